What follows belongs to an exercise in optimizing a design on an open flow for small area; a production flow would make more cautious choices.
Where RTL was checked, it was by simulation tests only, not by an equivalence proof against the original.
Runs are listed by start time; runs that overlapped did not see each other's results, and the first one shown may already differ from the original design.
Not every run is shown, and edits may drop behaviour that the tests do not exercise.
For runs 2 and 8, only the layout was checked, not whether the RTL still works.
The clock cells of runs 5 to 10 and 12 to 15 come from the design's own scripts or RTL, not from TritonCTS.
The clock input has no modelled driver; a real chip could not lean on it and would need a root buffer or a full tree.
No activity file was given, so power comes from the tool's default toggle rates.

## design.v

```verilog
`timescale 1ns / 1ps
module sel_adj(
    input adj,
    input clk_1hz,
    input clk_2hz,
    output which_clk
);
    reg which_clk_temp;
    always @(*) begin
        if (adj) begin
            which_clk_temp = clk_2hz;
        end
        else begin
            which_clk_temp = clk_1hz;
        end
    end
    assign which_clk = which_clk_temp;
endmodule
`timescale 1ns / 1ps
module clock_divider(
    input clk,
    input por,
    input rst,
    output reg clk_2hz,
    output reg clk_1hz,
    output reg clk_fast,
    output reg clk_blink
);
    localparam TWO_HZ_COUNT = 250;
    localparam ONE_HZ_COUNT = 500;
    localparam FAST_COUNT = 2;
    localparam BLINK_COUNT = 375;
    reg [15:0] counter_2hz;
    reg [15:0] counter_1hz;
    reg [15:0] counter_fast;
    reg [15:0] counter_blink;
    always @(posedge clk) begin
        if (por || rst) begin
            counter_2hz <= 0;
            counter_1hz <= 0;
            counter_fast <= 0;
            counter_blink <= 0;
            clk_2hz <= 0;
            clk_1hz <= 0;
            clk_fast <= 0;
            clk_blink <= 0;
        end
        else begin
            counter_2hz <= counter_2hz + 1;
            counter_1hz  <= counter_1hz + 1;
            counter_fast <= counter_fast + 1;
            counter_blink <= counter_blink + 1;
            if (counter_2hz >= TWO_HZ_COUNT) begin
                counter_2hz <= 0;
                clk_2hz <= ~clk_2hz;
            end
            if (counter_1hz >= ONE_HZ_COUNT) begin
                counter_1hz <= 0;
                clk_1hz <= ~clk_1hz;
            end
            if (counter_fast >= FAST_COUNT) begin
                counter_fast <= 0;
                clk_fast <= ~clk_fast;
            end
            if (counter_blink >= BLINK_COUNT) begin
                counter_blink <= 0;
                clk_blink <= ~clk_blink;
            end
        end
    end
endmodule
`timescale 1ns / 1ps
module debouncer(
   input clk,
   input por,
   input signal_i,
   output signal_f
);
   localparam DB_COUNT = 15;
   reg [15:0] counter;
   wire store;
   reg temp_signal;
   reg cur_signal;
   assign store = signal_i;
   always @(posedge clk) begin
       if (por)
           temp_signal <= 1'b0;
       else
           temp_signal <= store;
   end
   always @(posedge clk) begin
       if (por) begin
           counter <= 0;
           cur_signal <= 1'b0;
       end else if (cur_signal == temp_signal) begin
           counter <= 0;
       end else begin
           counter <= counter + 1'b1;
           if (counter == DB_COUNT) begin
               cur_signal <= temp_signal;
               counter <= 0;
           end
       end
   end
   assign signal_f = cur_signal;
endmodule
`timescale 1ns / 1ps
module counter(
	input clk,
	input por,
	input clk_1hz,
	input clk_2hz,
	input sel,
	input adj,
	input rst,
	input pause,
	output reg [3:0] minutes_tens,
	output reg [3:0] minutes_ones,
	output reg [3:0] seconds_tens,
	output reg [3:0] seconds_ones
);
	localparam MAX_ONES = 9;
	localparam MAX_TENS = 5;
	reg is_paused;
	reg pause_q;
	wire which_clk;
	reg which_clk_q;
	wire tick;
	sel_adj adjust(.adj(adj), .clk_1hz(clk_1hz), .clk_2hz(clk_2hz), .which_clk(which_clk));
	assign tick = which_clk & ~which_clk_q;
	always @(posedge clk) begin
		if (por) begin
			which_clk_q <= 1'b0;
			pause_q <= 1'b0;
			is_paused <= 1'b0;
		end else begin
			which_clk_q <= which_clk;
			pause_q <= pause;
			if (pause & ~pause_q)
				is_paused <= ~is_paused;
		end
	end
	always @(posedge clk) begin
		if (por || rst) begin
			minutes_tens <= 0;
			minutes_ones <= 0;
			seconds_tens <= 0;
			seconds_ones <= 0;
		end else if (tick) begin
		if (adj && ~is_paused) begin
			if (~sel) begin
				if (minutes_ones == MAX_ONES) begin
					minutes_ones <= 0;
					if (minutes_tens == MAX_TENS) begin
						minutes_tens <= 0;
					end else begin
						minutes_tens <= minutes_tens + 1'b1;
					end
				end else begin
					minutes_ones <= minutes_ones + 1'b1;
				end
			end else begin
				if (seconds_ones == MAX_ONES) begin
					seconds_ones <= 0;
					if (seconds_tens == MAX_TENS) begin
						seconds_tens <= 0;
					end else begin
						seconds_tens <= seconds_tens + 1'b1;
					end
				end else begin
					seconds_ones <= seconds_ones + 1'b1;
				end
			end
		end else if (~adj && ~is_paused) begin
			if (seconds_ones == MAX_ONES) begin
				seconds_ones <= 0;
				if (seconds_tens == MAX_TENS) begin
					seconds_tens <= 0;
					if (minutes_ones == MAX_ONES) begin
						minutes_ones <= 0;
						if (minutes_tens == MAX_TENS) begin
							minutes_tens <= 0;
						end else begin
							minutes_tens <= minutes_tens + 1'b1;
						end
					end else begin
						minutes_ones <= minutes_ones + 1'b1;
					end
				end else begin
					seconds_tens <= seconds_tens + 1'b1;
				end
			end else begin
				seconds_ones <= seconds_ones + 1'b1;
			end
		end
		end
	end
endmodule
`timescale 1ns / 1ps
module get_cathode(
   input [3:0] display_state,
   output reg [6:0] cathode
);
   localparam ZERO = 7'b1000000;
   localparam ONE = 7'b1111001;
   localparam TWO = 7'b0100100;
   localparam THREE = 7'b0110000;
   localparam FOUR = 7'b0011001;
   localparam FIVE = 7'b0010010;
   localparam SIX = 7'b0000010;
   localparam SEVEN = 7'b1111000;
   localparam EIGHT = 7'b0000000;
   localparam NINE = 7'b0010000;
   localparam OFF = 7'b1111111;
   always @* begin
       case(display_state)
           0: cathode = ZERO;
           1: cathode = ONE;
           2: cathode = TWO;
           3: cathode = THREE;
           4: cathode = FOUR;
           5: cathode = FIVE;
           6: cathode = SIX;
           7: cathode = SEVEN;
           8: cathode = EIGHT;
           9: cathode = NINE;
           default: cathode = OFF;
       endcase
   end
endmodule
`timescale 1ns / 1ps
module create_display(
    input clk,
    input por,
    input clk_fast,
    input clk_blink,
    input sel, input adj,
    input [6:0] minutes_tens_cathode,
	input [6:0] minutes_ones_cathode,
	input [6:0] seconds_tens_cathode,
	input [6:0] seconds_ones_cathode,
	output  [6:0] cathode,
	output  [3:0] anode
);
	localparam OFF = 7'b1111111;
	reg [1:0] switch;
	reg [6:0] cathode_temp;
	reg [3:0] anode_temp;
	reg clk_fast_q;
	always @(posedge clk) begin
		if (por) begin
			clk_fast_q <= 1'b0;
			switch <= 2'b00;
			anode_temp <= 4'b1111;
			cathode_temp <= OFF;
		end else begin
		clk_fast_q <= clk_fast;
		if (clk_fast & ~clk_fast_q) begin
		if (switch == 0) begin
			switch <= switch + 2'b1;
			anode_temp <= 4'b0111;
			if (adj && !sel) begin
				if (clk_blink) begin
					cathode_temp <= minutes_tens_cathode;
				end
				else begin
					cathode_temp <= OFF;
				end
			end
			else begin
				cathode_temp <= minutes_tens_cathode;
			end
		end
		else if (switch == 1) begin
			switch <= switch + 2'b1;
			anode_temp <= 4'b1011;
			if (adj && !sel) begin
				if (clk_blink) begin
					cathode_temp <= minutes_ones_cathode;
				end
				else begin
					cathode_temp <= OFF;
				end
			end
			else begin
				cathode_temp <= minutes_ones_cathode;
			end
		end
		else if (switch == 2) begin
			switch <= switch + 2'b1;
			anode_temp <= 4'b1101;
			if (adj && sel) begin
				if (clk_blink) begin
					cathode_temp <= seconds_tens_cathode;
				end
				else begin
					cathode_temp <= OFF;
				end
			end
			else begin
				cathode_temp <= seconds_tens_cathode;
			end
		end
		else if (switch == 3) begin
			switch <= 2'b0;
			anode_temp <= 4'b1110;
			if (adj && sel) begin
				if (clk_blink) begin
					cathode_temp <= seconds_ones_cathode;
				end
				else begin
					cathode_temp <= OFF;
				end
			end
			else begin
				cathode_temp <= seconds_ones_cathode;
			end
		end
		end
		end
	end
    assign cathode = cathode_temp;
	assign anode = anode_temp;
endmodule
`timescale 1ns / 1ps
module stopwatch(
	input clk,
	input rst,
	input SEL,
	input ADJ,
	input RESET,
	input PAUSE,
	output [6:0] cathode,
	output [3:0] anode
);
	wire clk_2hz;
	wire clk_1hz;
	wire clk_fast;
	wire clk_blink;
	wire sel;
	wire adj;
	wire rst_db;
	wire pause;
	wire [3:0] minutes_tens;
	wire [3:0] minutes_ones;
	wire [3:0] seconds_tens;
	wire [3:0] seconds_ones;
	wire [6:0] minutes_tens_cathode;
	wire [6:0] minutes_ones_cathode;
	wire [6:0] seconds_tens_cathode;
	wire [6:0] seconds_ones_cathode;
	clock_divider clk_div (
		.clk(clk),
		.por(rst),
		.rst(RESET),
		.clk_2hz(clk_2hz),
		.clk_1hz(clk_1hz),
		.clk_fast(clk_fast),
		.clk_blink(clk_blink)
	);
	debouncer sel_debouncer (
		.clk(clk),
		.por(rst),
		.signal_i(SEL),
		.signal_f(sel)
	);
	debouncer adj_debouncer (
		.clk(clk),
		.por(rst),
		.signal_i(ADJ),
		.signal_f(adj)
	);
	debouncer rst_debouncer (
		.clk(clk),
		.por(rst),
		.signal_i(RESET),
		.signal_f(rst_db)
	);
	debouncer pause_debouncer (
		.clk(clk),
		.por(rst),
		.signal_i(PAUSE),
		.signal_f(pause)
	);
	counter decade_counter (
		.clk(clk),
		.por(rst),
		.clk_1hz(clk_1hz),
		.clk_2hz(clk_2hz),
		.sel(sel),
		.adj(adj),
		.rst(rst_db),
		.pause(pause),
		.minutes_tens(minutes_tens),
		.minutes_ones(minutes_ones),
		.seconds_tens(seconds_tens),
		.seconds_ones(seconds_ones)
	);
	get_cathode translate_minutes_tens (
		.display_state(minutes_tens),
		.cathode(minutes_tens_cathode)
	);
	get_cathode translate_minutes_ones (
		.display_state(minutes_ones),
		.cathode(minutes_ones_cathode)
	);
	get_cathode translate_seconds_tens (
		.display_state(seconds_tens),
		.cathode(seconds_tens_cathode)
	);
	get_cathode translate_seconds_ones (
		.display_state(seconds_ones),
		.cathode(seconds_ones_cathode)
	);
	create_display display (
		.clk(clk),
		.por(rst),
		.clk_fast(clk_fast),
		.clk_blink(clk_blink),
		.sel(sel),
		.adj(adj),
		.minutes_tens_cathode(minutes_tens_cathode),
		.minutes_ones_cathode(minutes_ones_cathode),
		.seconds_tens_cathode(seconds_tens_cathode),
		.seconds_ones_cathode(seconds_ones_cathode),
		.cathode(cathode),
		.anode(anode)
	);
endmodule
```

## run.sh

```bash
#!/bin/bash
# synth_recipe.tcl (not shown) runs the flow's synth.tcl, then flattens the netlist and writes it again
# the make line also repeats each setting of config.mk as NAME=value (left out here)
make -C /OpenROAD-flow-scripts/flow DESIGN_CONFIG=/design/flow/config.mk WORK_HOME=/design/flow/orfs CLKGATE_MAP_FILE= SYNTH_SCRIPT=/design/flow/synth_recipe.tcl finish
```

## config.mk

```make
export PLATFORM = sky130hd
export DESIGN_NAME = stopwatch
export DESIGN_NICKNAME = stopwatch
export VERILOG_FILES = /design/flow/design.v
export SDC_FILE = /design/flow/constraint.sdc
export NUM_CORES = 4
export LEC_CHECK = 0
export CAP_MARGIN = 20
export CORE_MARGIN = 2
export CORE_UTILIZATION = 40
export SLEW_MARGIN = 20
```

## constraint.sdc

```tcl
create_clock -name core_clock -period 10.0 [get_ports {clk}]
set_input_delay 2.0000 -clock core_clock [delete_from_list [all_inputs] [get_ports {clk}]]
set_output_delay 2.0000 -clock core_clock [all_outputs]
set_load 0.01 [all_outputs]
```

==> results of run 1 <==
cell families after synthesis:
family | Yosys count | share of synthesized area (%)
flip-flops | 201 | 46.8
buffers and inverters | 58 | 2.97
other | 1 | 0.0437
AO/OA/AOI/OAI | 137 | 11.7
AND/OR/NAND/NOR | 354 | 20.5
multiplexers | 26 | 3.09
adder cells (fa/ha/maj) | 46 | 6.70
XOR/XNOR | 80 | 8.16
layout make-up:
type	count	area share (%)
clock buffers	29	6.47
flip-flops and latches	201	40.8
repair buffers	20	1.97
multi-input cells	678	45.2
inverters	37	1.42
clock inverters	7	0.660
well taps	275	3.49
power by group through the flow:
stage / logic [uW] / registers [uW] / clock network [uW]
3_3_place_gp: 54.7 / 843 / 0
4_1_cts: 55.3 / 825 / 805
5_1_grt: 62.6 / 827 / 837
3_5_place_dp: 55.0 / 843 / 0
2_1_floorplan: 35.0 / 843 / 0
6_report: 55.4 / 825 / 780
worst reg2reg max path, stage by stage (launching register included):
cell and delay (ns):
dfxtp_1 0.42, inv_1 0.07, ha_1 0.23, and3b_1 0.25, or2_2 0.31, o21ai_0 0.46
and2_1 0.26, inv_1 0.09, ha_1 0.22, o22ai_1 0.18, a211oi_1 0.09, nor3_1 0.24
a21oi_1 0.07
cell usage after synthesis (17+ instances only):
library cell / n
nand4_1: 17
ha_1: 46
dfxtp_1: 201
nand3_1: 39
mux2i_1: 24
a21oi_1: 32
nor4_1: 22
nand2_1: 44
o21ai_0: 31
xnor2_1: 42
inv_1: 35
xor2_1: 38
and3_1: 25
nor2_1: 133
state kept, by name (all words and copies together), names as in the netlist, 2 cells and up:
register                      cells
decade_counter.seconds_tens       4
display.switch                    2
clk_div.counter_1hz              16
display.anode_temp                4
display.minutes_tens_cathode      7
sel_debouncer.counter            16
adj_debouncer.counter            16
clk_div.counter_2hz              16
decade_counter.minutes_ones       4
decade_counter.minutes_tens       4
clk_div.counter_fast             16
decade_counter.seconds_ones       4
display.cathode_temp              7
clk_div.counter_blink            16
display.minutes_ones_cathode      7
pause_debouncer.counter          16
display.seconds_ones_cathode      7
display.seconds_tens_cathode      7
rst_debouncer.counter            16
worst paths after layout:
| path | cells after the start | to |
|---|---|---|
| setup reg to reg | 12 | display.seconds_tens_cathode[0]$_DFF_P_ |
| hold reg to reg | 1 | sel_debouncer.counter[0]$_SDFF_PP0_ |
| setup / recovery | 10 | display.minutes_ones_cathode[3]$_DFF_P_ |
| hold / removal | 1 | sel_debouncer.counter[0]$_SDFF_PP0_ |
layer usage:
layer  routed length, um  GRT usage (%)  up-vias
met2                6970           23.5       57
met5                  13              0        -
met3                 565           2.97       28
met1                7680           19.1     2846
met4                 306           4.53        2
li1                    -              -     3230
metrics by stage:
step           hold slack [ns]  std cells
3_5_place_dp             0.436       1210
2_1_floorplan            0.413        937
3_3_place_gp             0.427       1210
6_report                 0.443       1247
5_1_grt                  0.462       1247
4_1_cts                  0.446       1246
==> metrics.md, run 1 <==
| Metric | Value |
|---|---|
| Outcome | no timing/DRC/antenna violations |
| Most frequent cells in the layout | dfxtp_1 (201), nor2_1 (133), ha_1 (46) |
| Max-Cap Viols | 0 |
| Area growth, synth to finish | 14.7% |
| Routability-driven placement congestion ratio | just under 0.8 |
| Part of the power in registers | between 40% and 50% |
| Area contributors post-synth | dfxtp_1 (47%), ha_1 (6.7%), nor2_1 (5.8%), xnor2_1 (4.3%), xor2_1 (3.9%) |
| Post-Synthesis Cells | around 900 |
| Max IR drop VDD | slightly below 0.09 mV |
| Crit path cell chain | clkdlybuf4s50_1 -> buf_4 -> or2_1 -> buf_4 -> or3_1 -> mux2i_1 -> inv_1 -> ha_1 -> mux2i_1 -> a21oi_1 |
| CP Launch Type | input pin |
| Worst path required time | 10.37 ns |
| Sw Share | 21.0% |
| Antenna violations before repair | 1 |
| Worst slew margin | between 40 and 50% |
| Final Max Slew Viols | 0 |
| Initial Utilization | 40.9% |
| First-pass GRT wire length | between 20 and 30 mm |
| Final Power | 1660 uW |
| Psw | between 300 and 400 uW |
| CP top delay family | buffers and inverters |
| ANT nets after route | 0 |
| Register bit total from synthesis | 201 |
| Ys flop type | dfxtp_1 |
| Crit-path max cell delay | 0.39 ns |
| Total core area | 21000 sq um |
| Internal Power | between 1000 and 1500 uW |
| Setup Fix Bufs, Post-CTS | 0 |
| Combinational Power Share | under 10% |
| GRT Overall Usage | between 10 and 15% |
| Slowest cell on crit path | clkdlybuf4s50_1 |
| CTS tree | yes |
| Root buf cell | clkbuf_16 |
| Rows | 53 |
| Fin worst setup slack | 5.83 ns |
| Clock Power Share | 47.0% |
| DP Area | 9140 sq um |
| Fmax | 240 MHz |
| HP Class | flip-flop to flip-flop |
| PD cells | 168 nW/um^2 |
| DR vias | 6163 |
| Synth unique cells | 73 |
| Synth Cell Area | about 8600 sq um |
| Skew-Pair Late Insertion Delay | 0.51 ns |
| Number of port buffers | 16 |
| Share of cells above drive strength 1 | 6.89% |
| WL/cell | between 10 and 15 um |
| Final HPWL from detailed placement | 10.8 mm |
| Minimum clock period | 4.17 ns |
| Num CTS Buffers | 22 |
| Fillers | 2011 |
| Seq/Total Area, Yosys | a little under half |
| Reg clk slew, reported paths | 0.06 ns |
| Buf/Inv on CP | 4 |
| Layout Skew | 0.0167 ns |
| Sink Count | 201 |
| Commonest non-fill, non-tap cell in the layout | dfxtp_1 |
| Final Instance Area | 9860 sq um |
| Via-per-instance ratio | 4.94 |
| Endpoint class of the critical path | flip-flop |
| DRC viols | 0 |
| Synth top area share | 46.8% |
| Syn avg cell area | 9.51 sq um |
| Unrepaired setup endpoints after global routing | false |
| Final core occ | 46.9% |
| CP Class | input pin to flip-flop |
| Longest Clk Path Bufs | 3 |
| Pre-antenna DRT Iters | 4 |
| Largest area contributor in the netlist | dfxtp_1 |
| H-tree levels | 1 |
| Leak | 0.00376 uW |
| Hold Violations, Final | 0 |
| Final #Nets | 1012 |
| Arr. time, crit path | 4.54 ns |
| Final period utilization | between 40% and 50% |
| R2r startpoint | decade_counter.seconds_tens[1]$_SDFFE_PP0N_ |
| DRT iter0 DRCs | 202 |
| FF-to-FF setup slack | 6.99 ns |
| Worst Tran Pin Value | a little over 0.8 ns |
| Synth warn | 6 |
| Crit path max fanout | 38 |
| FFs w/ async S/R, synth | 0% |
| Worst Min Path Start | sel_debouncer.counter[0]$_SDFF_PP0_ |
| Post-synth EDFFs | 0 |
| Die W | 151 um |
| Worst setup startpoint | rst |
| Largest net degree at the start of global routing | 39 |
| Total grt overflow | 0 |
| Register Area | slightly above 4000 sq um |
| Multi-input logic area | 4450 sq um |
| Die height | 151 um |
| PostCTS Resize Cnt | 0 |
| WL final | 15.5 mm |
| N_diodes | 0 |
| Setup Viol. Count Final | 0 |
| Vias in the first global route | 5843 |
| Die area | 22700 sq um |
| Setup TNS | 0 ns |
| I/O pins | 17 |
| CTS Hold Bufs | 0 |
| Post-place setup slack | 5.34 ns |
==> run 2: changes to the inputs <==
==> design.v (replaced) <==
`timescale 1ns / 1ps
module sel_adj(
    input adj,
    input clk_1hz,
    input clk_2hz,
    output which_clk
);
    assign which_clk = adj ? clk_2hz : clk_1hz;
endmodule
`timescale 1ns / 1ps
module clock_divider(
    input clk,
    input por,
    input rst,
    output reg clk_2hz,
    output reg clk_1hz,
    output fast_step,
    output reg clk_blink
);
    wire clr = por | rst;
    reg [2:0] fast;
    assign fast_step = fast[2] & fast[0];
    reg [7:0] counter_2hz;
    reg [8:0] counter_1hz;
    reg [8:0] counter_blink;
    wire end_2hz = counter_2hz == 8'd250;
    wire end_1hz = counter_1hz == 9'd500;
    wire end_blink = counter_blink == 9'd375;
    always @(posedge clk) begin
        if (clr) begin
            fast <= 3'b000;
            counter_2hz <= 0;
            counter_1hz <= 0;
            counter_blink <= 0;
            clk_2hz <= 0;
            clk_1hz <= 0;
            clk_blink <= 0;
        end else begin
            fast <= {fast[1:0], ~fast[2]};
            counter_2hz <= end_2hz ? 8'd0 : counter_2hz + 1'b1;
            counter_1hz <= end_1hz ? 9'd0 : counter_1hz + 1'b1;
            counter_blink <= end_blink ? 9'd0 : counter_blink + 1'b1;
            clk_2hz <= clk_2hz ^ end_2hz;
            clk_1hz <= clk_1hz ^ end_1hz;
            clk_blink <= clk_blink ^ end_blink;
        end
    end
endmodule
`timescale 1ns / 1ps
module debouncer(
   input clk,
   input por,
   input signal_i,
   output signal_f
);
   reg [3:0] counter;
   reg temp_signal;
   reg cur_signal;
   wire diff = (cur_signal ^ temp_signal) & ~por;
   always @(posedge clk) begin
       temp_signal <= signal_i & ~por;
       counter <= diff ? counter + 1'b1 : 4'd0;
       if (por)
           cur_signal <= 1'b0;
       else if (diff && counter == 4'd15)
           cur_signal <= temp_signal;
   end
   assign signal_f = cur_signal;
endmodule
`timescale 1ns / 1ps
module counter(
	input clk,
	input por,
	input clk_1hz,
	input clk_2hz,
	input sel,
	input adj,
	input rst,
	input pause,
	output reg [2:0] minutes_tens,
	output reg [3:0] minutes_ones,
	output reg [2:0] seconds_tens,
	output reg [3:0] seconds_ones
);
	reg is_paused;
	reg pause_q;
	reg which_clk_q;
	wire which_clk;
	sel_adj adjust(.adj(adj), .clk_1hz(clk_1hz), .clk_2hz(clk_2hz), .which_clk(which_clk));
	wire step = which_clk & ~which_clk_q & ~is_paused;
	always @(posedge clk) begin
		if (por) begin
			which_clk_q <= 1'b0;
			pause_q <= 1'b0;
			is_paused <= 1'b0;
		end else begin
			which_clk_q <= which_clk;
			pause_q <= pause;
			is_paused <= is_paused ^ (pause & ~pause_q);
		end
	end
	wire so_end = seconds_ones == 4'd9;
	wire st_end = seconds_tens == 3'd5;
	wire mo_end = minutes_ones == 4'd9;
	wire mt_end = minutes_tens == 3'd5;
	wire sec_en = step & (~adj | sel);
	wire min_en = step & (adj ? ~sel : (so_end & st_end));
	wire clr = por | rst;
	always @(posedge clk) begin
		if (clr) begin
			minutes_tens <= 0;
			minutes_ones <= 0;
			seconds_tens <= 0;
			seconds_ones <= 0;
		end else begin
			if (sec_en) begin
				seconds_ones <= so_end ? 4'd0 : seconds_ones + 1'b1;
				if (so_end)
					seconds_tens <= st_end ? 3'd0 : seconds_tens + 1'b1;
			end
			if (min_en) begin
				minutes_ones <= mo_end ? 4'd0 : minutes_ones + 1'b1;
				if (mo_end)
					minutes_tens <= mt_end ? 3'd0 : minutes_tens + 1'b1;
			end
		end
	end
endmodule
`timescale 1ns / 1ps
module get_cathode(
   input [3:0] display_state,
   output reg [6:0] cathode
);
   always @* begin
       case(display_state)
           4'd0: cathode = 7'b1000000;
           4'd1: cathode = 7'b1111001;
           4'd2: cathode = 7'b0100100;
           4'd3: cathode = 7'b0110000;
           4'd4: cathode = 7'b0011001;
           4'd5: cathode = 7'b0010010;
           4'd6: cathode = 7'b0000010;
           4'd7: cathode = 7'b1111000;
           4'd8: cathode = 7'b0000000;
           4'd9: cathode = 7'b0010000;
           default: cathode = 7'b1111111;
       endcase
   end
endmodule
`timescale 1ns / 1ps
module create_display(
    input clk,
    input por,
    input fast_step,
    input clk_blink,
    input sel,
    input adj,
    input [2:0] minutes_tens,
    input [3:0] minutes_ones,
    input [2:0] seconds_tens,
    input [3:0] seconds_ones,
    output [6:0] cathode,
    output [3:0] anode
);
	reg [1:0] switch;
	reg started;
	reg [3:0] digit;
	reg [3:0] cur;
	always @* begin
		case (switch)
			2'd0: cur = {1'b0, minutes_tens};
			2'd1: cur = minutes_ones;
			2'd2: cur = {1'b0, seconds_tens};
			default: cur = seconds_ones;
		endcase
	end
	wire blank = adj & ~clk_blink & (switch[1] ~^ sel);
	always @(posedge clk) begin
		if (por) begin
			switch <= 2'd0;
			started <= 1'b0;
			digit <= 4'hf;
		end else if (fast_step) begin
			switch <= switch + 1'b1;
			started <= 1'b1;
			digit <= blank ? 4'hf : cur;
		end
	end
	get_cathode decode(.display_state(digit), .cathode(cathode));
	assign anode = ~started ? 4'b1111 :
	               switch == 2'd1 ? 4'b0111 :
	               switch == 2'd2 ? 4'b1011 :
	               switch == 2'd3 ? 4'b1101 : 4'b1110;
endmodule
`timescale 1ns / 1ps
module stopwatch(
	input clk,
	input rst,
	input SEL,
	input ADJ,
	input RESET,
	input PAUSE,
	output [6:0] cathode,
	output [3:0] anode
);
	wire clk_2hz, clk_1hz, fast_step, clk_blink;
	wire sel, adj, rst_db, pause;
	wire [2:0] minutes_tens, seconds_tens;
	wire [3:0] minutes_ones, seconds_ones;
	clock_divider clk_div (
		.clk(clk), .por(rst), .rst(RESET),
		.clk_2hz(clk_2hz), .clk_1hz(clk_1hz), .fast_step(fast_step), .clk_blink(clk_blink)
	);
	debouncer sel_debouncer (.clk(clk), .por(rst), .signal_i(SEL), .signal_f(sel));
	debouncer adj_debouncer (.clk(clk), .por(rst), .signal_i(ADJ), .signal_f(adj));
	debouncer rst_debouncer (.clk(clk), .por(rst), .signal_i(RESET), .signal_f(rst_db));
	debouncer pause_debouncer (.clk(clk), .por(rst), .signal_i(PAUSE), .signal_f(pause));
	counter decade_counter (
		.clk(clk), .por(rst), .clk_1hz(clk_1hz), .clk_2hz(clk_2hz),
		.sel(sel), .adj(adj), .rst(rst_db), .pause(pause),
		.minutes_tens(minutes_tens), .minutes_ones(minutes_ones),
		.seconds_tens(seconds_tens), .seconds_ones(seconds_ones)
	);
	create_display display (
		.clk(clk), .por(rst), .fast_step(fast_step), .clk_blink(clk_blink),
		.sel(sel), .adj(adj),
		.minutes_tens(minutes_tens), .minutes_ones(minutes_ones),
		.seconds_tens(seconds_tens), .seconds_ones(seconds_ones),
		.cathode(cathode), .anode(anode)
	);
endmodule
==> run 2 against run 1 <==
Net effect:
- still clean on timing, DRC and antenna
- fmax increased by 10%
- critical path depth down 6
- total power decreased by 62%
- sequential power decreased by 57%
- synthesized area fell by 57%
- sequential share of layout area rose by 0.90 points
- utilization rose by 0.52 points
- synthesized cell count decreased by 56%
- largest power group unchanged
==> metrics.md, run 2 <==
| Metric | Value |
|---|---|
| Outcome | no timing/DRC/antenna violations |
| Final #Nets | 442 |
| GRT Overall Usage | 14.0% |
| Rows | 34 |
| HP Class | flip-flop to flip-flop |
| Worst Tran Pin Value | 0.612 ns |
| Skew-Pair Late Insertion Delay | 0.35 ns |
| Die area | 9980 sq um |
| Sink Count | 87 |
| Largest area contributor in the netlist | dfxtp_1 |
| Longest Clk Path Bufs | 2 |
| Psw | 135 uW |
| Post-Synthesis Cells | around 400 |
| WL final | 6.28 mm |
| Via-per-instance ratio | between 5 and 6 |
| Syn avg cell area | 9.22 sq um |
| Largest net degree at the start of global routing | 31 |
| Ys flop type | dfxtp_1 |
| Setup Viol. Count Final | 0 |
| R2r endpoint | cathode[0]$_DFF_P_ |
| Num CTS Buffers | 9 |
| Worst hold slack | 0.439 ns |
| Post-synth EDFFs | 0 |
| CTS Hold Bufs | 0 |
| PD cells | 153 nW/um^2 |
| Most frequent cell after synthesis | dfxtp_1 |
| Root buf cell | clkbuf_8 |
| I/O pins | 17 |
| DR vias | 2682 |
| Final Max Slew Viols | 0 |
| First-pass GRT wire length | 11.4 mm |
| Setup Fix Bufs, Post-CTS | 0 |
| PostCTS Resize Cnt | 0 |
| Antenna violations before repair | 0 |
| Reg clk slew, reported paths | approximately 0.090 ns |
| Synth Cell Area | 3680 sq um |
| Combinational Power Share | about 2.2% |
| FFs w/ async S/R, synth | 0% |
| Worst slew margin | 58.9% |
| Synth warn | 5 |
| Share of cells above drive strength 1 | approximately 7% |
| Min-Delay Path Depth | 1 |
| Seq/Total Area, Yosys | 47.3% |
| H-tree levels | 3 |
| R2r startpoint | display.switch[1]$_SDFFE_PP0P_ |
| Most frequent cells after synthesis | dfxtp_1 (87), nor2_1 (68), nand2_1 (27), xnor2_1 (20), xor2_1 (19) |
| Part of the power in registers | 55.1% |
| Max IR drop VDD | 0.0901 mV |
| Die W | 99.9 um |
| Hold Violations, Final | 0 |
| Final HPWL from detailed placement | 4.60 mm |
| Max-Cap Viols | 0 |
| Hold Path End | clk_div.fast[2]$_SDFF_PP0_ |
| Worst Min Path Start | clk_div.fast[1]$_SDFF_PP0_ |
| ANT nets after route | 0 |
| Total core area | 8810 sq um |
| Total grt overflow | 0 |
| Synth top area share | a little under half |
| Arr. time, crit path | 1.79 ns |
| Endpoint class of the critical path | primary output |
| Most frequent cells in the layout | dfxtp_1 (87), nor2_1 (68), nand2_1 (27) |
| DRT iter0 DRCs | 80 |
| Clock Power Share | 42.7% |
| CTS tree | yes |
| Vias in the first global route | about 2600 |
| Met1 wire length | 3.00 mm |
| CP Launch Type | flip-flop |
| Placed cells | 516 |
| Number of port buffers | 16 |
| Max layer used | met4 |
| Met2 WL | 2.95 mm |
| Final Power | 639 uW |
| Fin cells | ~530 |
| WL/cell | 11.8 um |
| Initial Utilization | 41.8% |
| Pre-antenna DRT Iters | 4 |
| DRC viols | 0 |
| Top flop regs | clk_div.counter_1hz x9, clk_div.counter_blink x9, clk_div.counter_2hz x8 |
| Die height | 99.9 um |
| N_diodes | 0 |
| Area growth, synth to finish | 13.4% |
| Area contributors post-synth | dfxtp_1 (47%), nor2_1 (6.9%), ha_1 (5.8%), xnor2_1 (4.8%), xor2_1 (4.5%) |
| Leak | 0.00152 uW |
| Commonest non-fill, non-tap cell in the layout | dfxtp_1 |
| FF-to-FF setup slack | 7.70 ns |
| Routability-driven placement congestion ratio | 0.790 |
| Crit path max fanout | 6 |
| Unrepaired setup endpoints after global routing | false |
| Met3 wire length | between 200 and 250 um |
| Fillers | ~860 |
| R2r worst-path depth | 8 |
| Register bit total from synthesis | between 80 and 90 |
| Worst path required time | 8.00 ns |
| Synth unique cells | 48 |
| Setup TNS | 0 ns |
| Layout Skew | about 0.009 ns |
| Fmax | 264 MHz |
| Minimum clock period | ~3.8 ns |
| Internal Power | roughly 500 uW |
| Sw Share | 21.2% |
| Final period utilization | 37.9% |
| CP Class | flip-flop to primary output |
## run 2: changes by cell type in the layout (fill, tap and decap cells not counted), moves of 23 or more
cell       change
ha_1          -29
conb_1        -35
clkbuf_16     -23
nor2_1        -65
dfxtp_1      -114
## run 2: cell families (layout without fill, tap and decap cells)
logic type      Yosys count  after routing  synth area share (%)
simple gates            172            172                  22.7
flops                    87             87                  47.3
compound gates           52             52                  9.83
xor+xnor                 39             39                  9.28
buf+inv                  23             48                  2.58
fa+ha+maj                17             17                  5.78
mux                       9              9                  2.45
## run 2: how the worst max path moves through the flow
stage                                         startpoint            endpoint  slack (ns)  cells after the start
after floorplan                                      rst  cathode[5]$_DFF_P_        6.90                      5
after global placement                               rst  cathode[5]$_DFF_P_        6.28                      6
after detailed placement                             rst  cathode[5]$_DFF_P_        6.28                      6
after CTS                 display.switch[1]$_SDFFE_PP0P_            anode[3]        6.17                      4
after global routing      display.switch[1]$_SDFFE_PP0P_            anode[3]        6.09                      4
final                     display.switch[1]$_SDFFE_PP0P_            anode[3]        6.21                      4
## run 2: per-layer routing
layer	vias to the layer above	GRT usage, %
li1	1390	-
met1	1247	17.6
met2	36	22.8
met3	9	4.04
met4	0	5.37
met5	-	0
## run 2: power by group through the flow
stage	combinational, uW	clock [uW]	sequential [uW]
floorplan	9.52	0	360
finish	13.8	273	352
global placement	14.0	0	360
global route	16.1	298	353
detailed placement	14.2	0	360
CTS	14.4	284	352
## run 2: critical path, cell delays in order, from the launching register on
cell and delay (ns):
dfxtp_1 0.46, inv_1 0.10, ha_1 0.26, nand2_1 0.09, clkdlybuf4s50_1 0.53
## run 2: cell type report
class / instances / area (sq um) / share of cell area (%)
Clock buffer: 10 / 138 / 3.30
Sequential cell: 87 / 1740 / 41.7
Tap cell: 108 / 135 / 3.24
Inverter: 15 / 56.3 / 1.35
Timing Repair Buffer: 17 / 168 / 4.02
Multi-Input combinational cell: 289 / 1840 / 44.2
Clock inverter: 6 / 92.6 / 2.22
## run 2: stage by stage
stage / setup WS [ns] / utilization, % / instance area (sq um)
after floorplan: 6.90 / - / 3680
after global placement: 6.28 / 44.8 / 3940
after detailed placement: 6.28 / 44.8 / 3940
after CTS: 6.17 / 47.4 / 4170
after global routing: 6.09 / 47.4 / 4170
final: 6.21 / 47.4 / 4170
==> run 3: changes to the inputs <==
--- a/design.v
+++ b/design.v
@@ -19,17 +19,28 @@
 );
+    localparam [8:0] MASK = 9'b010101010;
     wire clr = por | rst;
-    reg [2:0] fast;
+    reg [2:0] fast_x;
+    wire [2:0] fast = fast_x ^ 3'b010;
     assign fast_step = fast[2] & fast[0];
-    reg [7:0] counter_2hz;
-    reg [8:0] counter_1hz;
-    reg [8:0] counter_blink;
-    wire end_2hz = counter_2hz == 8'd250;
-    wire end_1hz = counter_1hz == 9'd500;
-    wire end_blink = counter_blink == 9'd375;
+    reg [8:0] x_2hz, x_1hz, x_blink;
+    wire [8:0] s_2hz = x_2hz ^ MASK;
+    wire [8:0] s_1hz = x_1hz ^ MASK;
+    wire [8:0] s_blink = x_blink ^ MASK;
+    wire end_2hz = {s_2hz[8], s_2hz[5:3], s_2hz[1:0]} == 6'b111111;
+    wire end_1hz = s_1hz == 9'b010000111;
+    wire end_blink = {s_blink[8], s_blink[6:3], s_blink[1:0]} == 7'b1111111;
+    function [8:0] step;
+        input [8:0] s;
+        step = {s[7:0], s[8] ~^ s[3]};
+    endfunction
+    wire [8:0] n_2hz = (clr | end_2hz) ? 9'd0 : step(s_2hz);
+    wire [8:0] n_1hz = (clr | end_1hz) ? 9'd0 : step(s_1hz);
+    wire [8:0] n_blink = (clr | end_blink) ? 9'd0 : step(s_blink);
+    wire [2:0] n_fast = clr ? 3'b000 : {fast[1:0], ~fast[2]};
     always @(posedge clk) begin
+        x_2hz <= n_2hz ^ MASK;
+        x_1hz <= n_1hz ^ MASK;
+        x_blink <= n_blink ^ MASK;
+        fast_x <= n_fast ^ 3'b010;
         if (clr) begin
-            fast <= 3'b000;
-            counter_2hz <= 0;
-            counter_1hz <= 0;
-            counter_blink <= 0;
             clk_2hz <= 0;
@@ -38,6 +49,2 @@
         end else begin
-            fast <= {fast[1:0], ~fast[2]};
-            counter_2hz <= end_2hz ? 8'd0 : counter_2hz + 1'b1;
-            counter_1hz <= end_1hz ? 9'd0 : counter_1hz + 1'b1;
-            counter_blink <= end_blink ? 9'd0 : counter_blink + 1'b1;
             clk_2hz <= clk_2hz ^ end_2hz;
@@ -55,12 +62,18 @@
 );
-   reg [3:0] counter;
-   reg temp_signal;
+   localparam [3:0] MASK = 4'b0101;
+   reg [3:0] counter_x;
+   reg temp_n;
    reg cur_signal;
+   wire [3:0] counter = counter_x ^ MASK;
+   wire temp_signal = ~temp_n;
    wire diff = (cur_signal ^ temp_signal) & ~por;
+   wire last = counter == 4'b1000;
+   wire feedback = counter[3] ~^ (counter[2] & counter[1] & ~counter[0]);
+   wire [3:0] counter_n = diff ? {counter[2:0], feedback} : 4'd0;
    always @(posedge clk) begin
-       temp_signal <= signal_i & ~por;
-       counter <= diff ? counter + 1'b1 : 4'd0;
+       temp_n <= ~(signal_i & ~por);
+       counter_x <= counter_n ^ MASK;
        if (por)
            cur_signal <= 1'b0;
-       else if (diff && counter == 4'd15)
+       else if (diff && last)
            cur_signal <= temp_signal;
@@ -101,27 +114,23 @@
 	end
-	wire so_end = seconds_ones == 4'd9;
-	wire st_end = seconds_tens == 3'd5;
-	wire mo_end = minutes_ones == 4'd9;
-	wire mt_end = minutes_tens == 3'd5;
-	wire sec_en = step & (~adj | sel);
-	wire min_en = step & (adj ? ~sel : (so_end & st_end));
+	wire so_end = seconds_ones[3] & seconds_ones[0];
+	wire st_end = seconds_tens[2] & seconds_tens[0];
+	wire mo_end = minutes_ones[3] & minutes_ones[0];
+	wire e_so = step & (~adj | sel);
+	wire e_st = e_so & so_end;
+	wire e_mo = step & (adj ? ~sel : (so_end & st_end));
+	wire e_mt = e_mo & mo_end;
+	function [3:0] ones_flip;
+		input [3:0] q;
+		ones_flip = {q[0] & (q[3] | (q[2] & q[1])), q[0] & q[1], q[0] & ~q[3], 1'b1};
+	endfunction
+	function [2:0] tens_flip;
+		input [2:0] q;
+		tens_flip = {q[0] & (q[2] | q[1]), q[0] & ~q[2], 1'b1};
+	endfunction
 	wire clr = por | rst;
 	always @(posedge clk) begin
-		if (clr) begin
-			minutes_tens <= 0;
-			minutes_ones <= 0;
-			seconds_tens <= 0;
-			seconds_ones <= 0;
-		end else begin
-			if (sec_en) begin
-				seconds_ones <= so_end ? 4'd0 : seconds_ones + 1'b1;
-				if (so_end)
-					seconds_tens <= st_end ? 3'd0 : seconds_tens + 1'b1;
-			end
-			if (min_en) begin
-				minutes_ones <= mo_end ? 4'd0 : minutes_ones + 1'b1;
-				if (mo_end)
-					minutes_tens <= mt_end ? 3'd0 : minutes_tens + 1'b1;
-			end
-		end
+		seconds_ones <= {4{~clr}} & (seconds_ones ^ ({4{e_so}} & ones_flip(seconds_ones)));
+		seconds_tens <= {3{~clr}} & (seconds_tens ^ ({3{e_st}} & tens_flip(seconds_tens)));
+		minutes_ones <= {4{~clr}} & (minutes_ones ^ ({4{e_mo}} & ones_flip(minutes_ones)));
+		minutes_tens <= {3{~clr}} & (minutes_tens ^ ({3{e_mt}} & tens_flip(minutes_tens)));
 	end
@@ -131,19 +140,18 @@
    input [3:0] display_state,
-   output reg [6:0] cathode
-);
-   always @* begin
-       case(display_state)
-           4'd0: cathode = 7'b1000000;
-           4'd1: cathode = 7'b1111001;
-           4'd2: cathode = 7'b0100100;
-           4'd3: cathode = 7'b0110000;
-           4'd4: cathode = 7'b0011001;
-           4'd5: cathode = 7'b0010010;
-           4'd6: cathode = 7'b0000010;
-           4'd7: cathode = 7'b1111000;
-           4'd8: cathode = 7'b0000000;
-           4'd9: cathode = 7'b0010000;
-           default: cathode = 7'b1111111;
-       endcase
-   end
+   output [6:0] cathode
+);
+   wire [3:0] d = display_state;
+   wire off = d[3] & (d[2] | d[1]);
+   wire [9:0] is;
+   genvar i;
+   generate for (i = 0; i < 10; i = i + 1) begin : dec
+       assign is[i] = d == i;
+   end endgenerate
+   assign cathode[0] = off | is[1] | is[4];
+   assign cathode[1] = off | is[5] | is[6];
+   assign cathode[2] = off | is[2];
+   assign cathode[3] = off | is[1] | is[4] | is[7];
+   assign cathode[4] = off | is[1] | is[3] | is[4] | is[5] | is[7] | is[9];
+   assign cathode[5] = off | is[1] | is[2] | is[3] | is[7];
+   assign cathode[6] = off | is[0] | is[1] | is[7];
 endmodule
==> run 3 against run 2 <==
Net effect:
- still clean
- total power shrank 2.1%
- synthesized area shrank 17%
- register-to-register slack gained 0.56 ns
- clock power grew 4%
- die area shrank 16%
- synthesized cell count shrank 19%
- wire length shrank 16%
- clock skew is essentially flat
- non-clock buffer count shrank 1
- critical path type unchanged
- critical endpoint is now cathode[6]
==> metrics.md, run 3 <==
| Metric | Value |
|---|---|
| Share of cells above drive strength 1 | 6.07% |
| N_diodes | 0 |
| FFs w/ async S/R, synth | 0% |
| CTS Hold Bufs | 0 |
| Fillers | 695 |
| WL final | 5.27 mm |
| Initial Utilization | 41.7% |
| Total grt overflow | 0 |
| Worst Min Path Start | clk_div.x_2hz[2]$_SDFF_PP0_ |
| Synth top area share | ~53% |
| I/O pins | 17 |
| Minimum clock period | 3.87 ns |
| Final period utilization | 38.7% |
| Setup Viol. Count Final | 0 |
| First-pass GRT wire length | just over 9 mm |
| Max-Cap Viols | 0 |
| Top flop regs | clk_div.x_1hz x9, clk_div.x_2hz x9, clk_div.x_blink x9 |
| Worst slew margin | 52.6% |
| Hold Violations, Final | 0 |
| Final HPWL from detailed placement | 3.72 mm |
| Internal Power | 503 uW |
| PD cells | 177 nW/um^2 |
| Ys flop type | dfxtp_1 |
| Die W | 91.4 um |
| Endpoint class of the critical path | primary output |
| DR vias | 2212 |
| Syn avg cell area | 9.40 sq um |
| Num CTS Buffers | 9 |
| Setup Fix Bufs, Post-CTS | 0 |
| Most frequent cells in the layout | dfxtp_1 (81), nor2_1 (50), nand2_1 (50) |
| Combinational Power Share | ~2% |
| CP Launch Type | flip-flop |
| Final #Nets | 352 |
| Routability-driven placement congestion ratio | 0.761 |
| Largest net degree at the start of global routing | 22 |
| ANT nets after route | 0 |
| Final Max Slew Viols | 0 |
| FF-to-FF setup slack | 8.26 ns |
| Longest Clk Path Bufs | 2 |
| Most frequent cells after synthesis | dfxtp_1 (81), nand2_1 (50), nor2_1 (50), xnor2_1 (13) |
| Pre-antenna DRT Iters | 4 |
| Area growth, synth to finish | 15.7% |
| Hold Path End | clk_div.x_2hz[3]$_DFF_P_ |
| R2r endpoint | decade_counter.minutes_tens[2]$_DFF_P_ |
| Placed cells | 429 |
| Post-Synthesis Cells | 325 |
| Worst Tran Pin Value | roughly 0.7 ns |
| CTS tree | yes |
| Worst hold slack | 0.362 ns |
| Largest area contributor in the netlist | dfxtp_1 |
| Total core area | between 7000 and 8000 sq um |
| Fin cells | 445 |
| Sw Share | between 10% and 20% |
| Clock Power Share | between 40% and 50% |
| Arr. time, crit path | between 1.5 and 2 ns |
| R2r worst-path depth | 4 |
| Layout Skew | 0.00916 ns |
| Unrepaired setup endpoints after global routing | false |
| Psw | approximately 120 uW |
| GRT Overall Usage | roughly 14% |
| Sink Count | 81 |
| Seq/Total Area, Yosys | between 50% and 60% |
| Vias in the first global route | 2126 |
| CP Class | flip-flop to primary output |
| Rows | 31 |
| Synth Cell Area | 3060 sq um |
| Synth warn | 4 |
| Number of port buffers | 16 |
| Leak | 0.00125 uW |
| Setup TNS | 0 ns |
| Area contributors post-synth | dfxtp_1 (53%), nand2_1 (6.1%), nor2_1 (6.1%), xnor2_1 (3.7%), xor2_1 (2.3%) |
| Worst path required time | about 8 ns |
| Outcome | no timing/DRC/antenna violations |
| H-tree levels | 3 |
| Min-Delay Path Depth | 1 |
| DRC viols | 0 |
| Root buf cell | clkbuf_8 |
| Max IR drop VDD | 0.0809 mV |
| Antenna violations before repair | 0 |
| PostCTS Resize Cnt | 0 |
| Skew-Pair Late Insertion Delay | ~0.34 ns |
| HP Class | flip-flop to flip-flop |
| Part of the power in registers | 52.4% |
| WL/cell | 11.8 um |
| Register bit total from synthesis | 81 |
| Commonest non-fill, non-tap cell in the layout | dfxtp_1 |
| Crit path max fanout | 11 |
| Synth unique cells | 45 |
| Via-per-instance ratio | around 5 |
| Most frequent cell after synthesis | dfxtp_1 |
| Fmax | roughly 260 MHz |
| Reg clk slew, reported paths | ~0.08 ns |
| DRT iter0 DRCs | 66 |
| R2r startpoint | decade_counter.is_paused$_SDFF_PP0_ |
| Die height | 91.4 um |
| Die area | 8350 sq um |
| Post-synth EDFFs | 0 |
run 3: cell count changes after synthesis, moves of 5 or more:
cell | before | now
xnor2_1 | 20 | 13
o21ai_0 | 14 | 7
nor2_1 | 68 | 50
nor3_1 | 7 | 0
mux2i_1 | 9 | 3
and3_1 | 5 | 0
a211oi_1 | 0 | 5
ha_1 | 17 | 5
a21oi_1 | 16 | 11
dfxtp_1 | 87 | 81
nand2_1 | 27 | 50
nand3_1 | 17 | 4
xor2_1 | 19 | 8
nor2b_1 | 11 | 3
run 3: power by group through the flow:
stage                     registers [uW]  clock network (uW)  logic (uW)
after global placement               335                   0        12.7
final                                328                 285        12.6
after CTS                            328                 291        12.8
after floorplan                      335                   0        8.56
after detailed placement             335                   0        12.7
after global routing                 328                 306        14.2
run 3: how the worst max path moves through the flow:
stage	from	to	slack (ns)	cells past startpoint
after floorplan	display.digit[0]$_SDFFE_PP1P_	cathode[5]	6.99	4
final	display.digit[2]$_SDFFE_PP1P_	cathode[6]	6.13	3
after CTS	display.digit[2]$_SDFFE_PP1P_	cathode[6]	6.09	3
after global placement	rst	decade_counter.minutes_tens[0]$_DFF_P_	6.01	4
after detailed placement	rst	decade_counter.minutes_tens[0]$_DFF_P_	5.98	4
after global routing	display.digit[0]$_SDFFE_PP1P_	cathode[5]	5.99	4
run 3: final cells by class:
type                       count  area, sq um  share of cell area [%]
clock buffer                  11          141                    4.00
clock inverter                 5          103                    2.90
inverter                      11         41.3                    1.17
multi-input combinational    222         1340                    38.0
sequential                    81         1620                    45.9
tap                           99          124                    3.50
timing repair buffer          16          160                    4.53
run 3: critical path: stages (launching register included):
cell,delay (ns)
dfxtp_1,0.53
nor2_1,0.16
a221o_1,0.37
clkdlybuf4s50_1,0.47
run 3: cell families (layout without fill, tap and decap cells):
kind of cell / Yosys count / count (layout) / synth area share [%]
AND/OR/NAND/NOR: 147 / 147 / 23.5
flip-flops: 81 / 81 / 53.1
AO/OA/AOI/OAI: 46 / 46 / 11.5
buffers and inverters: 22 / 43 / 2.95
XOR/XNOR: 21 / 21 / 6.02
adder cells (fa/ha/maj): 5 / 5 / 2.05
multiplexers: 3 / 3 / 0.983
run 3: per-layer routing:
layer  routed length [um]  GRT usage, %  part of all wire, %  vias up
met2                 2280          21.6                   43       21
met4                   97          6.31                  1.8        0
met1                 2740          17.5                   52     1037
li1                     -             -                    -     1145
met3                  154          4.32                  2.9        9
met5                    0             0                    0        -
run 3: per-stage QoR:
stage          setup slack (ns)  total power [uW]  cell area (sq um)  util (%)
4_1_cts                    6.09               631               3530      48.2
6_report                   6.13               625               3530      48.2
5_1_grt                    5.99               648               3530      48.2
2_1_floorplan              6.99               343               3060         -
3_3_place_gp               6.01               348               3290      44.9
3_5_place_dp               5.98               348               3290      44.9
==> run 4: changes to the inputs <==
--- a/design.v
+++ b/design.v
@@ -143,15 +143,9 @@
    wire [3:0] d = display_state;
-   wire off = d[3] & (d[2] | d[1]);
-   wire [9:0] is;
-   genvar i;
-   generate for (i = 0; i < 10; i = i + 1) begin : dec
-       assign is[i] = d == i;
-   end endgenerate
-   assign cathode[0] = off | is[1] | is[4];
-   assign cathode[1] = off | is[5] | is[6];
-   assign cathode[2] = off | is[2];
-   assign cathode[3] = off | is[1] | is[4] | is[7];
-   assign cathode[4] = off | is[1] | is[3] | is[4] | is[5] | is[7] | is[9];
-   assign cathode[5] = off | is[1] | is[2] | is[3] | is[7];
-   assign cathode[6] = off | is[0] | is[1] | is[7];
+   assign cathode[0] = (d == 4'd1) | (d == 4'd4) | (d == 4'd11) | (d == 4'd14) | (d == 4'd15);
+   assign cathode[1] = (d == 4'd5) | (d == 4'd6) | (d == 4'd13) | (d == 4'd14) | (d == 4'd15);
+   assign cathode[2] = (d == 4'd2) | (d == 4'd10) | (d == 4'd11) | (d == 4'd14) | (d == 4'd15);
+   assign cathode[3] = (d == 4'd1) | (d == 4'd4) | (d == 4'd7) | (d == 4'd10) | (d == 4'd11) | (d == 4'd14) | (d == 4'd15);
+   assign cathode[4] = (d == 4'd1) | (d == 4'd3) | (d == 4'd4) | (d == 4'd5) | (d == 4'd7) | (d == 4'd9) | (d == 4'd11) | (d == 4'd13) | (d == 4'd15);
+   assign cathode[5] = (d == 4'd1) | (d == 4'd2) | (d == 4'd3) | (d == 4'd7) | (d == 4'd11) | (d == 4'd15);
+   assign cathode[6] = (d == 4'd0) | (d == 4'd1) | (d == 4'd7) | (d == 4'd15);
 endmodule
==> flow/run.sh (new file) <==
#!/bin/bash
# Own layout flow: the standard ORFS flow with three changes.
#  1. Synthesis is the standard flow's script (synth_recipe.tcl) with ABC's mapping script
#     replaced by flow/abc_area.script (no buffering or upsizing for speed).
#  2. Ports are buffered with sky130_fd_sc_hd__buf_1.
#  3. Clock tree synthesis uses small buffers and no dummy loads.
# Each tool's output goes to a log file in the work folder.
set -euo pipefail
W=$(pwd)
F=$W/flow

{
  head -n 1 synth_recipe.tcl
  echo "proc abc {args} { set i [lsearch \$args -script]; lset args [expr {\$i + 1}] $F/abc_area.script; yosys abc {*}\$args }"
  tail -n +2 synth_recipe.tcl
} > "$W/own_synth.tcl"

ARGS=(
  "SYNTH_SCRIPT=$W/own_synth.tcl"
  "BUFFER_PORTS_ARGS=-buffer_cell sky130_fd_sc_hd__buf_1"
  "CTS_ARGS=-sink_clustering_enable -repair_clock_nets -dont_use_dummy_load -buf_list {${CTS_BUFS:-sky130_fd_sc_hd__clkbuf_4 sky130_fd_sc_hd__clkbuf_8}} -sink_clustering_size ${CTS_SIZE:-40} -sink_clustering_max_diameter ${CTS_DIAM:-100}"
)

bash "$W/standard.sh" "${ARGS[@]}" synth > "$W/log_synth.txt" 2>&1
bash "$W/standard.sh" "${ARGS[@]}" finish > "$W/log_layout.txt" 2>&1
==> flow/abc_area.script (new file) <==
&get -n
&st
&dch
&nf -R 1000
&st
&syn2
&if -g -K 6
&synch2
&nf -R 1000
&st
&syn2
&if -g -K 6
&synch2
&nf -R 1000
&st
&syn2
&dch
&nf -R 1000 -p
&put
==> standard.sh (new file) <==
#!/bin/bash
# synth_recipe.tcl (not shown) runs the flow's synth.tcl, then flattens the netlist and writes it again
# the make line also repeats each setting of config.mk as NAME=value (left out here)
make -C /OpenROAD-flow-scripts/flow DESIGN_CONFIG=/design/flow/config.mk WORK_HOME=/design/flow/orfs CLKGATE_MAP_FILE= SYNTH_SCRIPT=/design/flow/synth_recipe.tcl "${@:-finish}"
removed: run.sh
==> run 4 against run 3 <==
Net effect:
- synthesized area decreased by 7.3%
- register-to-register slack got worse by 0.09 ns
- clock power shrank 38%
- utilization is 2.3 points lower
- design area decreased by 11%
- sequential power hardly changed
- critical path depth is 2 higher
- first-iteration DRC count rose by 26%
- global-route usage fell by 0.13 points
- total power shrank 17%
- largest power group unchanged
==> metrics.md, run 4 <==
| Metric | Value |
|---|---|
| Seq/Total Area, Yosys | 57.2% |
| ANT nets after route | 0 |
| Multi-input logic area | 1200 sq um |
| Fmax | 291 MHz |
| Die area | 7770 sq um |
| Fin cells | 421 |
| DP Area | 3010 sq um |
| Top flop regs | clk_div.x_1hz x9, clk_div.x_2hz x9, clk_div.x_blink x9 |
| Final Instance Area | between 3000 and 4000 sq um |
| Area growth, synth to finish | 10.7% |
| Die height | about 88 um |
| Num CTS Buffers | 9 |
| Area contributors post-synth | dfxtp_1 (57%), nor2_1 (6.6%), nand2_1 (5.4%), nor2b_1 (2.7%), a21oi_1 (2.5%) |
| Pre-antenna DRT Iters | 4 |
| Max IR drop VDD | 0.0680 mV |
| Most frequent cell after synthesis | dfxtp_1 |
| Skew-Pair Late Insertion Delay | around 0.34 ns |
| Worst slew margin | 41.9% |
| CP Launch Type | flip-flop |
| Reg clk slew, reported paths | ~0.07 ns |
| Synth top area share | 57.2% |
| Most frequent cells in the layout | dfxtp_1 (81), nor2_1 (50), nand2_1 (41) |
| CTS Hold Bufs | 0 |
| CP Class | flip-flop to primary output |
| Post-Synthesis Cells | 300 |
| Setup TNS | 0 ns |
| Fillers | 673 |
| Die W | 88.2 um |
| Ys flop type | dfxtp_1 |
| GRT Overall Usage | 13.7% |
| Final period utilization | 34.4% |
| Total core area | 6830 sq um |
| PD cells | between 150 and 200 nW/um^2 |
| Final Max Slew Viols | 0 |
| DRC viols | 0 |
| WL/cell | ~11 um |
| PostCTS Resize Cnt | 0 |
| Vias in the first global route | 1831 |
| Crit path max fanout | 7 |
| Leak | 0.00108 uW |
| Largest net degree at the start of global routing | 26 |
| Placed cells | 412 |
| N_diodes | 0 |
| Final HPWL from detailed placement | between 3 and 4 mm |
| Worst Tran Pin Value | 0.871 ns |
| Commonest non-fill, non-tap cell in the layout | dfxtp_1 |
| Hold Violations, Final | 0 |
| Final #Nets | 338 |
| Longest Clk Path Bufs | 2 |
| Share of cells above drive strength 1 | 2.77% |
| Outcome | no timing/DRC/antenna violations |
| First-pass GRT wire length | 8.13 mm |
| Antenna violations before repair | 0 |
| DRT iter0 DRCs | between 80 and 90 |
| Endpoint class of the critical path | primary output |
| Sink Count | 81 |
| FFs w/ async S/R, synth | 0% |
| DR vias | 2028 |
| H-tree levels | 3 |
| Register Area | 1620 sq um |
| Most frequent cells after synthesis | dfxtp_1 (81), nor2_1 (50), nand2_1 (41), a21oi_1 (14), nor2b_1 (12) |
| Post-synth EDFFs | 0 |
| I/O pins | 17 |
| Worst hold slack | 0.366 ns |
| Syn avg cell area | ~9.4 sq um |
| Setup Viol. Count Final | 0 |
| CTS tree | yes |
| Via-per-instance ratio | around 4.8 |
| Arr. time, crit path | 1.44 ns |
| Max-Cap Viols | 0 |
| Synth unique cells | 32 |
| Routability-driven placement congestion ratio | around 0.76 |
| Number of port buffers | 16 |
| Worst path required time | 8.00 ns |
| Register bit total from synthesis | 81 |
| Rows | 30 |
| HP Class | flip-flop to flip-flop |
| Unrepaired setup endpoints after global routing | false |
| Layout Skew | 0.0130 ns |
| Synth Cell Area | 2830 sq um |
| Final core occ | between 40 and 50% |
| Setup Fix Bufs, Post-CTS | 0 |
| Total grt overflow | 0 |
| Synth warn | 4 |
| Root buf cell | clkbuf_8 |
| Initial Utilization | 41.5% |
| Largest area contributor in the netlist | dfxtp_1 |
| WL final | roughly 4.7 mm |
| Minimum clock period | approximately 3.4 ns |
-- run 4: worst paths after layout --
kind	start	to	slack, ns	cells past startpoint
max	display.digit[0]$_SDFFE_PP1P_	cathode[0]	6.56	5
min	clk_div.x_2hz[6]$_SDFF_PP0_	clk_div.x_2hz[7]$_DFF_P_	0.37	1
max reg2reg	decade_counter.seconds_ones[3]$_DFF_P_	decade_counter.minutes_tens[1]$_DFF_P_	8.17	7
min reg2reg	clk_div.x_2hz[6]$_SDFF_PP0_	clk_div.x_2hz[7]$_DFF_P_	0.37	1
-- run 4: worst max-delay path: stages, from the launching register on --
cell and delay [ns]:
dfxtp_1 0.43, nor2_1 0.11, nor3_1 0.19, a22oi_1 0.12, nor2_1 0.10, buf_1 0.15
-- run 4: final cells by class --
class	instances	area share [%]
Inverter	2	0.239
Clock buffer	9	3.95
Sequential cell	81	51.7
Multi-Input combinational cell	217	38.4
Tap cell	96	3.83
Timing Repair Buffer	16	1.91
-- run 4: metrics by stage --
step / worst slack [ns] / power [uW]
6_report: 6.56 / 522
5_1_grt: 6.41 / 548
4_1_cts: 6.54 / 531
3_5_place_dp: 6.29 / 352
3_3_place_gp: 6.30 / 352
2_1_floorplan: 7.10 / 347
-- run 4: per-layer routing --
metal	track usage, %	share of wire [%]
met1	18.3	52
met2	20.0	42
met3	3.96	3.6
met4	7.44	2.1
met5	0	0
-- run 4: where the power goes --
group / total [uW] / switching [uW] / internal (uW)
clock: 177 / 96.8 / 80.4
sequential: 330 / 3.27 / 327
combinational: 15.0 / 9.87 / 5.14
-- run 4: logic make-up (layout without fill, tap and decap cells) --
| logic type | Yosys count | in the layout | share of synthesized area [%] |
|---|---|---|---|
| adder cells (fa/ha/maj) | 5 | 5 | 2.21 |
| AO/OA/AOI/OAI | 43 | 43 | 9.85 |
| flip-flops | 81 | 81 | 57.2 |
| AND/OR/NAND/NOR | 161 | 161 | 28.0 |
| buffers and inverters | 2 | 27 | 0.265 |
| XOR/XNOR | 8 | 8 | 2.47 |
==> run 5: changes to the inputs <==
--- a/flow/run.sh
+++ b/flow/run.sh
@@ -3,5 +3,7 @@
 #  1. Synthesis is the standard flow's script (synth_recipe.tcl) with ABC's mapping script
-#     replaced by flow/abc_area.script (no buffering or upsizing for speed).
+#     replaced by flow/abc_area.script (area-oriented mapping, no buffering
+#     or upsizing for speed), and without mapping adders to half/full adder
+#     cells ahead of ABC (ADDER_MAP_FILE empty).
 #  2. Ports are buffered with sky130_fd_sc_hd__buf_1.
-#  3. Clock tree synthesis uses small buffers and no dummy loads.
+#  3. The clock tree is one level of buffers, made by flow/cts_own.tcl.
 # Each tool's output goes to a log file in the work folder.
@@ -19,4 +21,5 @@
   "SYNTH_SCRIPT=$W/own_synth.tcl"
+  "ADDER_MAP_FILE="
   "BUFFER_PORTS_ARGS=-buffer_cell sky130_fd_sc_hd__buf_1"
-  "CTS_ARGS=-sink_clustering_enable -repair_clock_nets -dont_use_dummy_load -buf_list {${CTS_BUFS:-sky130_fd_sc_hd__clkbuf_4 sky130_fd_sc_hd__clkbuf_8}} -sink_clustering_size ${CTS_SIZE:-40} -sink_clustering_max_diameter ${CTS_DIAM:-100}"
+  "PRE_CTS_TCL=$F/cts_own.tcl"
 )
==> flow/abc_area.script (replaced) <==
strash
dch -f
amap
mfs2
strash
dch -f
amap
==> flow/cts_own.tcl (new file) <==
# Sourced before clock tree synthesis (PRE_CTS_TCL). Replaces ORFS's clock
# tree with one level of clock buffers: the flip-flops are split into K
# groups by position (k-means), and each group gets one buffer of type BUF at
# its centre, driven straight from the clock port. Every register sees the
# same single buffer stage.
proc clock_tree_synthesis { args } {
  set k [expr {[info exists ::env(OWN_CTS_K)] ? $::env(OWN_CTS_K) : 3}]
  set bufname [expr {[info exists ::env(OWN_CTS_BUF)] ? $::env(OWN_CTS_BUF) : "sky130_fd_sc_hd__clkbuf_16"}]
  set block [ord::get_db_block]
  set master [[ord::get_db] findMaster $bufname]
  set clk [$block findNet clk]
  set sinks {}
  foreach it [$clk getITerms] {
    set bb [[$it getInst] getBBox]
    lappend sinks [list $it [expr {([$bb xMin] + [$bb xMax]) / 2}] [expr {([$bb yMin] + [$bb yMax]) / 2}]]
  }
  set n [llength $sinks]
  set sorted [lsort -real -index 1 $sinks]
  set centers {}
  for {set c 0} {$c < $k} {incr c} {
    set s [lindex $sorted [expr {int(($c + 0.5) * $n / $k)}]]
    lappend centers [list [lindex $s 1] [lindex $s 2]]
  }
  for {set iter 0} {$iter < 30} {incr iter} {
    set assign {}
    foreach s $sinks {
      set best 0
      set bd 1e18
      for {set c 0} {$c < $k} {incr c} {
        set d [expr {abs([lindex $s 1] - [lindex $centers $c 0]) + abs([lindex $s 2] - [lindex $centers $c 1])}]
        if {$d < $bd} {
          set bd $d
          set best $c
        }
      }
      lappend assign $best
    }
    set new {}
    for {set c 0} {$c < $k} {incr c} {
      set sx 0
      set sy 0
      set m 0
      foreach s $sinks a $assign {
        if {$a == $c} {
          set sx [expr {$sx + [lindex $s 1]}]
          set sy [expr {$sy + [lindex $s 2]}]
          incr m
        }
      }
      if {$m == 0} {
        lappend new [lindex $centers $c]
      } else {
        lappend new [list [expr {$sx / $m}] [expr {$sy / $m}]]
      }
    }
    set centers $new
  }
  for {set c 0} {$c < $k} {incr c} {
    set net [odb::dbNet_create $block clknet_own_$c]
    $net setSigType CLOCK
    set inst [odb::dbInst_create $block $master clkbuf_own_$c]
    [$inst findITerm A] connect $clk
    [$inst findITerm X] connect $net
    set m 0
    foreach s $sinks a $assign {
      if {$a == $c} {
        set it [lindex $s 0]
        $it disconnect
        $it connect $net
        incr m
      }
    }
    $inst setLocation [expr {int([lindex $centers $c 0])}] [expr {int([lindex $centers $c 1])}]
    $inst setPlacementStatus PLACED
    puts "own clock buffer $c ($bufname): $m sinks"
  }
  set_propagated_clock [all_clocks]
}
==> run 5 against run 4 <==
Net effect:
- hold slack better by 0.022 ns
- wire length fell by 1.5%
- register-to-register slack got worse by 0.36 ns
- design area is 4.2% lower
- critical endpoint is now clk_div.x_1hz[0]$_SDFF_PP0_
- largest cell class unchanged
- still clean on timing, DRC and antenna
==> metrics.md, run 5 <==
| Metric | Value |
|---|---|
| WL/cell | 11.0 um |
| Final HPWL from detailed placement | 3.52 mm |
| Most frequent cells after synthesis | dfxtp_1 (81), nor2_1 (74), clkinv_1 (37), nand2_1 (24), a211oi_1 (16) |
| Routability-driven placement congestion ratio | 0.788 |
| Hold Path End | clk_div.fast_x[2]$_SDFF_PP0_ |
| Syn avg cell area | 8.71 sq um |
| PostCTS Resize Cnt | 0 |
| Setup Fix Bufs, Post-CTS | 0 |
| Vias in the first global route | 1873 |
| R2r endpoint | decade_counter.minutes_tens[2]$_DFF_P_ |
| Post-Synthesis Cells | 318 |
| Area growth, synth to finish | 8.50% |
| HP Class | flip-flop to flip-flop |
| Die height | slightly below 90 um |
| Max-Cap Viols | 0 |
| Total core area | 6760 sq um |
| N_diodes | 0 |
| Max IR drop VDD | 0.135 mV |
| Register bit total from synthesis | 81 |
| Buf/Inv on CP | 3 |
| GRT Overall Usage | 12.4% |
| Min-Delay Path Depth | 1 |
| Crit path max fanout | 14 |
| Setup Viol. Count Final | 0 |
| Unrepaired setup endpoints after global routing | false |
| Arr. time, crit path | 3.98 ns |
| Commonest non-fill, non-tap cell in the layout | dfxtp_1 |
| Pre-antenna DRT Iters | 6 |
| Leak | around 0.00095 uW |
| Crit path cell chain | buf_1 -> nor2_1 -> clkinv_1 -> nor2_1 -> clkinv_1 -> a211oi_1 |
| Area contributors post-synth | dfxtp_1 (59%), nor2_1 (10%), clkinv_1 (5.0%), a211oi_1 (4.3%), nand2_1 (3.3%) |
| Synth top area share | 58.6% |
| Most frequent cell after synthesis | dfxtp_1 |
| Final period utilization | 39.0% |
| Crit-path max cell delay | 0.68 ns |
| Share of cells above drive strength 1 | 0.890% |
| Number of port buffers | 16 |
| Fillers | around 690 |
| CTS Hold Bufs | 0 |
| Synth Cell Area | 2770 sq um |
| Multi-input logic area | 1010 sq um |
| Rows | 30 |
| Slowest cell on crit path | nor2_1 |
| R2r worst-path depth | 12 |
| Worst Tran Pin Value | 0.770 ns |
| Total grt overflow | 0 |
| DR vias | 2076 |
| Most frequent cells in the layout | dfxtp_1 (81), nor2_1 (74), clkinv_1 (37) |
| Worst path required time | 10.07 ns |
| Largest net degree at the start of global routing | 31 |
| Register Area | 1620 sq um |
| R2r startpoint | adj_debouncer.cur_signal$_SDFFE_PP0P_ |
| Fin cells | 417 |
| Largest area contributor in the netlist | dfxtp_1 |
| DRT iter0 DRCs | between 50 and 60 |
| Fmax | around 260 MHz |
| Setup TNS | 0 ns |
| ANT nets after route | 0 |
| FF-to-FF setup slack | slightly below 8 ns |
| Antenna violations before repair | 0 |
| CP Class | input pin to flip-flop |
| Die area | 7600 sq um |
| DRC viols | 0 |
| Skew-Pair Late Insertion Delay | 0.16 ns |
| Final #Nets | 345 |
| CP Launch Type | input pin |
| Placed cells | just over 400 |
| Minimum clock period | 3.90 ns |
| Initial Utilization | 41.0% |
| Reg clk slew, reported paths | 0.10 ns |
| Die W | roughly 87 um |
| Endpoint class of the critical path | flip-flop |
| Worst slew margin | 48.7% |
| First-pass GRT wire length | 8.03 mm |
| Synth warn | 4 |
| CP top delay family | simple AND/OR/NAND/NOR gates |
| I/O pins | 17 |
| Final Max Slew Viols | 0 |
| Worst Min Path Start | clk_div.fast_x[1]$_DFF_P_ |
| Layout Skew | roughly 0.015 ns |
| Via-per-instance ratio | 4.98 |
| WL final | roughly 4.6 mm |
| PD cells | ~160 nW/um^2 |
| Hold Violations, Final | 0 |
| Seq/Total Area, Yosys | 58.6% |
| Post-synth EDFFs | 0 |
| Worst hold slack | 0.387 ns |
| Top flop regs | clk_div.x_1hz x9, clk_div.x_2hz x9, clk_div.x_blink x9 |
| Ys flop type | dfxtp_1 |
| FFs w/ async S/R, synth | 0% |
| Synth unique cells | 28 |
| Outcome | no timing/DRC/antenna violations |
==> run 5: worst reg2reg max path, stage by stage (launching register included) <==
cell and delay (ns):
dfxtp_1 0.37, clkinv_1 0.13, o22ai_1 0.12, nor3_1 0.22
o21ai_0 0.19, nor2_1 0.22, clkinv_1 0.11, nor2_1 0.15
clkinv_1 0.12, nor3_1 0.19, and2_0 0.19, a21oi_1 0.05
nor2_1 0.09
==> run 5: cell families after synthesis <==
group                  count (synthesis)  share of synthesized area, %
AO/OA/AOI/OAI                         60                          14.4
buffers and inverters                 37                          5.02
flip-flops                            81                          58.6
AND/OR/NAND/NOR                      140                          22.0
==> run 5: cell type report <==
cell class              count  area share [%]
plain buffers               3            2.50
inverters                  37            4.62
repair buffers             16            2.00
multi-input cells         200            33.6
flip-flops and latches     81            54.0
well taps                  80            3.33
==> run 5: layer usage <==
metal  global-route usage, %  vias to the layer above  routed length [um]
met4                   0.839                        0                  19
met3                   0.853                        2                 126
met2                    22.5                       27                2090
met5                       0                        -                   0
li1                        -                     1133                   -
met1                    16.9                      914                2360
==> run 5: how the worst max path moves through the flow <==
stage	start	to	slack, ns	cells past startpoint
floorplan	rst	clk_div.x_1hz[0]$_SDFF_PP0_	6.63	5
global placement	rst	clk_div.x_1hz[0]$_SDFF_PP0_	5.99	6
detailed placement	rst	clk_div.x_1hz[0]$_SDFF_PP0_	5.82	6
CTS	rst	clk_div.x_1hz[0]$_SDFF_PP0_	6.03	6
global route	rst	clk_div.x_1hz[0]$_SDFF_PP0_	5.77	6
finish	rst	clk_div.x_1hz[0]$_SDFF_PP0_	6.10	6
==> run 5: stage by stage <==
| step | worst slack, ns | utilization (%) | total power (uW) | instance area [sq um] |
|---|---|---|---|---|
| 6_report | 6.10 | 44.5 | 469 | 3000 |
| 2_1_floorplan | 6.63 | - | 341 | 2770 |
| 4_1_cts | 6.03 | 44.5 | 475 | 3000 |
| 3_5_place_dp | 5.82 | 43.4 | 345 | 2930 |
| 3_3_place_gp | 5.99 | 43.4 | 345 | 2930 |
| 5_1_grt | 5.77 | 44.5 | 489 | 3000 |
==> run 5: report_power, final <==
part / internal [uW] / switching, uW
Clock: 55.3 / 76.4
Combinational: 2.69 / 7.23
Sequential: 326 / 1.92
Total: 384 / 85.6
==> run 6: changes to the inputs <==
--- a/flow/cts_own.tcl
+++ b/flow/cts_own.tcl
@@ -7,3 +7,3 @@
   set k [expr {[info exists ::env(OWN_CTS_K)] ? $::env(OWN_CTS_K) : 3}]
-  set bufname [expr {[info exists ::env(OWN_CTS_BUF)] ? $::env(OWN_CTS_BUF) : "sky130_fd_sc_hd__clkbuf_16"}]
+  set bufname [expr {[info exists ::env(OWN_CTS_BUF)] ? $::env(OWN_CTS_BUF) : "sky130_fd_sc_hd__buf_12"}]
   set block [ord::get_db_block]
==> run 6 against run 5 <==
Net effect:
- synthesized area is the same
- combinational power about the same
- total power decreased by 2.0%
- worst setup slack worse by 0.029 ns
- final cell count unchanged
- sequential cell count unchanged
- critical path type unchanged
- design area is 0.50% lower
==> metrics.md, run 6 <==
| Metric | Value |
|---|---|
| Final Max Slew Viols | 0 |
| Vias in the first global route | 1880 |
| Antenna violations before repair | 0 |
| Max-Cap Viols | 0 |
| First-pass GRT wire length | about 8.0 mm |
| Area growth, synth to finish | 7.95% |
| Largest area contributor in the netlist | dfxtp_1 |
| DRC viols | 0 |
| Slowest cell on crit path | nor2_1 |
| Fmax | 254 MHz |
| Outcome | no timing/DRC/antenna violations |
| Max IR drop VDD | 0.140 mV |
| Area contributors post-synth | dfxtp_1 (59%), nor2_1 (10%), clkinv_1 (5.0%), a211oi_1 (4.3%), nand2_1 (3.3%) |
| DRT iter0 DRCs | 80 |
| WL/cell | about 11 um |
| Fin worst setup slack | between 6 and 7 ns |
| Setup TNS | 0 ns |
| HP Class | flip-flop to flip-flop |
| Final HPWL from detailed placement | 3.52 mm |
| Largest family of logic cells by synthesized area | simple AND/OR/NAND/NOR gates |
| Die W | 87.2 um |
| Worst path required time | 10.04 ns |
| Die area | 7600 sq um |
| DR vias | 2083 |
| Skew-Pair Late Insertion Delay | 0.13 ns |
| Minimum clock period | between 3 and 4 ns |
| Post-synthesis mux area share | 0% |
| Share of cells above drive strength 1 | less than 1% |
| Synth warn | 4 |
| Final period utilization | 39.3% |
| Synth Area in Compound Gates | about 14% |
| Largest net degree at the start of global routing | 31 |
| Endpoint class of the critical path | flip-flop |
| Seq/Total Area, Yosys | 58.6% |
| Via-per-instance ratio | 5.00 |
| CP Launch Type | input pin |
| CTS Hold Bufs | 0 |
| Post-Synth XOR/XNOR Area | 0% |
| PD cells | 154 nW/um^2 |
| Post-synth EDFFs | 0 |
| Unrepaired setup endpoints after global routing | false |
| Worst hold slack | about 0.39 ns |
| Initial Utilization | 41.0% |
| Final Instance Area | about 3000 sq um |
| Most frequent cell after synthesis | dfxtp_1 |
| Setup Viol. Count Final | 0 |
| Pre-antenna DRT Iters | 6 |
| Worst slew margin | 48.7% |
| Register bit total from synthesis | 81 |
| Most frequent cells in the layout | dfxtp_1 (81), nor2_1 (74), clkinv_1 (37) |
| Reg clk slew, reported paths | 0.10 ns |
| Final core occ | 44.2% |
| Worst Tran Pin Value | 0.770 ns |
| Top flop regs | clk_div.x_1hz x9, clk_div.x_2hz x9, clk_div.x_blink x9 |
| I/O pins | 17 |
| Routability-driven placement congestion ratio | 0.788 |
| Final #Nets | 345 |
| CP top delay family | simple AND/OR/NAND/NOR gates |
| DP Area | 2930 sq um |
| Rows | 30 |
| Synth Area in Adders | 0% |
| Total core area | 6760 sq um |
| Most frequent cells after synthesis | dfxtp_1 (81), nor2_1 (74), clkinv_1 (37), nand2_1 (24), a211oi_1 (16) |
| Syn avg cell area | just under 9 sq um |
| Synth Area in Simple Gates | 22.0% |
| N_diodes | 0 |
| Buf/Inv on CP | 3 |
| Number of port buffers | 16 |
| Commonest non-fill, non-tap cell in the layout | dfxtp_1 |
| Synth unique cells | 28 |
| Leak | 0.000945 uW |
| Layout Skew | 0.0167 ns |
| Synth Cell Area | ~2800 sq um |
| GRT Overall Usage | 12.3% |
| Post-place setup slack | 5.82 ns |
| FFs w/ async S/R, synth | 0% |
| PostCTS Resize Cnt | 0 |
| Register Area | 1620 sq um |
| Hold Violations, Final | 0 |
| Fillers | slightly below 700 |
| Die height | 87.2 um |
| Crit path cell chain | buf_1 -> nor2_1 -> clkinv_1 -> nor2_1 -> clkinv_1 -> a211oi_1 |
| Crit path max fanout | 14 |
| ANT nets after route | 0 |
| Setup Fix Bufs, Post-CTS | 0 |
| Synth top area share | between 50% and 60% |
| Crit-path max cell delay | 0.68 ns |
| Multi-input logic area | 1010 sq um |
| CP Class | input pin to flip-flop |
| Arr. time, crit path | approximately 4.0 ns |
| Post-Synthesis Cells | around 320 |
| WL final | about 4.6 mm |
| Total grt overflow | 0 |
| Ys flop type | dfxtp_1 |
| FF-to-FF setup slack | 7.80 ns |
-- run 6: final timing paths --
| kind | endpoint | startpoint | cells after the start |
|---|---|---|---|
| max reg2reg | decade_counter.minutes_tens[2]$_DFF_P_ | adj_debouncer.cur_signal$_SDFFE_PP0P_ | 12 |
| min | clk_div.fast_x[2]$_SDFF_PP0_ | clk_div.fast_x[1]$_DFF_P_ | 1 |
| min reg2reg | clk_div.fast_x[2]$_SDFF_PP0_ | clk_div.fast_x[1]$_DFF_P_ | 1 |
| max | clk_div.x_1hz[0]$_SDFF_PP0_ | rst | 6 |
-- run 6: cells by family (layout without fill, tap and decap cells) --
group / count (synthesis) / count (layout)
AOI/OAI and AO/OA: 60 / 60
buffers and inverters: 37 / 56
and+or+nand+nor: 140 / 140
DFF: 81 / 81
-- run 6: power by group --
part	internal (uW)	switching (uW)
sequential	326	1.90
clock	48.9	73.2
combinational	2.69	7.21
total	377	82.3
-- run 6: through the flow --
| step | std cells | total power (uW) |
|---|---|---|
| 2_1_floorplan | 318 | 341 |
| 3_5_place_dp | 414 | 345 |
| 4_1_cts | 417 | 468 |
| 5_1_grt | 417 | 480 |
| 6_report | 417 | 460 |
| 3_3_place_gp | 414 | 345 |
-- run 6: worst register-to-register path, cell delays in order (launching register included) --
cell	delay (ns)
dfxtp_1	0.37
clkinv_1	0.13
o22ai_1	0.12
nor3_1	0.22
o21ai_0	0.19
nor2_1	0.22
clkinv_1	0.11
nor2_1	0.15
clkinv_1	0.12
nor3_1	0.19
and2_0	0.19
a21oi_1	0.05
nor2_1	0.09
-- run 6: routing by layer --
metal / global-route usage, % / wire length [um] / vias to the layer above
met4: 1.12 / 34 / 0
met5: 0 / 0 / -
met2: 22.6 / 2080 / 30
li1: - / - / 1134
met3: 0.853 / 143 / 4
met1: 16.6 / 2320 / 915
-- run 6: cell type report --
cell class	count	share of cell area, %
plain buffers	3	2.01
inverters	37	4.65
multi-input cells	200	33.7
flip-flops and latches	81	54.2
well taps	80	3.35
repair buffers	16	2.01
==> run 7: changes to the inputs <==
--- a/config.mk
+++ b/config.mk
@@ -9,3 +9,3 @@
 export CORE_MARGIN = 2
-export CORE_UTILIZATION = 40
+export CORE_UTILIZATION = 70
 export SLEW_MARGIN = 20
==> run 7 against run 6 <==
Net effect:
- critical endpoint unchanged
- critical path type unchanged
- combinational power increased by 0.4%
- register-to-register slack got worse by 0.06 ns
- worst setup slack got worse by 0.019 ns
- die area fell by 41%
==> metrics.md, run 7 <==
| Metric | Value |
|---|---|
| Crit path cell chain | buf_1 -> nor2_1 -> clkinv_1 -> nor2_1 -> clkinv_1 -> a211oi_1 |
| Area contributors post-synth | dfxtp_1 (59%), nor2_1 (10%), clkinv_1 (5.0%), a211oi_1 (4.3%), nand2_1 (3.3%) |
| Buf/Inv on CP | 3 |
| Unrepaired setup endpoints after global routing | false |
| R2r startpoint | adj_debouncer.cur_signal$_SDFFE_PP0P_ |
| Rows | 22 |
| Final HPWL from detailed placement | 3.49 mm |
| Synth warn | 4 |
| Top flop regs | clk_div.x_1hz x9, clk_div.x_2hz x9, clk_div.x_blink x9 |
| Routability-driven placement congestion ratio | 0.814 |
| Endpoint class of the critical path | flip-flop |
| Pre-antenna DRT Iters | 4 |
| DRT iter0 DRCs | 154 |
| N_diodes | 0 |
| Layout Skew | 0.0195 ns |
| Synth Cell Area | ~2800 sq um |
| Share of cells above drive strength 1 | 0.890% |
| Final #Nets | 345 |
| DRC viols | 0 |
| Register bit total from synthesis | 81 |
| Psw | ~82 uW |
| CP top delay family | simple AND/OR/NAND/NOR gates |
| Worst slew margin | around 46% |
| Final core occ | 78.8% |
| Post-synth EDFFs | 0 |
| Slowest cell on crit path | nor2_1 |
| FFs w/ async S/R, synth | 0% |
| Synth unique cells | 28 |
| Combinational Power Share | 2.2% |
| Die W | roughly 67 um |
| Ys flop type | dfxtp_1 |
| Outcome | no timing/DRC/antenna violations |
| Worst setup startpoint | rst |
| Hold Path End | clk_div.fast_x[1]$_DFF_P_ |
| First-pass GRT wire length | 7.75 mm |
| Most frequent cells after synthesis | dfxtp_1 (81), nor2_1 (74), clkinv_1 (37), nand2_1 (24), a211oi_1 (16) |
| Minimum clock period | slightly below 4 ns |
| FF-to-FF setup slack | 7.74 ns |
| Worst path required time | 10.07 ns |
| Via-per-instance ratio | 5.52 |
| Total grt overflow | 0 |
| Total core area | 3740 sq um |
| Part of the power in registers | between 70% and 80% |
| Setup Fix Bufs, Post-CTS | 0 |
| GRT Overall Usage | a little over a fifth |
| Max-Cap Viols | 0 |
| Initial Utilization | 74.0% |
| PostCTS Resize Cnt | 0 |
| Commonest non-fill, non-tap cell in the layout | dfxtp_1 |
| Seq/Total Area, Yosys | 58.6% |
| Setup Viol. Count Final | 0 |
| WL/cell | ~12 um |
| Final period utilization | between 30 and 40% |
| R2r endpoint | decade_counter.minutes_tens[2]$_DFF_P_ |
| Max IR drop VDD | 0.171 mV |
| Die area | 4470 sq um |
| Largest area contributor in the netlist | dfxtp_1 |
| ANT nets after route | 0 |
| Arr. time, crit path | 4.02 ns |
| Sw Share | 17.9% |
| Worst Min Path Start | clk_div.fast_x[0]$_SDFF_PP0_ |
| CTS Hold Bufs | 0 |
| Number of port buffers | 16 |
| Setup TNS | 0 ns |
| Area growth, synth to finish | 6.51% |
| Skew-Pair Late Insertion Delay | between 0.1 and 0.15 ns |
| Min-Delay Path Depth | 1 |
| CP Class | input pin to flip-flop |
| Most frequent cell after synthesis | dfxtp_1 |
| Fmax | ~250 MHz |
| Die height | 66.9 um |
| Worst Tran Pin Value | 0.807 ns |
| Final Max Slew Viols | 0 |
| Most frequent cells in the layout | dfxtp_1 (81), nor2_1 (74), clkinv_1 (37) |
| Clock Power Share | 26.5% |
| Antenna violations before repair | 0 |
| HP Class | flip-flop to flip-flop |
| Synth top area share | about three fifths |
| Fin cells | 385 |
| Leak | 0.000945 uW |
| DR vias | around 2100 |
| Worst path depth | 6 |
| Internal Power | ~380 uW |
| Crit path max fanout | 14 |
| Crit-path max cell delay | 0.71 ns |
| I/O pins | 17 |
| Hold Violations, Final | 0 |
| PD cells | 156 nW/um^2 |
| Post-Synthesis Cells | 318 |
| R2r worst-path depth | 12 |
| Vias in the first global route | 1959 |
| WL final | 4.58 mm |
| Syn avg cell area | between 8 and 9 sq um |
| Largest net degree at the start of global routing | 33 |
| Reg clk slew, reported paths | 0.11 ns |
| Placed cells | about 380 |
| CP Launch Type | input pin |
==> run 7: cells by family after synthesis <==
logic type	count (synthesis)	share of synthesized area, %
AOI/OAI and AO/OA	60	14.4
DFF	81	58.6
buffers and inverters	37	5.02
and+or+nand+nor	140	22.0
==> run 7: layout make-up <==
cell class | instances | area (sq um)
flip-flops and latches | 81 | 1620
multi-input cells | 200 | 1010
fillers | 254 | 795
inverters | 37 | 139
repair buffers | 16 | 60.1
plain buffers | 3 | 60.1
well taps | 48 | 60.1
==> run 7: worst register-to-register path, delay by kind of cell (launching register included) <==
| kind | cells | cell delay, ns |
|---|---|---|
| buffers and inverters | 3 | 0.36 |
| and+or+nand+nor | 6 | 1.13 |
| DFF | 1 | 0.35 |
| AOI/OAI and AO/OA | 3 | 0.36 |
==> run 7: routing by layer <==
| layer | wire (um) | vias up | track usage, % |
|---|---|---|---|
| met5 | 0 | - | 0 |
| li1 | - | 1129 | - |
| met2 | 2190 | 36 | 40.8 |
| met3 | 167 | 6 | 1.52 |
| met4 | 42 | 0 | 3.32 |
| met1 | 2190 | 953 | 27.0 |
==> run 7: per-stage QoR <==
| stage | hold slack, ns | total power, uW | cell area, sq um | worst slack [ns] |
|---|---|---|---|---|
| 5_1_grt | 0.392 | 475 | 2950 | 5.76 |
| 6_report | 0.382 | 460 | 2950 | 6.05 |
| 3_5_place_dp | 0.368 | 345 | 2890 | 5.92 |
| 2_1_floorplan | 0.353 | 341 | 2770 | 6.63 |
| 4_1_cts | 0.384 | 463 | 2950 | 6.06 |
| 3_3_place_gp | 0.359 | 345 | 2890 | 6.04 |
==> run 7: worst max-delay path by stage <==
stage,end,slack [ns]
2_1_floorplan,clk_div.x_1hz[0]$_SDFF_PP0_,6.63
3_3_place_gp,clk_div.x_1hz[0]$_SDFF_PP0_,6.04
3_5_place_dp,clk_div.x_1hz[0]$_SDFF_PP0_,5.92
4_1_cts,clk_div.x_1hz[0]$_SDFF_PP0_,6.06
5_1_grt,clk_div.x_1hz[0]$_SDFF_PP0_,5.76
6_report,clk_div.x_1hz[0]$_SDFF_PP0_,6.05
==> run 7: power groups by stage <==
| stage | clock, uW | sequential (uW) | combinational (uW) |
|---|---|---|---|
| after global routing | 136 | 328 | 11.4 |
| after detailed placement | 0 | 335 | 10.1 |
| final | 122 | 328 | 9.93 |
| after global placement | 0 | 335 | 9.57 |
| after floorplan | 0 | 335 | 6.55 |
| after CTS | 125 | 328 | 10.1 |
==> run 8: changes to the inputs <==
--- a/design.v
+++ b/design.v
@@ -24,7 +24,8 @@
     assign fast_step = fast[2] & fast[0];
-    reg [8:0] x_2hz, x_1hz, x_blink;
-    wire [8:0] s_2hz = x_2hz ^ MASK;
+    reg [7:0] x_2hz;
+    reg [8:0] x_1hz, x_blink;
+    wire [7:0] s_2hz = x_2hz ^ MASK[7:0];
     wire [8:0] s_1hz = x_1hz ^ MASK;
     wire [8:0] s_blink = x_blink ^ MASK;
-    wire end_2hz = {s_2hz[8], s_2hz[5:3], s_2hz[1:0]} == 6'b111111;
+    wire end_2hz = {s_2hz[7:4], s_2hz[2:0]} == 7'b1111000;
     wire end_1hz = s_1hz == 9'b010000111;
@@ -35,3 +36,3 @@
     endfunction
-    wire [8:0] n_2hz = (clr | end_2hz) ? 9'd0 : step(s_2hz);
+    wire [7:0] n_2hz = (clr | end_2hz) ? 8'd0 : {s_2hz[6:0], s_2hz[7] ^ ~(s_2hz[0] & s_2hz[4])};
     wire [8:0] n_1hz = (clr | end_1hz) ? 9'd0 : step(s_1hz);
@@ -40,3 +41,3 @@
     always @(posedge clk) begin
-        x_2hz <= n_2hz ^ MASK;
+        x_2hz <= n_2hz ^ MASK[7:0];
         x_1hz <= n_1hz ^ MASK;
==> flow/run.sh (replaced) <==
#!/bin/bash
set -euo pipefail
W=$(pwd)
F=$W/flow

{
  head -n 1 synth_recipe.tcl
  cat "$F/multi_abc.tcl"
  tail -n +2 synth_recipe.tcl
} > "$W/own_synth.tcl"
export OWN_ABC_DIR="$F/abc"

ARGS=(
  "SYNTH_SCRIPT=$W/own_synth.tcl"
  "ADDER_MAP_FILE="
  "BUFFER_PORTS_ARGS=-buffer_cell sky130_fd_sc_hd__buf_1"
  "PRE_CTS_TCL=$F/cts_own.tcl"
)

bash "$W/standard.sh" "${ARGS[@]}" synth > "$W/log_synth.txt" 2>&1
bash "$W/standard.sh" "${ARGS[@]}" finish > "$W/log_layout.txt" 2>&1
==> flow/abc/a.script (new file) <==
strash
dch -f
amap
mfs2
strash
dch -f
amap
==> flow/abc/b.script (new file) <==
strash
balance
rewrite
refactor
balance
rewrite
rewrite -z
balance
refactor -z
rewrite -z
balance
dch -f
amap
==> flow/abc/c.script (new file) <==
strash
dch -f
map -a
strash
dch -f
amap
==> flow/abc/d.script (new file) <==
&get -n
&st
&dch
&nf -R 1000
&st
&syn2
&if -g -K 6
&synch2
&nf -R 1000
&st
&syn2
&if -g -K 6
&synch2
&nf -R 1000
&st
&syn2
&dch
&put
amap
==> flow/abc/e.script (new file) <==
&get -n
&st
&syn2
&dch -f
&put
dch -f
amap
==> flow/abc/f.script (new file) <==
&get -n
&st
&dch
&nf -R 1000
&st
&syn2
&if -g -K 6
&synch2
&nf -R 1000
&st
&syn2
&if -g -K 6
&synch2
&nf -R 1000
&st
&syn2
&dch
&nf -R 1000 -p
&put
==> flow/multi_abc.tcl (new file) <==
# ABC with several mapping scripts; keeps the smallest result.
proc abc {args} {
  set i [lsearch $args -script]
  set libs {}
  foreach {k v} $args { if {$k eq "-liberty"} { lappend libs -liberty $v } }
  yosys design -save own_pre_abc
  set best ""
  set best_area 1e18
  foreach s [lsort [glob $::env(OWN_ABC_DIR)/*.script]] {
    yosys design -load own_pre_abc
    lset args [expr {$i + 1}] $s
    yosys abc {*}$args
    set st [yosys tee -q -s result.string stat {*}$libs]
    regexp {Chip area for module[^:]*:\s*([0-9.]+)} $st -> area
    puts "OWN_ABC $s area $area"
    if {$area < $best_area} {
      set best_area $area
      set best $s
      yosys design -save own_best_abc
    }
  }
  puts "OWN_ABC best $best area $best_area"
  yosys design -load own_best_abc
}
removed: flow/abc_area.script
==> run 8 against run 7 <==
Net effect:
- clock power barely moved
- worst setup slack improved by 0.31 ns
- synthesized cell count is 0.63% lower
- critical path type unchanged
- combinational power increased by 0.6%
- still clean on timing, DRC and antenna
==> metrics.md, run 8 <==
| Metric | Value |
|---|---|
| Unrepaired setup endpoints after global routing | false |
| Vias in the first global route | 1827 |
| PD cells | 156 nW/um^2 |
| Post-synth EDFFs | 0 |
| Minimum clock period | between 3 and 4 ns |
| CP Launch Type | input pin |
| Final period utilization | 36.4% |
| Area contributors post-synth | dfxtp_1 (58%), nor2_1 (9.6%), clkinv_1 (4.9%), a211oi_1 (4.6%), nand2_1 (4.2%) |
| Worst Tran Pin Value | 0.567 ns |
| Largest area contributor in the netlist | dfxtp_1 |
| Arr. time, crit path | between 3 and 4 ns |
| Most frequent cells after synthesis | dfxtp_1 (80), nor2_1 (70), clkinv_1 (36), nand2_1 (31), a211oi_1 (17) |
| Share of cells above drive strength 1 | 0.896% |
| Antenna violations before repair | 0 |
| Register bit total from synthesis | 80 |
| Die W | 66.6 um |
| Largest net degree at the start of global routing | 30 |
| CTS Hold Bufs | 0 |
| ANT nets after route | 0 |
| DRT iter0 DRCs | 138 |
| Reg clk slew, reported paths | 0.10 ns |
| Final Power | 456 uW |
| HP Class | flip-flop to flip-flop |
| Die area | approximately 4400 sq um |
| Ys flop type | dfxtp_1 |
| Seq/Total Area, Yosys | 58.3% |
| Outcome | no timing/DRC/antenna violations |
| Die height | 66.6 um |
| Commonest non-fill, non-tap cell in the layout | dfxtp_1 |
| Syn avg cell area | a little under 9 sq um |
| Most frequent cells in the layout | dfxtp_1 (80), nor2_1 (70), clkinv_1 (36) |
| PostCTS Resize Cnt | 0 |
| Fmax | roughly 270 MHz |
| FFs w/ async S/R, synth | 0% |
| First-pass GRT wire length | between 7 and 8 mm |
| Rows | 22 |
| Endpoint class of the critical path | flip-flop |
| Met2 Use GR | between 40% and 50% |
| Number of port buffers | 16 |
| Max IR drop VDD | 0.150 mV |
| Layer with the highest usage | met2 |
| Area growth, synth to finish | 6.56% |
| Total core area | 3720 sq um |
| GR Util met3 | 1.35% |
| DRC viols | 0 |
| Total grt overflow | 0 |
| Final core occ | 78.7% |
| Pre-antenna DRT Iters | 4 |
| Leak | 0.000960 uW |
| Max-Cap Viols | 0 |
| I/O pins | 17 |
| DR vias | 2144 |
| Most frequent cell after synthesis | dfxtp_1 |
| N_diodes | 0 |
| GRT Overall Usage | 21.7% |
| Top flop regs | clk_div.x_1hz x9, clk_div.x_blink x9, clk_div.x_2hz x8 |
| Synth Cell Area | 2750 sq um |
| Via-per-instance ratio | roughly 5.6 |
| WL/cell | 12.4 um |
| WL final | around 4.8 mm |
| Crit path max fanout | 13 |
| Final HPWL from detailed placement | 3.53 mm |
| CP Class | input pin to flip-flop |
| Initial Utilization | 73.9% |
| Skew-Pair Late Insertion Delay | around 0.13 ns |
| Layout Skew | 0.0113 ns |
| Synth warn | 4 |
| Final #Nets | 343 |
| Synth unique cells | 27 |
| FF-to-FF setup slack | 8.00 ns |
| Fillers | between 200 and 300 |
| Setup Viol. Count Final | 0 |
| Setup TNS | 0 ns |
| Setup Fix Bufs, Post-CTS | 0 |
| Worst path required time | 10.06 ns |
| Worst slew margin | 62.2% |
| Routability-driven placement congestion ratio | approximately 0.74 |
| Met1 Use GR | 29.2% |
| Final Max Slew Viols | 0 |
| Post-Synthesis Cells | ~320 |
| Hold Violations, Final | 0 |
| Synth top area share | 58.3% |
run 8: cell types whose count changed after synthesis, moves of 2 or more:
cell,change
a21oi_1,-4
nand3_1,-5
nand2_1,+7
nor3_1,+3
nor2_1,-4
o221ai_1,+2
run 8: through the flow:
step / cells / setup WS, ns / instance area [sq um] / hold slack (ns)
6_report: 383 / 6.36 / 2930 / 0.394
5_1_grt: 383 / 6.19 / 2930 / 0.397
4_1_cts: 383 / 6.36 / 2930 / 0.391
3_5_place_dp: 380 / 6.22 / 2870 / 0.375
3_3_place_gp: 380 / 6.31 / 2870 / 0.368
2_1_floorplan: 316 / 6.82 / 2750 / 0.353
run 8: critical path, cell delays in order:
cell and delay (ns):
buf_1 0.25, nor2_1 0.43, clkinv_1 0.27, nor2_1 0.34, clkinv_1 0.22, a211oi_1 0.19
run 8: cell type report:
class | instances | area, sq um | area share, %
inverters | 36 | 135 | 4.62
multi-input cells | 200 | 1010 | 34.5
repair buffers | 16 | 60.1 | 2.05
flip-flops and latches | 80 | 1600 | 54.7
plain buffers | 3 | 60.1 | 2.05
well taps | 48 | 60.1 | 2.05
run 8: per-layer routing:
| metal | wire, um | part of all wire, % |
|---|---|---|
| met1 | 2270 | 48 |
| met2 | 2310 | 49 |
| met3 | 142 | 3.0 |
| met4 | 38 | 0.80 |
| met5 | 0 | 0 |
run 8: power breakdown:
group          switching [uW]  internal (uW)
Sequential               2.10            322
Clock                    73.2           48.9
Combinational            7.33           2.66
run 8: cells by family (layout without fill, tap and decap cells):
group,Yosys count,count (layout),share of synthesized area [%]
AND/OR/NAND/NOR,142,142,22.5
flip-flops,80,80,58.3
AO/OA/AOI/OAI,58,58,14.3
buffers and inverters,36,55,4.92
run 8: final timing paths:
path,start,endpoint,depth (start not counted)
worst max-delay path,rst,clk_div.x_1hz[0]$_SDFF_PP0_,6
worst min-delay path,clk_div.x_blink[7]$_DFF_P_,clk_div.x_blink[8]$_SDFF_PP0_,1
worst max register to register,adj_debouncer.cur_signal$_SDFFE_PP0P_,decade_counter.minutes_tens[2]$_DFF_P_,9
worst min register to register,clk_div.x_blink[7]$_DFF_P_,clk_div.x_blink[8]$_SDFF_PP0_,1
==> run 9: changes to the inputs <==
--- a/design.v
+++ b/design.v
@@ -173,5 +173,5 @@
 		case (switch)
-			2'd0: cur = {1'b0, minutes_tens};
-			2'd1: cur = minutes_ones;
-			2'd2: cur = {1'b0, seconds_tens};
+			2'b00: cur = {1'b0, minutes_tens};
+			2'b01: cur = minutes_ones;
+			2'b11: cur = {1'b0, seconds_tens};
 			default: cur = seconds_ones;
@@ -186,3 +186,3 @@
 		end else if (fast_step) begin
-			switch <= switch + 1'b1;
+			switch <= {switch[0], ~switch[1]};
 			started <= 1'b1;
@@ -193,5 +193,5 @@
 	assign anode = ~started ? 4'b1111 :
-	               switch == 2'd1 ? 4'b0111 :
-	               switch == 2'd2 ? 4'b1011 :
-	               switch == 2'd3 ? 4'b1101 : 4'b1110;
+	               switch == 2'b01 ? 4'b0111 :
+	               switch == 2'b11 ? 4'b1011 :
+	               switch == 2'b10 ? 4'b1101 : 4'b1110;
 endmodule
==> run 9 against run 8 <==
Net effect:
- still clean on timing, DRC and antenna
- clock power is essentially flat
- worst setup slack lost 0.053 ns
- sequential share of layout area grew 0.24 points
- sequential power is essentially flat
- die area shrank 0.42%
==> metrics.md, run 9 <==
| Metric | Value |
|---|---|
| Synth warn | 4 |
| WL/cell | 13.3 um |
| Register Area | 1600 sq um |
| Fillers | 251 |
| Synth unique cells | 28 |
| Crit path cell chain | buf_1 -> nor2_1 -> clkinv_1 -> nor2_1 -> clkinv_1 -> a211oi_1 |
| Fmax | 271 MHz |
| Most frequent cells in the layout | dfxtp_1 (80), nor2_1 (70), clkinv_1 (32) |
| Slowest cell on crit path | nor2_1 |
| Pre-antenna DRT Iters | 4 |
| R2r worst-path depth | 8 |
| Synth Cell Area | ~2700 sq um |
| Endpoint class of the critical path | flip-flop |
| Top flop regs | clk_div.x_1hz x9, clk_div.x_blink x9, clk_div.x_2hz x8 |
| Die height | 66.5 um |
| Setup Fix Bufs, Post-CTS | 0 |
| Unrepaired setup endpoints after global routing | false |
| Routability-driven placement congestion ratio | 0.739 |
| Die area | 4420 sq um |
| Seq/Total Area, Yosys | 58.6% |
| Syn avg cell area | a little under 9 sq um |
| Layout Skew | 0.00966 ns |
| Via-per-instance ratio | between 5 and 6 |
| Minimum clock period | 3.69 ns |
| Most frequent cells after synthesis | dfxtp_1 (80), nor2_1 (70), clkinv_1 (32), nand2_1 (29), a211oi_1 (18) |
| Largest net degree at the start of global routing | 30 |
| Total core area | 3720 sq um |
| Die W | 66.5 um |
| Commonest non-fill, non-tap cell in the layout | dfxtp_1 |
| CP Launch Type | input pin |
| Register bit total from synthesis | 80 |
| Most frequent cell after synthesis | dfxtp_1 |
| Worst slew margin | 47.2% |
| Hold Path End | clk_div.x_1hz[7]$_DFF_P_ |
| Ys flop type | dfxtp_1 |
| Rows | 22 |
| Skew-Pair Late Insertion Delay | 0.14 ns |
| Outcome | no timing/DRC/antenna violations |
| Crit-path max cell delay | 0.45 ns |
| PD cells | 157 nW/um^2 |
| Antenna violations before repair | 0 |
| ANT nets after route | 0 |
| CTS Hold Bufs | 0 |
| First-pass GRT wire length | approximately 8.4 mm |
| Initial Utilization | between 70% and 80% |
| Final #Nets | 336 |
| Area growth, synth to finish | 6.59% |
| Worst Min Path Start | clk_div.x_1hz[6]$_SDFF_PP0_ |
| DR vias | 2112 |
| Final period utilization | 36.9% |
| Final HPWL from detailed placement | between 3 and 4 mm |
| Reg clk slew, reported paths | approximately 0.1 ns |
| PostCTS Resize Cnt | 0 |
| CP Class | input pin to flip-flop |
| Min-Delay Path Depth | 1 |
| Synth top area share | 58.6% |
| Crit path max fanout | 13 |
| Hold Violations, Final | 0 |
| Fin worst setup slack | 6.31 ns |
| Largest area contributor in the netlist | dfxtp_1 |
| Leak | 0.000970 uW |
| Post-synth EDFFs | 0 |
| R2r endpoint | decade_counter.minutes_tens[1]$_DFF_P_ |
| Vias in the first global route | 1948 |
| Total grt overflow | 0 |
| DRC viols | 0 |
| Max IR drop VDD | 0.115 mV |
| Number of port buffers | 16 |
| Worst path required time | around 10 ns |
| Setup Viol. Count Final | 0 |
| Setup TNS | 0 ns |
| I/O pins | 17 |
| N_diodes | 0 |
| Max-Cap Viols | 0 |
| Worst Tran Pin Value | 0.792 ns |
| DRT iter0 DRCs | 111 |
| Share of cells above drive strength 1 | 0.915% |
| Area contributors post-synth | dfxtp_1 (59%), nor2_1 (9.6%), a211oi_1 (4.9%), clkinv_1 (4.4%), nand2_1 (4.0%) |
| Post-Synthesis Cells | roughly 310 |
| Final Max Slew Viols | 0 |
| HP Class | flip-flop to flip-flop |
| Arr. time, crit path | 3.76 ns |
| FF-to-FF setup slack | 7.97 ns |
| GRT Overall Usage | approximately a quarter |
| FFs w/ async S/R, synth | 0% |
| R2r startpoint | adj_debouncer.cur_signal$_SDFFE_PP0P_ |
| Worst hold slack | 0.383 ns |
| Multi-input logic area | 1010 sq um |
| WL final | 4.99 mm |
| Post-place setup slack | slightly above 6 ns |
[run 9: final cells by class]
type                            instances  share of cell area, %
Sequential cell                        80                   55.0
Multi-Input combinational cell        197                   34.7
Inverter                               32                   4.12
Timing Repair Buffer                   16                   2.06
Buffer                                  3                   2.06
Tap cell                               48                   2.06
[run 9: how the worst max path moves through the flow]
| stage | to | slack [ns] | startpoint |
|---|---|---|---|
| 5_1_grt | clk_div.x_2hz[0]$_SDFF_PP0_ | 5.94 | rst |
| 3_5_place_dp | clk_div.x_2hz[0]$_SDFF_PP0_ | 6.17 | rst |
| 6_report | clk_div.x_2hz[0]$_SDFF_PP0_ | 6.31 | rst |
| 4_1_cts | clk_div.x_2hz[0]$_SDFF_PP0_ | 6.30 | rst |
| 2_1_floorplan | clk_div.x_1hz[0]$_SDFF_PP0_ | 6.82 | rst |
| 3_3_place_gp | clk_div.x_1hz[0]$_SDFF_PP0_ | 6.31 | rst |
[run 9: cells by family after synthesis]
kind of cell,share of synthesized area (%)
flip-flops,58.6
AND/OR/NAND/NOR,21.5
AO/OA/AOI/OAI,15.5
buffers and inverters,4.40
[run 9: power breakdown]
part           internal (uW)  switching, uW
registers                322           2.19
clock network           48.9           74.5
logic                   2.70           7.31
[run 9: layer usage]
metal	global-route usage [%]	up-vias	share of wire [%]
met5	0	-	0
met4	3.83	0	1.5
met3	1.52	8	2.7
li1	-	1098	-
met2	43.9	36	50
met1	30.8	970	46
[run 9: critical path, delay by kind of cell]
kind	cells	cell delay, ns
buf+inv	3	0.74
simple gates	2	0.83
compound gates	1	0.18
[run 9: metrics by stage]
stage | power, uW | instances | instance area [sq um] | util [%]
after global placement | 341 | 373 | 2850 | 76.8
after detailed placement | 341 | 373 | 2850 | 76.8
after floorplan | 337 | 309 | 2730 | -
final | 457 | 376 | 2910 | 78.4
after global routing | 473 | 376 | 2910 | 78.4
after CTS | 458 | 376 | 2910 | 78.4
==> run 10: changes to the inputs <==
--- a/design.v
+++ b/design.v
@@ -63,9 +63,12 @@
 );
-   localparam [3:0] MASK = 4'b0101;
+   localparam [3:0] MASK = 4'b1101;
+   localparam TP = 1'b0;
+   localparam CP = 1'b1;
    reg [3:0] counter_x;
-   reg temp_n;
-   reg cur_signal;
+   reg temp_x;
+   reg cur_x;
    wire [3:0] counter = counter_x ^ MASK;
-   wire temp_signal = ~temp_n;
-   wire diff = (cur_signal ^ temp_signal) & ~por;
+   wire temp_signal = temp_x ^ TP;
+   wire cur_signal = cur_x ^ CP;
+   wire diff = cur_signal ^ temp_signal;
    wire last = counter == 4'b1000;
@@ -73,9 +76,7 @@
    wire [3:0] counter_n = diff ? {counter[2:0], feedback} : 4'd0;
+   wire cur_n = por ? 1'b0 : (diff & last) ? temp_signal : cur_signal;
    always @(posedge clk) begin
-       temp_n <= ~(signal_i & ~por);
+       temp_x <= (signal_i & ~por) ^ TP;
        counter_x <= counter_n ^ MASK;
-       if (por)
-           cur_signal <= 1'b0;
-       else if (diff && last)
-           cur_signal <= temp_signal;
+       cur_x <= cur_n ^ CP;
    end
@@ -105,11 +106,8 @@
 	always @(posedge clk) begin
-		if (por) begin
-			which_clk_q <= 1'b0;
-			pause_q <= 1'b0;
+		which_clk_q <= which_clk;
+		pause_q <= pause;
+		if (por)
 			is_paused <= 1'b0;
-		end else begin
-			which_clk_q <= which_clk;
-			pause_q <= pause;
+		else
 			is_paused <= is_paused ^ (pause & ~pause_q);
-		end
 	end
==> flow/abc/j.script (new file) <==
strash
dch -f
amap -m -F 3 -A 8
mfs2
strash
dc2
dch -f
amap -m -F 3 -A 8
mfs2
strash
dch -f
amap -m -F 3 -A 8
==> flow/abc/x1.script (new file) <==
strash
dch -f
amap
mfs2
strash
dch -f
amap
==> flow/abc/x10.script (new file) <==
strash
balance
rewrite
refactor
balance
rewrite
rewrite -z
balance
refactor -z
rewrite -z
balance
dch -f
amap -m
mfs2
strash
dch -f
amap
==> flow/abc/x11.script (new file) <==
strash
balance
rewrite
refactor
balance
rewrite
rewrite -z
balance
refactor -z
rewrite -z
balance
dch
amap -F 2 -A 6
mfs2
strash
dch
amap
==> flow/abc/x12.script (new file) <==
strash
balance
rewrite
refactor
balance
rewrite
rewrite -z
balance
refactor -z
rewrite -z
balance
dch -f
amap
mfs2
strash
dc2
dch -f
amap
mfs2
strash
dch -f
amap
==> flow/abc/x13.script (new file) <==
strash
ifraig
dc2
dch -f
amap
mfs2
strash
dch -f
amap
==> flow/abc/x14.script (new file) <==
strash
ifraig
dc2
dch -f
amap -m
mfs2
strash
dch -f
amap
==> flow/abc/x15.script (new file) <==
strash
ifraig
dc2
dch
amap -F 2 -A 6
mfs2
strash
dch
amap
==> flow/abc/x16.script (new file) <==
strash
ifraig
dc2
dch -f
amap
mfs2
strash
dc2
dch -f
amap
mfs2
strash
dch -f
amap
==> flow/abc/x17.script (new file) <==
&get -n
&st
&syn2
&put
dch -f
amap
mfs2
strash
dch -f
amap
==> flow/abc/x18.script (new file) <==
&get -n
&st
&syn2
&put
dch -f
amap -m
mfs2
strash
dch -f
amap
==> flow/abc/x19.script (new file) <==
&get -n
&st
&syn2
&put
dch
amap -F 2 -A 6
mfs2
strash
dch
amap
==> flow/abc/x2.script (new file) <==
strash
dch -f
amap -m
mfs2
strash
dch -f
amap
==> flow/abc/x20.script (new file) <==
&get -n
&st
&syn2
&put
dch -f
amap
mfs2
strash
dc2
dch -f
amap
mfs2
strash
dch -f
amap
==> flow/abc/x3.script (new file) <==
strash
dch
amap -F 2 -A 6
mfs2
strash
dch
amap
==> flow/abc/x4.script (new file) <==
strash
dch -f
amap
mfs2
strash
dc2
dch -f
amap
mfs2
strash
dch -f
amap
==> flow/abc/x5.script (new file) <==
strash
dc2
dch -f
amap
mfs2
strash
dch -f
amap
==> flow/abc/x6.script (new file) <==
strash
dc2
dch -f
amap -m
mfs2
strash
dch -f
amap
==> flow/abc/x7.script (new file) <==
strash
dc2
dch
amap -F 2 -A 6
mfs2
strash
dch
amap
==> flow/abc/x8.script (new file) <==
strash
dc2
dch -f
amap
mfs2
strash
dc2
dch -f
amap
mfs2
strash
dch -f
amap
==> flow/abc/x9.script (new file) <==
strash
balance
rewrite
refactor
balance
rewrite
rewrite -z
balance
refactor -z
rewrite -z
balance
dch -f
amap
mfs2
strash
dch -f
amap
==> run 10 against run 9 <==
Net effect:
- still clean
- register-to-register slack worse by 0.30 ns
- sequential share of layout area is 0.60 points higher
- synthesized cell count is 0.32% lower
- hold slack worse by 0.0026 ns
- critical endpoint is now clk_div.x_1hz[0]$_SDFF_PP0_
- largest power group unchanged
==> metrics.md, run 10 <==
| Metric | Value |
|---|---|
| Outcome | no timing/DRC/antenna violations |
| WL final | 4.84 mm |
| Skew-Pair Late Insertion Delay | 0.14 ns |
| PD cells | 159 nW/um^2 |
| Reg clk slew, reported paths | 0.10 ns |
| Top flop regs | clk_div.x_1hz x9, clk_div.x_blink x9, clk_div.x_2hz x8 |
| Seq/Total Area, Yosys | between 50 and 60% |
| Setup Fix Bufs, Post-CTS | 0 |
| Endpoint class of the critical path | flip-flop |
| Area contributors post-synth | dfxtp_1 (59%), nor2_1 (8.5%), nand2_1 (4.6%), a21oi_1 (3.7%), clkinv_1 (3.6%) |
| Most frequent cell after synthesis | dfxtp_1 |
| First-pass GRT wire length | 8.25 mm |
| Total grt overflow | 0 |
| Die height | 66.1 um |
| Worst path required time | 10.05 ns |
| Crit path cell chain | buf_1 -> nor2_1 -> clkinv_1 -> nor2_1 -> clkinv_1 -> a211oi_1 |
| Share of cells above drive strength 1 | 0.917% |
| FFs w/ async S/R, synth | 0% |
| Final HPWL from detailed placement | 3.59 mm |
| I/O pins | 17 |
| CP top delay family | buffers and inverters |
| Final Power | 459 uW |
| Synth top area share | approximately three fifths |
| Worst path depth | 6 |
| Die area | 4370 sq um |
| Min-Delay Path Depth | 1 |
| Final period utilization | 34.6% |
| Synth unique cells | 27 |
| Slowest cell on crit path | nor2_1 |
| Vias in the first global route | 1989 |
| GRT Overall Usage | a little under a quarter |
| Crit-path max cell delay | 0.34 ns |
| Commonest non-fill, non-tap cell in the layout | dfxtp_1 |
| N_diodes | 0 |
| Minimum clock period | 3.46 ns |
| Fmax | 289 MHz |
| Arr. time, crit path | 3.50 ns |
| Area growth, synth to finish | 6.67% |
| Number of port buffers | 16 |
| Setup Viol. Count Final | 0 |
| Post-Synthesis Cells | 308 |
| WL/cell | around 13 um |
| CP Launch Type | input pin |
| Largest area contributor in the netlist | dfxtp_1 |
| Rows | 22 |
| Crit path max fanout | 14 |
| Register bit total from synthesis | 80 |
| Most frequent cells after synthesis | dfxtp_1 (80), nor2_1 (61), nand2_1 (33), clkinv_1 (26), a21oi_1 (20) |
| Worst Tran Pin Value | 0.628 ns |
| CP Class | input pin to flip-flop |
| Total core area | about 3700 sq um |
| PostCTS Resize Cnt | 0 |
| Max IR drop VDD | 0.159 mV |
| Buf/Inv on CP | 3 |
| Syn avg cell area | 8.77 sq um |
| Synth warn | 4 |
| Fillers | 274 |
| ANT nets after route | 0 |
| CTS Hold Bufs | 0 |
| HP Class | flip-flop to flip-flop |
| Hold Violations, Final | 0 |
| Unrepaired setup endpoints after global routing | false |
| Layout Skew | between 0.015 and 0.02 ns |
| Max-Cap Viols | 0 |
| DR vias | roughly 2200 |
| DRT iter0 DRCs | 140 |
| Final #Nets | between 300 and 400 |
| Antenna violations before repair | 0 |
| Largest net degree at the start of global routing | 29 |
| Die W | 66.1 um |
| Initial Utilization | approximately 73% |
| Post-synth EDFFs | 0 |
| Leak | between 0.001 and 0.0015 uW |
| Final Max Slew Viols | 0 |
| Pre-antenna DRT Iters | 4 |
| Setup TNS | 0 ns |
| DRC viols | 0 |
| Ys flop type | dfxtp_1 |
| Via-per-instance ratio | 5.74 |
| R2r worst-path depth | 10 |
| Synth Cell Area | 2700 sq um |
| Most frequent cells in the layout | dfxtp_1 (80), nor2_1 (61), nand2_1 (33) |
| Routability-driven placement congestion ratio | 0.742 |
| Worst slew margin | between 50% and 60% |
[run 10: cell count changes in the layout (fill, tap and decap cells not counted), moves of 3 or more]
cell      delta
nor3_1       -4
or2_0        -4
o21ai_0      +9
o221ai_1     -6
a21oi_1      +9
nand3b_1     -4
nor2_1       -9
nand2_1      +4
a211oi_1    -10
nand4_1      -3
and3_1       +6
o22ai_1      +4
nor2b_1      +5
clkinv_1     -6
[run 10: power by group]
group	internal [uW]	switching [uW]
clock	48.9	73.9
sequential	323	2.97
combinational	3.29	7.22
[run 10: per-stage QoR]
step	utilization, %	hold slack (ns)	setup WS, ns	cell area, sq um	std cells
floorplan	-	0.343	7.03	2700	308
CTS	78.1	0.379	6.51	2880	375
global placement	76.5	0.350	6.45	2820	372
finish	78.1	0.381	6.54	2880	375
detailed placement	76.5	0.362	6.39	2820	372
global route	78.1	0.389	6.35	2880	375
[run 10: cell families after synthesis]
group	synth area share [%]
buffers and inverters	3.61
AND/OR/NAND/NOR	21.2
flip-flops	59.3
AO/OA/AOI/OAI	15.9
[run 10: worst register-to-register path: stages, from the launching register on]
cell	delay, ns
dfxtp_1	0.42
clkinv_1	0.16
nor2b_1	0.21
a21oi_1	0.10
nor4_1	0.49
nand2_1	0.17
nor2_1	0.23
nand2_1	0.11
nor2_1	0.17
o21ai_0	0.10
a21oi_1	0.13
[run 10: layer usage]
layer	share of wire, %	global-route usage [%]	up-vias	routed length (um)
li1	-	-	1101	-
met1	44	29.5	981	2110
met2	50	44.0	57	2430
met3	3.8	1.19	14	185
met4	2.5	5.10	0	122
met5	0	0	-	0
[run 10: final cells by class]
cell class / count / area (sq um) / area share (%)
Buffer: 3 / 60.1 / 2.08
Tap cell: 48 / 60.1 / 2.08
Inverter: 26 / 97.6 / 3.39
Multi-Input combinational cell: 202 / 1000 / 34.8
Timing Repair Buffer: 16 / 60.1 / 2.08
Sequential cell: 80 / 1600 / 55.6
[run 10: worst paths after layout]
check             slack (ns)                          start                                     end
hold / removal          0.38  clk_div.x_blink[2]$_SDFF_PP0_              clk_div.x_blink[3]$_DFF_P_
hold reg to reg         0.38  clk_div.x_blink[2]$_SDFF_PP0_              clk_div.x_blink[3]$_DFF_P_
setup / recovery        6.54                            rst             clk_div.x_1hz[0]$_SDFF_PP0_
setup reg to reg        7.67    adj_debouncer.cur_x$_DFF_P_  decade_counter.minutes_tens[1]$_DFF_P_
==> run 11: changes to the inputs <==
--- a/flow/cts_own.tcl
+++ b/flow/cts_own.tcl
@@ -6,4 +6,4 @@
 proc clock_tree_synthesis { args } {
-  set k [expr {[info exists ::env(OWN_CTS_K)] ? $::env(OWN_CTS_K) : 3}]
-  set bufname [expr {[info exists ::env(OWN_CTS_BUF)] ? $::env(OWN_CTS_BUF) : "sky130_fd_sc_hd__buf_12"}]
+  set k [expr {[info exists ::env(OWN_CTS_K)] ? $::env(OWN_CTS_K) : 2}]
+  set bufname [expr {[info exists ::env(OWN_CTS_BUF)] ? $::env(OWN_CTS_BUF) : "sky130_fd_sc_hd__buf_16"}]
   set block [ord::get_db_block]
--- a/config.mk
+++ b/config.mk
@@ -9,3 +9,3 @@
 export CORE_MARGIN = 2
-export CORE_UTILIZATION = 70
+export CORE_UTILIZATION = 85
 export SLEW_MARGIN = 20
==> run 11 against run 10 <==
Net effect:
- the flow now stops in global placement (3_3_place_gp)
- synthesized area did not move
- synthesized cell count unchanged
==> metrics.md, run 11 <==
| Metric | Value |
|---|---|
| Post-synth EDFFs | 0 |
| Register bit total from synthesis | 80 |
| Ys flop type | dfxtp_1 |
| Area contributors post-synth | dfxtp_1 (59%), nor2_1 (8.5%), nand2_1 (4.6%), a21oi_1 (3.7%), clkinv_1 (3.6%) |
| FFs w/ async S/R, synth | 0% |
| Seq/Total Area, Yosys | 59.3% |
| Halt Stage | global placement (3_3_place_gp) |
| Most frequent cells after synthesis | dfxtp_1 (80), nor2_1 (61), nand2_1 (33), clkinv_1 (26), a21oi_1 (20) |
| Outcome | aborted with a tool error |
| Most frequent cell after synthesis | dfxtp_1 |
| I/O pins | 17 |
| Synth Cell Area | 2700 sq um |
| Number of port buffers | 16 |
| Post-Synthesis Cells | 308 |
| Syn avg cell area | between 8 and 9 sq um |
| Rows | 20 |
| Die height | 60.4 um |
| Synth unique cells | 27 |
| Die W | a little over 60 um |
| Largest area contributor in the netlist | dfxtp_1 |
| Synth top area share | between 50% and 60% |
| Stop err | [ERROR GPL-0301] Utilization 102.019 % exceeds 100%. |
| Initial Utilization | 89.2% |
| Synth warn | 4 |
-- run 11: kinds of logic after synthesis --
| family | count (synthesis) | synth area share (%) |
|---|---|---|
| buf+inv | 26 | 3.61 |
| simple gates | 132 | 21.2 |
| compound gates | 70 | 15.9 |
| flops | 80 | 59.3 |
==> run 12: changes to the inputs <==
--- a/design.v
+++ b/design.v
@@ -190,6 +190,6 @@
 	get_cathode decode(.display_state(digit), .cathode(cathode));
-	assign anode = ~started ? 4'b1111 :
-	               switch == 2'b01 ? 4'b0111 :
-	               switch == 2'b11 ? 4'b1011 :
-	               switch == 2'b10 ? 4'b1101 : 4'b1110;
+	assign anode[3] = switch != 2'b01;
+	assign anode[2] = switch != 2'b11;
+	assign anode[1] = switch != 2'b10;
+	assign anode[0] = ~(started & (switch == 2'b00));
 endmodule
==> flow/abc/ds10_0.script (new file) <==
&get -n
&deepsyn -T 10 -S 0
&put
dch -f
amap
mfs2
strash
dch -f
amap
==> flow/abc/ds10_1.script (new file) <==
&get -n
&deepsyn -T 10 -S 1
&put
dch -f
amap
mfs2
strash
dch -f
amap
--- a/flow/cts_own.tcl
+++ b/flow/cts_own.tcl
@@ -6,4 +6,4 @@
 proc clock_tree_synthesis { args } {
-  set k [expr {[info exists ::env(OWN_CTS_K)] ? $::env(OWN_CTS_K) : 2}]
-  set bufname [expr {[info exists ::env(OWN_CTS_BUF)] ? $::env(OWN_CTS_BUF) : "sky130_fd_sc_hd__buf_16"}]
+  set k [expr {[info exists ::env(OWN_CTS_K)] ? $::env(OWN_CTS_K) : 3}]
+  set bufname [expr {[info exists ::env(OWN_CTS_BUF)] ? $::env(OWN_CTS_BUF) : "sky130_fd_sc_hd__buf_12"}]
   set block [ord::get_db_block]
--- a/config.mk
+++ b/config.mk
@@ -9,3 +9,3 @@
 export CORE_MARGIN = 2
-export CORE_UTILIZATION = 85
+export CORE_UTILIZATION = 70
 export SLEW_MARGIN = 20
removed: flow/abc/c.script
removed: flow/abc/f.script
removed: flow/abc/j.script
removed: flow/abc/x1.script
removed: flow/abc/x11.script
removed: flow/abc/x12.script
removed: flow/abc/x15.script
removed: flow/abc/x16.script
removed: flow/abc/x18.script
removed: flow/abc/x2.script
removed: flow/abc/x20.script
removed: flow/abc/x3.script
removed: flow/abc/x4.script
removed: flow/abc/x5.script
removed: flow/abc/x6.script
removed: flow/abc/x7.script
removed: flow/abc/x9.script
==> run 12 against run 11 <==
Net effect:
- now clean on timing, DRC and antenna
- synthesized area barely moved
- synthesized cell count fell by 0.65%
==> metrics.md, run 12 <==
| Metric | Value |
|---|---|
| Skew-Pair Late Insertion Delay | 0.14 ns |
| Setup TNS | 0 ns |
| R2r startpoint | adj_debouncer.cur_x$_DFF_P_ |
| Leak | a little over 0.001 uW |
| Largest net degree at the start of global routing | 33 |
| Ys flop type | dfxtp_1 |
| Endpoint class of the critical path | flip-flop |
| Antenna violations before repair | 0 |
| Max IR drop VDD | 0.145 mV |
| N_diodes | 0 |
| Largest area contributor in the netlist | dfxtp_1 |
| Reg clk slew, reported paths | 0.09 ns |
| Slowest cell on crit path | nor2_1 |
| Vias in the first global route | approximately 1800 |
| CP top delay family | simple AND/OR/NAND/NOR gates |
| Post-Synthesis Cells | 306 |
| Buf/Inv on CP | 3 |
| Worst path depth | 6 |
| Fin worst setup slack | 6.25 ns |
| Synth unique cells | 26 |
| CP Class | input pin to flip-flop |
| Syn avg cell area | 8.82 sq um |
| CTS Hold Bufs | 0 |
| Die area | 4370 sq um |
| R2r endpoint | decade_counter.minutes_tens[2]$_DFF_P_ |
| Total grt overflow | 0 |
| Pre-antenna DRT Iters | 6 |
| Worst hold slack | 0.382 ns |
| Outcome | no timing/DRC/antenna violations |
| Worst slew margin | about 65% |
| Routability-driven placement congestion ratio | ~0.84 |
| Final Max Slew Viols | 0 |
| DP Area | 2820 sq um |
| Hold Path End | clk_div.x_blink[3]$_DFF_P_ |
| I/O pins | 17 |
| WL/cell | 11.7 um |
| WL final | 4.36 mm |
| PostCTS Resize Cnt | 0 |
| Final HPWL from detailed placement | 3.21 mm |
| Number of port buffers | 16 |
| Most frequent cells after synthesis | dfxtp_1 (80), nor2_1 (56), nand2_1 (35), clkinv_1 (32) |
| DRC viols | 0 |
| Fmax | 267 MHz |
| Area growth, synth to finish | 6.68% |
| First-pass GRT wire length | 7.62 mm |
| Total core area | between 3000 and 4000 sq um |
| Hold Violations, Final | 0 |
| Area contributors post-synth | dfxtp_1 (59%), nor2_1 (7.8%), nand2_1 (4.9%), clkinv_1 (4.5%), o22ai_1 (2.5%) |
| Final Instance Area | 2880 sq um |
| Crit path cell chain | buf_1 -> nor2_1 -> clkinv_1 -> nor2_1 -> clkinv_1 -> a211oi_1 |
| FFs w/ async S/R, synth | 0% |
| Seq/Total Area, Yosys | between 50% and 60% |
| Die height | 66.1 um |
| Die W | 66.1 um |
| Register bit total from synthesis | 80 |
| ANT nets after route | 0 |
| Post-place setup slack | 6.09 ns |
| FF-to-FF setup slack | about 7.7 ns |
| Synth top area share | 59.3% |
| Crit-path max cell delay | 0.49 ns |
| Synth warn | 4 |
| Max-Cap Viols | 0 |
| PD cells | between 150 and 200 nW/um^2 |
| Commonest non-fill, non-tap cell in the layout | dfxtp_1 |
| Worst Min Path Start | clk_div.x_blink[2]$_SDFF_PP0_ |
| Via-per-instance ratio | 5.38 |
| Setup Fix Bufs, Post-CTS | 0 |
| Unrepaired setup endpoints after global routing | false |
| Worst Tran Pin Value | 0.520 ns |
| Setup Viol. Count Final | 0 |
| Share of cells above drive strength 1 | 0.923% |
| HP Class | flip-flop to flip-flop |
| Most frequent cell after synthesis | dfxtp_1 |
| Initial Utilization | ~73% |
| Worst path required time | approximately 10 ns |
| Arr. time, crit path | ~3.8 ns |
| GRT Overall Usage | 21.2% |
| R2r worst-path depth | 12 |
| Min-Delay Path Depth | 1 |
| Post-synth EDFFs | 0 |
| Most frequent cells in the layout | dfxtp_1 (80), nor2_1 (56), nand2_1 (35) |
| Synth Cell Area | 2700 sq um |
| Final #Nets | around 330 |
| DR vias | between 2000 and 2500 |
| Crit path max fanout | 12 |
| Top flop regs | clk_div.x_1hz x9, clk_div.x_blink x9, clk_div.x_2hz x8 |
| DRT iter0 DRCs | 109 |
| CP Launch Type | input pin |
| Final period utilization | a little under two fifths |
| Layout Skew | 0.0151 ns |
| Rows | 22 |
| Minimum clock period | 3.75 ns |
[run 12: changes by cell type after synthesis, sizes merged, moves of 4 or more]
cell	previous run	this run
a21oi	20	13
clkinv	26	32
nor2	61	56
nor3	6	13
nor4	4	0
o21ai	19	9
o22a	0	4
o22ai	6	11
or2	1	5
[run 12: routing by layer]
metal	vias to the layer above	share of wire (%)	GRT usage, %
li1	1078	-	-
met1	892	51	29.9
met2	31	45	37.0
met3	4	3.0	1.19
met4	0	0.96	3.06
met5	-	0	0
[run 12: cells by family (layout without fill, tap and decap cells)]
group,Yosys count,in the layout,share of synthesized area [%]
AOI/OAI and AO/OA,55,55,13.0
and+or+nand+nor,139,139,23.2
DFF,80,80,59.3
buffers and inverters,32,51,4.45
[run 12: how the worst max path moves through the flow]
stage / endpoint / slack, ns / startpoint
finish: clk_div.x_blink[0]$_SDFF_PP0_ / 6.25 / rst
global placement: clk_div.x_blink[0]$_SDFF_PP0_ / 6.22 / rst
global route: clk_div.x_blink[0]$_SDFF_PP0_ / 5.90 / rst
CTS: clk_div.x_blink[0]$_SDFF_PP0_ / 6.24 / rst
floorplan: clk_div.x_blink[0]$_SDFF_PP0_ / 6.75 / rst
detailed placement: clk_div.x_blink[0]$_SDFF_PP0_ / 6.09 / rst
[run 12: per-stage QoR]
stage | total power [uW] | utilization (%) | instances
after floorplan | 339 | - | 306
after detailed placement | 343 | 76.4 | 370
after CTS | 462 | 78.1 | 373
after global placement | 343 | 76.4 | 370
after global routing | 475 | 78.1 | 373
final | 459 | 78.1 | 373
[run 12: report_power, final]
part | switching, uW | internal [uW] | leakage, uW
sequential | 2.80 | 323 | 0.000650
clock | 74.1 | 48.9 | 0.0000282
combinational | 7.11 | 3.31 | 0.000327
total | 84.0 | 375 | 0.00101
[run 12: worst register-to-register path, cell delays in order, from the launching register on]
cell and delay [ns]:
dfxtp_1 0.47, clkinv_1 0.13, o22ai_1 0.23, nor3_1 0.11
o21ai_0 0.20, o21a_1 0.23, nand2_1 0.08, nor2_1 0.16
nand2_1 0.11, or2_0 0.24, nor2_1 0.16, a21oi_1 0.06
nor2_1 0.08
[run 12: layout make-up]
cell class              instances  area, sq um
plain buffers                   3         60.1
inverters                      32          120
fillers                       270          810
multi-input cells             194          977
flip-flops and latches         80         1600
well taps                      48         60.1
repair buffers                 16         60.1
==> run 13: changes to the inputs <==
==> flow/abc/ds10_2.script (new file) <==
&get -n
&deepsyn -T 10 -S 2
&put
dch -f
amap
mfs2
strash
dch -f
amap
==> flow/abc/ds10_3.script (new file) <==
&get -n
&deepsyn -T 10 -S 3
&put
dch -f
amap
mfs2
strash
dch -f
amap
==> flow/abc/ds10_4.script (new file) <==
&get -n
&deepsyn -T 10 -S 4
&put
dch -f
amap
mfs2
strash
dch -f
amap
==> flow/abc/ds10_5.script (new file) <==
&get -n
&deepsyn -T 10 -S 5
&put
dch -f
amap
mfs2
strash
dch -f
amap
==> flow/abc/ds10_6.script (new file) <==
&get -n
&deepsyn -T 10 -S 6
&put
dch -f
amap
mfs2
strash
dch -f
amap
==> flow/abc/ds10_7.script (new file) <==
&get -n
&deepsyn -T 10 -S 7
&put
dch -f
amap
mfs2
strash
dch -f
amap
==> run 13 against run 12 <==
Net effect:
- sequential share of layout area grew 0.22 points
- final cell count shrank 1.1%
- clock skew shrank 0.0033 ns
- synthesized area shrank 0.42%
- total power grew 0.18%
- sequential cell count is the same
- sequential power is essentially flat
- global-route usage grew 1.4 points
- critical endpoint unchanged
- wire length grew 7.2%
- via count grew 1.8%
- hold slack lost 0.0067 ns
==> metrics.md, run 13 <==
| Metric | Value |
|---|---|
| Outcome | no timing/DRC/antenna violations |
| HP Class | flip-flop to flip-flop |
| Via-per-instance ratio | 5.53 |
| Crit-path max cell delay | 0.47 ns |
| Hold Violations, Final | 0 |
| Die height | 66.0 um |
| Fin cells | 369 |
| Min-Delay Path Depth | 1 |
| Setup Viol. Count Final | 0 |
| PD cells | roughly 160 nW/um^2 |
| Total core area | 3690 sq um |
| WL/cell | 12.7 um |
| Final Max Slew Viols | 0 |
| Die area | approximately 4400 sq um |
| R2r endpoint | decade_counter.minutes_tens[1]$_DFF_P_ |
| Internal Power | 375 uW |
| CP Class | input pin to flip-flop |
| Crit path max fanout | 12 |
| Fillers | approximately 270 |
| Pre-antenna DRT Iters | 4 |
| Synth unique cells | 26 |
| Fin worst setup slack | 6.27 ns |
| Multi-input logic area | between 900 and 1000 sq um |
| CP Capture Point | clk_div.x_blink[0]$_SDFF_PP0_ |
| Skew-Pair Late Insertion Delay | 0.13 ns |
| Max IR drop VDD | 0.168 mV |
| Met1 Use GR | 29.8% |
| CP Launch Type | input pin |
| Largest net degree at the start of global routing | 29 |
| Final HPWL from detailed placement | 3.45 mm |
| Setup Fix Bufs, Post-CTS | 0 |
| Layout Skew | 0.0118 ns |
| Final #Nets | 329 |
| Register Area | 1600 sq um |
| Slowest cell on crit path | nor2_1 |
| Worst path required time | 10.06 ns |
| Minimum clock period | approximately 3.7 ns |
| Final period utilization | 37.3% |
| Top flop regs | clk_div.x_1hz x9, clk_div.x_blink x9, clk_div.x_2hz x8 |
| Seq/Total Area, Yosys | between 50% and 60% |
| Placed cells | 366 |
| Post-synth EDFFs | 0 |
| Max-Cap Viols | 0 |
| Post-Synthesis Cells | around 300 |
| Largest area contributor in the netlist | dfxtp_1 |
| FF-to-FF setup slack | between 7 and 8 ns |
| Synth warn | 4 |
| Area contributors post-synth | dfxtp_1 (60%), nor2_1 (7.4%), nand2_1 (4.9%), clkinv_1 (4.3%), a21oi_1 (3.0%) |
| Synth Cell Area | 2690 sq um |
| FFs w/ async S/R, synth | 0% |
| Most frequent cell after synthesis | dfxtp_1 |
| Worst slew margin | 64.7% |
| Worst setup startpoint | rst |
| Setup TNS | 0 ns |
| Syn avg cell area | around 8.9 sq um |
| PostCTS Resize Cnt | 0 |
| Part of the power in registers | between 70% and 80% |
| Post-place setup slack | 6.09 ns |
| R2r worst-path depth | 10 |
| N_diodes | 0 |
| Endpoint class of the critical path | flip-flop |
| Sw Share | 18.5% |
| Most frequent cells after synthesis | dfxtp_1 (80), nor2_1 (53), nand2_1 (35), clkinv_1 (31), a21oi_1 (16) |
| First-pass GRT wire length | 8.01 mm |
| Most frequent cells in the layout | dfxtp_1 (80), nor2_1 (53), nand2_1 (35) |
| ANT nets after route | 0 |
| Clock Power Share | 26.9% |
| Unrepaired setup endpoints after global routing | false |
| Number of port buffers | 16 |
| Worst Tran Pin Value | about 0.52 ns |
| Worst hold slack | 0.376 ns |
| Crit path cell chain | buf_1 -> nor2_1 -> clkinv_1 -> nor2_1 -> clkinv_1 -> a211oi_1 |
| Routability-driven placement congestion ratio | 0.762 |
| Vias in the first global route | 1889 |
| Met2 Use GR | 41.5% |
| Commonest non-fill, non-tap cell in the layout | dfxtp_1 |
| Total grt overflow | 0 |
| DRT iter0 DRCs | 106 |
| Share of cells above drive strength 1 | less than 1% |
| Leak | 0.00101 uW |
| Layer with the highest usage | met2 |
| Reg clk slew, reported paths | about 0.10 ns |
| Synth top area share | approximately three fifths |
| I/O pins | 17 |
| Ys flop type | dfxtp_1 |
| Initial Utilization | 72.9% |
| Combinational Power Share | 2.3% |
| Area growth, synth to finish | 6.70% |
| CTS Hold Bufs | 0 |
| Psw | 84.8 uW |
| DR vias | 2041 |
| Rows | 22 |
| DRC viols | 0 |
| Die W | approximately 66 um |
| GR Util met3 | 1.70% |
| Antenna violations before repair | 0 |
| WL final | 4.67 mm |
| Fmax | 268 MHz |
| GRT Overall Usage | 22.6% |
| Register bit total from synthesis | 80 |
| R2r startpoint | adj_debouncer.cur_x$_DFF_P_ |
| Arr. time, crit path | 3.79 ns |
## run 13: cell types whose count changed after synthesis, sizes merged
cell,before,now
a21oi,13,16
nor2,56,53
nor3,13,10
o21a,1,4
nor2b,7,5
clkinv,32,31
o21bai,0,1
o31ai,1,0
or2,5,4
## run 13: per-layer routing
metal | up-vias | share of wire, %
met5 | - | 0
met2 | 30 | 48
met1 | 937 | 48
li1 | 1069 | -
met4 | 0 | 0.86
met3 | 5 | 2.5
## run 13: layout make-up
type	count	area share (%)
flip-flops and latches	80	55.8
multi-input cells	191	33.8
inverters	31	4.06
repair buffers	16	2.09
plain buffers	3	2.09
well taps	48	2.09
## run 13: cells by family (layout without fill, tap and decap cells)
| group | after synthesis | count (layout) | synth area share [%] |
|---|---|---|---|
| compound gates | 61 | 61 | 14.5 |
| buf+inv | 31 | 50 | 4.33 |
| flops | 80 | 80 | 59.6 |
| simple gates | 130 | 130 | 21.6 |
## run 13: stage by stage
step                      area [sq um]  total power, uW  utilization (%)
after floorplan                   2690              339                -
after global placement            2810              343             76.1
after detailed placement          2810              343             76.1
after CTS                         2870              461             77.7
after global routing              2870              475             77.7
final                             2870              460             77.7
## run 13: worst max-delay path: cells and delay by family
kind	cells	cell delay (ns)
simple gates	2	0.81
buf+inv	3	0.79
compound gates	1	0.19
## run 13: how the worst min path moves through the flow
stage	startpoint	end	slack (ns)
detailed placement	clk_div.x_2hz[0]$_SDFF_PP0_	clk_div.x_2hz[1]$_DFF_P_	0.36
floorplan	clk_div.x_blink[2]$_SDFF_PP0_	clk_div.x_blink[3]$_DFF_P_	0.34
global route	clk_div.fast_x[1]$_DFF_P_	clk_div.fast_x[2]$_SDFF_PP0_	0.38
finish	clk_div.fast_x[1]$_DFF_P_	clk_div.fast_x[2]$_SDFF_PP0_	0.38
global placement	clk_div.x_blink[2]$_SDFF_PP0_	clk_div.x_blink[3]$_DFF_P_	0.36
CTS	clk_div.fast_x[1]$_DFF_P_	clk_div.fast_x[2]$_SDFF_PP0_	0.38
## run 13: power by group through the flow
stage | logic, uW | registers (uW) | clock network [uW]
after global routing | 12.3 | 326 | 136
after detailed placement | 10.7 | 333 | 0
after global placement | 10.1 | 333 | 0
after CTS | 10.8 | 325 | 125
after floorplan | 7.30 | 332 | 0
final | 10.6 | 325 | 124
==> run 14: changes to the inputs <==
--- a/design.v
+++ b/design.v
@@ -72,3 +72,3 @@
    wire cur_signal = cur_x ^ CP;
-   wire diff = cur_signal ^ temp_signal;
+   wire diff = (cur_signal ^ temp_signal) & ~por;
    wire last = counter == 4'b1000;
@@ -106,8 +106,11 @@
 	always @(posedge clk) begin
-		which_clk_q <= which_clk;
-		pause_q <= pause;
-		if (por)
+		if (por) begin
+			which_clk_q <= 1'b0;
+			pause_q <= 1'b0;
 			is_paused <= 1'b0;
-		else
+		end else begin
+			which_clk_q <= which_clk;
+			pause_q <= pause;
 			is_paused <= is_paused ^ (pause & ~pause_q);
+		end
 	end
==> run 14 against run 13 <==
Net effect:
- critical endpoint unchanged
- die area is 0.36% higher
- still clean on timing, DRC and antenna
- clock power about the same
- final cell count down 0.81%
- fmax decreased by 4.3%
- synthesized area rose by 0.37%
- critical path type unchanged
- combinational power shrank 6%
- sequential power hardly changed
- largest power group unchanged
- total power fell by 0.73%
- hold slack better by 0.0052 ns
- via count is 1.7% lower
- register-to-register slack got worse by 0.12 ns
==> metrics.md, run 14 <==
| Metric | Value |
|---|---|
| Outcome | no timing/DRC/antenna violations |
| Initial Utilization | 73.1% |
| Hold Violations, Final | 0 |
| Layout Skew | 0.0302 ns |
| DRT iter0 DRCs | about 120 |
| Final period utilization | 39.0% |
| Arr. time, crit path | 3.94 ns |
| Area contributors post-synth | dfxtp_1 (59%), nor2_1 (7.8%), nand2_1 (4.5%), a211oi_1 (3.3%), clkinv_1 (3.3%) |
| Fmax | 257 MHz |
| CTS Hold Bufs | 0 |
| Total core area | 3690 sq um |
| Die area | around 4400 sq um |
| Number of port buffers | 16 |
| Post-synth EDFFs | 0 |
| Syn avg cell area | ~9.0 sq um |
| Seq/Total Area, Yosys | 59.4% |
| Worst setup startpoint | rst |
| Most frequent cell after synthesis | dfxtp_1 |
| Area growth, synth to finish | 6.68% |
| Commonest non-fill, non-tap cell in the layout | dfxtp_1 |
| Endpoint class of the critical path | flip-flop |
| CP Launch Type | input pin |
| Skew-Pair Late Insertion Delay | roughly 0.15 ns |
| Synth warn | 4 |
| Placed cells | roughly 360 |
| R2r worst-path depth | 11 |
| CP Class | input pin to flip-flop |
| Total grt overflow | 0 |
| GRT Overall Usage | 22.4% |
| Die W | 66.1 um |
| N_diodes | 0 |
| I/O pins | 17 |
| Max IR drop VDD | 0.147 mV |
| R2r startpoint | adj_debouncer.cur_x$_DFF_P_ |
| Setup Fix Bufs, Post-CTS | 0 |
| PostCTS Resize Cnt | 0 |
| Min-Delay Path Depth | 1 |
| Setup TNS | 0 ns |
| Final #Nets | 326 |
| WL/cell | 12.5 um |
| Max-Cap Viols | 0 |
| First-pass GRT wire length | ~8 mm |
| Worst path required time | 10.04 ns |
| Synth Cell Area | 2700 sq um |
| Top flop regs | clk_div.x_1hz x9, clk_div.x_blink x9, clk_div.x_2hz x8 |
| Final Max Slew Viols | 0 |
| Register bit total from synthesis | 80 |
| DR vias | 2007 |
| Most frequent cells after synthesis | dfxtp_1 (80), nor2_1 (56), nand2_1 (32), clkinv_1 (24), a21oi_1 (15) |
| Setup Viol. Count Final | 0 |
| Rows | 22 |
| Routability-driven placement congestion ratio | 0.772 |
| R2r endpoint | decade_counter.seconds_tens[2]$_DFF_P_ |
| FFs w/ async S/R, synth | 0% |
| Minimum clock period | 3.90 ns |
| Pre-antenna DRT Iters | 4 |
| Reg clk slew, reported paths | 0.09 ns |
| Leak | between 0.0009 and 0.001 uW |
| Synth top area share | between 50% and 60% |
| Ys flop type | dfxtp_1 |
| Fin cells | 366 |
| Worst Tran Pin Value | 0.608 ns |
| PD cells | 159 nW/um^2 |
| ANT nets after route | 0 |
| Fillers | 258 |
| DP Area | 2820 sq um |
| WL final | around 4.6 mm |
| Worst hold slack | 0.381 ns |
| Largest area contributor in the netlist | dfxtp_1 |
| Largest net degree at the start of global routing | 34 |
| Antenna violations before repair | 0 |
| Vias in the first global route | 1926 |
| Most frequent cells in the layout | dfxtp_1 (80), nor2_1 (56), nand2_1 (32) |
| Via-per-instance ratio | 5.48 |
| Final Instance Area | 2880 sq um |
| Crit path max fanout | 15 |
| HP Class | flip-flop to flip-flop |
| CP Capture Point | clk_div.x_blink[0]$_SDFF_PP0_ |
| Final HPWL from detailed placement | 3.48 mm |
| DRC viols | 0 |
| FF-to-FF setup slack | ~7.7 ns |
| Unrepaired setup endpoints after global routing | false |
| Worst slew margin | 59.5% |
| Die height | 66.1 um |
| Synth unique cells | 28 |
| Share of cells above drive strength 1 | 0.943% |
| Post-Synthesis Cells | between 200 and 300 |
-- run 14: cell type report --
cell class / instances / area, sq um / share of cell area (%)
repair buffers: 16 / 60.1 / 2.09
plain buffers: 3 / 60.1 / 2.09
multi-input cells: 195 / 1010 / 35.0
flip-flops and latches: 80 / 1600 / 55.7
well taps: 48 / 60.1 / 2.09
inverters: 24 / 90.1 / 3.13
-- run 14: worst max-delay path, cell delays in order --
cell and delay (ns):
buf_1 0.26, nor2_1 0.51, clkinv_1 0.36, nor2_1 0.37, clkinv_1 0.21, a211oi_1 0.22
-- run 14: per-layer routing --
layer / GRT usage [%] / routed length [um] / vias up
li1: - / - / 1066
met4: 3.06 / 56 / 0
met5: 0 / 0 / -
met3: 1.87 / 131 / 6
met2: 40.4 / 2220 / 29
met1: 30.0 / 2150 / 906
-- run 14: logic make-up (layout without fill, tap and decap cells) --
family,Yosys count,in the layout,synth area share [%]
flip-flops,80,80,59.4
buffers and inverters,24,43,3.34
AO/OA/AOI/OAI,67,67,16.2
AND/OR/NAND/NOR,128,128,21.1
-- run 14: power by group --
| group | internal (uW) | switching (uW) | total [uW] |
|---|---|---|---|
| sequential | 322 | 2.06 | 324 |
| combinational | 3.04 | 6.94 | 9.98 |
| clock | 48.9 | 73.5 | 122 |
| total | 374 | 82.5 | 456 |
-- run 14: how the worst min path moves through the flow --
| stage | slack, ns | endpoint | start |
|---|---|---|---|
| global placement | 0.36 | clk_div.x_blink[3]$_DFF_P_ | clk_div.x_blink[2]$_SDFF_PP0_ |
| global route | 0.40 | clk_div.x_blink[3]$_DFF_P_ | clk_div.x_blink[2]$_SDFF_PP0_ |
| detailed placement | 0.36 | clk_div.x_blink[3]$_DFF_P_ | clk_div.x_blink[2]$_SDFF_PP0_ |
| finish | 0.38 | clk_div.x_blink[3]$_DFF_P_ | clk_div.x_blink[2]$_SDFF_PP0_ |
| CTS | 0.39 | clk_div.x_blink[3]$_DFF_P_ | clk_div.x_blink[2]$_SDFF_PP0_ |
| floorplan | 0.34 | clk_div.x_blink[3]$_DFF_P_ | clk_div.x_blink[2]$_SDFF_PP0_ |
-- run 14: metrics by stage --
step / worst slack (ns) / util (%) / total power, uW
floorplan: 6.73 / - / 337
global placement: 6.15 / 76.4 / 341
detailed placement: 5.99 / 76.4 / 341
CTS: 6.12 / 78.0 / 458
global route: 5.86 / 78.0 / 470
finish: 6.10 / 78.0 / 456
==> run 15: changes to the inputs <==
--- a/design.v
+++ b/design.v
@@ -29,4 +29,5 @@
     wire [8:0] s_blink = x_blink ^ MASK;
+    localparam [8:0] ONE_HZ_START = 9'b011101110;
     wire end_2hz = {s_2hz[7:4], s_2hz[2:0]} == 7'b1111000;
-    wire end_1hz = s_1hz == 9'b010000111;
+    wire end_1hz = {s_1hz[8:7], s_1hz[5:3], s_1hz[1:0]} == 7'b1111111;
     wire end_blink = {s_blink[8], s_blink[6:3], s_blink[1:0]} == 7'b1111111;
@@ -37,3 +38,3 @@
     wire [7:0] n_2hz = (clr | end_2hz) ? 8'd0 : {s_2hz[6:0], s_2hz[7] ^ ~(s_2hz[0] & s_2hz[4])};
-    wire [8:0] n_1hz = (clr | end_1hz) ? 9'd0 : step(s_1hz);
+    wire [8:0] n_1hz = (clr | end_1hz) ? ONE_HZ_START : step(s_1hz);
     wire [8:0] n_blink = (clr | end_blink) ? 9'd0 : step(s_blink);
@@ -72,3 +73,3 @@
    wire cur_signal = cur_x ^ CP;
-   wire diff = (cur_signal ^ temp_signal) & ~por;
+   wire diff = cur_signal ^ temp_signal;
    wire last = counter == 4'b1000;
@@ -106,11 +107,8 @@
 	always @(posedge clk) begin
-		if (por) begin
-			which_clk_q <= 1'b0;
-			pause_q <= 1'b0;
+		which_clk_q <= which_clk;
+		pause_q <= pause;
+		if (por)
 			is_paused <= 1'b0;
-		end else begin
-			which_clk_q <= which_clk;
-			pause_q <= pause;
+		else
 			is_paused <= is_paused ^ (pause & ~pause_q);
-		end
 	end
==> run 15 against run 14 <==
Net effect:
- clock power hardly changed
- final cell count is 0.55% higher
- sequential cell count stayed put
- synthesized area is 0.56% lower
- combinational power is 9% higher
- die area is 0.53% lower
- design area is 0.52% lower
- global-route usage is 1.0 points lower
- critical path type unchanged
- critical endpoint is now clk_div.x_1hz[0]$_SDFF_PP0_
- largest cell class unchanged
==> metrics.md, run 15 <==
| Metric | Value |
|---|---|
| Min-Delay Path Depth | 1 |
| Via-per-instance ratio | 5.55 |
| Met1 wire length | 2.02 mm |
| FFs w/ async S/R, synth | 0% |
| Synth Area in Compound Gates | between 10% and 20% |
| Setup Viol. Count Final | 0 |
| Synth Area in Simple Gates | 20.6% |
| Layout Skew | between 0.02 and 0.03 ns |
| Fmax | 275 MHz |
| Post-place setup slack | 6.24 ns |
| Final Max Slew Viols | 0 |
| Psw | 83.8 uW |
| Clock Power Share | a little over a quarter |
| Sw Share | a little under a fifth |
| Synth Area in Adders | 0% |
| I/O pins | 17 |
| Setup Fix Bufs, Post-CTS | 0 |
| Synth Cell Area | 2680 sq um |
| Total grt overflow | 0 |
| Post-synthesis mux area share | 0% |
| Unrepaired setup endpoints after global routing | false |
| Arr. time, crit path | 3.71 ns |
| CP Class | input pin to flip-flop |
| Setup TNS | 0 ns |
| Ys flop type | dfxtp_1 |
| Area growth, synth to finish | 6.72% |
| Die W | 65.9 um |
| Synth unique cells | 27 |
| Initial Utilization | 73.3% |
| Largest family of logic cells by synthesized area | simple AND/OR/NAND/NOR gates |
| Most frequent cells after synthesis | dfxtp_1 (80), nor2_1 (55), nand2_1 (34), clkinv_1 (32), a21oi_1 (18) |
| DRT iter0 DRCs | slightly below 80 |
| Outcome | no timing/DRC/antenna violations |
| Rows | 22 |
| Syn avg cell area | 8.91 sq um |
| Internal Power | roughly 380 uW |
| CTS Hold Bufs | 0 |
| Fillers | 247 |
| Final #Nets | 328 |
| N_diodes | 0 |
| Max layer used | met4 |
| Largest net degree at the start of global routing | 34 |
| Number of port buffers | 16 |
| Post-Synthesis Cells | 301 |
| Max IR drop VDD | between 0.1 and 0.15 mV |
| Crit path cell chain | buf_1 -> nor2_1 -> clkinv_1 -> nor2_1 -> clkinv_1 -> a211oi_1 |
| Hold Violations, Final | 0 |
| Worst path required time | 10.06 ns |
| WL final | 4.39 mm |
| Synth top area share | 59.7% |
| Buf/Inv on CP | 3 |
| Endpoint class of the critical path | flip-flop |
| Total core area | 3660 sq um |
| Met3 wire length | ~160 um |
| Share of cells above drive strength 1 | less than 1% |
| ANT nets after route | 0 |
| HP Class | flip-flop to flip-flop |
| Post-Synth XOR/XNOR Area | 0% |
| PostCTS Resize Cnt | 0 |
| Minimum clock period | about 3.6 ns |
| Worst path depth | 6 |
| Routability-driven placement congestion ratio | between 0.7 and 0.8 |
| Final Power | 460 uW |
| Final core occ | between 70% and 80% |
| Largest area contributor in the netlist | dfxtp_1 |
| Post-synth EDFFs | 0 |
| Worst slew margin | 62.8% |
| Final HPWL from detailed placement | 3.20 mm |
| Reg clk slew, reported paths | 0.11 ns |
| Final period utilization | 36.4% |
| Area contributors post-synth | dfxtp_1 (60%), nor2_1 (7.7%), nand2_1 (4.8%), clkinv_1 (4.5%), a21oi_1 (3.4%) |
| Die height | between 60 and 70 um |
| CP Launch Type | input pin |
| Fin worst setup slack | 6.36 ns |
| Die area | 4340 sq um |
| Commonest non-fill, non-tap cell in the layout | dfxtp_1 |
| DRC viols | 0 |
| Antenna violations before repair | 0 |
| R2r worst-path depth | 12 |
| Max-Cap Viols | 0 |
| Part of the power in registers | a little under three quarters |
| Vias in the first global route | around 1900 |
| Crit path max fanout | 12 |
| Most frequent cells in the layout | dfxtp_1 (80), nor2_1 (55), nand2_1 (34) |
| Register bit total from synthesis | 80 |
| Slowest cell on crit path | nor2_1 |
| PD cells | 161 nW/um^2 |
| GRT Overall Usage | 21.4% |
| Skew-Pair Late Insertion Delay | ~0.15 ns |
| Worst Tran Pin Value | 0.553 ns |
| Leak | 0.00101 uW |
| Most frequent cell after synthesis | dfxtp_1 |
| Pre-antenna DRT Iters | 4 |
| First-pass GRT wire length | 7.61 mm |
| DR vias | between 2000 and 2500 |
| Combinational Power Share | 2.4% |
| Synth warn | 4 |
| Worst hold slack | 0.381 ns |
| Top flop regs | clk_div.x_1hz x9, clk_div.x_blink x9, clk_div.x_2hz x8 |
| Seq/Total Area, Yosys | 59.7% |
| Met2 WL | ~2.2 mm |
| WL/cell | 11.9 um |
| CP top delay family | buffers and inverters |
| Crit-path max cell delay | 0.44 ns |
## run 15: power groups by stage
stage	Clock, uW	Combinational [uW]	Sequential [uW]
floorplan	0	7.78	333
global placement	0	10.5	334
detailed placement	0	11.0	334
CTS	123	11.1	327
global route	133	12.7	328
finish	122	10.9	327
## run 15: cell families (layout without fill, tap and decap cells)
group	count (synthesis)	count (layout)
DFF	80	80
AOI/OAI and AO/OA	64	64
buffers and inverters	32	51
and+or+nand+nor	125	125
## run 15: worst paths after layout
kind                                                     from                                endpoint  slack (ns)
worst min register to register  clk_div.x_blink[2]$_SDFF_PP0_              clk_div.x_blink[3]$_DFF_P_        0.38
worst max-delay path                                      rst             clk_div.x_1hz[0]$_SDFF_PP0_        6.36
worst max register to register    adj_debouncer.cur_x$_DFF_P_  decade_counter.minutes_tens[2]$_DFF_P_        7.80
worst min-delay path            clk_div.x_blink[2]$_SDFF_PP0_              clk_div.x_blink[3]$_DFF_P_        0.38
## run 15: area by class of cell
cell class | instances | area, sq um | area share [%]
flip-flops and latches | 80 | 1600 | 55.9
multi-input cells | 189 | 961 | 33.6
inverters | 32 | 120 | 4.20
repair buffers | 16 | 60.1 | 2.10
plain buffers | 3 | 60.1 | 2.10
well taps | 48 | 60.1 | 2.10
## run 15: layer usage
| metal | up-vias | global-route usage (%) |
|---|---|---|
| met2 | 34 | 40.8 |
| met1 | 952 | 25.9 |
| met4 | 0 | 4.17 |
| met5 | - | 0 |
| met3 | 4 | 2.04 |
| li1 | 1054 | - |
## run 15: metrics by stage
stage               area [sq um]  std cells
finish                      2860        368
global route                2860        368
CTS                         2860        368
detailed placement          2800        365
global placement            2800        365
floorplan                   2680        301

## re-timing with driven ports
Ports are ideal in the flow. The routed layouts listed here were re-timed in OpenROAD. Step 1 assumes that a clkbuf_16 drives the clock port and a buf_2 every other input. Step 2 times the ports against the registers' clock, not the clock port: input delays grow and output delays shrink by t, the midpoint of the rising clock arrivals with the driver on. Slacks: no drivers / after step 1 / after step 2; pairs: no drivers / after step 1.
| run | shift t [ns] | slack for setup (ns) | worst setup path at the end | clock arrival spread, ns | worst data-port slew with drivers (ns) |
|---|---|---|---|---|---|
| run 1 | 0.539 | 5.830 / 5.848 / 5.309 | input to register | 0.018 / 0.018 | 0.07 |
| run 2 | 0.377 | 6.208 / 6.179 / 6.273 | input to register | 0.009 / 0.009 | 0.04 |
| run 3 | 0.370 | 6.127 / 6.096 / 5.981 | input to register | 0.009 / 0.009 | 0.03 |
| run 4 | 0.363 | 6.564 / 6.537 / 6.296 | input to register | 0.014 / 0.013 | 0.03 |
| run 5 | 0.212 | 6.096 / 6.128 / 5.916 | input to register | 0.024 / 0.024 | 0.03 |
| run 6 | 0.192 | 6.066 / 6.107 / 5.915 | input to register | 0.028 / 0.028 | 0.03 |
| run 7 | 0.190 | 6.047 / 6.087 / 5.897 | input to register | 0.020 / 0.020 | 0.03 |
| run 8 | 0.192 | 6.359 / 6.402 / 6.210 | input to register | 0.014 / 0.014 | 0.03 |
| run 9 | 0.193 | 6.306 / 6.341 / 6.148 | input to register | 0.010 / 0.010 | 0.03 |
| run 10 | 0.193 | 6.542 / 6.505 / 6.391 | input to register | 0.019 / 0.019 | 0.04 |
| run 12 | 0.191 | 6.254 / 6.293 / 6.102 | input to register | 0.015 / 0.016 | 0.03 |
| run 13 | 0.192 | 6.270 / 6.312 / 6.120 | input to register | 0.012 / 0.012 | 0.03 |
| run 14 | 0.194 | 6.102 / 6.142 / 5.948 | input to register | 0.031 / 0.031 | 0.03 |
| run 15 | 0.196 | 6.358 / 6.401 / 6.206 | input to register | 0.027 / 0.027 | 0.03 |
After both steps setup and hold are still met in every run listed. For run 1, which loses most, drivers alone change the setup slack by +0.018 ns; drivers and shift together by -0.521 ns.
